Source: an optimization exercise on an open RTL-to-GDS flow (aim: small area, a short achievable clock period and few clock cycles per item). Production flows keep margins and buffers that such runs may drop.
At most, simulation tests tie the RTL to the original design; equivalence was not proved.
Runs are listed by start time; runs that overlapped did not see each other's results, and the first one shown may already differ from the original design.
Some runs may be left out. An edit can pass the tests and still lose a function that they never use.
Function not checked in runs 2 to 8, 15, 18, 19, 22, 25, 29 and 34 to 36: the RTL went through the layout flow alone.
No activity file was given, so power comes from the tool's default toggle rates.

$ cat flow/run.sh
#!/bin/bash
# synth_recipe.tcl (not shown) runs the flow's synth.tcl, then flattens the netlist and writes it again
# the make line also repeats each setting of config.mk as NAME=value (left out here)
make -C /OpenROAD-flow-scripts/flow DESIGN_CONFIG=/design/flow/config.mk WORK_HOME=/design/flow/orfs CLKGATE_MAP_FILE= SYNTH_SCRIPT=/design/flow/synth_recipe.tcl finish
$ cat flow/design.v
module suma_fp(input clk, input rst, input start, input [31:0] A, B, output [31:0] Y, output done);
reg idle;                      
reg done_r;                    
reg [23:0] upMA, upMB;         
reg [7:0] eA, eB;              
reg shift_listo;               
reg suma_lista;                
reg [31:0] cont_shift;
reg [7:0] veces_shift;         
reg caerle_encima;             
reg comparador;
reg normalizado;               
reg signoA, signoB;
reg [24:0] comp2_A, comp2_B, posA, posB, res_mantissa;
reg [31:0] resultado_final;
always @ (posedge clk) begin
  done_r <= 1'b0;
  if (rst) begin
    idle = 1'b1;
  end else if (idle) begin
    if (start) begin
      cont_shift = 32'b0;
      upMA = {1'b1, A[22:0]};
      upMB = {1'b1, B[22:0]};
      eA = A[30:23];
      eB = B[30:23];
      signoA = A[31];
      signoB = B[31];
      shift_listo = 1'b0;
      suma_lista = 1'b0;
      caerle_encima = 1'b0;
      normalizado = 1'b0;
      if (eA > eB) begin
        veces_shift = eA-eB;
        comparador = 1'b0;
      end else if (eA < eB) begin
        veces_shift = eB-eA;
        comparador = 1'b1;
      end else begin
        veces_shift = 0;
      end
      idle = 1'b0;
    end
  end else begin
    if (cont_shift == {24'b0, veces_shift}) begin
      shift_listo = 1;
    end else begin
      if (comparador) begin
        upMA = upMA >> 1;
        eA = eA + 1;
      end else begin
        upMB = upMB >> 1;
        eB = eB + 1;
      end
      cont_shift = cont_shift + 1'b1;
    end
    if (shift_listo == 1) begin         
      if (signoA ^ signoB) begin        
        if (suma_lista == 0) begin      
          comp2_A = {1'b1, ~(upMA)+1'b1};
          comp2_B = {1'b1, ~(upMB)+1'b1};
          if (signoA) begin             
            posB = {1'b0, upMB};
            posA = comp2_A;
          end else begin
            posA = {1'b0, upMA};
            posB = comp2_B;
          end
          res_mantissa = posA + posB;
          if (res_mantissa[24]) begin    
            res_mantissa = ~(res_mantissa)+1'b1;
            caerle_encima = 1'b1;
          end
          if (res_mantissa == 25'b0) begin   
            resultado_final = 32'b0;
            idle = 1'b1;
            done_r <= 1'b1;
          end
          suma_lista = 1'b1;
        end else begin                  
          if (res_mantissa[24:23] == 2'b01) begin
            normalizado = 1'b1;
          end else if (res_mantissa[24:23] == 2'b00) begin
            res_mantissa = res_mantissa << 1;
            eA = eA - 1;
          end else begin
            res_mantissa = res_mantissa >> 1;
            eA = eA + 1;
            normalizado = 1'b1;
          end
          if (normalizado) begin
            if (caerle_encima) begin
              res_mantissa[24] = 1'b1;
            end
            resultado_final = {res_mantissa[24], eA, res_mantissa[22:0]};
            idle = 1'b1;
            done_r <= 1'b1;
          end
        end
      end else begin        
        posA = {1'b0, upMA};
        posB = {1'b0, upMB};
        res_mantissa = posA + posB;
        if (res_mantissa[23] == 0) begin
          res_mantissa = res_mantissa >> 1;
          eA = eA + 1;
        end else if (res_mantissa[24]) begin
          res_mantissa = res_mantissa >> 1;
          eA = eA + 1;
        end
        res_mantissa[24] = signoA && signoB;
        resultado_final = {res_mantissa[24], eA, res_mantissa[22:0]};
        idle = 1'b1;
        done_r <= 1'b1;
      end
    end  
  end
end
assign Y = resultado_final;
assign done = done_r;
endmodule
$ cat flow/config.mk
export PLATFORM = sky130hd
export DESIGN_NAME = suma_fp
export DESIGN_NICKNAME = suma_fp
export VERILOG_FILES = /design/flow/design.v
export SDC_FILE = /design/flow/constraint.sdc
export NUM_CORES = 4
export LEC_CHECK = 0
export CAP_MARGIN = 20
export CORE_MARGIN = 2
export CORE_UTILIZATION = 40
export PLACE_DENSITY = 0.6
export SLEW_MARGIN = 20
$ cat flow/constraint.sdc
create_clock -name core_clock -period 20.0 [get_ports {clk}]
set_input_delay 4.0000 -clock core_clock [delete_from_list [all_inputs] [get_ports {clk}]]
set_output_delay 4.0000 -clock core_clock [all_outputs]
set_load 0.01 [all_outputs]
==> results of run 1 <==
## routing by layer
metal	global-route usage	wire length, um	vias up
met5	0	0	-
met4	0.0526	657	0
li1	-	-	6503
met2	0.402	21800	384
met1	0.336	21500	6418
met3	0.0299	2250	36
## power by group
| part | switching, mW | internal, mW |
|---|---|---|
| Sequential | 0.0238 | 0.420 |
| Clock | 0.151 | 0.223 |
| Combinational | 0.453 | 0.266 |
| Total | 0.628 | 0.909 |
## worst min-delay path, delay by kind of cell, from the launching register on
kind | cells | cell delay [ns]
simple gates | 1 | 0.07
flops | 1 | 0.39
xor+xnor | 1 | 0.08
## cells in the mapped netlist (8+ instances only)
cell type    n
nand2_1    213
nor2_1     164
edfxtp_1   160
a21oi_1    132
xnor2_1     87
clkbuf_1    76
o21ai_0     71
inv_1       70
xor2_1      69
ha_1        67
a21o_1      65
mux2i_1     48
nand3_1     47
mux2_2      43
nor3_1      38
nand4_1     28
and3_1      21
a31oi_1     19
o22ai_1     18
and2_1      15
nor4_1      14
o21a_1      14
or3_1       14
nor2b_1     13
o31ai_1     13
a211oi_1    12
or2_2       12
nand2b_1    11
o211ai_1    11
and4_1      10
a311oi_1     9
a31o_2       8
o21bai_1     8
## cells by family (layout without fill, tap and decap cells)
group / after synthesis / after routing
muxes: 91 / 91
and+or+nand+nor: 632 / 632
DFF: 162 / 162
AOI/OAI and AO/OA: 462 / 462
adders and majority gates: 70 / 70
buffers and inverters: 162 / 226
xor gates and xnor gates: 157 / 157
## state kept, by name (all words and copies together) (netlist names), 8 cells and up
| name | count |
|---|---|
| eA | 8 |
| upMB | 24 |
| cont_shift | 32 |
| resultado_final | 32 |
| upMA | 24 |
| res_mantissa | 25 |
| veces_shift | 8 |
## through the flow
step                cells   util  worst slack (ns)  hold slack, ns  instance area [um^2]
floorplan            1736      -             10.90           0.554                 14900
global placement     2237  0.446             11.48           0.629                 16300
detailed placement   2237  0.446             11.50           0.632                 16300
CTS                  2268  0.463             11.47           0.654                 17000
global route         2268  0.463             10.77           0.676                 17000
finish               2268  0.463             11.44           0.657                 17000
## cell type report
class | count | area share
inverter | 72 | 0.0159
multi-input combinational | 1412 | 0.556
tap | 468 | 0.0345
timing repair buffer | 123 | 0.0690
clock inverter | 14 | 0.0134
clock buffer | 17 | 0.0251
sequential | 162 | 0.286
## worst paths after layout
check	from	end	slack, ns	depth (start not counted)
worst max-delay path	cont_shift[20]	resultado_final[12]	11.44	23
worst min-delay path	cont_shift[27]	cont_shift[27]	0.66	2
worst max register to register	cont_shift[20]	resultado_final[12]	11.44	23
worst min register to register	cont_shift[27]	cont_shift[27]	0.66	2
==> reports/metrics.yaml, run 1 <==
floorplanning:
  rows: 70
  die-area_um2: 38700
  chipHeight_um: 197
  core_area_um2: 36600
  pin_count: 100
  initial_core_util: 0.406
  die-width_um: 197
drt:
  dr.pass1.iters: 5
  vias_per_cell: 5.88
  drt-wirelength-per-cell_um: 20.4
  drc: 0
  vias: 13300
  ant_nets: 0
  wl_um: 46200
  first_iter_violations: 1134
cells_and_area:
  layout.nets: 1925
  seq_area_um2: 4850
  drive_gt1_frac: 0.0789
  fillers: 3577
  multiInputGateArea_um2: 9440
  syn2layout_area_growth_pct: 14.2
  final_common_cell: "nand2_1"
  layout_common_cells: "nand2_1 (213), nor2_1 (163), edfxtp_1 (160)"
  diodes: 0
logic_synthesis:
  syn-num-nets: 1873
  synth_mux_area_frac: 0.0649
  synth_area_leaders: "edfxtp_1 (32%), ha_1 (5.6%), nand2_1 (5.4%), xnor2_1 (5.1%), a21oi_1 (4.4%)"
  syn_avg_cell_area_um2: 8.56
  synth_top_family_by_area: "compound AO/OA/AOI/OAI gates"
  yosysWarningCount: 1
  synth.largest_area_cell: "edfxtp_1"
  yosysSeqAreaShare: 0.326
  yosys.area_share.simple: 0.203
  yosysUniqueCellTypes: 83
  syn_area_um2: 14900
  synth_xor_area_frac: 0.0930
  synthAdderAreaFrac: 0.0605
  ys_ff_latch: 162
  synthCells: 1736
  synth_top_area_frac: 0.323
  synth_edf_count: 160
  synth_compound_area_frac: 0.210
  ys.flop_type: "edfxtp_1"
  ys_async_sr_fraction: 0
worst_setup_path:
  crit_chain: "nor4_2 -> nand4_1 -> o41ai_4 -> buf_4 -> mux2i_1 -> and4_1 -> nand3_1 -> or2_2 -> o21ai_0 -> xnor2_1 -> ha_1 -> a21oi_1 -> mux2_2 -> a211o_1 -> a211o_1 -> o21ai_1 -> or4_1 -> nor4_1 -> nand4_1 -> a311oi_1 -> o2111ai_1 -> a311oi_4 -> buf_4"
  cp.arrival_ns: 8.69
  endpoint_kind: "flop"
  critPathSlowestCell: "a311oi_4"
  cpLargestDelayFamily: "compound AO/OA/AOI/OAI gates"
  setup.worst_path.class: "flop to flop"
  cp-start-kind: "flop"
  required_ns: 20.13
  cp.buffers_inverters: 2
  crit_fanout: 25
  slowest_delay_ns: 0.88
power_and_ir_drop:
  p_leak_nw: 6.62
  powerDensity_nw_per_um2: 90.6
  finalPower_mw: 1.54
  peakVddDrop_v: 0.0000734
hold_path:
  hp-class: "flop to flop"
timing:
  min_period_over_period: 0.428
  fin_skew_ns: 0.0153
  layout_min_cycle_time_ns: 8.56
  timing.setup.tns_ns: 0
  setup_violations: 0
  rsz0062_at_grt: "false"
  fmax_mhz: 117
  slew_viol_final: 0
  slew-limit-headroom: 0.332
  tightest_slew_ns: 1.00
  hold_violations: 0
clock_tree:
  clock_latency_ns: 0.45
  clock_sinks: 162
  cts.htree.levels: 4
  cts_setup_buffers: 0
  cts.repair.resized: 0
  clk_pin_slew_ns: 0.07
  cts_tree: "yes"
  postCtsHoldBufs: 0
  clock_path_buffers: 2
  cts_buffers: 17
  root_buffer: "clkbuf_16"
placed_design:
  place_congestion: 0.942
  portBuffers: 99
  dp_hpwl_um: 35800
global_route:
  overflow: 0
  grt.total_usage: 0.241
  grt_pass1_vias: 12700
  grt_max_degree: 70
  grt_pass1_wl_um: 73000
  antenna_found_initial: 0
run_status:
  status: "complete, no violations"
job:
  maxCapViolations: 0
Testbench counts, summed over its fixed seeds: cycles 34,347, items 3,200.
==> inputs of run 2 (changes only) <==
==> flow/design.v (replaced) <==
module suma_fp(input clk, input rst, input start, input [31:0] A, B, output [31:0] Y, output done);
wire        sA = A[31], sB = B[31];
wire [7:0]  eA = A[30:23], eB = B[30:23];
wire [23:0] mA = {1'b1, A[22:0]}, mB = {1'b1, B[22:0]};
wire        e_lt  = eA < eB;                  
wire        swap  = A[30:0] < B[30:0];        
wire [7:0]  d     = e_lt ? (eB - eA) : (eA - eB);
wire [23:0] Xm    = swap ? mB : mA;           
wire [23:0] Zm    = swap ? mA : mB;           
wire [7:0]  ex    = e_lt ? eB : eA;
wire        xs    = swap ? sB : sA;
wire        zs    = swap ? sA : sB;
wire        far   = d > 8'd23;
wire [23:0] Zs    = far ? 24'd0 : (Zm >> d[4:0]);
wire        sub   = sA ^ sB;
wire        q     = sub & zs & far;
wire        inv   = sub & ~q;
wire [24:0] R     = {1'b0, Xm ^ {24{q}}} + {inv, Zs ^ {24{inv}}} + {24'd0, sub};
reg [24:0] r_q;
reg [7:0]  e1_q;      
reg        neg_q;
reg        done_q;
always @(posedge clk) begin
  r_q    <= R;
  e1_q   <= ex + 8'd1;
  neg_q  <= xs | q;
  done_q <= start & ~rst;
end
reg [4:0] lz;
integer i;
always @* begin
  lz = 5'd25;
  for (i = 0; i < 25; i = i + 1)
    if (r_q[i]) lz = 5'd24 - i[4:0];
end
wire [24:0] nrm  = r_q << lz;
wire        zero = ~|r_q;
wire [7:0]  eo   = e1_q - {3'd0, lz};
assign Y    = zero ? 32'd0 : {neg_q, eo, nrm[23:1]};
assign done = done_q;
endmodule
==> run 2 against run 1 <==
  * Still clean
  * Setup slack worse by 2.9 ns
  * Routed wire length down 47%
  * Sequential cell count down 127
  * Global-route usage down 1.5 points
  * Count of clock-buffer cells in the layout down 11
  * Combinational power up 26%
  * Non-clock buffer count down 12
  * Worst hold slack better by 3.6 ns
  * Via count down 39%
  * Sequential share of layout area down 21 points
  * Largest cell class unchanged
==> reports/metrics.yaml, run 2 <==
drt:
  vias_per_cell: 5.83
  wl_um: 24500
  first_iter_violations: 523
  vias: 8165
  ant_nets: 0
  dr.pass1.iters: 6
  drt-wirelength-per-cell_um: 17.5
  drc: 0
timing:
  slew-limit-headroom: 0.380
  timing.setup.tns_ns: 0
  setup_violations: 0
  min_period_over_period: 0.574
  fmax_mhz: 87.0
  tightest_slew_ns: 0.923
  rsz0062_at_grt: "false"
  layout_min_cycle_time_ns: 11.49
  hold_violations: 0
  slew_viol_final: 0
logic_synthesis:
  ys_async_sr_fraction: 0
  syn_area_um2: 7940
  syn_avg_cell_area_um2: 7.40
  synthCells: 1074
  synth_top_area_frac: 0.108
  ys.flop_type: "dfxtp_1"
  ys_ff_latch: 35
  yosysSeqAreaShare: 0.0882
  synth.largest_area_cell: "mux2i_1"
  yosysMostFrequentCell: "a21oi_1"
  synth_edf_count: 0
  synth_area_leaders: "mux2i_1 (11%), ha_1 (11%), dfxtp_1 (8.8%), xnor2_1 (8.2%), a21oi_1 (6.9%)"
  ys_top_cells_by_count: "a21oi_1 (110), nor2_1 (93), nand2_1 (87)"
  yosysUniqueCellTypes: 76
  yosysWarningCount: 1
  syn-num-nets: 1213
clock_tree:
  clk_pin_slew_ns: 0.05
  cts_buffers: 5
  clock_path_buffers: 2
  postCtsHoldBufs: 0
  cts_tree: "yes"
  cts_setup_buffers: 0
  root_buffer: "clkbuf_16"
  clock_sinks: 35
  cts.htree.levels: 2
  cts.repair.resized: 0
cells_and_area:
  fillers: 1982
  seq_area_um2: 701
  layout.nets: 1274
  final_common_cell: "a21oi_1"
  multiInputGateArea_um2: 6740
  top_register: "r_q"
  drive_gt1_frac: 0.0660
  diodes: 0
  largest_reg_flops: 25
  layout_common_cells: "a21oi_1 (110), clkdlybuf4s50_1 (99), nor2_1 (92)"
  layout.cells.non_filler: 1401
  syn2layout_area_growth_pct: 16.3
hold_path:
  hp-class: "input port to flop"
  min_from: "rst"
  worstHoldPathCells: 2
  whs_endpoint: "done_q"
global_route:
  grt.total_usage: 0.226
  antenna_found_initial: 0
  overflow: 0
  grt_pass1_vias: 7774
  grt_max_degree: 51
  grt_pass1_wl_um: 40000
power_and_ir_drop:
  powerDensity_nw_per_um2: 122
  p_leak_nw: 3.93
  p_clk_frac: 0.063
  peakVddDrop_v: 0.0000495
  p_seq_frac: 0.130
  p_switching_mw: 0.556
  intPower_mw: 0.571
  pwr-share-comb: 0.806
  switching_share: 0.493
floorplanning:
  initial_core_util: 0.408
  chipHeight_um: 145
  core_area_um2: 19500
  pin_count: 100
  die-width_um: 145
  rows: 51
  die-area_um2: 21000
worst_setup_path:
  cp.arrival_ns: 11.62
  crit_fanout: 30
  setup.worst_path.class: "input port to flop"
  endpoint_kind: "flop"
  cp-start-kind: "input port"
  required_ns: 20.13
run_status:
  status: "complete, no violations"
placed_design:
  portBuffers: 99
  dp_hpwl_um: 19900
  place_congestion: 0.995
  dp_cells: 1393
job:
  maxCapViolations: 0
## run 2: through the flow
stage	worst slack, ns	power (mW)	cell area, um^2	hold slack [ns]	utilization
6_report	8.51	1.13	9240	4.26	0.475
4_1_cts	8.53	1.12	9240	4.26	0.475
5_1_grt	7.70	1.22	9240	4.28	0.475
2_1_floorplan	10.24	0.746	7940	4.07	-
3_3_place_gp	8.45	1.04	9100	4.53	0.467
3_5_place_dp	8.29	1.05	9100	4.55	0.467
## run 2: worst max-delay path, stage by stage
cell and delay [ns]:
clkdlybuf4s50_1 0.51, inv_1 0.08, ha_1 0.83, nand3_1 0.30, a21o_4 0.31, a21oi_1 0.50, a211o_1 0.78, mux2i_1 0.17
a21o_1 0.23, a21o_1 0.24, a221oi_1 0.43, xnor2_1 0.16, fa_1 0.42, inv_1 0.08, fa_1 0.21, nor2b_1 0.06
o21a_1 0.17, o21ai_0 0.22, a31oi_1 0.23, a211oi_1 0.34, nor3_1 0.11, a2111oi_0 0.60, o21bai_1 0.11, a21oi_1 0.23
o21ai_0 0.15, xnor2_1 0.15
## run 2: power groups by stage
stage	sequential (mW)	clock, mW	combinational [mW]
2_1_floorplan	0.127	0	0.619
3_3_place_gp	0.147	0	0.897
3_5_place_dp	0.148	0	0.899
4_1_cts	0.146	0.0735	0.904
5_1_grt	0.152	0.0759	0.992
6_report	0.147	0.0714	0.908
## run 2: logic make-up after synthesis
logic type	count (synthesis)	synth area share
compound gates	333	0.271
flops	35	0.0882
xor+xnor	82	0.0904
buf+inv	123	0.0649
mux	118	0.182
simple gates	311	0.186
fa+ha+maj	72	0.118
## run 2: area by class of cell
cell class | instances | share of cell area
Sequential cell | 35 | 0.0758
Clock buffer | 6 | 0.0140
Multi-Input combinational cell | 916 | 0.729
Timing Repair Buffer | 111 | 0.117
Tap cell | 265 | 0.0359
Inverter | 66 | 0.0268
Clock inverter | 2 | 0.00135
## run 2: metal layers
metal / GRT usage / wire, um
met2: 0.378 / 11200
met1: 0.300 / 11000
met3: 0.0173 / 1230
met4: 0.0960 / 1030
met5: 0 / 0
## run 2: worst max-delay path by stage
stage / to / cells after the start / slack [ns] / start
2_1_floorplan: r_q[24] / 29 / 10.24 / B[23]
3_3_place_gp: r_q[24] / 26 / 8.45 / A[25]
3_5_place_dp: r_q[24] / 26 / 8.29 / A[25]
4_1_cts: r_q[24] / 26 / 8.53 / A[25]
5_1_grt: r_q[24] / 26 / 7.70 / A[25]
6_report: r_q[24] / 26 / 8.51 / A[25]
==> inputs of run 3 (changes only) <==
--- a/flow/config.mk
+++ b/flow/config.mk
@@ -5,6 +5,7 @@
 export SDC_FILE = /design/flow/constraint.sdc
 export NUM_CORES = 4
 export LEC_CHECK = 0
+export ABC_CLOCK_PERIOD_IN_PS = 6000
 export CAP_MARGIN = 20
 export CORE_MARGIN = 2
 export CORE_UTILIZATION = 40
==> run 3 against run 2 <==
  * Setup slack is the same
  * Area after synthesis is the same
  * Total power is the same
  * Global-route usage is the same
  * Via count is the same
  * Core utilization is the same
  * Worst hold slack is the same
  * Die area is the same
  * Design area is the same
  * Combinational power is essentially flat
  * Non-clock buffer count is the same
  * Count of clock-buffer cells in the layout is the same
  * Critical path type unchanged
==> reports/metrics.yaml, run 3 <==
logic_synthesis:
  synth_top_area_frac: 0.108
  ys_async_sr_fraction: 0
  syn_avg_cell_area_um2: 7.40
  yosysUniqueCellTypes: 76
  ys_ff_latch: 35
  yosysWarningCount: 1
  synth_area_leaders: "mux2i_1 (11%), ha_1 (11%), dfxtp_1 (8.8%), xnor2_1 (8.2%), a21oi_1 (6.9%)"
  synthCells: 1074
  ys.flop_type: "dfxtp_1"
  synth.largest_area_cell: "mux2i_1"
  yosysMostFrequentCell: "a21oi_1"
  yosysSeqAreaShare: 0.0882
  synth_edf_count: 0
  syn_area_um2: 7940
  syn-num-nets: 1213
  ys_top_cells_by_count: "a21oi_1 (110), nor2_1 (93), nand2_1 (87)"
global_route:
  antenna_found_initial: 0
  overflow: 0
  grt.total_usage: 0.226
  grt_pass1_vias: 7774
  grt_pass1_wl_um: 40000
  grt_max_degree: 51
floorplanning:
  initial_core_util: 0.408
  chipHeight_um: 145
  die-area_um2: 21000
  pin_count: 100
  rows: 51
  die-width_um: 145
  core_area_um2: 19500
drt:
  vias: 8165
  wl_um: 24500
  drc: 0
  vias_per_cell: 5.83
  drt-wirelength-per-cell_um: 17.5
  first_iter_violations: 523
  dr.pass1.iters: 6
  ant_nets: 0
worst_setup_path:
  cp.arrival_ns: 11.62
  required_ns: 20.13
  cp-start-kind: "input port"
  critPathSlowestCell: "ha_1"
  crit_fanout: 30
  setup.worst_path.class: "input port to flop"
  endpoint_kind: "flop"
  slowest_delay_ns: 0.83
power_and_ir_drop:
  p_leak_nw: 3.93
  powerDensity_nw_per_um2: 122
  peakVddDrop_v: 0.0000495
timing:
  hold_violations: 0
  rsz0062_at_grt: "false"
  layout_min_cycle_time_ns: 11.49
  tightest_slew_ns: 0.923
  slew_viol_final: 0
  min_period_over_period: 0.574
  timing.setup.tns_ns: 0
  whs_ns: 4.26
  fmax_mhz: 87.0
  setup_violations: 0
  slew-limit-headroom: 0.380
cells_and_area:
  layout_common_cells: "a21oi_1 (110), clkdlybuf4s50_1 (99), nor2_1 (92)"
  fillers: 1982
  fin_util: 0.475
  syn2layout_area_growth_pct: 16.3
  layout.nets: 1274
  final_common_cell: "a21oi_1"
  drive_gt1_frac: 0.0660
  top_register: "r_q"
  largest_reg_flops: 25
  diodes: 0
hold_path:
  worstHoldPathCells: 2
  hp-class: "input port to flop"
clock_tree:
  root_buffer: "clkbuf_16"
  clock_path_buffers: 2
  cts_tree: "yes"
  clock_sinks: 35
  cts_setup_buffers: 0
  cts.repair.resized: 0
  cts.htree.levels: 2
  cts_buffers: 5
  postCtsHoldBufs: 0
  clk_pin_slew_ns: 0.05
placed_design:
  portBuffers: 99
  place_congestion: 0.995
  dp_hpwl_um: 19900
run_status:
  status: "complete, no violations"
job:
  maxCapViolations: 0
run 3: cells by family (layout without fill, tap and decap cells):
family / after synthesis / in the layout / share of synthesized area
XOR/XNOR: 82 / 82 / 0.0904
adder cells (fa/ha/maj): 72 / 72 / 0.118
buffers and inverters: 123 / 185 / 0.0649
AND/OR/NAND/NOR: 311 / 311 / 0.186
multiplexers: 118 / 118 / 0.182
AO/OA/AOI/OAI: 333 / 333 / 0.271
flip-flops: 35 / 35 / 0.0882
run 3: per-layer routing:
layer,vias up,track usage,share of wire
li1,4076,-,-
met4,0,0.0960,0.042
met3,56,0.0173,0.050
met1,3747,0.300,0.45
met2,286,0.378,0.46
met5,-,0,0
run 3: final timing paths:
| path | start | endpoint |
|---|---|---|
| worst max-delay path | A[25] | r_q[24] |
| worst min-delay path | rst | done_q |
run 3: report_power, final:
part	internal (mW)	total, mW	switching [mW]
sequential	0.103	0.147	0.0439
clock	0.0458	0.0714	0.0256
combinational	0.422	0.908	0.486
run 3: worst max-delay path: cells and delay by family:
kind                       cells  cell delay, ns
AOI/OAI and AO/OA             14            4.54
xor gates and xnor gates       2            0.31
adders and majority gates      3            1.46
buffers and inverters          3            0.67
muxes                          1            0.17
and+or+nand+nor                3            0.47
run 3: cell type report:
cell class                 count  area [um^2]  area share
clock buffer                   6          129      0.0140
tap                          265          332      0.0359
timing repair buffer         111         1080       0.117
sequential                    35          701      0.0758
multi-input combinational    916         6740       0.729
inverter                      66          248      0.0268
clock inverter                 2         12.5     0.00135
run 3: through the flow:
step                worst slack (ns)  power (mW)  area [um^2]  cells
floorplan                      10.24       0.746         7940   1074
global placement                8.45        1.04         9100   1393
detailed placement              8.29        1.05         9100   1393
CTS                             8.53        1.12         9240   1401
global route                    7.70        1.22         9240   1401
finish                          8.51        1.13         9240   1401
==> inputs of run 4 (changes only) <==
--- a/flow/config.mk
+++ b/flow/config.mk
@@ -5,7 +5,7 @@
 export SDC_FILE = /design/flow/constraint.sdc
 export NUM_CORES = 4
 export LEC_CHECK = 0
-export ABC_CLOCK_PERIOD_IN_PS = 6000
+export ABC_CLOCK_PERIOD_IN_PS = 3000
 export CAP_MARGIN = 20
 export CORE_MARGIN = 2
 export CORE_UTILIZATION = 40
==> run 4 against run 3 <==
  * Count of clock-buffer cells in the layout stayed put
  * Routed wire length stayed put
  * Still clean
  * Critical path depth stayed put
  * Setup slack stayed put
  * Global-route usage stayed put
  * Combinational power hardly changed
  * First-iteration DRC count stayed put
  * Final cell count stayed put
==> reports/metrics.yaml, run 4 <==
run_status:
  status: "complete, no violations"
power_and_ir_drop:
  powerDensity_nw_per_um2: 122
  intPower_mw: 0.571
  pwr-share-comb: 0.806
  p_switching_mw: 0.556
  p_seq_frac: 0.130
  finalPower_mw: 1.13
  switching_share: 0.493
  p_leak_nw: 3.93
  peakVddDrop_v: 0.0000495
  p_clk_frac: 0.063
hold_path:
  whs_endpoint: "done_q"
  min_from: "rst"
  hp-class: "input port to flop"
  worstHoldPathCells: 2
drt:
  vias_per_cell: 5.83
  wl_um: 24500
  dr.pass1.iters: 6
  drc: 0
  first_iter_violations: 523
  drt-wirelength-per-cell_um: 17.5
  vias: 8165
  ant_nets: 0
timing:
  rsz0062_at_grt: "false"
  min_period_over_period: 0.574
  timing.setup.tns_ns: 0
  layout_min_cycle_time_ns: 11.49
  hold_violations: 0
  whs_ns: 4.26
  fin_ws_ns: 8.51
  slew-limit-headroom: 0.380
  slew_viol_final: 0
  setup_violations: 0
  fmax_mhz: 87.0
  tightest_slew_ns: 0.923
cells_and_area:
  layout.cells.non_filler: 1401
  layout.nets: 1274
  fin_util: 0.475
  top_register: "r_q"
  fin_area_um2: 9240
  layout_common_cells: "a21oi_1 (110), clkdlybuf4s50_1 (99), nor2_1 (92)"
  final_common_cell: "a21oi_1"
  syn2layout_area_growth_pct: 16.3
  largest_reg_flops: 25
  diodes: 0
  drive_gt1_frac: 0.0660
  fillers: 1982
placed_design:
  dpl_cell_area_um2: 9100
  dp_hpwl_um: 19900
  portBuffers: 99
  dp_slack_ns: 8.29
  dp_cells: 1393
  place_congestion: 0.995
logic_synthesis:
  ys_ff_latch: 35
  synth_top_area_frac: 0.108
  synth_edf_count: 0
  syn_avg_cell_area_um2: 7.40
  synth.largest_area_cell: "mux2i_1"
  ys_top_cells_by_count: "a21oi_1 (110), nor2_1 (93), nand2_1 (87)"
  syn_area_um2: 7940
  ys.flop_type: "dfxtp_1"
  yosysWarningCount: 1
  yosysUniqueCellTypes: 76
  yosysMostFrequentCell: "a21oi_1"
  ys_async_sr_fraction: 0
  synthCells: 1074
  syn-num-nets: 1213
  yosysSeqAreaShare: 0.0882
  synth_area_leaders: "mux2i_1 (11%), ha_1 (11%), dfxtp_1 (8.8%), xnor2_1 (8.2%), a21oi_1 (6.9%)"
worst_setup_path:
  cp.buffers_inverters: 3
  slowest_delay_ns: 0.83
  cpLargestDelayFamily: "compound AO/OA/AOI/OAI gates"
  critical_path.startpoint: "A[25]"
  required_ns: 20.13
  crit_fanout: 30
  setup.worst_path.class: "input port to flop"
  endpoint_kind: "flop"
  critPathSlowestCell: "ha_1"
  cp-start-kind: "input port"
  path_depth: 26
  cp.arrival_ns: 11.62
floorplanning:
  core_area_um2: 19500
  initial_core_util: 0.408
  chipHeight_um: 145
  die-width_um: 145
  rows: 51
  die-area_um2: 21000
  pin_count: 100
clock_tree:
  cts.htree.levels: 2
  cts_setup_buffers: 0
  root_buffer: "clkbuf_16"
  cts_tree: "yes"
  cts.repair.resized: 0
  postCtsHoldBufs: 0
  clock_path_buffers: 2
  clock_sinks: 35
  clk_pin_slew_ns: 0.05
  cts_buffers: 5
global_route:
  grt_pass1_wl_um: 40000
  grt_pass1_vias: 7774
  grt.total_usage: 0.226
  antenna_found_initial: 0
  overflow: 0
  grt_max_degree: 51
job:
  maxCapViolations: 0
[run 4: worst max-delay path by stage]
stage / endpoint / slack [ns]
after floorplan: r_q[24] / 10.24
after global placement: r_q[24] / 8.45
after detailed placement: r_q[24] / 8.29
after CTS: r_q[24] / 8.53
after global routing: r_q[24] / 7.70
final: r_q[24] / 8.51
[run 4: layer usage]
metal	vias to the layer above	part of all wire	track usage
li1	4076	-	-
met1	3747	0.45	0.300
met2	286	0.46	0.378
met3	56	0.050	0.0173
met4	0	0.042	0.0960
met5	-	0	0
[run 4: cell families after synthesis]
logic type / after synthesis / synth area share
mux: 118 / 0.182
buf+inv: 123 / 0.0649
fa+ha+maj: 72 / 0.118
compound gates: 333 / 0.271
xor+xnor: 82 / 0.0904
flops: 35 / 0.0882
simple gates: 311 / 0.186
[run 4: power by group through the flow]
stage	registers (mW)	clock network (mW)	logic [mW]
3_5_place_dp	0.148	0	0.899
6_report	0.147	0.0714	0.908
5_1_grt	0.152	0.0759	0.992
3_3_place_gp	0.147	0	0.897
2_1_floorplan	0.127	0	0.619
4_1_cts	0.146	0.0735	0.904
[run 4: layout make-up]
cell class / instances / area, um^2 / share of cell area
multi-input cells: 916 / 6740 / 0.729
repair buffers: 111 / 1080 / 0.117
flip-flops and latches: 35 / 701 / 0.0758
well taps: 265 / 332 / 0.0359
inverters: 66 / 248 / 0.0268
clock buffers: 6 / 129 / 0.0140
clock inverters: 2 / 12.5 / 0.00135
==> inputs of run 5 (changes only) <==
--- a/flow/config.mk
+++ b/flow/config.mk
@@ -5,7 +5,7 @@
 export SDC_FILE = /design/flow/constraint.sdc
 export NUM_CORES = 4
 export LEC_CHECK = 0
-export ABC_CLOCK_PERIOD_IN_PS = 3000
+export ABC_AREA = 1
 export CAP_MARGIN = 20
 export CORE_MARGIN = 2
 export CORE_UTILIZATION = 40
==> run 5 against run 4 <==
  * Still clean
  * Via count shrank 1.7%
  * Sequential share of layout area grew 0.75 points
  * Synthesized cell count grew 17%
  * Maximum frequency grew 6.1%
  * Global-route usage grew 0.75 points
  * Total power grew 5.2%
  * Combinational power grew 5.3%
  * First-iteration DRC count grew 15%
  * Routed wire length shrank 13%
  * Critical path type unchanged
==> reports/metrics.yaml, run 5 <==
logic_synthesis:
  yosysWarningCount: 1
  ys_top_cells_by_count: "nand2_1 (371), nand3_1 (185), inv_1 (153)"
  synth.largest_area_cell: "nand2_1"
  syn_avg_cell_area_um2: 5.66
  yosysMostFrequentCell: "nand2_1"
  yosysSeqAreaShare: 0.0982
  ys.flop_type: "dfxtp_1"
  yosysUniqueCellTypes: 48
  synth_edf_count: 0
  ys_ff_latch: 35
  syn-num-nets: 1400
  syn_area_um2: 7130
  ys_async_sr_fraction: 0
  synth_area_leaders: "nand2_1 (20%), nand3_1 (13%), ha_1 (12%), dfxtp_1 (9.8%), inv_1 (8.0%)"
  synthCells: 1261
  synth_top_area_frac: 0.195
drt:
  vias: 8026
  dr.pass1.iters: 6
  drt-wirelength-per-cell_um: 13.7
  wl_um: 21300
  first_iter_violations: 600
  ant_nets: 0
  drc: 0
  vias_per_cell: 5.18
power_and_ir_drop:
  peakVddDrop_v: 0.000124
  switching_share: 0.532
  p_clk_frac: 0.074
  p_switching_mw: 0.631
  intPower_mw: 0.554
  p_leak_nw: 4.23
  powerDensity_nw_per_um2: 141
  p_seq_frac: 0.119
  pwr-share-comb: 0.807
clock_tree:
  cts_setup_buffers: 0
  clock_sinks: 35
  postCtsHoldBufs: 0
  clk_pin_slew_ns: 0.05
  clock_path_buffers: 2
  cts_buffers: 5
  cts.repair.resized: 0
  cts.htree.levels: 2
  root_buffer: "clkbuf_16"
  cts_tree: "yes"
global_route:
  grt.total_usage: 0.234
  antenna_found_initial: 0
  grt_max_degree: 94
  grt_pass1_vias: 7462
  grt_pass1_wl_um: 35500
  overflow: 0
floorplanning:
  chipHeight_um: 138
  die-area_um2: 18900
  initial_core_util: 0.411
  die-width_um: 138
  pin_count: 100
  core_area_um2: 17400
  rows: 48
worst_setup_path:
  endpoint_kind: "flop"
  path_common_cell: "o21ai_1"
  required_ns: 20.22
  cp.arrival_ns: 11.05
  cp-start-kind: "input port"
  slowest_delay_ns: 0.54
  crit_fanout: 30
  critPathSlowestCell: "or3_1"
  setup.worst_path.class: "input port to flop"
timing:
  setup_violations: 0
  hold_violations: 0
  min_period_over_period: 0.541
  slew-limit-headroom: 0.396
  layout_min_cycle_time_ns: 10.83
  slew_viol_final: 0
  tightest_slew_ns: 0.904
  rsz0062_at_grt: "false"
  timing.setup.tns_ns: 0
  fmax_mhz: 92.3
cells_and_area:
  final_common_cell: "nand2_1"
  drive_gt1_frac: 0.0272
  top_register: "r_q"
  largest_reg_flops: 25
  fillers: 1903
  diodes: 0
  fin_area_um2: 8400
  layout_common_cells: "nand2_1 (371), nand3_1 (184), inv_1 (153)"
  layout.nets: 1462
  syn2layout_area_growth_pct: 17.8
placed_design:
  place_congestion: 0.893
  dpl_cell_area_um2: 8240
  portBuffers: 99
  dp_hpwl_um: 17800
run_status:
  status: "complete, no violations"
job:
  maxCapViolations: 0
hold_path:
  hp-class: "input port to flop"
-- run 5: cell types whose count changed after synthesis, sizes merged, moves of 16 or more --
cell,previous run,this run
xor2,8,61
a211oi,20,3
xnor2,74,15
a22oi,21,0
inv,65,156
mux2i,86,1
nand3,31,185
o21ai,60,108
nand2,88,373
a21o,22,2
nor2,95,58
a21oi,113,65
mux4,19,0
nor3,30,14
-- run 5: final timing paths --
check | from | end | cells after the start
worst max-delay path | A[29] | r_q[20] | 34
worst min-delay path | rst | done_q | 2
-- run 5: cell type report --
| cell class | count | area, um^2 | share of cell area |
|---|---|---|---|
| timing repair buffer | 108 | 1060 | 0.126 |
| clock inverter | 3 | 43.8 | 0.00521 |
| sequential | 35 | 701 | 0.0834 |
| clock buffer | 5 | 125 | 0.0149 |
| tap | 225 | 282 | 0.0335 |
| multi-input combinational | 1013 | 5590 | 0.666 |
| inverter | 160 | 601 | 0.0715 |
-- run 5: power by group through the flow --
stage          Sequential (mW)  Combinational, mW  Clock (mW)
5_1_grt                  0.145               1.08      0.0934
3_3_place_gp             0.141              0.947           0
4_1_cts                  0.140              0.953      0.0909
2_1_floorplan            0.126              0.647           0
3_5_place_dp             0.141              0.949           0
6_report                 0.141              0.956      0.0882
-- run 5: critical path, delay by kind of cell --
| kind | cells | cell delay, ns |
|---|---|---|
| adder cells (fa/ha/maj) | 3 | 0.95 |
| buffers and inverters | 8 | 1.65 |
| AO/OA/AOI/OAI | 13 | 2.24 |
| XOR/XNOR | 2 | 0.29 |
| AND/OR/NAND/NOR | 8 | 1.88 |
-- run 5: kinds of logic after synthesis --
group	synth area share
DFF	0.0982
buffers and inverters	0.119
muxes	0.00140
xor gates and xnor gates	0.0944
adders and majority gates	0.132
and+or+nand+nor	0.388
AOI/OAI and AO/OA	0.167
-- run 5: per-layer routing --
metal | GRT usage | up-vias | part of all wire
met5 | 0 | - | 0
met2 | 0.410 | 209 | 0.47
met4 | 0.0830 | 0 | 0.031
met3 | 0.0235 | 37 | 0.038
li1 | - | 4253 | -
met1 | 0.296 | 3527 | 0.46
-- run 5: per-stage QoR --
step / setup slack [ns] / hold WS (ns) / instances / total power, mW / utilization
2_1_floorplan: 11.05 / 4.07 / 1261 / 0.774 / -
3_3_place_gp: 9.08 / 4.52 / 1541 / 1.09 / 0.474
3_5_place_dp: 8.87 / 4.54 / 1541 / 1.09 / 0.474
4_1_cts: 9.17 / 4.23 / 1549 / 1.18 / 0.484
5_1_grt: 8.39 / 4.26 / 1549 / 1.32 / 0.484
6_report: 9.17 / 4.24 / 1549 / 1.18 / 0.484
==> inputs of run 6 (changes only) <==
==> flow/flow/run.sh (new file) <==
#!/bin/bash
set -e
export BUFFER_PORTS_ARGS="-buffer_cell sky130_fd_sc_hd__buf_1"
bash standard.sh > standard.log 2>&1
==> flow/standard.sh (new file) <==
#!/bin/bash
# synth_recipe.tcl (not shown) runs the flow's synth.tcl, then flattens the netlist and writes it again
# the make line also repeats each setting of config.mk as NAME=value (left out here)
make -C /OpenROAD-flow-scripts/flow DESIGN_CONFIG=/design/flow/config.mk WORK_HOME=/design/flow/orfs CLKGATE_MAP_FILE= SYNTH_SCRIPT=/design/flow/synth_recipe.tcl "${@:-finish}"
--- a/flow/config.mk
+++ b/flow/config.mk
@@ -5,7 +5,6 @@
 export SDC_FILE = /design/flow/constraint.sdc
 export NUM_CORES = 4
 export LEC_CHECK = 0
-export ABC_AREA = 1
 export CAP_MARGIN = 20
 export CORE_MARGIN = 2
 export CORE_UTILIZATION = 40
removed: flow/run.sh
==> run 6 against run 5 <==
  * Via count grew 2.6%
  * Worst hold slack lost 0.36 ns
  * Die area grew 11%
  * Routed wire length grew 14%
  * Area after synthesis grew 11%
  * First-iteration DRC count shrank 6.7%
  * Sequential share of layout area shrank 0.22 points
  * Clock power shrank 12%
  * Critical path depth shrank 8
  * Global-route usage shrank 1.2 points
  * Critical path type unchanged
  * Largest power group unchanged
==> reports/metrics.yaml, run 6 <==
logic_synthesis:
  synth_area_leaders: "mux2i_1 (11%), ha_1 (11%), dfxtp_1 (8.8%), xnor2_1 (8.2%), a21oi_1 (6.9%)"
  synth_top_family_by_area: "compound AO/OA/AOI/OAI gates"
  syn_area_um2: 7940
  yosysWarningCount: 1
  ys_top_cells_by_count: "a21oi_1 (110), nor2_1 (93), nand2_1 (87)"
  synth_xor_area_frac: 0.0904
  syn-num-nets: 1213
  yosysMostFrequentCell: "a21oi_1"
  yosysSeqAreaShare: 0.0882
  synth_edf_count: 0
  ys_async_sr_fraction: 0
  yosys.area_share.simple: 0.186
  synthAdderAreaFrac: 0.118
  ys_ff_latch: 35
  synthCells: 1074
  synth_mux_area_frac: 0.182
  synth.largest_area_cell: "mux2i_1"
  synth_compound_area_frac: 0.271
  synth_top_area_frac: 0.108
  ys.flop_type: "dfxtp_1"
  syn_avg_cell_area_um2: 7.40
  yosysUniqueCellTypes: 76
timing:
  slew-limit-headroom: 0.360
  min_period_over_period: 0.561
  setup_violations: 0
  tightest_slew_ns: 0.953
  slew_viol_final: 0
  hold_violations: 0
  layout_min_cycle_time_ns: 11.23
  timing.setup.tns_ns: 0
  rsz0062_at_grt: "false"
  fmax_mhz: 89.1
run_status:
  status: "complete, no violations"
clock_tree:
  clock_path_buffers: 2
  root_buffer: "clkbuf_16"
  clock_sinks: 35
  cts_buffers: 5
  cts_setup_buffers: 0
  cts_tree: "yes"
  postCtsHoldBufs: 0
  cts.htree.levels: 2
  clk_pin_slew_ns: 0.05
  cts.repair.resized: 0
global_route:
  overflow: 0
  grt_pass1_wl_um: 39300
  antenna_found_initial: 0
  grt_max_degree: 51
  grt_pass1_vias: 7553
  grt.total_usage: 0.222
cells_and_area:
  largest_reg_flops: 25
  layout.cells.non_filler: 1401
  final_common_cell: "a21oi_1"
  top_register: "r_q"
  fin_area_um2: 8640
  layout_common_cells: "a21oi_1 (110), buf_1 (99), nor2_1 (92)"
  syn2layout_area_growth_pct: 8.73
  layout.nets: 1274
  diodes: 0
  drive_gt1_frac: 0.0669
power_and_ir_drop:
  p_switching_mw: 0.553
  pwr-share-comb: 0.783
  powerDensity_nw_per_um2: 120
  finalPower_mw: 1.03
  p_seq_frac: 0.142
  p_leak_nw: 3.67
  peakVddDrop_v: 0.0000466
  intPower_mw: 0.481
  switching_share: 0.535
  p_clk_frac: 0.075
floorplanning:
  core_area_um2: 19500
  chipHeight_um: 145
  die-area_um2: 21000
  rows: 51
  initial_core_util: 0.408
  pin_count: 100
  die-width_um: 145
hold_path:
  min_from: "rst"
  hp-class: "input port to flop"
drt:
  ant_nets: 0
  drt-wirelength-per-cell_um: 17.3
  vias: 8238
  drc: 0
  first_iter_violations: 560
  vias_per_cell: 5.88
  dr.pass1.iters: 5
  wl_um: 24200
placed_design:
  dp_hpwl_um: 19700
  portBuffers: 99
  dpl_cell_area_um2: 8480
  dp_cells: 1393
  place_congestion: 0.940
worst_setup_path:
  required_ns: 20.12
  cp-start-kind: "input port"
  cpLargestDelayFamily: "compound AO/OA/AOI/OAI gates"
  setup.worst_path.class: "input port to flop"
  critical_path.startpoint: "A[25]"
  slowest_delay_ns: 0.83
  cp.arrival_ns: 11.35
  crit_fanout: 30
  cp.buffers_inverters: 3
  critPathSlowestCell: "ha_1"
  endpoint_kind: "flop"
job:
  maxCapViolations: 0
-- run 6: cell count changes after synthesis, sizes merged, moves of 16 or more --
cell	previous run	this run
a211oi	3	20
a21o	2	22
a21oi	65	113
a22oi	0	21
inv	156	65
mux2i	1	86
mux4	0	19
nand2	373	88
nand3	185	31
nor2	58	95
nor3	14	30
o21ai	108	60
xnor2	15	74
xor2	61	8
-- run 6: metal layers --
metal / share of wire / track usage
met1: 0.46 / 0.300
met2: 0.44 / 0.359
met3: 0.053 / 0.0151
met4: 0.046 / 0.106
met5: 0 / 0
-- run 6: final timing paths --
check	to	slack (ns)	cells past startpoint
max	r_q[24]	8.77	26
min	done_q	3.88	2
-- run 6: final cells by class --
| class | instances | area, um^2 |
|---|---|---|
| fillers | 2058 | 10800 |
| multi-input cells | 916 | 6740 |
| flip-flops and latches | 35 | 701 |
| repair buffers | 111 | 462 |
| well taps | 265 | 332 |
| inverters | 66 | 248 |
| clock buffers | 7 | 153 |
| clock inverters | 1 | 7.51 |
-- run 6: cells by family (layout without fill, tap and decap cells) --
kind of cell,after synthesis,count (layout)
XOR/XNOR,82,82
multiplexers,118,118
flip-flops,35,35
AND/OR/NAND/NOR,311,311
AO/OA/AOI/OAI,333,333
adder cells (fa/ha/maj),72,72
buffers and inverters,123,185
-- run 6: per-stage QoR --
step / utilization / worst slack [ns] / hold WS [ns]
floorplan: - / 10.24 / 4.07
global placement: 0.436 / 8.88 / 4.15
detailed placement: 0.436 / 8.62 / 4.16
CTS: 0.444 / 8.92 / 3.87
global route: 0.444 / 8.25 / 3.89
finish: 0.444 / 8.77 / 3.88
-- run 6: power by group through the flow --
stage          Clock, mW  Combinational [mW]  Sequential (mW)
2_1_floorplan          0               0.619            0.127
3_3_place_gp           0               0.798            0.147
3_5_place_dp           0               0.802            0.147
4_1_cts           0.0797               0.806            0.145
5_1_grt           0.0823               0.896            0.152
6_report          0.0778               0.810            0.146
==> inputs of run 7 (changes only) <==
--- a/flow/design.v
+++ b/flow/design.v
@@ -15,7 +15,31 @@
 wire        sub   = sA ^ sB;
 wire        q     = sub & zs & far;
 wire        inv   = sub & ~q;
-wire [24:0] R     = {1'b0, Xm ^ {24{q}}} + {inv, Zs ^ {24{inv}}} + {24'd0, sub};
+wire [23:0] opa   = Xm ^ {24{q}};
+wire [23:0] opb   = Zs ^ {24{inv}};
+wire [23:0] g0 = opa & opb;
+wire [23:0] p0 = opa ^ opb;
+wire [24:0] G [0:5];
+wire [24:0] P [0:5];
+assign G[0] = {g0, sub};
+assign P[0] = {p0, 1'b0};
+genvar l, k;
+generate
+  for (l = 0; l < 5; l = l + 1) begin : lv
+    for (k = 0; k < 25; k = k + 1) begin : bt
+      if ((k >> l) & 1) begin : cmb
+        localparam integer J = ((k >> l) << l) - 1;
+        assign G[l+1][k] = G[l][k] | (P[l][k] & G[l][J]);
+        assign P[l+1][k] = P[l][k] & P[l][J];
+      end else begin : pas
+        assign G[l+1][k] = G[l][k];
+        assign P[l+1][k] = P[l][k];
+      end
+    end
+  end
+endgenerate
+wire [24:0] cy = G[5];                
+wire [24:0] R  = {cy[24] ^ inv, p0 ^ cy[23:0]};
 reg [24:0] r_q;
 reg [7:0]  e1_q;      
 reg        neg_q;
==> flow/flow/run.sh (replaced) <==
#!/bin/bash
set -e
export BUFFER_PORTS_ARGS="-buffer_cell sky130_fd_sc_hd__buf_1"
export SETUP_SLACK_MARGIN=11
bash standard.sh > standard.log 2>&1
--- a/flow/config.mk
+++ b/flow/config.mk
@@ -5,6 +5,7 @@
 export SDC_FILE = /design/flow/constraint.sdc
 export NUM_CORES = 4
 export LEC_CHECK = 0
+export ABC_AREA = 1
 export CAP_MARGIN = 20
 export CORE_MARGIN = 2
 export CORE_UTILIZATION = 40
==> run 7 against run 6 <==
  * Still clean on timing, DRC and antenna
  * Count of clock-buffer cells in the layout did not move
  * Worst hold slack got worse by 0.012 ns
  * Clock power shrank 6.9%
  * Die area decreased by 11%
  * Core utilization is 7.2 points higher
  * Largest cell class unchanged
  * Largest power group unchanged
==> reports/metrics.yaml, run 7 <==
run_status:
  status: "complete, no violations"
global_route:
  grt.total_usage: 0.215
  antenna_found_initial: 0
  grt_max_degree: 44
  grt_pass1_vias: 7103
  overflow: 0
  grt_pass1_wl_um: 33300
placed_design:
  place_congestion: 0.891
  dp_slack_ns: 9.35
  portBuffers: 99
  dp_hpwl_um: 15300
logic_synthesis:
  syn-num-nets: 1396
  ys_top_cells_by_count: "nand2_1 (399), nand3_1 (188), inv_1 (156)"
  syn_avg_cell_area_um2: 5.60
  yosysUniqueCellTypes: 46
  synth_area_leaders: "nand2_1 (21%), nand3_1 (13%), ha_1 (12%), dfxtp_1 (10%), inv_1 (8.3%)"
  synth.largest_area_cell: "nand2_1"
  ys_ff_latch: 35
  ys_async_sr_fraction: 0
  yosysWarningCount: 1
  yosysMostFrequentCell: "nand2_1"
  ys.flop_type: "dfxtp_1"
  synth_top_area_frac: 0.213
  synthCells: 1255
  yosysSeqAreaShare: 0.0996
  syn_area_um2: 7030
  synth_edf_count: 0
clock_tree:
  root_buffer: "clkbuf_16"
  cts_buffers: 5
  cts_tree: "yes"
  clk_pin_slew_ns: 0.05
  clock_path_buffers: 2
  clock_sinks: 35
  cts.htree.levels: 2
worst_setup_path:
  cp.arrival_ns: 9.03
  endpoint_kind: "flop"
  slowest_delay_ns: 0.31
  setup.worst_path.class: "input port to flop"
  critical_path.startpoint: "A[28]"
  critPathSlowestCell: "ha_4"
  crit_fanout: 9
  cp-start-kind: "input port"
  required_ns: 20.22
floorplanning:
  initial_core_util: 0.408
  die-area_um2: 18700
  pin_count: 100
  die-width_um: 137
  core_area_um2: 17200
  chipHeight_um: 137
  rows: 48
job:
  maxCapViolations: 0
cells_and_area:
  final_common_cell: "nand2_1"
  layout.nets: 1529
  largest_reg_flops: 25
  syn2layout_area_growth_pct: 26.5
  drive_gt1_frac: 0.140
  layout_common_cells: "nand2_1 (375), nand3_1 (180), inv_1 (149)"
  top_register: "r_q"
  diodes: 0
timing:
  rsz0062_at_grt: "false"
  tightest_slew_ns: 1.05
  hold_violations: 0
  min_period_over_period: 0.440
  layout_min_cycle_time_ns: 8.81
  timing.setup.tns_ns: 0
  fin_ws_ns: 11.19
  fmax_mhz: 114
  setup_violations: 0
  slew-limit-headroom: 0.297
  slew_viol_final: 0
drt:
  ant_nets: 0
  drt-wirelength-per-cell_um: 13.6
  dr.pass1.iters: 5
  vias_per_cell: 5.16
  m1WireLength_um: 9970
  vias: 8336
  dr_wl_met3_um: 817
  drc: 0
  first_iter_violations: 468
  routed.top_layer: "met4"
  wl_um: 21900
  wl_met2_um: 10500
hold_path:
  min_from: "rst"
  hp-class: "input port to flop"
power_and_ir_drop:
  powerDensity_nw_per_um2: 127
  switching_share: 0.569
  p_clk_frac: 0.064
  peakVddDrop_v: 0.0000932
  p_seq_frac: 0.119
  p_switching_mw: 0.645
  p_leak_nw: 4.50
  intPower_mw: 0.488
  pwr-share-comb: 0.818
[run 7: changes by cell type after synthesis, moves of 49 or more]
cell / delta
a21oi_1: -65
inv_1: +93
mux2i_1: -84
nand2_1: +312
nand3_1: +158
xnor2_1: -65
xor2_1: +49
[run 7: kinds of logic (layout without fill, tap and decap cells)]
group,count (synthesis),after routing,share of synthesized area
buffers and inverters,212,334,0.119
DFF,35,35,0.0996
AOI/OAI and AO/OA,173,173,0.137
and+or+nand+nor,691,702,0.415
xor gates and xnor gates,67,68,0.0861
muxes,3,3,0.00445
adders and majority gates,74,74,0.139
[run 7: layout make-up]
cell class	instances	area, um^2
Fill cell	1831	8340
Multi-Input combinational cell	1020	6170
Timing Repair Buffer	165	988
Sequential cell	35	701
Inverter	161	624
Tap cell	225	282
Clock buffer	7	133
Clock inverter	1	5.00
[run 7: stage by stage]
step | instance area [um^2] | std cells | utilization | total power, mW | hold slack, ns
finish | 8900 | 1614 | 0.516 | 1.13 | 3.87
global route | 8900 | 1614 | 0.516 | 1.27 | 3.89
CTS | 8050 | 1559 | 0.467 | 1.06 | 3.86
detailed placement | 7490 | 1532 | 0.435 | 0.953 | 4.15
global placement | 7490 | 1532 | 0.435 | 0.948 | 4.15
floorplan | 7030 | 1255 | - | 0.761 | 4.07
[run 7: final timing paths]
path / to / slack [ns] / depth (start not counted)
max: r_q[17] / 11.19 / 42
min: done_q / 3.87 / 2
[run 7: timing repair]
action / CTS / global route
endpoints found under the hold margin: 0 / 0
pin swaps: 11 / 50
hold buffers: 0 / 0
cloned: 6 / 9
setup buffers: 13 / 46
setup endpoints to repair: 18 / 18
gates resized for setup: 44 / 121
[run 7: worst max-delay path, delay by kind of cell]
family,cells,cell delay [ns]
simple gates,21,1.88
xor+xnor,1,0.15
fa+ha+maj,2,0.60
compound gates,12,1.61
buf+inv,6,0.79
[run 7: power groups by stage]
stage          combinational, mW  clock, mW  sequential (mW)
2_1_floorplan              0.635          0            0.126
3_3_place_gp               0.813          0            0.135
3_5_place_dp               0.818          0            0.135
4_1_cts                    0.852     0.0746            0.134
5_1_grt                     1.06     0.0769            0.141
6_report                   0.926     0.0724            0.134
[run 7: layer usage]
metal / GRT usage / vias to the layer above
met1: 0.300 / 3710
met3: 0.00704 / 44
li1: - / 4345
met5: 0 / -
met4: 0.0677 / 0
met2: 0.358 / 237
==> inputs of run 8 (changes only) <==
==> flow/flow/run.sh (replaced) <==
#!/bin/bash
set -e
export BUFFER_PORTS_ARGS="-buffer_cell sky130_fd_sc_hd__buf_1"
export SETUP_SLACK_MARGIN=0
bash standard.sh > standard.log 2>&1
==> run 8 against run 7 <==
  * Die area did not move
  * Critical path depth decreased by 5
  * Count of clock-buffer cells in the layout unchanged
  * Maximum frequency is 15% lower
  * Synthesized cell count unchanged
  * Worst hold slack improved by 0.0020 ns
  * Largest power group unchanged
==> reports/metrics.yaml, run 8 <==
cells_and_area:
  syn2layout_area_growth_pct: 8.59
  multiInputGateArea_um2: 5510
  fillers: 1967
  seq_area_um2: 701
  layout.nets: 1455
  final_common_cell: "nand2_1"
  drive_gt1_frac: 0.0221
  layout_common_cells: "nand2_1 (398), nand3_1 (188), inv_1 (156)"
  top_register: "r_q"
  layout.cells.non_filler: 1540
  diodes: 0
  largest_reg_flops: 25
timing:
  hold_violations: 0
  min_period_over_period: 0.516
  setup_violations: 0
  slew-limit-headroom: 0.330
  tightest_slew_ns: 1.00
  layout_min_cycle_time_ns: 10.33
  fmax_mhz: 96.8
  timing.setup.tns_ns: 0
  fin_ws_ns: 9.67
  rsz0062_at_grt: "false"
  slew_viol_final: 0
power_and_ir_drop:
  peakVddDrop_v: 0.0000937
  p_seq_frac: 0.131
  p_clk_frac: 0.070
  p_leak_nw: 3.99
  p_switching_mw: 0.595
  powerDensity_nw_per_um2: 134
  switching_share: 0.580
  pwr-share-comb: 0.799
  intPower_mw: 0.430
placed_design:
  place_congestion: 0.891
  dp_cells: 1532
  portBuffers: 99
  dp_slack_ns: 9.35
  dp_hpwl_um: 15300
logic_synthesis:
  synth_area_leaders: "nand2_1 (21%), nand3_1 (13%), ha_1 (12%), dfxtp_1 (10%), inv_1 (8.3%)"
  synthAdderAreaFrac: 0.139
  synth_edf_count: 0
  ys_async_sr_fraction: 0
  synthCells: 1255
  yosys.area_share.simple: 0.415
  syn_area_um2: 7030
  synth_top_area_frac: 0.213
  synth.largest_area_cell: "nand2_1"
  syn-num-nets: 1396
  ys_ff_latch: 35
  yosysUniqueCellTypes: 46
  synth_mux_area_frac: 0.00445
  yosysSeqAreaShare: 0.0996
  ys.flop_type: "dfxtp_1"
  yosysWarningCount: 1
  ys_top_cells_by_count: "nand2_1 (399), nand3_1 (188), inv_1 (156)"
  synth_xor_area_frac: 0.0861
  synth_compound_area_frac: 0.137
  yosysMostFrequentCell: "nand2_1"
  syn_avg_cell_area_um2: 5.60
  synth_top_family_by_area: "simple AND/OR/NAND/NOR gates"
worst_setup_path:
  cp.arrival_ns: 10.50
  crit_fanout: 29
  cp-start-kind: "input port"
  slowest_delay_ns: 0.70
  required_ns: 20.17
  critPathSlowestCell: "xor2_1"
  path_common_cell: "nand2_1"
  setup.worst_path.class: "input port to flop"
  endpoint_kind: "flop"
job:
  maxCapViolations: 0
drt:
  drc: 0
  vias: 7682
  first_iter_violations: 434
  wl_um: 18500
  drt-wirelength-per-cell_um: 12.0
  dr.pass1.iters: 5
  vias_per_cell: 4.99
  ant_nets: 0
global_route:
  grt_pass1_wl_um: 31700
  grt_pass1_vias: 6788
  grt_max_degree: 87
  grt.total_usage: 0.204
  antenna_found_initial: 0
  overflow: 0
clock_tree:
  cts_buffers: 5
  clock_sinks: 35
  cts.repair.resized: 0
  postCtsHoldBufs: 0
  cts_tree: "yes"
  cts.htree.levels: 2
  clk_pin_slew_ns: 0.05
  cts_setup_buffers: 0
  root_buffer: "clkbuf_16"
  clock_path_buffers: 2
floorplanning:
  rows: 48
  chipHeight_um: 137
  pin_count: 100
  initial_core_util: 0.408
  die-width_um: 137
  die-area_um2: 18700
  core_area_um2: 17200
run_status:
  status: "complete, no violations"
hold_path:
  hp-class: "input port to flop"
==> run 8: cell counts after synthesis <==
No cell type changed its count.
==> run 8: worst paths after layout <==
path                  start      end  cells after the start
worst max-delay path  A[27]  r_q[20]                     37
worst min-delay path    rst   done_q                      2
==> run 8: final cells by class <==
class	count	share of cell area
timing repair buffer	103	0.0526
inverter	161	0.0791
clock inverter	1	0.000655
clock buffer	7	0.0174
tap	225	0.0369
sequential	35	0.0917
multi-input combinational	1008	0.722
==> run 8: per-stage QoR <==
stage / area [um^2] / utilization / hold WS (ns) / power (mW)
floorplan: 7030 / - / 4.07 / 0.761
global placement: 7490 / 0.435 / 4.15 / 0.948
detailed placement: 7490 / 0.435 / 4.15 / 0.953
CTS: 7630 / 0.443 / 3.86 / 1.03
global route: 7640 / 0.443 / 3.89 / 1.17
finish: 7640 / 0.443 / 3.87 / 1.02
==> run 8: worst max-delay path: cells and delay by family <==
family / cells / cell delay, ns
compound gates: 9 / 1.49
buf+inv: 4 / 0.65
xor+xnor: 2 / 0.98
fa+ha+maj: 2 / 0.65
simple gates: 20 / 2.74
==> run 8: cells by family after synthesis <==
| kind of cell | Yosys count |
|---|---|
| muxes | 3 |
| xor gates and xnor gates | 67 |
| and+or+nand+nor | 691 |
| DFF | 35 |
| AOI/OAI and AO/OA | 173 |
| buffers and inverters | 212 |
| adders and majority gates | 74 |
==> run 8: per-layer routing <==
layer | global-route usage | wire length [um] | vias up | part of all wire
met3 | 0.00667 | 561 | 23 | 0.030
met4 | 0.0602 | 355 | 0 | 0.019
met5 | 0 | 0 | - | 0
met1 | 0.295 | 9320 | 3305 | 0.50
met2 | 0.329 | 8260 | 171 | 0.45
li1 | - | - | 4183 | -
==> run 8: power by group through the flow <==
stage | combinational, mW | clock [mW] | sequential [mW]
finish | 0.819 | 0.0720 | 0.134
detailed placement | 0.818 | 0 | 0.135
floorplan | 0.635 | 0 | 0.126
global placement | 0.813 | 0 | 0.135
global route | 0.951 | 0.0769 | 0.141
CTS | 0.821 | 0.0746 | 0.134
==> inputs of run 9 (changes only) <==
==> flow/design.v (replaced) <==
module suma_fp(input clk, input rst, input start, input [31:0] A, B, output [31:0] Y, output done);
wire        sA = A[31], sB = B[31];
wire [7:0]  eA = A[30:23], eB = B[30:23];
wire [23:0] mA = {1'b1, A[22:0]}, mB = {1'b1, B[22:0]};
wire        e_lt  = eA < eB;                  
wire [7:0]  d     = e_lt ? (eB - eA) : (eA - eB);
wire [23:0] Xm    = e_lt ? mB : mA;           
wire [23:0] Zm    = e_lt ? mA : mB;           
wire [7:0]  ex    = e_lt ? eB : eA;
wire        xs    = e_lt ? sB : sA;
wire        zs    = e_lt ? sA : sB;
wire        far   = d > 8'd23;
wire [23:0] Zs    = far ? 24'd0 : (Zm >> d[4:0]);
wire        sub   = sA ^ sB;
wire        q     = sub & zs & far;
wire [23:0] opa = Xm;
wire [23:0] opb = Zs ^ {24{sub}};
wire [23:0] g0  = opa & opb;
wire [23:0] p0  = opa ^ opb;
wire [23:0] G [0:5];
wire [23:0] P [0:5];
assign G[0] = g0;
assign P[0] = p0;
genvar l, k;
generate
  for (l = 0; l < 5; l = l + 1) begin : lv
    for (k = 0; k < 24; k = k + 1) begin : bt
      if ((k >> l) & 1) begin : cmb
        localparam integer J = ((k >> l) << l) - 1;
        assign G[l+1][k] = G[l][k] | (P[l][k] & G[l][J]);
        assign P[l+1][k] = P[l][k] & P[l][J];
      end else begin : pas
        assign G[l+1][k] = G[l][k];
        assign P[l+1][k] = P[l][k];
      end
    end
  end
endgenerate
wire        cout = G[5][23];
wire        eac  = sub & ~q & cout;
wire [23:0] cy   = {G[5][22:0] | (P[5][22:0] & {23{eac}}), eac};
wire [23:0] S    = p0 ^ cy;
wire        inv  = sub & (q | ~cout);
wire        neg  = sub ? (q | (cout ? xs : zs)) : sA;
reg [24:0] r_q;       
reg        inv_q;     
reg [7:0]  e1_q;      
reg        neg_q;
reg        done_q;
always @(posedge clk) begin
  r_q    <= {~sub & cout, S};
  inv_q  <= inv;
  e1_q   <= ex + 8'd1;
  neg_q  <= neg;
  done_q <= start & ~rst;
end
wire [24:0] rm = {r_q[24], r_q[23:0] ^ {24{inv_q}}};
reg [4:0] lz;
integer i;
always @* begin
  lz = 5'd25;
  for (i = 0; i < 25; i = i + 1)
    if (rm[i]) lz = 5'd24 - i[4:0];
end
wire [24:0] nrm  = rm << lz;
wire        zero = ~|rm;
wire [7:0]  eo   = e1_q - {3'd0, lz};
assign Y    = zero ? 32'd0 : {neg_q, eo, nrm[23:1]};
assign done = done_q;
endmodule
==> run 9 against run 8 <==
  * First-iteration DRC count increased by 0.46%
  * Routed wire length decreased by 3.8%
  * Sequential cell count increased by 1
  * Non-clock buffer count unchanged
  * Sequential power decreased by about 10%
  * Final cell count decreased by 5.0%
  * Clock power decreased by 2%
  * Core utilization decreased by 0.31 points
  * Highest routed layer unchanged
  * Synthesized cell count decreased by 5.2%
  * Combinational power increased by 3.2%
==> reports/metrics.yaml, run 9 <==
placed_design:
  place_congestion: 0.970
  dp_hpwl_um: 14800
  dp_cells: 1456
  portBuffers: 99
global_route:
  grt.total_usage: 0.202
  antenna_found_initial: 0
  grt_pass1_vias: 6456
  grt_pass1_wl_um: 30400
  grt_max_degree: 60
  grt_busiest_layer: "met2"
  grt.met2_usage: 0.345
  use_met3: 0.00690
  overflow: 0
  grt_use_met1: 0.280
cells_and_area:
  syn2layout_area_growth_pct: 8.64
  largest_reg_flops: 25
  layout.cells.non_filler: 1463
  layout.nets: 1357
  layout_common_cells: "nand2_1 (317), inv_1 (159), nand3_1 (155)"
  diodes: 0
  drive_gt1_frac: 0.0265
  final_common_cell: "nand2_1"
  top_register: "r_q"
  fin_util: 0.440
floorplanning:
  rows: 47
  die-area_um2: 17700
  die-width_um: 133
  core_area_um2: 16400
  initial_core_util: 0.405
  chipHeight_um: 133
  pin_count: 100
worst_setup_path:
  critPathSlowestCell: "xor2_1"
  slowest_delay_ns: 0.78
  required_ns: 20.14
  cp-start-kind: "input port"
  endpoint_kind: "flop"
  path_common_cell: "nand2_1"
  cp.arrival_ns: 11.39
  setup.worst_path.class: "input port to flop"
  crit_fanout: 59
drt:
  dr.pass1.iters: 5
  wl_um: 17800
  vias_per_cell: 4.98
  drc: 0
  ant_nets: 0
  first_iter_violations: 436
  vias: 7284
  drt-wirelength-per-cell_um: 12.2
power_and_ir_drop:
  p_leak_nw: 3.50
  powerDensity_nw_per_um2: 143
  p_seq_frac: 0.116
  intPower_mw: 0.428
  pwr-share-comb: 0.816
  peakVddDrop_v: 0.0000785
  p_switching_mw: 0.607
  switching_share: 0.586
  p_clk_frac: 0.068
timing:
  slew-limit-headroom: 0.337
  setup_violations: 0
  timing.setup.tns_ns: 0
  whs_ns: 3.87
  fmax_mhz: 89.0
  min_period_over_period: 0.562
  tightest_slew_ns: 0.991
  hold_violations: 0
  layout_min_cycle_time_ns: 11.24
  rsz0062_at_grt: "false"
  slew_viol_final: 0
logic_synthesis:
  yosysSeqAreaShare: 0.108
  synth.largest_area_cell: "nand2_1"
  yosysWarningCount: 1
  syn_avg_cell_area_um2: 5.58
  syn-num-nets: 1304
  ys.flop_type: "dfxtp_1"
  synthCells: 1190
  syn_area_um2: 6640
  ys_ff_latch: 36
  synth_top_area_frac: 0.180
  synth_area_leaders: "nand2_1 (18%), nand3_1 (12%), dfxtp_1 (11%), inv_1 (9.0%), o21ai_0 (8.4%)"
  ys_top_cells_by_count: "nand2_1 (318), inv_1 (159), nand3_1 (155)"
  ys_async_sr_fraction: 0
  yosysMostFrequentCell: "nand2_1"
  synth_edf_count: 0
  yosysUniqueCellTypes: 46
job:
  maxCapViolations: 0
clock_tree:
  cts_buffers: 5
  cts_tree: "yes"
  cts.repair.resized: 0
  clock_path_buffers: 2
  cts.htree.levels: 2
  postCtsHoldBufs: 0
  cts_setup_buffers: 0
  root_buffer: "clkbuf_16"
  clk_pin_slew_ns: 0.05
  clock_sinks: 36
run_status:
  status: "complete, no violations"
hold_path:
  worstHoldPathCells: 2
  hp-class: "input port to flop"
-- run 9: cell count changes in the layout (fill, tap and decap cells not counted), moves of 5 or more --
cell | previous run | this run
nand3_1 | 188 | 155
a31oi_1 | 2 | 8
o221ai_1 | 1 | 6
xnor2_1 | 9 | 25
nand2_1 | 398 | 317
o21ai_0 | 89 | 111
nand4_1 | 6 | 14
nor2_1 | 71 | 82
ha_1 | 67 | 44
-- run 9: logic make-up (layout without fill, tap and decap cells) --
family                     after synthesis  after routing  share of synthesized area
and+or+nand+nor                        591            591                      0.378
buffers and inverters                  221            274                      0.130
AOI/OAI and AO/OA                      214            214                      0.183
xor gates and xnor gates                80             80                      0.107
adders and majority gates               47             47                     0.0919
DFF                                     36             36                      0.108
muxes                                    1              1                    0.00151
-- run 9: power by group through the flow --
stage / logic [mW] / clock network [mW] / registers, mW
3_3_place_gp: 0.841 / 0 / 0.122
2_1_floorplan: 0.649 / 0 / 0.115
4_1_cts: 0.845 / 0.0721 / 0.121
3_5_place_dp: 0.843 / 0 / 0.122
5_1_grt: 0.967 / 0.0748 / 0.125
6_report: 0.845 / 0.0703 / 0.120
-- run 9: path summary, 6_finish.rpt --
kind	slack (ns)	from	endpoint
max	8.76	A[23]	r_q[23]
min	3.87	rst	done_q
-- run 9: critical path, delay by kind of cell --
family	cells	cell delay, ns
XOR/XNOR	2	0.95
AO/OA/AOI/OAI	6	1.45
adder cells (fa/ha/maj)	3	0.77
buffers and inverters	7	1.65
AND/OR/NAND/NOR	18	2.57
-- run 9: cell type report --
cell class	count	area, um^2
inverters	164	621
repair buffers	103	402
fillers	1844	9190
clock buffers	5	125
well taps	220	275
flip-flops and latches	36	722
clock inverters	2	12.5
multi-input cells	933	5060
-- run 9: routing by layer --
layer / vias to the layer above / wire length, um
met3: 18 / 621
met5: - / 0
met2: 172 / 8150
li1: 3964 / -
met1: 3130 / 8750
met4: 0 / 261
-- run 9: through the flow --
| step | area (um^2) | worst slack (ns) | power, mW |
|---|---|---|---|
| 5_1_grt | 7220 | 7.78 | 1.17 |
| 6_report | 7220 | 8.76 | 1.04 |
| 3_3_place_gp | 7080 | 8.66 | 0.963 |
| 3_5_place_dp | 7080 | 8.47 | 0.965 |
| 2_1_floorplan | 6640 | 10.77 | 0.764 |
| 4_1_cts | 7220 | 8.79 | 1.04 |
Testbench counts for the RTL of run 9, summed over its fixed seeds: cycles 3,200, items 3,200.
==> inputs of run 10 (changes only) <==
==> flow/flow/run.sh (replaced) <==
#!/bin/bash
set -e
export BUFFER_PORTS_ARGS="-buffer_cell sky130_fd_sc_hd__buf_1"
export SETUP_SLACK_MARGIN=10
bash standard.sh > standard.log 2>&1
==> run 10 against run 9 <==
  * Non-clock buffer count rose by 25
  * Sequential power is essentially flat
  * Routed wire length is 9.3% higher
  * Maximum frequency increased by 16%
  * Final cell count grew 2.1%
  * Sequential share of layout area decreased by 0.63 points
  * Critical path type unchanged
==> reports/metrics.yaml, run 10 <==
run_status:
  status: "complete, no violations"
logic_synthesis:
  yosysSeqAreaShare: 0.108
  synth.largest_area_cell: "nand2_1"
  synth_edf_count: 0
  syn-num-nets: 1304
  yosysWarningCount: 1
  synth_top_area_frac: 0.180
  ys_async_sr_fraction: 0
  yosysUniqueCellTypes: 46
  synth_area_leaders: "nand2_1 (18%), nand3_1 (12%), dfxtp_1 (11%), inv_1 (9.0%), o21ai_0 (8.4%)"
  yosysMostFrequentCell: "nand2_1"
  syn_area_um2: 6640
  syn_avg_cell_area_um2: 5.58
  synthCells: 1190
  ys_ff_latch: 36
  ys_top_cells_by_count: "nand2_1 (318), inv_1 (159), nand3_1 (155)"
  ys.flop_type: "dfxtp_1"
cells_and_area:
  syn2layout_area_growth_pct: 16.0
  layout.nets: 1388
  fillers: 1791
  layout_common_cells: "nand2_1 (316), inv_1 (155), nand3_1 (155)"
  diodes: 0
  drive_gt1_frac: 0.0628
  final_common_cell: "nand2_1"
  largest_reg_flops: 25
  top_register: "r_q"
global_route:
  overflow: 0
  grt.total_usage: 0.207
  antenna_found_initial: 0
  grt_pass1_wl_um: 31100
  grt_pass1_vias: 6594
  grt_max_degree: 60
floorplanning:
  core_area_um2: 16400
  die-area_um2: 17700
  die-width_um: 133
  initial_core_util: 0.405
  chipHeight_um: 133
  pin_count: 100
  rows: 47
worst_setup_path:
  cp-start-kind: "input port"
  cp.arrival_ns: 9.87
  setup.worst_path.class: "input port to flop"
  critical_path.startpoint: "A[23]"
  endpoint_kind: "flop"
  crit_fanout: 30
  path_common_cell: "inv_1"
  slowest_delay_ns: 0.39
  critPathSlowestCell: "fa_1"
  required_ns: 20.20
timing:
  tightest_slew_ns: 0.929
  setup_violations: 0
  whs_ns: 3.87
  timing.setup.tns_ns: 0
  rsz0062_at_grt: "true"
  hold_violations: 0
  slew-limit-headroom: 0.380
  fmax_mhz: 103
  layout_min_cycle_time_ns: 9.67
  slew_viol_final: 0
  fin_ws_ns: 10.33
  min_period_over_period: 0.484
drt:
  vias_per_cell: 5.06
  drt-wirelength-per-cell_um: 13.0
  wl_um: 19400
  dr.pass1.iters: 6
  first_iter_violations: 448
  vias: 7565
  ant_nets: 0
  drc: 0
clock_tree:
  postCtsHoldBufs: 0
  clock_path_buffers: 2
  clk_pin_slew_ns: 0.05
  cts.htree.levels: 2
  clock_sinks: 36
  root_buffer: "clkbuf_16"
  cts_buffers: 5
  cts_tree: "yes"
placed_design:
  dp_slack_ns: 8.47
  dp_hpwl_um: 14800
  portBuffers: 99
  place_congestion: 0.970
power_and_ir_drop:
  p_leak_nw: 3.68
  powerDensity_nw_per_um2: 140
  finalPower_mw: 1.08
  peakVddDrop_v: 0.0000786
hold_path:
  min_from: "rst"
  hp-class: "input port to flop"
  whs_endpoint: "done_q"
  worstHoldPathCells: 2
job:
  maxCapViolations: 0
## run 10: cell type report
class / count / area (um^2) / share of cell area
clock buffer: 5 / 125 / 0.0162
clock inverter: 2 / 12.5 / 0.00162
sequential: 36 / 722 / 0.0937
inverter: 164 / 666 / 0.0864
timing repair buffer: 128 / 639 / 0.0830
tap: 220 / 275 / 0.0357
multi-input combinational: 936 / 5240 / 0.680
timing repair inverter: 3 / 26.3 / 0.00341
## run 10: through the flow
step / util / instances / area (um^2)
floorplan: - / 1190 / 6640
CTS: 0.451 / 1473 / 7400
global route: 0.470 / 1494 / 7700
finish: 0.470 / 1494 / 7700
detailed placement: 0.431 / 1456 / 7080
global placement: 0.431 / 1456 / 7080
## run 10: timing repair
action / 4_1_cts / 5_1_grt
setup endpoints to repair: 27 / 27
cloned: 3 / 4
hold endpoints to repair: 0 / 0
gates resized for setup: 19 / 33
setup buffers: 7 / 17
pin swaps: 4 / 7
## run 10: power breakdown
part	switching [mW]	leakage, nW	internal (mW)	total, mW
Sequential	0.0172	0.304	0.103	0.121
Clock	0.0258	0.0657	0.0450	0.0708
Combinational	0.585	3.31	0.306	0.891
Total	0.628	3.68	0.454	1.08
## run 10: layer usage
metal / global-route usage / routed length, um / vias to the layer above
met3: 0.00651 / 774 / 23
li1: - / - / 4032
met4: 0.0532 / 303 / 0
met1: 0.282 / 9100 / 3297
met5: 0 / 0 / -
met2: 0.361 / 9260 / 213
## run 10: worst max-delay path by stage
stage                          to  slack, ns  depth (start not counted)
after floorplan           r_q[16]      10.77                         41
after global placement    r_q[23]       8.66                         36
after detailed placement  r_q[23]       8.47                         36
after CTS                 r_q[17]      10.05                         39
after global routing      r_q[12]       9.85                         41
final                      r_q[9]      10.33                         41
## run 10: worst max-delay path: cells and delay by family
kind                       cells  cell delay, ns
xor gates and xnor gates       3            0.49
adders and majority gates      3            0.89
and+or+nand+nor               17            2.39
AOI/OAI and AO/OA              6            0.69
buffers and inverters         12            1.41
## run 10: cell families after synthesis
| logic type | share of synthesized area |
|---|---|
| AO/OA/AOI/OAI | 0.183 |
| XOR/XNOR | 0.107 |
| adder cells (fa/ha/maj) | 0.0919 |
| buffers and inverters | 0.130 |
| flip-flops | 0.108 |
| multiplexers | 0.00151 |
| AND/OR/NAND/NOR | 0.378 |
==> inputs of run 11 (changes only) <==
--- a/flow/design.v
+++ b/flow/design.v
@@ -2,15 +2,17 @@
 wire        sA = A[31], sB = B[31];
 wire [7:0]  eA = A[30:23], eB = B[30:23];
 wire [23:0] mA = {1'b1, A[22:0]}, mB = {1'b1, B[22:0]};
-wire        e_lt  = eA < eB;                  
-wire [7:0]  d     = e_lt ? (eB - eA) : (eA - eB);
+wire [8:0]  de    = {1'b0, eA} - {1'b0, eB};
+wire        e_lt  = de[8];                    
+wire [7:0]  d     = de[7:0] ^ {8{e_lt}};
 wire [23:0] Xm    = e_lt ? mB : mA;           
-wire [23:0] Zm    = e_lt ? mA : mB;           
+wire [23:0] Zm    = e_lt ? {1'b0, mA[23:1]} : mB;    
 wire [7:0]  ex    = e_lt ? eB : eA;
 wire        xs    = e_lt ? sB : sA;
 wire        zs    = e_lt ? sA : sB;
-wire        far   = d > 8'd23;
-wire [23:0] Zs    = far ? 24'd0 : (Zm >> d[4:0]);
+wire        big   = |d[7:5];
+wire        far   = big | (d[4] & d[3]) | (e_lt & d[4] & d[2] & d[1] & d[0]);
+wire [23:0] Zs    = big ? 24'd0 : (Zm >> d[4:0]);
 wire        sub   = sA ^ sB;
 wire        q     = sub & zs & far;
 wire [23:0] opa = Xm;
==> flow/flow/run.sh (replaced) <==
#!/bin/bash
set -e
export BUFFER_PORTS_ARGS="-buffer_cell sky130_fd_sc_hd__buf_1"
export SETUP_SLACK_MARGIN=12
bash standard.sh > standard.log 2>&1
==> run 11 against run 10 <==
  * Maximum frequency grew 7.8%
  * Non-clock buffer count grew 89
  * Critical path type unchanged
  * Sequential cell count is the same
==> reports/metrics.yaml, run 11 <==
power_and_ir_drop:
  p_leak_nw: 4.05
  powerDensity_nw_per_um2: 156
  finalPower_mw: 1.35
  peakVddDrop_v: 0.0000734
timing:
  tightest_slew_ns: 0.665
  slew_viol_final: 0
  whs_ns: 3.87
  rsz0062_at_grt: "true"
  hold_violations: 0
  min_period_over_period: 0.449
  timing.setup.tns_ns: 0
  layout_min_cycle_time_ns: 8.97
  fmax_mhz: 111
  fin_ws_ns: 11.03
  slew-limit-headroom: 0.556
  setup_violations: 0
worst_setup_path:
  cp.buffers_inverters: 15
  setup.worst_path.class: "input port to flop"
  endpoint_kind: "flop"
  critPathSlowestCell: "ha_4"
  slowest_delay_ns: 0.43
  path_common_cell: "buf_4"
  cp.arrival_ns: 9.14
  cp-start-kind: "input port"
  required_ns: 20.17
  crit_fanout: 7
  cpLargestDelayFamily: "simple AND/OR/NAND/NOR gates"
logic_synthesis:
  yosysSeqAreaShare: 0.114
  ys_async_sr_fraction: 0
  ys_top_cells_by_count: "nand2_1 (306), nand3_1 (139), inv_1 (123)"
  yosysWarningCount: 1
  synth_top_area_frac: 0.182
  ys.flop_type: "dfxtp_1"
  synth_edf_count: 0
  syn_area_um2: 6310
  synth.largest_area_cell: "nand2_1"
  synthCells: 1103
  ys_ff_latch: 36
  yosysUniqueCellTypes: 53
  syn-num-nets: 1212
  syn_avg_cell_area_um2: 5.72
  yosysMostFrequentCell: "nand2_1"
  synth_area_leaders: "nand2_1 (18%), dfxtp_1 (11%), nand3_1 (11%), o21ai_0 (9.2%), ha_1 (7.7%)"
global_route:
  antenna_found_initial: 0
  grt.total_usage: 0.235
  grt_max_degree: 53
  grt_pass1_wl_um: 32400
  grt_pass1_vias: 6984
  overflow: 0
cells_and_area:
  drive_gt1_frac: 0.217
  layout.nets: 1394
  top_register: "r_q"
  fin_util: 0.564
  largest_reg_flops: 25
  final_common_cell: "nand2_1"
  layout_common_cells: "nand2_1 (283), nand3_1 (134), inv_1 (109)"
  syn2layout_area_growth_pct: 36.8
  diodes: 0
placed_design:
  dp_hpwl_um: 14100
  dp_slack_ns: 9.90
  portBuffers: 99
  place_congestion: 0.938
floorplanning:
  pin_count: 100
  die-width_um: 130
  initial_core_util: 0.412
  rows: 45
  chipHeight_um: 130
  die-area_um2: 16800
  core_area_um2: 15300
job:
  maxCapViolations: 0
drt:
  drt-wirelength-per-cell_um: 13.8
  dr.pass1.iters: 5
  ant_nets: 0
  first_iter_violations: 460
  wl_um: 20700
  vias_per_cell: 5.15
  vias: 7714
  drc: 0
run_status:
  status: "complete, no violations"
clock_tree:
  clock_sinks: 36
  cts.htree.levels: 2
  clock_path_buffers: 2
  clk_pin_slew_ns: 0.05
  cts_buffers: 5
  cts_tree: "yes"
  root_buffer: "clkbuf_16"
hold_path:
  hp-class: "input port to flop"
==> run 11: cell count changes in the layout (fill, tap and decap cells not counted), sizes merged, moves of 7 or more <==
cell   change
a21oi      -7
buf       +87
inv       -30
nand3     -19
nand4     -10
nor2       -7
==> run 11: worst paths after layout <==
path / slack, ns / to / depth (start not counted) / from
worst min-delay path: 3.87 / done_q / 2 / rst
worst max-delay path: 11.03 / r_q[15] / 43 / A[23]
==> run 11: layer usage <==
metal  global-route usage  vias to the layer above  share of wire
li1                     -                     3962              -
met1                0.296                     3465           0.43
met2                0.421                      239           0.50
met3               0.0120                       48          0.040
met4               0.0892                        0          0.030
met5                    0                        -              0
==> run 11: layout make-up <==
type / instances / area (um^2)
Sequential cell: 36 / 724
Timing Repair Buffer: 217 / 1420
Inverter: 131 / 541
Clock buffer: 6 / 129
Tap cell: 211 / 264
Fill cell: 1560 / 6680
Timing Repair inverter: 2 / 18.8
Clock inverter: 2 / 35.0
Multi-Input combinational cell: 892 / 5510
==> run 11: timing repair <==
item                                    in CTS  in global routing
pin swaps                                   55                 57
hold buffers                                 0                  0
gates cloned                                 8                  2
endpoints found under the setup margin      31                 45
buffers inserted                            70                 40
resized for setup                          101                 73
==> run 11: per-stage QoR <==
| stage | cells | cell area, um^2 |
|---|---|---|
| final | 1497 | 8630 |
| after floorplan | 1103 | 6450 |
| after CTS | 1455 | 8050 |
| after global routing | 1497 | 8630 |
| after detailed placement | 1369 | 6850 |
| after global placement | 1369 | 6850 |
==> run 11: cells by family (layout without fill, tap and decap cells) <==
logic type                 Yosys count  after routing  share of synthesized area
DFF                                 36             36                      0.114
adders and majority gates           42             42                     0.0868
muxes                                1              1                    0.00159
xor gates and xnor gates            83             84                      0.123
and+or+nand+nor                    557            561                      0.376
buffers and inverters              180            358                      0.114
AOI/OAI and AO/OA                  204            204                      0.184
==> run 11: report_power, final <==
group | total, mW | internal [mW] | leakage [nW] | switching (mW)
Clock | 0.0862 | 0.0585 | 0.0808 | 0.0277
Sequential | 0.121 | 0.105 | 0.304 | 0.0163
Combinational | 1.14 | 0.450 | 3.66 | 0.688
Testbench counts for the RTL of run 11, summed over its fixed seeds: cycles 3,200, items 3,200.
==> inputs of run 12 (changes only) <==
==> flow/flow/run.sh (replaced) <==
#!/bin/bash
set -e
export BUFFER_PORTS_ARGS="-buffer_cell sky130_fd_sc_hd__buf_1"
export SETUP_SLACK_MARGIN=0
bash standard.sh > standard.log 2>&1
==> run 12 against run 11 <==
  * Still clean on timing, DRC and antenna
  * Area after synthesis unchanged
  * First-iteration DRC count down 12%
  * Setup slack worse by 1.5 ns
  * Sequential power about the same
  * Routed wire length shrank 18%
  * Via count is 9.9% lower
  * Total power fell by 18%
  * Count of clock-buffer cells in the layout shrank 1
  * Clock power shrank 1%
  * Largest power group unchanged
==> reports/metrics.yaml, run 12 <==
timing:
  tightest_slew_ns: 0.800
  timing.setup.tns_ns: 0
  hold_violations: 0
  fin_ws_ns: 9.52
  rsz0062_at_grt: "false"
  setup_violations: 0
  min_period_over_period: 0.524
  fmax_mhz: 95.4
  slew-limit-headroom: 0.466
  slew_viol_final: 0
  layout_min_cycle_time_ns: 10.48
power_and_ir_drop:
  intPower_mw: 0.464
  powerDensity_nw_per_um2: 158
  p_switching_mw: 0.633
  p_leak_nw: 3.32
  p_seq_frac: 0.109
  p_clk_frac: 0.078
  switching_share: 0.577
  pwr-share-comb: 0.814
  peakVddDrop_v: 0.0000799
clock_tree:
  cts_tree: "yes"
  postCtsHoldBufs: 0
  cts.htree.levels: 2
  root_buffer: "clkbuf_16"
  cts_setup_buffers: 0
  clock_path_buffers: 2
  clk_pin_slew_ns: 0.05
  cts_buffers: 5
  cts.repair.resized: 0
  clock_sinks: 36
logic_synthesis:
  syn_area_um2: 6310
  syn-num-nets: 1212
  ys.flop_type: "dfxtp_1"
  syn_avg_cell_area_um2: 5.72
  yosysUniqueCellTypes: 53
  yosysSeqAreaShare: 0.114
  synth_edf_count: 0
  synthCells: 1103
  ys_async_sr_fraction: 0
  yosysMostFrequentCell: "nand2_1"
  synth_top_area_frac: 0.182
  synth.largest_area_cell: "nand2_1"
  ys_top_cells_by_count: "nand2_1 (306), nand3_1 (139), inv_1 (123)"
  synth_area_leaders: "nand2_1 (18%), dfxtp_1 (11%), nand3_1 (11%), o21ai_0 (9.2%), ha_1 (7.7%)"
  ys_ff_latch: 36
  yosysWarningCount: 1
floorplanning:
  rows: 45
  chipHeight_um: 130
  pin_count: 100
  core_area_um2: 15300
  die-width_um: 130
  initial_core_util: 0.412
  die-area_um2: 16800
drt:
  drc: 0
  first_iter_violations: 407
  ant_nets: 0
  dr.pass1.iters: 6
  drt-wirelength-per-cell_um: 12.3
  vias: 6954
  wl_um: 17000
  vias_per_cell: 5.05
global_route:
  grt_pass1_wl_um: 28200
  grt_pass1_vias: 6173
  grt_max_degree: 69
  grt_use_met1: 0.276
  use_met3: 0.00372
  grt.met2_usage: 0.343
  overflow: 0
  antenna_found_initial: 0
  grt_busiest_layer: "met2"
  grt.total_usage: 0.201
worst_setup_path:
  cp.buffers_inverters: 8
  cp-start-kind: "input port"
  endpoint_kind: "flop"
  cpLargestDelayFamily: "compound AO/OA/AOI/OAI gates"
  critPathSlowestCell: "ha_1"
  crit_fanout: 68
  required_ns: 20.16
  path_common_cell: "inv_1"
  cp.arrival_ns: 10.64
  slowest_delay_ns: 0.74
  setup.worst_path.class: "input port to flop"
job:
  maxCapViolations: 0
placed_design:
  portBuffers: 99
  dp_slack_ns: 9.22
  place_congestion: 0.929
  dp_hpwl_um: 14100
cells_and_area:
  layout_common_cells: "nand2_1 (306), nand3_1 (139), inv_1 (123)"
  top_register: "r_q"
  diodes: 0
  syn2layout_area_growth_pct: 9.83
  fin_util: 0.453
  drive_gt1_frac: 0.0428
  largest_reg_flops: 25
  fillers: 1757
  final_common_cell: "nand2_1"
  layout.nets: 1275
run_status:
  status: "complete, no violations"
hold_path:
  hp-class: "input port to flop"
## run 12: changes by cell type in the layout (fill, tap and decap cells not counted), moves of 16 or more
cell / delta
o21ai_2: -16
o21ai_0: +35
nand2_2: -18
nand2_1: +23
buf_4: -98
o21ai_1: -16
## run 12: layer usage
layer / routed length (um) / part of all wire
met2: 7810 / 0.46
met4: 308 / 0.018
met5: 0 / 0
met1: 8250 / 0.49
met3: 605 / 0.036
## run 12: cells by family (layout without fill, tap and decap cells)
family,after synthesis,after routing,share of synthesized area
AOI/OAI and AO/OA,204,204,0.184
buffers and inverters,180,244,0.114
DFF,36,36,0.114
adders and majority gates,42,42,0.0868
xor gates and xnor gates,83,83,0.123
and+or+nand+nor,557,557,0.376
muxes,1,1,0.00159
## run 12: per-stage QoR
stage,hold slack (ns),total power [mW],cell area [um^2],std cells
3_5_place_dp,4.16,1.01,6770,1370
2_1_floorplan,4.07,0.808,6310,1103
6_report,3.87,1.10,6930,1378
4_1_cts,3.86,1.10,6930,1378
3_3_place_gp,4.15,1.01,6770,1370
5_1_grt,3.89,1.23,6930,1378
## run 12: area by class of cell
type	count	area (um^2)	share of cell area
Timing Repair Buffer	105	417	0.0601
Sequential cell	36	721	0.104
Clock inverter	3	42.5	0.00614
Multi-Input combinational cell	887	4870	0.702
Inverter	131	494	0.0713
Tap cell	211	264	0.0381
Clock buffer	5	125	0.0180
## run 12: power by group through the flow
| stage | Sequential (mW) | Clock [mW] | Combinational, mW |
|---|---|---|---|
| 6_report | 0.119 | 0.0850 | 0.893 |
| 4_1_cts | 0.120 | 0.0871 | 0.894 |
| 3_5_place_dp | 0.122 | 0 | 0.891 |
| 3_3_place_gp | 0.121 | 0 | 0.887 |
| 2_1_floorplan | 0.117 | 0 | 0.691 |
| 5_1_grt | 0.123 | 0.0895 | 1.02 |
## run 12: worst paths after layout
path                   from  endpoint  depth (start not counted)
worst max-delay path  A[23]    r_q[9]                         37
worst min-delay path    rst    done_q                          2
==> inputs of run 13 (changes only) <==
==> flow/flow/run.sh (replaced) <==
#!/bin/bash
set -e
export BUFFER_PORTS_ARGS="-buffer_cell sky130_fd_sc_hd__buf_1"
export SETUP_SLACK_MARGIN=11
bash standard.sh > standard.log 2>&1
==> run 13 against run 12 <==
  * Core utilization is 5.2 points higher
  * Synthesized cell count did not move
  * Global-route usage is 0.85 points higher
  * Combinational power up 11%
  * Setup slack gained 1.6 ns
  * Sequential power about the same
  * Total power is 7.6% higher
  * Final cell count up 3.0%
  * First-iteration DRC count is 0.98% lower
  * Worst hold slack gained 0.0041 ns
  * Largest cell class unchanged
==> reports/metrics.yaml, run 13 <==
floorplanning:
  chipHeight_um: 130
  die-width_um: 130
  pin_count: 100
  initial_core_util: 0.412
  core_area_um2: 15300
  die-area_um2: 16800
  rows: 45
hold_path:
  hp-class: "input port to flop"
drt:
  vias: 7195
  dr.pass1.iters: 6
  wl_um: 18700
  first_iter_violations: 403
  drc: 0
  vias_per_cell: 5.07
  ant_nets: 0
  drt-wirelength-per-cell_um: 13.2
clock_tree:
  postCtsHoldBufs: 0
  cts_buffers: 5
  root_buffer: "clkbuf_16"
  cts_tree: "yes"
  cts.htree.levels: 2
  clk_pin_slew_ns: 0.05
  clock_sinks: 36
  clock_path_buffers: 2
worst_setup_path:
  endpoint_kind: "flop"
  slowest_delay_ns: 0.39
  required_ns: 20.16
  cp-start-kind: "input port"
  crit_fanout: 6
  cp.arrival_ns: 9.09
  critPathSlowestCell: "fa_2"
  setup.worst_path.class: "input port to flop"
placed_design:
  portBuffers: 99
  dp_slack_ns: 9.89
  dp_hpwl_um: 14100
  place_congestion: 0.937
logic_synthesis:
  yosysWarningCount: 1
  syn_area_um2: 6310
  synth_edf_count: 0
  syn-num-nets: 1212
  ys_ff_latch: 36
  synth.largest_area_cell: "nand2_1"
  synth_area_leaders: "nand2_1 (18%), dfxtp_1 (11%), nand3_1 (11%), o21ai_0 (9.2%), ha_1 (7.7%)"
  yosysMostFrequentCell: "nand2_1"
  synthCells: 1103
  ys.flop_type: "dfxtp_1"
  ys_async_sr_fraction: 0
  synth_top_area_frac: 0.182
  yosysUniqueCellTypes: 53
  syn_avg_cell_area_um2: 5.72
  ys_top_cells_by_count: "nand2_1 (306), nand3_1 (139), inv_1 (123)"
  yosysSeqAreaShare: 0.114
cells_and_area:
  layout_common_cells: "nand2_1 (299), nand3_1 (136), inv_1 (114)"
  drive_gt1_frac: 0.126
  top_register: "r_q"
  syn2layout_area_growth_pct: 22.5
  largest_reg_flops: 25
  final_common_cell: "nand2_1"
  layout.nets: 1318
  diodes: 0
global_route:
  grt.total_usage: 0.209
  grt_max_degree: 53
  antenna_found_initial: 0
  overflow: 0
  grt_pass1_wl_um: 29100
  grt_pass1_vias: 6302
job:
  maxCapViolations: 0
timing:
  fin_ws_ns: 11.07
  layout_min_cycle_time_ns: 8.93
  min_period_over_period: 0.446
  rsz0062_at_grt: "true"
  slew_viol_final: 0
  slew-limit-headroom: 0.554
  timing.setup.tns_ns: 0
  setup_violations: 0
  fmax_mhz: 112
  tightest_slew_ns: 0.668
  hold_violations: 0
power_and_ir_drop:
  peakVddDrop_v: 0.0000678
  powerDensity_nw_per_um2: 153
  p_leak_nw: 3.61
run_status:
  status: "complete, no violations"
[run 13: cell count changes in the layout (fill, tap and decap cells not counted), sizes merged, moves of 2 or more]
cell	before	now
buf	105	138
nand2	314	316
clkinvlp	1	3
clkbuf	5	9
[run 13: worst max-delay path, delay by kind of cell]
kind	cells	cell delay (ns)
xor+xnor	2	0.28
buf+inv	8	0.73
simple gates	11	1.03
fa+ha+maj	4	1.19
compound gates	13	1.87
[run 13: cell type report]
| cell class | count | area, um^2 |
|---|---|---|
| clock buffer | 5 | 125 |
| clock inverter | 2 | 12.5 |
| fill | 1646 | 7580 |
| inverter | 131 | 531 |
| multi-input combinational | 890 | 5250 |
| sequential | 36 | 721 |
| tap | 211 | 264 |
| timing repair buffer | 143 | 817 |
| timing repair inverter | 2 | 16.3 |
[run 13: logic make-up after synthesis]
| kind of cell | Yosys count | synth area share |
|---|---|---|
| muxes | 1 | 0.00159 |
| AOI/OAI and AO/OA | 204 | 0.184 |
| xor gates and xnor gates | 83 | 0.123 |
| and+or+nand+nor | 557 | 0.376 |
| DFF | 36 | 0.114 |
| adders and majority gates | 42 | 0.0868 |
| buffers and inverters | 180 | 0.114 |
[run 13: report_power, final]
| part | total [mW] | switching, mW | internal, mW |
|---|---|---|---|
| sequential | 0.119 | 0.0139 | 0.105 |
| combinational | 0.991 | 0.632 | 0.358 |
| clock | 0.0713 | 0.0263 | 0.0450 |
| total | 1.18 | 0.673 | 0.508 |
[run 13: path summary, 6_finish.rpt]
kind,start,to,cells after the start
hold / removal,rst,done_q,2
setup / recovery,A[23],r_q[3],38
[run 13: timing repair]
item,CTS,global route
resized for setup,21,68
pin swaps,5,51
setup buffers,7,30
endpoints found under the setup margin,27,27
endpoints found under the hold margin,0,0
gates cloned,4,3
[run 13: routing by layer]
| metal | GRT usage | wire length [um] | up-vias |
|---|---|---|---|
| li1 | - | - | 3799 |
| met1 | 0.282 | 8600 | 3160 |
| met2 | 0.363 | 8950 | 196 |
| met3 | 0.00619 | 669 | 40 |
| met4 | 0.0651 | 518 | 0 |
| met5 | 0 | 0 | - |
[run 13: metrics by stage]
stage	area (um^2)	cells	util	hold slack [ns]	total power [mW]
2_1_floorplan	6450	1103	-	4.07	0.821
3_3_place_gp	6850	1369	0.447	4.15	1.02
3_5_place_dp	6850	1369	0.447	4.16	1.02
4_1_cts	7200	1387	0.470	3.87	1.12
5_1_grt	7730	1420	0.505	3.89	1.32
6_report	7730	1420	0.505	3.87	1.18
==> inputs of run 14 (changes only) <==
==> flow/flow/run.sh (replaced) <==
#!/bin/bash
set -e
export BUFFER_PORTS_ARGS="-buffer_cell sky130_fd_sc_hd__buf_1"
export SETUP_SLACK_MARGIN=10
bash standard.sh > standard.log 2>&1
==> run 14 against run 13 <==
  * Worst hold slack lost 0.0044 ns
  * Core utilization shrank 3.9 points
  * Setup slack lost 0.48 ns
  * Critical path type unchanged
==> reports/metrics.yaml, run 14 <==
floorplanning:
  core_area_um2: 15300
  pin_count: 100
  die-width_um: 130
  chipHeight_um: 130
  initial_core_util: 0.412
  die-area_um2: 16800
  rows: 45
clock_tree:
  clock_path_buffers: 2
  cts.htree.levels: 2
  cts_buffers: 5
  clock_sinks: 36
  clk_pin_slew_ns: 0.05
  cts_tree: "yes"
  root_buffer: "clkbuf_16"
logic_synthesis:
  yosysUniqueCellTypes: 53
  synth_area_leaders: "nand2_1 (18%), dfxtp_1 (11%), nand3_1 (11%), o21ai_0 (9.2%), ha_1 (7.7%)"
  yosysWarningCount: 1
  synth.largest_area_cell: "nand2_1"
  synthAdderAreaFrac: 0.0868
  ys_async_sr_fraction: 0
  syn-num-nets: 1212
  synth_mux_area_frac: 0.00159
  synth_top_family_by_area: "simple AND/OR/NAND/NOR gates"
  synth_edf_count: 0
  synth_compound_area_frac: 0.184
  yosysMostFrequentCell: "nand2_1"
  syn_avg_cell_area_um2: 5.72
  synth_xor_area_frac: 0.123
  ys_top_cells_by_count: "nand2_1 (306), nand3_1 (139), inv_1 (123)"
  ys.flop_type: "dfxtp_1"
  ys_ff_latch: 36
  yosysSeqAreaShare: 0.114
  syn_area_um2: 6310
  synthCells: 1103
  synth_top_area_frac: 0.182
  yosys.area_share.simple: 0.376
timing:
  rsz0062_at_grt: "false"
  hold_violations: 0
  slew_viol_final: 0
  min_period_over_period: 0.471
  fmax_mhz: 106
  tightest_slew_ns: 0.665
  timing.setup.tns_ns: 0
  setup_violations: 0
  fin_ws_ns: 10.59
  whs_ns: 3.87
  slew-limit-headroom: 0.556
  layout_min_cycle_time_ns: 9.41
run_status:
  status: "complete, no violations"
drt:
  vias_per_cell: 5.07
  ant_nets: 0
  first_iter_violations: 436
  wl_um: 17400
  vias: 7071
  drc: 0
  drt-wirelength-per-cell_um: 12.5
  dr.pass1.iters: 6
global_route:
  grt_busiest_layer: "met2"
  overflow: 0
  use_met3: 0.00413
  grt_use_met1: 0.277
  antenna_found_initial: 0
  grt_pass1_vias: 6212
  grt.total_usage: 0.202
  grt_pass1_wl_um: 28400
  grt_max_degree: 69
  grt.met2_usage: 0.345
worst_setup_path:
  path_depth: 39
  endpoint_kind: "flop"
  cp.buffers_inverters: 10
  critical_path.startpoint: "A[23]"
  cp.arrival_ns: 9.58
  crit_end: "r_q[23]"
  cp-start-kind: "input port"
  cpLargestDelayFamily: "compound AO/OA/AOI/OAI gates"
  required_ns: 20.17
  crit_fanout: 34
  slowest_delay_ns: 0.40
  critPathSlowestCell: "fa_1"
  path_common_cell: "inv_1"
  setup.worst_path.class: "input port to flop"
cells_and_area:
  multiInputGateArea_um2: 4930
  diodes: 0
  fin_area_um2: 7140
  layout.cells.non_filler: 1396
  fillers: 1754
  syn2layout_area_growth_pct: 13.1
  top_register: "r_q"
  layout.nets: 1293
  seq_area_um2: 721
  layout_common_cells: "nand2_1 (305), nand3_1 (139), inv_1 (121)"
  largest_reg_flops: 25
  final_common_cell: "nand2_1"
  drive_gt1_frac: 0.0633
power_and_ir_drop:
  p_leak_nw: 3.40
  powerDensity_nw_per_um2: 157
  peakVddDrop_v: 0.0000800
job:
  maxCapViolations: 0
placed_design:
  dp_slack_ns: 9.22
  dpl_cell_area_um2: 6770
  dp_cells: 1370
  portBuffers: 99
  place_congestion: 0.929
  dp_hpwl_um: 14100
hold_path:
  hp-class: "input port to flop"
-- run 14: cell counts after synthesis --
Identical to the previous run, type by type.
-- run 14: cell type report --
type,count,area share
clock buffer,5,0.0175
clock inverter,3,0.00596
inverter,131,0.0706
multi-input combinational,888,0.690
sequential,36,0.101
tap,211,0.0370
timing repair buffer,119,0.0755
timing repair inverter,3,0.00280
-- run 14: per-layer routing --
metal	wire length, um	vias up
li1	-	3751
met1	8400	3125
met2	8110	165
met3	546	30
met4	360	0
met5	0	-
-- run 14: how the worst min path moves through the flow --
stage                     from  endpoint  slack (ns)  cells past startpoint
after floorplan            rst    done_q        4.07                      1
final                      rst    done_q        3.87                      2
after global routing       rst    done_q        3.89                      2
after detailed placement   rst    done_q        4.16                      2
after CTS                  rst    done_q        3.86                      2
after global placement     rst    done_q        4.15                      2
-- run 14: power by group --
part / internal (mW) / switching (mW) / total [mW]
sequential: 0.105 / 0.0148 / 0.119
combinational: 0.315 / 0.600 / 0.915
clock: 0.0584 / 0.0267 / 0.0851
-- run 14: repair_timing --
action | CTS | global route
resized for setup | 5 | 10
hold buffers | 0 | 0
pin swaps | 0 | 3
setup endpoints to repair | 27 | 27
gates cloned | 1 | 3
setup buffers | 0 | 14
-- run 14: kinds of logic after synthesis --
group / Yosys count
AOI/OAI and AO/OA: 204
xor gates and xnor gates: 83
adders and majority gates: 42
buffers and inverters: 180
DFF: 36
muxes: 1
and+or+nand+nor: 557
-- run 14: stage by stage --
step / util / power [mW]
detailed placement: 0.442 / 1.01
finish: 0.466 / 1.12
floorplan: - / 0.808
CTS: 0.455 / 1.10
global placement: 0.442 / 1.01
global route: 0.466 / 1.25
==> inputs of run 15 (changes only) <==
==> flow/design.v (replaced) <==
module suma_fp(input clk, input rst, input start, input [31:0] A, B, output [31:0] Y, output done);
wire        sA = A[31], sB = B[31];
wire [7:0]  eA = A[30:23], eB = B[30:23];
wire [23:0] mA = {1'b1, A[22:0]}, mB = {1'b1, B[22:0]};
wire [8:0]  de    = {1'b0, eA} - {1'b0, eB};
wire        e_lt  = de[8];                    
wire [7:0]  d     = de[7:0] ^ {8{e_lt}};
wire [23:0] Xm    = e_lt ? mB : mA;           
wire [23:0] Zm    = e_lt ? {1'b0, mA[23:1]} : mB;    
wire [7:0]  ex    = e_lt ? eB : eA;
wire        xs    = e_lt ? sB : sA;
wire        zs    = e_lt ? sA : sB;
wire        big   = |d[7:5];
wire        far   = big | (d[4] & d[3]) | (e_lt & d[4] & d[2] & d[1] & d[0]);
wire [23:0] Zs    = big ? 24'd0 : (Zm >> d[4:0]);
wire        sub   = sA ^ sB;
wire        q     = sub & zs & far;
wire [23:0] opb = Zs ^ {24{sub}};
wire [23:0] p0  = Xm ^ opb;
wire [23:0] G [0:5];
wire [23:0] P [0:5];
assign G[0] = Xm & opb;
assign P[0] = p0;
genvar l, m;
generate
  for (l = 0; l < 5; l = l + 1) begin : lv
    for (m = 0; m < 24; m = m + 1) begin : bt
      if ((m >> l) & 1) begin : cmb
        localparam integer J = ((m >> l) << l) - 1;
        assign G[l+1][m] = G[l][m] | (P[l][m] & G[l][J]);
        assign P[l+1][m] = P[l][m] & P[l][J];
      end else begin : pas
        assign G[l+1][m] = G[l][m];
        assign P[l+1][m] = P[l][m];
      end
    end
  end
endgenerate
wire [24:0] S    = {G[5][23], p0 ^ {G[5][22:0], 1'b0}};
wire        cout = S[24];
wire        inc  = sub & ~q & cout;
wire        inv  = sub & (q | ~cout);
wire        neg  = sub ? (q | (cout ? xs : zs)) : sA;
reg [24:0] r_q;       
reg        inc_q;     
reg        inv_q;     
reg [7:0]  e1_q;      
reg        neg_q;
reg        done_q;
always @(posedge clk) begin
  r_q    <= {~sub & cout, S[23:0]};
  inc_q  <= inc;
  inv_q  <= inv;
  e1_q   <= ex + 8'd1;
  neg_q  <= neg;
  done_q <= start & ~rst;
end
reg  [23:0] all1;     
integer j;
always @* begin
  all1[0] = 1'b1;
  for (j = 1; j < 24; j = j + 1) all1[j] = all1[j-1] & r_q[j-1];
end
wire [24:0] rm = {r_q[24], (r_q[23:0] ^ {24{inv_q}}) ^ (all1 & {24{inc_q}})};
wire [31:0] lzin = {rm, 7'b1111111};
wire [15:0] v1;  wire [15:0] z1;
wire [7:0]  v2;  wire [15:0] z2;
wire [3:0]  v3;  wire [11:0] z3;
wire [1:0]  v4;  wire [7:0]  z4;
genvar k;
generate
  for (k = 0; k < 16; k = k + 1) begin : l1
    assign v1[k] = lzin[2*k+1] | lzin[2*k];
    assign z1[k] = ~lzin[2*k+1];
  end
  for (k = 0; k < 8; k = k + 1) begin : l2
    assign v2[k] = v1[2*k+1] | v1[2*k];
    assign z2[2*k+1:2*k] = v1[2*k+1] ? {1'b0, z1[2*k+1]} : {1'b1, z1[2*k]};
  end
  for (k = 0; k < 4; k = k + 1) begin : l3
    assign v3[k] = v2[2*k+1] | v2[2*k];
    assign z3[3*k+2:3*k] = v2[2*k+1] ? {1'b0, z2[4*k+3:4*k+2]} : {1'b1, z2[4*k+1:4*k]};
  end
  for (k = 0; k < 2; k = k + 1) begin : l4
    assign v4[k] = v3[2*k+1] | v3[2*k];
    assign z4[4*k+3:4*k] = v3[2*k+1] ? {1'b0, z3[6*k+5:6*k+3]} : {1'b1, z3[6*k+2:6*k]};
  end
endgenerate
wire [4:0]  lz   = v4[1] ? {1'b0, z4[7:4]} : {1'b1, z4[3:0]};
wire        zero = ~|rm;
wire [24:0] n4 = lz[4] ? {rm[8:0], 16'd0} : rm;
wire [24:0] n3 = lz[3] ? {n4[16:0], 8'd0} : n4;
wire [24:0] n2 = lz[2] ? {n3[20:0], 4'd0} : n3;
wire [24:0] n1 = lz[1] ? {n2[22:0], 2'd0} : n2;
wire [24:0] n0 = lz[0] ? {n1[23:0], 1'd0} : n1;
wire [7:0]  eo = e1_q - {3'd0, lz};
assign Y    = {neg_q & ~zero, eo & {8{~zero}}, n0[23:1]};
assign done = done_q;
endmodule
==> run 15 against run 14 <==
  * Core utilization fell by 0.41 points
  * Critical path depth fell by 3
  * Via count fell by 0.41%
  * Routed wire length rose by 5.8%
  * Sequential cell count rose by 1
  * Sequential share of layout area barely moved
  * Non-clock buffer count fell by 4
  * Clock power rose by 5.2%
  * Global-route usage barely moved
  * First-iteration DRC count rose by 18%
  * Critical path type unchanged
  * Critical endpoint is now r_q[15]
  * Largest power group unchanged
==> reports/metrics.yaml, run 15 <==
placed_design:
  dpl_cell_area_um2: 7020
  portBuffers: 99
  dp_hpwl_um: 14900
  place_congestion: 0.895
job:
  maxCapViolations: 0
logic_synthesis:
  synthAdderAreaFrac: 0.0939
  ys.flop_type: "dfxtp_1"
  yosysWarningCount: 1
  ys_async_sr_fraction: 0
  synthCells: 1096
  yosys.area_share.simple: 0.360
  ys_top_cells_by_count: "nand2_1 (297), inv_1 (131), o21ai_0 (129)"
  syn_area_um2: 6560
  syn_avg_cell_area_um2: 5.98
  synth_edf_count: 0
  syn-num-nets: 1208
  synth.largest_area_cell: "nand2_1"
  synth_area_leaders: "nand2_1 (17%), dfxtp_1 (11%), o21ai_0 (9.8%), xor2_1 (9.0%), nand3_1 (7.9%)"
  yosysUniqueCellTypes: 49
  ys_ff_latch: 37
  yosysSeqAreaShare: 0.113
  yosysMostFrequentCell: "nand2_1"
  synth_xor_area_frac: 0.136
  synth_compound_area_frac: 0.177
  synth_top_family_by_area: "simple AND/OR/NAND/NOR gates"
  synth_mux_area_frac: 0.00458
  synth_top_area_frac: 0.170
global_route:
  grt.total_usage: 0.202
  grt_pass1_vias: 6280
  grt_pass1_wl_um: 29900
  overflow: 0
  antenna_found_initial: 0
  grt_max_degree: 64
power_and_ir_drop:
  p_leak_nw: 3.47
  powerDensity_nw_per_um2: 152
  peakVddDrop_v: 0.0000741
clock_tree:
  cts_tree: "yes"
  cts.htree.levels: 2
  clock_sinks: 37
  clk_pin_slew_ns: 0.05
  clock_path_buffers: 2
  cts_buffers: 5
  root_buffer: "clkbuf_16"
  postCtsHoldBufs: 0
worst_setup_path:
  setup.worst_path.class: "input port to flop"
  crit_fanout: 32
  required_ns: 20.20
  cp-start-kind: "input port"
  slowest_delay_ns: 0.39
  endpoint_kind: "flop"
  path_common_cell: "a21oi_1"
  critPathSlowestCell: "fa_1"
  cp.arrival_ns: 9.72
drt:
  vias: 7042
  vias_per_cell: 5.06
  drc: 0
  dr.pass1.iters: 5
  drt-wirelength-per-cell_um: 13.2
  first_iter_violations: 516
  wl_um: 18400
  ant_nets: 0
floorplanning:
  chipHeight_um: 132
  die-area_um2: 17400
  initial_core_util: 0.411
  die-width_um: 132
  pin_count: 100
  rows: 46
  core_area_um2: 15900
timing:
  rsz0062_at_grt: "true"
  layout_min_cycle_time_ns: 9.51
  tightest_slew_ns: 0.856
  timing.setup.tns_ns: 0
  hold_violations: 0
  slew-limit-headroom: 0.429
  slew_viol_final: 0
  min_period_over_period: 0.476
  setup_violations: 0
  fmax_mhz: 105
cells_and_area:
  top_register: "r_q"
  layout.nets: 1287
  final_common_cell: "nand2_1"
  layout_common_cells: "nand2_1 (296), inv_1 (129), o21ai_0 (118)"
  fin_area_um2: 7370
  drive_gt1_frac: 0.0638
  largest_reg_flops: 25
  diodes: 0
  fillers: 1770
  syn2layout_area_growth_pct: 12.4
hold_path:
  hp-class: "input port to flop"
run_status:
  status: "complete, no violations"
==> run 15: cell count changes after synthesis, moves of 7 or more <==
cell	previous run	this run
nand4_1	4	13
inv_1	123	131
nor2_4	0	7
xnor2_1	23	33
xor2_1	55	67
o21ai_0	116	129
nor2_1	74	60
nand2_1	306	297
nand3_1	139	103
==> run 15: final timing paths <==
check	cells after the start	to	slack, ns	start
max	36	r_q[15]	10.49	A[23]
min	2	done_q	3.87	rst
==> run 15: power breakdown <==
group	switching, mW	internal, mW
sequential	0.0346	0.106
clock	0.0275	0.0621
combinational	0.587	0.301
==> run 15: repair_timing <==
item / CTS / global route
hold endpoints to repair: 0 / 0
endpoints found under the setup margin: 12 / 14
resized for setup: 6 / 26
pin swaps: 0 / 2
cloned: 1 / 4
buffers inserted: 0 / 7
==> run 15: through the flow <==
step	utilization	hold WS [ns]	worst slack, ns	power (mW)	cells
after floorplan	-	4.07	10.06	0.807	1096
after global placement	0.440	4.15	9.18	1.01	1372
after detailed placement	0.440	4.16	9.13	1.01	1372
after CTS	0.453	3.86	10.09	1.10	1381
after global routing	0.462	3.88	10.00	1.25	1392
final	0.462	3.87	10.49	1.12	1392
==> run 15: critical path: cells and delay by family <==
kind            cells  cell delay, ns
compound gates     14            2.55
buf+inv             8            0.99
fa+ha+maj           3            0.83
simple gates        8            0.77
xor+xnor            3            0.58
==> run 15: kinds of logic after synthesis <==
group / Yosys count
AND/OR/NAND/NOR: 516
AO/OA/AOI/OAI: 208
buffers and inverters: 186
XOR/XNOR: 101
adder cells (fa/ha/maj): 45
flip-flops: 37
multiplexers: 3
==> run 15: area by class of cell <==
type	instances	area, um^2	area share
Multi-Input combinational cell	874	5090	0.691
Timing Repair inverter	3	20.0	0.00272
Timing Repair Buffer	115	529	0.0718
Sequential cell	37	741	0.101
Clock inverter	2	37.5	0.00509
Tap cell	216	270	0.0367
Inverter	139	539	0.0732
Clock buffer	6	139	0.0188
==> run 15: metal layers <==
layer | vias up | routed length [um] | global-route usage
li1 | 3745 | - | -
met1 | 3113 | 8770 | 0.279
met2 | 166 | 8770 | 0.348
met3 | 18 | 659 | 0.00846
met4 | 0 | 227 | 0.0471
met5 | - | 0 | 0
==> inputs of run 16 (changes only) <==
==> flow/design.v (replaced) <==
module suma_fp(input clk, input rst, input start, input [31:0] A, B, output [31:0] Y, output done);
wire        sA = A[31], sB = B[31];
wire [7:0]  eA = A[30:23], eB = B[30:23];
wire [23:0] mA = {1'b1, A[22:0]}, mB = {1'b1, B[22:0]};
wire [8:0]  de    = {1'b0, eA} - {1'b0, eB};
wire        e_lt  = de[8];                    
wire [7:0]  d     = de[7:0] ^ {8{e_lt}};
wire [23:0] Xm    = e_lt ? mB : mA;           
wire [23:0] Zm    = e_lt ? {1'b0, mA[23:1]} : mB;    
wire [7:0]  ex    = e_lt ? eB : eA;
wire        xs    = e_lt ? sB : sA;
wire        zs    = e_lt ? sA : sB;
wire        big   = |d[7:5];
wire        far   = big | (d[4] & d[3]) | (e_lt & d[4] & d[2] & d[1] & d[0]);
wire [23:0] Zs    = big ? 24'd0 : (Zm >> d[4:0]);
wire        sub   = sA ^ sB;
wire        q     = sub & zs & far;
wire [23:0] opa = Xm;
wire [23:0] opb = Zs ^ {24{sub}};
wire [23:0] g0  = opa & opb;
wire [23:0] p0  = opa ^ opb;
wire [23:0] G [0:5];
wire [23:0] P [0:5];
assign G[0] = g0;
assign P[0] = p0;
genvar l, k;
generate
  for (l = 0; l < 5; l = l + 1) begin : lv
    for (k = 0; k < 24; k = k + 1) begin : bt
      if ((k >> l) & 1) begin : cmb
        localparam integer J = ((k >> l) << l) - 1;
        assign G[l+1][k] = G[l][k] | (P[l][k] & G[l][J]);
        assign P[l+1][k] = P[l][k] & P[l][J];
      end else begin : pas
        assign G[l+1][k] = G[l][k];
        assign P[l+1][k] = P[l][k];
      end
    end
  end
endgenerate
wire        cout = G[5][23];
wire        eac  = sub & ~q & cout;
wire [23:0] cy   = {G[5][22:0] | (P[5][22:0] & {23{eac}}), eac};
wire [23:0] S    = p0 ^ cy;
wire        inv  = sub & (q | ~cout);
wire        neg  = sub ? (q | (cout ? xs : zs)) : sA;
reg [24:0] r_q;       
reg        inv_q;     
reg [7:0]  e1_q;      
reg        neg_q;
reg        done_q;
always @(posedge clk) begin
  r_q    <= {~sub & cout, S};
  inv_q  <= inv;
  e1_q   <= ex + 8'd1;
  neg_q  <= neg;
  done_q <= start & ~rst;
end
wire [24:0] rm = {r_q[24], r_q[23:0] ^ {24{inv_q}}};
reg [4:0] lz;
integer i;
always @* begin
  lz = 5'd25;
  for (i = 0; i < 25; i = i + 1)
    if (rm[i]) lz = 5'd24 - i[4:0];
end
wire [24:0] nrm  = rm << lz;
wire        zero = ~|rm;
wire [7:0]  eo   = e1_q - {3'd0, lz};
assign Y    = {neg_q & ~zero, eo & {8{~zero}}, nrm[23:1]};
assign done = done_q;
endmodule
==> run 16 against run 15 <==
  * Via count shrank 2.4%
  * Core utilization fell by 0.39 points
  * Count of clock-buffer cells in the layout unchanged
  * Critical path depth grew 3
  * Design area is 5.1% lower
  * Critical path type unchanged
  * Largest power group unchanged
  * Highest routed layer unchanged
==> reports/metrics.yaml, run 16 <==
clock_tree:
  clk_pin_slew_ns: 0.05
  root_buffer: "clkbuf_16"
  clock_sinks: 36
  cts.htree.levels: 2
  cts_tree: "yes"
  cts_buffers: 5
  clock_path_buffers: 2
cells_and_area:
  largest_reg_flops: 25
  syn2layout_area_growth_pct: 11.5
  layout.nets: 1266
  final_common_cell: "nand2_1"
  layout_common_cells: "nand2_1 (272), nand3_1 (138), inv_1 (121)"
  drive_gt1_frac: 0.0648
  top_register: "r_q"
  diodes: 0
  fin_util: 0.458
global_route:
  grt.total_usage: 0.202
  grt_pass1_wl_um: 28100
  grt_pass1_vias: 6158
  antenna_found_initial: 0
  overflow: 0
  grt_max_degree: 69
power_and_ir_drop:
  p_leak_nw: 3.33
  p_switching_mw: 0.593
  switching_share: 0.578
  peakVddDrop_v: 0.0000576
  powerDensity_nw_per_um2: 147
  p_clk_frac: 0.072
  finalPower_mw: 1.03
  p_seq_frac: 0.113
  intPower_mw: 0.434
  pwr-share-comb: 0.815
logic_synthesis:
  synth_edf_count: 0
  ys_ff_latch: 36
  syn_avg_cell_area_um2: 5.79
  synth.largest_area_cell: "nand2_1"
  yosysSeqAreaShare: 0.115
  synth_area_leaders: "nand2_1 (16%), dfxtp_1 (11%), nand3_1 (11%), o21ai_0 (8.9%), xor2_1 (8.1%)"
  ys_top_cells_by_count: "nand2_1 (273), nand3_1 (138), inv_1 (121)"
  ys_async_sr_fraction: 0
  synth_top_area_frac: 0.163
  syn-num-nets: 1194
  synthCells: 1084
  yosysMostFrequentCell: "nand2_1"
  ys.flop_type: "dfxtp_1"
  yosysWarningCount: 1
  syn_area_um2: 6270
  yosysUniqueCellTypes: 47
drt:
  vias_per_cell: 5.03
  routed.top_layer: "met4"
  vias: 6875
  ant_nets: 0
  drc: 0
  dr_wl_met3_um: 702
  dr.pass1.iters: 5
  wl_um: 17400
  drt-wirelength-per-cell_um: 12.8
  first_iter_violations: 411
  wl_met2_um: 8130
  m1WireLength_um: 8200
timing:
  rsz0062_at_grt: "false"
  fmax_mhz: 105
  layout_min_cycle_time_ns: 9.49
  setup_violations: 0
  hold_violations: 0
  slew-limit-headroom: 0.489
  min_period_over_period: 0.474
  slew_viol_final: 0
  timing.setup.tns_ns: 0
  tightest_slew_ns: 0.764
worst_setup_path:
  cp-start-kind: "input port"
  path_depth: 39
  crit_end: "r_q[10]"
  cpLargestDelayFamily: "compound AO/OA/AOI/OAI gates"
  setup.worst_path.class: "input port to flop"
  endpoint_kind: "flop"
  required_ns: 20.15
  critical_path.startpoint: "A[23]"
  critPathSlowestCell: "fa_1"
  cp.buffers_inverters: 7
  cp.arrival_ns: 9.64
  crit_fanout: 18
  slowest_delay_ns: 0.39
placed_design:
  portBuffers: 99
  place_congestion: 0.961
  dp_hpwl_um: 14000
run_status:
  status: "complete, no violations"
job:
  maxCapViolations: 0
floorplanning:
  initial_core_util: 0.411
  pin_count: 100
  chipHeight_um: 129
  die-width_um: 129
  die-area_um2: 16700
  rows: 45
  core_area_um2: 15300
hold_path:
  hp-class: "input port to flop"
-- run 16: changes by cell type after synthesis, sizes merged, moves of 9 or more --
cell   before  now
nand3     107  138
nand2     302  283
nand4      19    3
nor2       69   81
o21ai     135  145
xnor2      33   24
-- run 16: cells by family after synthesis --
kind of cell / synth area share
buf+inv: 0.118
flops: 0.115
xor+xnor: 0.125
simple gates: 0.359
compound gates: 0.193
fa+ha+maj: 0.0894
-- run 16: what timing repair did --
item | in CTS | in global routing
endpoints found under the setup margin | 27 | 27
resized for setup | 5 | 10
hold buffers | 0 | 0
gates cloned | 0 | 3
buffers inserted | 0 | 4
endpoints found under the hold margin | 0 | 0
pin swaps | 0 | 3
-- run 16: worst min-delay path by stage --
| stage | from | end | slack (ns) | cells after the start |
|---|---|---|---|---|
| 2_1_floorplan | rst | done_q | 4.07 | 1 |
| 3_3_place_gp | rst | done_q | 4.15 | 2 |
| 3_5_place_dp | rst | done_q | 4.18 | 2 |
| 4_1_cts | rst | done_q | 3.88 | 2 |
| 5_1_grt | rst | done_q | 3.90 | 2 |
| 6_report | rst | done_q | 3.88 | 2 |
-- run 16: power by group through the flow --
stage          Sequential (mW)  Combinational (mW)  Clock, mW
2_1_floorplan            0.116               0.634          0
3_3_place_gp             0.118               0.819          0
3_5_place_dp             0.118               0.821          0
4_1_cts                  0.116               0.825     0.0762
5_1_grt                  0.119               0.950     0.0793
6_report                 0.116               0.837     0.0740
-- run 16: layer usage --
metal,up-vias,global-route usage
met2,184,0.343
met1,2992,0.274
met4,0,0.0748
li1,3671,-
met5,-,0
met3,28,0.00619
-- run 16: final cells by class --
cell class | instances | area (um^2)
fillers | 1717 | 8260
multi-input cells | 867 | 4890
flip-flops and latches | 36 | 721
inverters | 137 | 527
repair buffers | 109 | 447
well taps | 211 | 264
clock buffers | 6 | 139
clock inverters | 2 | 10.0
-- run 16: metrics by stage --
stage | instance area (um^2) | setup slack, ns | cells | hold WS [ns]
2_1_floorplan | 6270 | 10.06 | 1084 | 4.07
3_3_place_gp | 6730 | 8.93 | 1353 | 4.15
3_5_place_dp | 6730 | 8.82 | 1353 | 4.18
4_1_cts | 6900 | 10.05 | 1361 | 3.88
5_1_grt | 6990 | 9.99 | 1368 | 3.90
6_report | 6990 | 10.51 | 1368 | 3.88
Testbench counts for the RTL of run 16, summed over its fixed seeds: cycles 3,200, items 3,200.
==> inputs of run 17 (changes only) <==
--- a/flow/config.mk
+++ b/flow/config.mk
@@ -8,6 +8,7 @@
 export ABC_AREA = 1
 export CAP_MARGIN = 20
 export CORE_MARGIN = 2
-export CORE_UTILIZATION = 40
-export PLACE_DENSITY = 0.6
+export CORE_UTILIZATION = 65
+export CTS_BUF_LIST = sky130_fd_sc_hd__clkbuf_4
+export PLACE_DENSITY = 0.8
 export SLEW_MARGIN = 20
==> run 17 against run 16 <==
  * Still clean on timing, DRC and antenna
  * Core utilization is 27 points higher
  * Sequential power hardly changed
  * Total power is 4.4% lower
  * Routed wire length is 3.8% lower
  * Design area is 3.3% lower
  * Maximum frequency is 0.40% higher
  * Via count is 3.1% higher
  * Synthesized cell count stayed put
  * First-iteration DRC count is 2.7% lower
  * Sequential share of layout area is 0.35 points higher
  * Sequential cell count stayed put
  * Highest routed layer unchanged
==> reports/metrics.yaml, run 17 <==
run_status:
  status: "complete, no violations"
logic_synthesis:
  ys_async_sr_fraction: 0
  yosysMostFrequentCell: "nand2_1"
  ys_ff_latch: 36
  synth_top_area_frac: 0.163
  synthCells: 1084
  syn_avg_cell_area_um2: 5.79
  syn-num-nets: 1194
  ys.flop_type: "dfxtp_1"
  ys_top_cells_by_count: "nand2_1 (273), nand3_1 (138), inv_1 (121)"
  syn_area_um2: 6270
  yosysWarningCount: 1
  yosysUniqueCellTypes: 47
  synth_area_leaders: "nand2_1 (16%), dfxtp_1 (11%), nand3_1 (11%), o21ai_0 (8.9%), xor2_1 (8.1%)"
  yosysSeqAreaShare: 0.115
  synth.largest_area_cell: "nand2_1"
  synth_edf_count: 0
floorplanning:
  core_area_um2: 9280
  die-area_um2: 10500
  die-width_um: 102
  pin_count: 100
  initial_core_util: 0.676
  chipHeight_um: 102
  rows: 35
timing:
  timing.setup.tns_ns: 0
  min_period_over_period: 0.472
  rsz0062_at_grt: "false"
  tightest_slew_ns: 0.749
  whs_ns: 3.81
  slew_viol_final: 0
  hold_violations: 0
  layout_min_cycle_time_ns: 9.45
  fmax_mhz: 106
  slew-limit-headroom: 0.500
  setup_violations: 0
power_and_ir_drop:
  switching_share: 0.598
  p_leak_nw: 3.26
  powerDensity_nw_per_um2: 145
  p_seq_frac: 0.119
  peakVddDrop_v: 0.0000972
  pwr-share-comb: 0.847
  p_clk_frac: 0.033
  intPower_mw: 0.395
  p_switching_mw: 0.587
global_route:
  overflow: 0
  grt_pass1_vias: 6058
  grt_max_degree: 69
  antenna_found_initial: 0
  grt.total_usage: 0.313
  grt_pass1_wl_um: 26900
drt:
  drc: 0
  dr.pass1.iters: 5
  first_iter_violations: 400
  drt-wirelength-per-cell_um: 13.1
  wl_um: 16800
  vias_per_cell: 5.53
  vias: 7091
  ant_nets: 0
cells_and_area:
  largest_reg_flops: 25
  top_register: "r_q"
  layout.nets: 1263
  diodes: 0
  drive_gt1_frac: 0.0598
  layout_common_cells: "nand2_1 (272), nand3_1 (138), inv_1 (121)"
  fillers: 890
  final_common_cell: "nand2_1"
  syn2layout_area_growth_pct: 7.82
placed_design:
  portBuffers: 99
  place_congestion: 1.00
  dp_hpwl_um: 13500
worst_setup_path:
  slowest_delay_ns: 0.40
  cp.arrival_ns: 9.66
  cp-start-kind: "input port"
  crit_fanout: 18
  required_ns: 20.21
  setup.worst_path.class: "input port to flop"
  path_common_cell: "inv_1"
  endpoint_kind: "flop"
  critPathSlowestCell: "fa_1"
clock_tree:
  root_buffer: "clkbuf_4"
  cts.htree.levels: 2
  postCtsHoldBufs: 0
  cts_tree: "yes"
  clk_pin_slew_ns: 0.10
  clock_sinks: 36
  cts_buffers: 5
  clock_path_buffers: 2
job:
  maxCapViolations: 0
hold_path:
  hp-class: "input port to flop"
==> run 17: final cells by class <==
type	instances	area (um^2)	area share
clock buffers	5	37.5	0.00555
well taps	129	161	0.0239
multi-input cells	867	4890	0.723
repair buffers	106	424	0.0627
flip-flops and latches	36	721	0.107
clock inverters	2	7.51	0.00111
inverters	137	524	0.0775
==> run 17: worst max-delay path: cells and delay by family <==
kind                       cells  cell delay, ns
and+or+nand+nor               10            1.08
AOI/OAI and AO/OA             14            2.26
xor gates and xnor gates       2            0.37
buffers and inverters         10            0.88
adders and majority gates      4            1.07
==> run 17: cells by family after synthesis <==
logic type      synth area share
fa+ha+maj                 0.0894
xor+xnor                   0.125
simple gates               0.359
buf+inv                    0.118
flops                      0.115
compound gates             0.193
==> run 17: stage by stage <==
| stage | power [mW] | cells | cell area, um^2 | setup slack, ns | utilization |
|---|---|---|---|---|---|
| CTS | 0.964 | 1278 | 6690 | 10.08 | 0.721 |
| detailed placement | 0.928 | 1271 | 6630 | 8.96 | 0.714 |
| floorplan | 0.750 | 1084 | 6270 | 10.06 | - |
| global placement | 0.916 | 1271 | 6630 | 9.19 | 0.714 |
| finish | 0.981 | 1282 | 6760 | 10.55 | 0.728 |
| global route | 1.10 | 1282 | 6760 | 10.10 | 0.728 |
==> run 17: path summary, 6_finish.rpt <==
kind,start,endpoint,depth (start not counted)
worst max-delay path,A[23],r_q[10],40
worst min-delay path,rst,done_q,2
==> run 17: metal layers <==
layer | track usage | routed length [um]
met1 | 0.401 | 7250
met2 | 0.538 | 7990
met3 | 0.0246 | 926
met4 | 0.141 | 610
met5 | 0 | 0
==> run 17: what timing repair did <==
item                                   in CTS  in global routing
resized for setup                           4                  9
endpoints found under the hold margin       0                  0
pin swaps                                   0                  3
cloned                                      0                  3
setup endpoints to repair                  27                 27
setup buffers                               0                  1
==> run 17: power groups by stage <==
stage	Combinational (mW)	Sequential [mW]	Clock [mW]
detailed placement	0.809	0.119	0
floorplan	0.634	0.116	0
finish	0.832	0.117	0.0328
global placement	0.798	0.118	0
CTS	0.813	0.117	0.0338
global route	0.943	0.120	0.0362
==> inputs of run 18 (changes only) <==
--- a/flow/design.v
+++ b/flow/design.v
@@ -2,9 +2,17 @@
 wire        sA = A[31], sB = B[31];
 wire [7:0]  eA = A[30:23], eB = B[30:23];
 wire [23:0] mA = {1'b1, A[22:0]}, mB = {1'b1, B[22:0]};
-wire [8:0]  de    = {1'b0, eA} - {1'b0, eB};
-wire        e_lt  = de[8];                    
-wire [7:0]  d     = de[7:0] ^ {8{e_lt}};
+wire        sub = sA ^ sB;
+wire [7:0]  lt0 = ~eA & eB;
+wire [7:0]  eq0 = ~(eA ^ eB);
+wire [3:0]  lt1 = {lt0[7] | (eq0[7] & lt0[6]), lt0[5] | (eq0[5] & lt0[4]),
+                                      lt0[3] | (eq0[3] & lt0[2]), lt0[1] | (eq0[1] & lt0[0])};
+wire [3:0]  eq1 = {eq0[7] & eq0[6], eq0[5] & eq0[4], eq0[3] & eq0[2], eq0[1] & eq0[0]};
+wire [1:0]  lt2 = {lt1[3] | (eq1[3] & lt1[2]), lt1[1] | (eq1[1] & lt1[0])};
+wire        eq2 = eq1[3] & eq1[2];
+wire        e_lt = lt2[1] | (eq2 & lt2[0]);   
+wire [7:0]  de    = eA - eB;
+wire [7:0]  d     = de ^ {8{e_lt}};
 wire [23:0] Xm    = e_lt ? mB : mA;           
 wire [23:0] Zm    = e_lt ? {1'b0, mA[23:1]} : mB;    
 wire [7:0]  ex    = e_lt ? eB : eA;
@@ -13,15 +21,12 @@
 wire        big   = |d[7:5];
 wire        far   = big | (d[4] & d[3]) | (e_lt & d[4] & d[2] & d[1] & d[0]);
 wire [23:0] Zs    = big ? 24'd0 : (Zm >> d[4:0]);
-wire        sub   = sA ^ sB;
 wire        q     = sub & zs & far;
-wire [23:0] opa = Xm;
-wire [23:0] opb = Zs ^ {24{sub}};
-wire [23:0] g0  = opa & opb;
-wire [23:0] p0  = opa ^ opb;
+wire [23:0] opa = Xm ^ {24{sub}};
+wire [23:0] p0  = opa ^ Zs;
 wire [23:0] G [0:5];
 wire [23:0] P [0:5];
-assign G[0] = g0;
+assign G[0] = opa & Zs;
 assign P[0] = p0;
 genvar l, k;
 generate
@@ -39,11 +44,11 @@
   end
 endgenerate
 wire        cout = G[5][23];
-wire        eac  = sub & ~q & cout;
+wire        eac  = sub & (q | cout);
 wire [23:0] cy   = {G[5][22:0] | (P[5][22:0] & {23{eac}}), eac};
 wire [23:0] S    = p0 ^ cy;
-wire        inv  = sub & (q | ~cout);
-wire        neg  = sub ? (q | (cout ? xs : zs)) : sA;
+wire        inv  = sub & ~q & ~cout;
+wire        neg  = sub ? (q | (cout ? zs : xs)) : sA;
 reg [24:0] r_q;       
 reg        inv_q;     
 reg [7:0]  e1_q;      
==> run 18 against run 17 <==
  * Still clean
  * Worst hold slack worse by 0.012 ns
  * Sequential cell count unchanged
  * Area after synthesis up 3.3%
  * Sequential share of layout area down 0.44 points
  * Critical path depth is 6 lower
  * First-iteration DRC count rose by 42%
  * Design area up 4.3%
  * Global-route usage fell by 2.6 points
  * Die area increased by 3.2%
  * Setup slack worse by 0.13 ns
  * Largest power group unchanged
==> reports/metrics.yaml, run 18 <==
logic_synthesis:
  yosysMostFrequentCell: "nand2_1"
  synth.largest_area_cell: "nand2_1"
  yosysSeqAreaShare: 0.111
  syn-num-nets: 1242
  syn_area_um2: 6480
  ys_async_sr_fraction: 0
  yosysWarningCount: 1
  synthCells: 1125
  syn_avg_cell_area_um2: 5.76
  yosysUniqueCellTypes: 48
  ys.flop_type: "dfxtp_1"
  synth_area_leaders: "nand2_1 (16%), dfxtp_1 (11%), nand3_1 (10%), ha_1 (9.1%), o21ai_0 (9.0%)"
  ys_top_cells_by_count: "nand2_1 (273), inv_1 (142), nand3_1 (133)"
  synth_top_area_frac: 0.158
  synth_edf_count: 0
  ys_ff_latch: 36
worst_setup_path:
  slowest_delay_ns: 0.39
  endpoint_kind: "flop"
  cp.arrival_ns: 9.84
  required_ns: 20.26
  cpLargestDelayFamily: "compound AO/OA/AOI/OAI gates"
  cp-start-kind: "input port"
  setup.worst_path.class: "input port to flop"
  path_depth: 34
  cp.buffers_inverters: 9
  critPathSlowestCell: "ha_1"
  path_common_cell: "o21ai_0"
  crit_fanout: 52
global_route:
  grt_pass1_wl_um: 26700
  antenna_found_initial: 0
  grt.total_usage: 0.288
  grt_max_degree: 53
  grt_pass1_vias: 6113
  overflow: 0
clock_tree:
  root_buffer: "clkbuf_4"
  clock_sinks: 36
  cts_buffers: 5
  cts_tree: "yes"
  clk_pin_slew_ns: 0.10
  cts.htree.levels: 2
  postCtsHoldBufs: 0
  clock_path_buffers: 2
drt:
  vias_per_cell: 5.37
  drt-wirelength-per-cell_um: 12.2
  wl_um: 16200
  first_iter_violations: 568
  dr.pass1.iters: 6
  vias: 7152
  drc: 0
  ant_nets: 0
timing:
  fmax_mhz: 104
  layout_min_cycle_time_ns: 9.58
  hold_violations: 0
  fin_ws_ns: 10.42
  setup_violations: 0
  min_period_over_period: 0.479
  slew-limit-headroom: 0.451
  rsz0062_at_grt: "false"
  slew_viol_final: 0
  timing.setup.tns_ns: 0
  tightest_slew_ns: 0.822
hold_path:
  hp-class: "input port to flop"
  worstHoldPathCells: 2
cells_and_area:
  diodes: 0
  drive_gt1_frac: 0.0526
  syn2layout_area_growth_pct: 8.82
  fillers: 943
  layout_common_cells: "nand2_1 (272), inv_1 (141), nand3_1 (133)"
  final_common_cell: "nand2_1"
  top_register: "r_q"
  largest_reg_flops: 25
  fin_area_um2: 7050
  layout.nets: 1314
floorplanning:
  chipHeight_um: 104
  initial_core_util: 0.666
  pin_count: 100
  rows: 36
  die-width_um: 104
  die-area_um2: 10800
  core_area_um2: 9730
placed_design:
  dpl_cell_area_um2: 6810
  dp_hpwl_um: 12700
  place_congestion: 0.976
  dp_slack_ns: 8.59
  portBuffers: 99
job:
  maxCapViolations: 0
power_and_ir_drop:
  peakVddDrop_v: 0.0000710
  powerDensity_nw_per_um2: 121
  p_leak_nw: 3.55
run_status:
  status: "complete, no violations"
==> run 18: cell types whose count changed in the layout (fill, tap and decap cells not counted), moves of 8 or more <==
cell / before / now
inv_1: 121 / 141
inv_2: 13 / 4
nor2_1: 79 / 88
nand4_1: 3 / 11
o21ai_1: 25 / 15
ha_1: 38 / 46
==> run 18: area by class of cell <==
class	instances	area [um^2]	share of cell area
clock buffer	5	37.5	0.00532
timing repair inverter	2	12.5	0.00177
sequential	36	721	0.102
tap	133	166	0.0236
multi-input combinational	892	5060	0.718
inverter	147	557	0.0790
timing repair buffer	113	480	0.0681
clock inverter	3	13.8	0.00195
==> run 18: worst paths after layout <==
check | end | from
max | r_q[12] | A[26]
min | done_q | rst
==> run 18: logic make-up (layout without fill, tap and decap cells) <==
group,Yosys count,count (layout),share of synthesized area
flops,36,36,0.111
fa+ha+maj,50,50,0.100
buf+inv,200,270,0.126
simple gates,541,543,0.360
mux,1,1,0.00154
compound gates,212,212,0.183
xor+xnor,85,86,0.118
==> run 18: through the flow <==
stage / instances / hold slack, ns / util / power, mW
floorplan: 1125 / 4.07 / - / 0.662
global placement: 1310 / 4.15 / 0.700 / 0.796
detailed placement: 1310 / 4.15 / 0.700 / 0.803
CTS: 1321 / 3.78 / 0.713 / 0.843
global route: 1331 / 3.81 / 0.725 / 0.959
finish: 1331 / 3.80 / 0.725 / 0.856
==> run 18: where the power goes <==
group          internal [mW]  leakage (nW)  switching, mW
clock                 0.0129        0.0324         0.0215
combinational          0.243          3.22          0.470
sequential            0.0977         0.303         0.0117
==> run 18: per-layer routing <==
metal,part of all wire,global-route usage,vias to the layer above
li1,-,-,3816
met1,0.45,0.381,3057
met2,0.46,0.495,232
met3,0.048,0.0113,47
met4,0.039,0.109,0
met5,0,0,-
==> run 18: timing repair <==
item                       CTS  global route
setup buffers                1             7
setup endpoints to repair   27            27
resized for setup            8             8
cloned                       2             3
pin swaps                    2             7
==> inputs of run 19 (changes only) <==
--- a/flow/design.v
+++ b/flow/design.v
@@ -3,16 +3,9 @@
 wire [7:0]  eA = A[30:23], eB = B[30:23];
 wire [23:0] mA = {1'b1, A[22:0]}, mB = {1'b1, B[22:0]};
 wire        sub = sA ^ sB;
-wire [7:0]  lt0 = ~eA & eB;
-wire [7:0]  eq0 = ~(eA ^ eB);
-wire [3:0]  lt1 = {lt0[7] | (eq0[7] & lt0[6]), lt0[5] | (eq0[5] & lt0[4]),
-                                      lt0[3] | (eq0[3] & lt0[2]), lt0[1] | (eq0[1] & lt0[0])};
-wire [3:0]  eq1 = {eq0[7] & eq0[6], eq0[5] & eq0[4], eq0[3] & eq0[2], eq0[1] & eq0[0]};
-wire [1:0]  lt2 = {lt1[3] | (eq1[3] & lt1[2]), lt1[1] | (eq1[1] & lt1[0])};
-wire        eq2 = eq1[3] & eq1[2];
-wire        e_lt = lt2[1] | (eq2 & lt2[0]);   
-wire [7:0]  de    = eA - eB;
-wire [7:0]  d     = de ^ {8{e_lt}};
+wire [8:0]  de    = {1'b0, eA} - {1'b0, eB};
+wire        e_lt  = de[8];                    
+wire [7:0]  d     = de[7:0] ^ {8{e_lt}};
 wire [23:0] Xm    = e_lt ? mB : mA;           
 wire [23:0] Zm    = e_lt ? {1'b0, mA[23:1]} : mB;    
 wire [7:0]  ex    = e_lt ? eB : eA;
==> run 19 against run 18 <==
  * Still clean
  * Count of clock-buffer cells in the layout unchanged
  * Final cell count fell by 2.0%
  * First-iteration DRC count decreased by 35%
  * Routed wire length increased by 4.2%
  * Area after synthesis fell by 2.4%
  * Combinational power fell by 3.8%
  * Sequential power hardly changed
  * Sequential cell count unchanged
  * Die area down 2.3%
  * Design area fell by 2.1%
  * Maximum frequency up 0.54%
  * Largest cell class unchanged
==> reports/metrics.yaml, run 19 <==
hold_path:
  hp-class: "input port to flop"
placed_design:
  dp_hpwl_um: 13300
  portBuffers: 99
  dpl_cell_area_um2: 6710
  dp_cells: 1289
  place_congestion: 0.998
  dp_slack_ns: 9.55
logic_synthesis:
  ys.flop_type: "dfxtp_1"
  syn_avg_cell_area_um2: 5.77
  yosysMostFrequentCell: "nand2_1"
  synth_top_area_frac: 0.159
  synth_area_leaders: "nand2_1 (16%), dfxtp_1 (11%), nand3_1 (10%), o21ai_0 (9.7%), inv_1 (8.4%)"
  ys_async_sr_fraction: 0
  yosysWarningCount: 1
  yosysSeqAreaShare: 0.114
  synth.largest_area_cell: "nand2_1"
  syn-num-nets: 1208
  yosysUniqueCellTypes: 48
  ys_top_cells_by_count: "nand2_1 (268), inv_1 (142), nand3_1 (128)"
  synth_edf_count: 0
  ys_ff_latch: 36
  syn_area_um2: 6330
  synthCells: 1097
drt:
  vias: 7172
  first_iter_violations: 368
  wl_um: 16900
  vias_per_cell: 5.50
  drc: 0
  dr.pass1.iters: 5
  drt-wirelength-per-cell_um: 13.0
  ant_nets: 0
cells_and_area:
  final_common_cell: "nand2_1"
  diodes: 0
  layout.cells.non_filler: 1305
  largest_reg_flops: 25
  top_register: "r_q"
  syn2layout_area_growth_pct: 9.16
  seq_area_um2: 721
  multiInputGateArea_um2: 4890
  drive_gt1_frac: 0.0546
  layout_common_cells: "nand2_1 (267), inv_1 (140), nand3_1 (128)"
  layout.nets: 1283
  fin_area_um2: 6910
  fillers: 913
clock_tree:
  clk_pin_slew_ns: 0.10
  cts_buffers: 5
  postCtsHoldBufs: 0
  clock_path_buffers: 2
  root_buffer: "clkbuf_4"
  cts_tree: "yes"
  clock_sinks: 36
  cts.htree.levels: 2
global_route:
  grt.total_usage: 0.309
  grt_pass1_vias: 6010
  antenna_found_initial: 0
  grt_pass1_wl_um: 26800
  overflow: 0
  grt_max_degree: 60
timing:
  min_period_over_period: 0.476
  rsz0062_at_grt: "false"
  slew-limit-headroom: 0.364
  slew_viol_final: 0
  fmax_mhz: 105
  whs_ns: 3.81
  fin_ws_ns: 10.48
  timing.setup.tns_ns: 0
  layout_min_cycle_time_ns: 9.52
  setup_violations: 0
  hold_violations: 0
  tightest_slew_ns: 0.952
floorplanning:
  chipHeight_um: 103
  initial_core_util: 0.659
  core_area_um2: 9590
  rows: 36
  die-area_um2: 10500
  die-width_um: 103
  pin_count: 100
worst_setup_path:
  endpoint_kind: "flop"
  crit_fanout: 57
  cp-start-kind: "input port"
  slowest_delay_ns: 0.39
  cp.arrival_ns: 9.74
  setup.worst_path.class: "input port to flop"
  required_ns: 20.21
  critPathSlowestCell: "fa_1"
  path_common_cell: "o21ai_0"
power_and_ir_drop:
  powerDensity_nw_per_um2: 120
  p_leak_nw: 3.48
  peakVddDrop_v: 0.0000608
job:
  maxCapViolations: 0
run_status:
  status: "complete, no violations"
-- run 19: cell types whose count changed in the layout (fill, tap and decap cells not counted), sizes merged, moves of 2 or more --
cell    delta
a21oi     -12
and2       -3
ha         -6
mux2i      +2
nand2      -4
nand3b     -2
nand4      -3
nor2       +5
nor3b      -2
o211ai     -2
o21ai      +7
o311ai     -2
o31ai      -2
-- run 19: layout make-up --
cell class              instances  area share
multi-input cells             867       0.707
flip-flops and latches         36       0.104
inverters                     147      0.0810
repair buffers                113      0.0745
well taps                     133      0.0241
clock buffers                   5     0.00543
repair inverters                2     0.00217
clock inverters                 2     0.00109
-- run 19: worst paths after layout --
path / start / end / slack (ns) / cells after the start
hold / removal: rst / done_q / 3.81 / 2
setup / recovery: A[23] / r_q[3] / 10.48 / 36
-- run 19: stage by stage --
stage | power [mW] | utilization
3_3_place_gp | 0.763 | 0.699
6_report | 0.830 | 0.720
5_1_grt | 0.933 | 0.720
3_5_place_dp | 0.771 | 0.699
2_1_floorplan | 0.627 | -
4_1_cts | 0.807 | 0.705
-- run 19: critical path: cells and delay by family --
family / cells / cell delay, ns
adders and majority gates: 3 / 0.83
and+or+nand+nor: 12 / 1.38
xor gates and xnor gates: 1 / 0.15
buffers and inverters: 6 / 0.77
AOI/OAI and AO/OA: 14 / 2.53
-- run 19: per-layer routing --
metal  up-vias  GRT usage  part of all wire
met5         -          0                 0
met4         0      0.115             0.038
met3        51     0.0231             0.049
met2       256      0.542              0.48
met1      3158      0.396              0.44
li1       3707          -                 -
-- run 19: what timing repair did --
action | CTS | global route
resized for setup | 2 | 15
setup buffers | 0 | 5
gates cloned | 0 | 4
setup endpoints to repair | 16 | 25
pin swaps | 0 | 2
-- run 19: kinds of logic (layout without fill, tap and decap cells) --
family | Yosys count | count (layout) | share of synthesized area
AO/OA/AOI/OAI | 203 | 203 | 0.179
XOR/XNOR | 84 | 85 | 0.122
adder cells (fa/ha/maj) | 44 | 44 | 0.0906
buffers and inverters | 195 | 269 | 0.124
flip-flops | 36 | 36 | 0.114
multiplexers | 3 | 3 | 0.00475
AND/OR/NAND/NOR | 532 | 532 | 0.365
-- run 19: power by group --
group / internal (mW) / leakage (nW) / switching, mW
sequential: 0.0971 / 0.303 / 0.0124
clock: 0.0123 / 0.0261 / 0.0214
combinational: 0.231 / 3.15 / 0.455
==> inputs of run 20 (changes only) <==
--- a/flow/design.v
+++ b/flow/design.v
@@ -2,7 +2,6 @@
 wire        sA = A[31], sB = B[31];
 wire [7:0]  eA = A[30:23], eB = B[30:23];
 wire [23:0] mA = {1'b1, A[22:0]}, mB = {1'b1, B[22:0]};
-wire        sub = sA ^ sB;
 wire [8:0]  de    = {1'b0, eA} - {1'b0, eB};
 wire        e_lt  = de[8];                    
 wire [7:0]  d     = de[7:0] ^ {8{e_lt}};
@@ -14,12 +13,15 @@
 wire        big   = |d[7:5];
 wire        far   = big | (d[4] & d[3]) | (e_lt & d[4] & d[2] & d[1] & d[0]);
 wire [23:0] Zs    = big ? 24'd0 : (Zm >> d[4:0]);
+wire        sub   = sA ^ sB;
 wire        q     = sub & zs & far;
-wire [23:0] opa = Xm ^ {24{sub}};
-wire [23:0] p0  = opa ^ Zs;
+wire [23:0] opa = Xm;
+wire [23:0] opb = Zs ^ {24{sub}};
+wire [23:0] g0  = opa & opb;
+wire [23:0] p0  = opa ^ opb;
 wire [23:0] G [0:5];
 wire [23:0] P [0:5];
-assign G[0] = opa & Zs;
+assign G[0] = g0;
 assign P[0] = p0;
 genvar l, k;
 generate
@@ -37,11 +39,11 @@
   end
 endgenerate
 wire        cout = G[5][23];
-wire        eac  = sub & (q | cout);
+wire        eac  = sub & ~q & cout;
 wire [23:0] cy   = {G[5][22:0] | (P[5][22:0] & {23{eac}}), eac};
 wire [23:0] S    = p0 ^ cy;
-wire        inv  = sub & ~q & ~cout;
-wire        neg  = sub ? (q | (cout ? zs : xs)) : sA;
+wire        inv  = sub & (q | ~cout);
+wire        neg  = sub ? (q | (cout ? xs : zs)) : sA;
 reg [24:0] r_q;       
 reg        inv_q;     
 reg [7:0]  e1_q;      
--- a/flow/config.mk
+++ b/flow/config.mk
@@ -5,7 +5,7 @@
 export SDC_FILE = /design/flow/constraint.sdc
 export NUM_CORES = 4
 export LEC_CHECK = 0
-export ABC_AREA = 1
+export ABC_AREA = 0
 export CAP_MARGIN = 20
 export CORE_MARGIN = 2
 export CORE_UTILIZATION = 65
==> run 20 against run 19 <==
  * Still clean on timing, DRC and antenna
  * Critical path depth shrank 9
  * Setup slack lost 0.28 ns
  * Via count grew 3.9%
  * Global-route usage grew 2.4 points
  * Maximum frequency shrank 2.8%
  * Combinational power grew 32%
  * Sequential power grew 45%
  * Largest power group unchanged
==> reports/metrics.yaml, run 20 <==
clock_tree:
  root_buffer: "clkbuf_4"
  clock_path_buffers: 2
  postCtsHoldBufs: 0
  clock_sinks: 36
  cts.htree.levels: 2
  cts_tree: "yes"
  clk_pin_slew_ns: 0.11
  cts_buffers: 5
placed_design:
  portBuffers: 99
  place_congestion: 0.980
  dp_hpwl_um: 15300
global_route:
  grt_pass1_vias: 6544
  grt_pass1_wl_um: 31300
  antenna_found_initial: 0
  overflow: 0
  grt_max_degree: 64
  grt.total_usage: 0.332
cells_and_area:
  multiInputGateArea_um2: 5970
  seq_area_um2: 721
  final_common_cell: "nand2_1"
  syn2layout_area_growth_pct: 13.4
  top_register: "r_q"
  drive_gt1_frac: 0.101
  fillers: 850
  fin_util: 0.754
  largest_reg_flops: 25
  layout_common_cells: "nand2_1 (133), buf_1 (99), nor2_1 (80), mux2i_1 (80), xnor2_1 (69)"
  diodes: 0
  layout.nets: 1141
hold_path:
  worstHoldPathCells: 2
  hp-class: "input port to flop"
  whs_endpoint: "done_q"
  min_from: "rst"
floorplanning:
  die-area_um2: 11400
  die-width_um: 107
  initial_core_util: 0.665
  core_area_um2: 10300
  rows: 37
  chipHeight_um: 107
  pin_count: 100
worst_setup_path:
  slowest_delay_ns: 0.42
  endpoint_kind: "flop"
  cp.buffers_inverters: 5
  cp.arrival_ns: 10.04
  required_ns: 20.23
  setup.worst_path.class: "input port to flop"
  crit_fanout: 32
  cp-start-kind: "input port"
  cpLargestDelayFamily: "compound AO/OA/AOI/OAI gates"
  critPathSlowestCell: "fa_2"
timing:
  rsz0062_at_grt: "false"
  setup_violations: 0
  min_period_over_period: 0.490
  slew-limit-headroom: 0.340
  timing.setup.tns_ns: 0
  hold_violations: 0
  tightest_slew_ns: 0.982
  layout_min_cycle_time_ns: 9.80
  slew_viol_final: 0
  fmax_mhz: 102
logic_synthesis:
  synth_area_leaders: "mux2i_1 (12%), dfxtp_1 (11%), xnor2_1 (9.5%), ha_1 (7.3%), nand2_1 (7.3%)"
  yosysSeqAreaShare: 0.105
  syn-num-nets: 1063
  synthCells: 953
  syn_area_um2: 6840
  ys_top_cells_by_count: "nand2_1 (133), mux2i_1 (85), nor2_1 (82)"
  ys_async_sr_fraction: 0
  ys.flop_type: "dfxtp_1"
  yosysWarningCount: 1
  synth.largest_area_cell: "mux2i_1"
  yosysMostFrequentCell: "nand2_1"
  synth_edf_count: 0
  synth_top_area_frac: 0.124
  yosysUniqueCellTypes: 77
  ys_ff_latch: 36
  syn_avg_cell_area_um2: 7.18
drt:
  first_iter_violations: 690
  dr.pass1.iters: 5
  ant_nets: 0
  drt-wirelength-per-cell_um: 17.0
  vias_per_cell: 6.38
  vias: 7452
  drc: 0
  wl_um: 19800
power_and_ir_drop:
  switching_share: 0.544
  powerDensity_nw_per_um2: 144
  p_switching_mw: 0.607
  p_clk_frac: 0.045
  p_seq_frac: 0.143
  intPower_mw: 0.508
  p_leak_nw: 3.14
  pwr-share-comb: 0.812
  peakVddDrop_v: 0.000101
run_status:
  status: "complete, no violations"
job:
  maxCapViolations: 0
run 20: final cells by class:
cell class                 instances  share of cell area
clock buffer                       5             0.00484
clock inverter                     3             0.00549
inverter                          37              0.0195
multi-input combinational        824               0.770
sequential                        36              0.0929
tap                              136              0.0219
timing repair buffer             127              0.0852
run 20: worst max path at each step:
stage / from / endpoint / depth (start not counted)
4_1_cts: A[23] / r_q[22] / 26
2_1_floorplan: A[23] / r_q[12] / 33
6_report: A[23] / r_q[22] / 27
3_5_place_dp: A[23] / r_q[12] / 28
3_3_place_gp: A[23] / r_q[22] / 26
5_1_grt: A[23] / r_q[22] / 29
run 20: what timing repair did:
action	in CTS	in global routing
pin swaps	1	8
setup endpoints to repair	24	25
buffers inserted	2	16
gates resized for setup	5	25
gates cloned	0	1
run 20: metrics by stage:
stage / cells / hold WS (ns) / worst slack, ns / instance area (um^2) / power [mW]
floorplan: 953 / 4.07 / 9.88 / 7040 / 0.816
global placement: 1141 / 4.15 / 9.40 / 7330 / 1.00
global route: 1168 / 3.79 / 9.96 / 7750 / 1.20
finish: 1168 / 3.79 / 10.20 / 7750 / 1.11
detailed placement: 1141 / 4.17 / 9.24 / 7330 / 1.01
CTS: 1151 / 3.79 / 10.01 / 7460 / 1.07
run 20: power groups by stage:
stage / clock, mW / combinational (mW) / sequential (mW)
2_1_floorplan: 0 / 0.689 / 0.127
3_3_place_gp: 0 / 0.845 / 0.157
3_5_place_dp: 0 / 0.850 / 0.158
4_1_cts: 0.0511 / 0.859 / 0.156
5_1_grt: 0.0544 / 0.981 / 0.164
6_report: 0.0503 / 0.905 / 0.159
run 20: cells by family (layout without fill, tap and decap cells):
kind of cell	Yosys count	after routing	share of synthesized area
AO/OA/AOI/OAI	240	240	0.241
XOR/XNOR	88	88	0.113
adder cells (fa/ha/maj)	43	43	0.0820
buffers and inverters	93	172	0.0547
flip-flops	36	36	0.105
multiplexers	102	102	0.169
AND/OR/NAND/NOR	351	351	0.235
run 20: metal layers:
| layer | up-vias | global-route usage | wire length (um) |
|---|---|---|---|
| met2 | 386 | 0.556 | 9500 |
| met4 | 0 | 0.108 | 482 |
| met3 | 41 | 0.0359 | 1380 |
| li1 | 3626 | - | - |
| met5 | - | 0 | 0 |
| met1 | 3399 | 0.449 | 8460 |
Testbench counts for the RTL of run 20, summed over its fixed seeds: cycles 3,200, items 3,200.
==> inputs of run 21 (changes only) <==
==> flow/flow/run.sh (replaced) <==
#!/bin/bash
set -e
export BUFFER_PORTS_ARGS="-buffer_cell sky130_fd_sc_hd__buf_1"
export SETUP_SLACK_MARGIN=10.5
bash standard.sh > standard.log 2>&1
--- a/flow/config.mk
+++ b/flow/config.mk
@@ -5,7 +5,7 @@
 export SDC_FILE = /design/flow/constraint.sdc
 export NUM_CORES = 4
 export LEC_CHECK = 0
-export ABC_AREA = 0
+export ABC_AREA = 1
 export CAP_MARGIN = 20
 export CORE_MARGIN = 2
 export CORE_UTILIZATION = 65
==> run 21 against run 20 <==
  * Worst hold slack improved by 0.022 ns
  * Still clean
  * Routed wire length decreased by 18%
  * Synthesized cell count increased by 14%
  * Design area decreased by 11%
  * Count of clock-buffer cells in the layout unchanged
==> reports/metrics.yaml, run 21 <==
run_status:
  status: "complete, no violations"
worst_setup_path:
  setup.worst_path.class: "input port to flop"
  slowest_delay_ns: 0.36
  cp.arrival_ns: 9.47
  crit_fanout: 28
  required_ns: 20.23
  endpoint_kind: "flop"
  cp-start-kind: "input port"
  critPathSlowestCell: "fa_2"
timing:
  tightest_slew_ns: 0.730
  rsz0062_at_grt: "false"
  fmax_mhz: 108
  slew-limit-headroom: 0.512
  timing.setup.tns_ns: 0
  slew_viol_final: 0
  hold_violations: 0
  layout_min_cycle_time_ns: 9.25
  min_period_over_period: 0.462
  setup_violations: 0
logic_synthesis:
  yosysMostFrequentCell: "nand2_1"
  ys.flop_type: "dfxtp_1"
  synth_top_area_frac: 0.163
  syn_area_um2: 6270
  ys_async_sr_fraction: 0
  synth_area_leaders: "nand2_1 (16%), dfxtp_1 (11%), nand3_1 (11%), o21ai_0 (8.9%), xor2_1 (8.1%)"
  yosysSeqAreaShare: 0.115
  synth.largest_area_cell: "nand2_1"
  ys_ff_latch: 36
  synth_edf_count: 0
  syn_avg_cell_area_um2: 5.79
  yosysWarningCount: 1
  ys_top_cells_by_count: "nand2_1 (273), nand3_1 (138), inv_1 (121)"
  synthCells: 1084
  syn-num-nets: 1194
  yosysUniqueCellTypes: 47
cells_and_area:
  fin_util: 0.739
  drive_gt1_frac: 0.0725
  largest_reg_flops: 25
  layout_common_cells: "nand2_1 (272), nand3_1 (138), inv_1 (121)"
  top_register: "r_q"
  layout.nets: 1267
  final_common_cell: "nand2_1"
  diodes: 0
  syn2layout_area_growth_pct: 9.42
global_route:
  grt.met2_usage: 0.532
  grt.total_usage: 0.304
  use_met3: 0.0198
  overflow: 0
  grt_use_met1: 0.387
  grt_max_degree: 70
  antenna_found_initial: 0
  grt_pass1_wl_um: 26100
  grt_busiest_layer: "met2"
  grt_pass1_vias: 5955
drt:
  first_iter_violations: 452
  wl_um: 16300
  drt-wirelength-per-cell_um: 12.6
  ant_nets: 0
  drc: 0
  dr.pass1.iters: 9
  vias_per_cell: 5.46
  vias: 7033
power_and_ir_drop:
  peakVddDrop_v: 0.0000762
  powerDensity_nw_per_um2: 146
  p_leak_nw: 3.31
floorplanning:
  core_area_um2: 9280
  die-width_um: 102
  chipHeight_um: 102
  die-area_um2: 10500
  rows: 35
  initial_core_util: 0.676
  pin_count: 100
clock_tree:
  clk_pin_slew_ns: 0.11
  cts.htree.levels: 2
  postCtsHoldBufs: 0
  clock_path_buffers: 2
  cts_tree: "yes"
  root_buffer: "clkbuf_4"
  cts_buffers: 5
  clock_sinks: 36
placed_design:
  dp_hpwl_um: 12800
  portBuffers: 99
  place_congestion: 0.983
hold_path:
  hp-class: "input port to flop"
job:
  maxCapViolations: 0
[run 21: report_power, final]
group | internal, mW | switching (mW) | leakage, nW
Clock | 0.0260 | 0.0234 | 0.0412
Combinational | 0.284 | 0.550 | 2.96
Sequential | 0.103 | 0.0137 | 0.304
Total | 0.413 | 0.587 | 3.31
[run 21: cell type report]
cell class,instances,area [um^2]
inverter,137,524
tap,129,161
fill,895,2420
sequential,36,721
multi-input combinational,867,4920
clock buffer,5,37.5
clock inverter,3,42.5
timing repair buffer,110,454
[run 21: metal layers]
metal	vias to the layer above	part of all wire	wire [um]
met3	46	0.057	926
li1	3684	-	-
met2	251	0.48	7790
met1	3052	0.43	6990
met4	0	0.034	561
met5	-	0	0
[run 21: final timing paths]
kind / startpoint / endpoint / slack [ns] / cells past startpoint
hold / removal: rst / done_q / 3.81 / 2
setup / recovery: A[23] / r_q[14] / 10.75 / 38
[run 21: per-stage QoR]
stage          area [um^2]  setup WS [ns]  cells  hold slack [ns]  power, mW
2_1_floorplan         6330          10.51   1084             4.07      0.756
3_3_place_gp          6660           9.94   1271             4.15      0.917
3_5_place_dp          6660           9.83   1271             4.17      0.929
4_1_cts               6780          10.55   1282             3.80      0.984
5_1_grt               6860          10.47   1287             3.80       1.11
6_report              6860          10.75   1287             3.81       1.00
[run 21: kinds of logic after synthesis]
logic type	count (synthesis)	share of synthesized area
AND/OR/NAND/NOR	524	0.359
AO/OA/AOI/OAI	213	0.193
adder cells (fa/ha/maj)	43	0.0894
flip-flops	36	0.115
buffers and inverters	184	0.118
XOR/XNOR	84	0.125
[run 21: what timing repair did]
action,CTS,global route
pin swaps,3,3
cloned,1,2
resized for setup,2,17
setup endpoints to repair,24,26
setup buffers,2,3
[run 21: critical path, delay by kind of cell]
family / cells / cell delay [ns]
buffers and inverters: 6 / 0.51
AND/OR/NAND/NOR: 12 / 1.23
XOR/XNOR: 2 / 0.28
adder cells (fa/ha/maj): 4 / 1.18
AO/OA/AOI/OAI: 14 / 2.24
==> inputs of run 22 (changes only) <==
--- a/flow/design.v
+++ b/flow/design.v
@@ -15,18 +15,21 @@
 wire [23:0] Zs    = big ? 24'd0 : (Zm >> d[4:0]);
 wire        sub   = sA ^ sB;
 wire        q     = sub & zs & far;
-wire [23:0] opa = Xm;
+wire        e_eq = ~|de;
+wire        m_gt = A[22:0] > B[22:0];
+wire        xgt  = ~e_eq | m_gt;              
+wire        eac  = sub & ~q & xgt;
+wire        inv  = sub & (q | ~xgt);
 wire [23:0] opb = Zs ^ {24{sub}};
-wire [23:0] g0  = opa & opb;
-wire [23:0] p0  = opa ^ opb;
-wire [23:0] G [0:5];
-wire [23:0] P [0:5];
-assign G[0] = g0;
-assign P[0] = p0;
+wire [24:0] G [0:5];
+wire [24:0] P [0:5];
+wire [23:0] p0 = Xm ^ opb;
+assign G[0] = {Xm & opb, eac};
+assign P[0] = {p0, 1'b0};
 genvar l, k;
 generate
   for (l = 0; l < 5; l = l + 1) begin : lv
-    for (k = 0; k < 24; k = k + 1) begin : bt
+    for (k = 0; k < 25; k = k + 1) begin : bt
       if ((k >> l) & 1) begin : cmb
         localparam integer J = ((k >> l) << l) - 1;
         assign G[l+1][k] = G[l][k] | (P[l][k] & G[l][J]);
@@ -38,12 +41,9 @@
     end
   end
 endgenerate
-wire        cout = G[5][23];
-wire        eac  = sub & ~q & cout;
-wire [23:0] cy   = {G[5][22:0] | (P[5][22:0] & {23{eac}}), eac};
-wire [23:0] S    = p0 ^ cy;
-wire        inv  = sub & (q | ~cout);
-wire        neg  = sub ? (q | (cout ? xs : zs)) : sA;
+wire        cout = G[5][24];
+wire [23:0] S    = p0 ^ G[5][23:0];
+wire        neg  = sub ? (q | (xgt ? xs : zs)) : sA;
 reg [24:0] r_q;       
 reg        inv_q;     
 reg [7:0]  e1_q;      
==> run 22 against run 21 <==
  * Routed wire length grew 14%
  * Critical path depth shrank 1
  * Combinational power grew 5.6%
  * Total power grew 3.3%
  * Final cell count grew 6.3%
==> reports/metrics.yaml, run 22 <==
clock_tree:
  root_buffer: "clkbuf_4"
  clock_path_buffers: 2
  cts.htree.levels: 2
  cts_buffers: 5
  postCtsHoldBufs: 0
  cts_tree: "yes"
  clock_sinks: 36
  clk_pin_slew_ns: 0.10
drt:
  vias: 7621
  vias_per_cell: 5.57
  dr.pass1.iters: 7
  ant_nets: 0
  drt-wirelength-per-cell_um: 13.6
  first_iter_violations: 608
  drc: 0
  wl_um: 18600
logic_synthesis:
  synth_edf_count: 0
  synthCells: 1151
  ys_top_cells_by_count: "nand2_1 (309), inv_1 (145), o21ai_0 (126)"
  yosysUniqueCellTypes: 51
  ys_ff_latch: 36
  syn_avg_cell_area_um2: 5.84
  synth.largest_area_cell: "nand2_1"
  syn_area_um2: 6720
  ys.flop_type: "dfxtp_1"
  synth_area_leaders: "nand2_1 (17%), ha_1 (12%), dfxtp_1 (11%), o21ai_0 (9.4%), nand3_1 (9.1%)"
  synth_top_area_frac: 0.173
  yosysWarningCount: 1
  ys_async_sr_fraction: 0
  syn-num-nets: 1287
  yosysMostFrequentCell: "nand2_1"
  yosysSeqAreaShare: 0.107
worst_setup_path:
  cp-start-kind: "input port"
  cpLargestDelayFamily: "compound AO/OA/AOI/OAI gates"
  critPathSlowestCell: "fa_2"
  endpoint_kind: "flop"
  setup.worst_path.class: "input port to flop"
  required_ns: 20.23
  cp.arrival_ns: 9.44
  slowest_delay_ns: 0.40
  cp.buffers_inverters: 5
  critical_path.startpoint: "A[23]"
  path_common_cell: "a21oi_2"
  crit_fanout: 17
placed_design:
  dpl_cell_area_um2: 7200
  dp_slack_ns: 9.03
  place_congestion: 0.967
  dp_hpwl_um: 14500
  portBuffers: 99
timing:
  fin_ws_ns: 10.80
  hold_violations: 0
  slew-limit-headroom: 0.528
  layout_min_cycle_time_ns: 9.20
  timing.setup.tns_ns: 0
  tightest_slew_ns: 0.707
  slew_viol_final: 0
  min_period_over_period: 0.460
  setup_violations: 0
  fmax_mhz: 109
  rsz0062_at_grt: "false"
cells_and_area:
  fin_area_um2: 7480
  top_register: "r_q"
  largest_reg_flops: 25
  syn2layout_area_growth_pct: 11.3
  layout.nets: 1367
  final_common_cell: "nand2_1"
  drive_gt1_frac: 0.0771
  layout_common_cells: "nand2_1 (303), inv_1 (141), nand3_1 (119)"
  diodes: 0
hold_path:
  min_from: "rst"
  hp-class: "input port to flop"
global_route:
  grt.total_usage: 0.328
  grt_pass1_vias: 6779
  antenna_found_initial: 0
  grt_max_degree: 51
  grt_pass1_wl_um: 30700
  overflow: 0
floorplanning:
  pin_count: 100
  die-area_um2: 11200
  die-width_um: 106
  rows: 37
  chipHeight_um: 106
  core_area_um2: 10200
  initial_core_util: 0.660
job:
  maxCapViolations: 0
run_status:
  status: "complete, no violations"
power_and_ir_drop:
  powerDensity_nw_per_um2: 138
  peakVddDrop_v: 0.0000937
  p_leak_nw: 3.69
==> run 22: cells by family after synthesis <==
group | synth area share
and+or+nand+nor | 0.349
xor gates and xnor gates | 0.106
muxes | 0.00298
adders and majority gates | 0.136
buffers and inverters | 0.120
AOI/OAI and AO/OA | 0.178
DFF | 0.107
==> run 22: final timing paths <==
kind                   to  depth (start not counted)
setup / recovery  r_q[16]                         37
hold / removal     done_q                          2
==> run 22: stage by stage <==
stage	total power, mW	std cells	hold WS, ns	util
3_5_place_dp	0.961	1345	4.16	0.707
6_report	1.03	1368	3.80	0.735
3_3_place_gp	0.949	1345	4.15	0.707
2_1_floorplan	0.781	1151	4.07	-
4_1_cts	1.00	1358	3.79	0.721
5_1_grt	1.15	1368	3.82	0.735
==> run 22: timing repair <==
action	4_1_cts	5_1_grt
setup endpoints to repair	14	11
pin swaps	4	12
gates resized for setup	11	37
buffers inserted	2	8
cloned	3	2
==> run 22: power breakdown <==
part           switching, mW  internal, mW  total, mW  leakage, nW
sequential            0.0147         0.102      0.117        0.303
clock                 0.0216        0.0129     0.0345       0.0324
combinational          0.578         0.303      0.881         3.36
total                  0.614         0.418       1.03         3.69
==> run 22: layer usage <==
metal | share of wire | global-route usage | routed length (um) | up-vias
met5 | 0 | 0 | 0 | -
met4 | 0.033 | 0.123 | 616 | 0
met3 | 0.051 | 0.0148 | 951 | 34
met2 | 0.48 | 0.579 | 8920 | 255
met1 | 0.44 | 0.421 | 8130 | 3395
li1 | - | - | - | 3937
==> run 22: layout make-up <==
cell class,count,area [um^2]
clock buffer,5,37.5
multi-input combinational,918,5420
tap,136,170
sequential,36,721
timing repair inverter,1,8.76
clock inverter,3,13.8
timing repair buffer,117,513
inverter,152,601
fill,976,2700
==> inputs of run 23 (changes only) <==
--- a/flow/design.v
+++ b/flow/design.v
@@ -15,21 +15,18 @@
 wire [23:0] Zs    = big ? 24'd0 : (Zm >> d[4:0]);
 wire        sub   = sA ^ sB;
 wire        q     = sub & zs & far;
-wire        e_eq = ~|de;
-wire        m_gt = A[22:0] > B[22:0];
-wire        xgt  = ~e_eq | m_gt;              
-wire        eac  = sub & ~q & xgt;
-wire        inv  = sub & (q | ~xgt);
+wire [23:0] opa = Xm;
 wire [23:0] opb = Zs ^ {24{sub}};
-wire [24:0] G [0:5];
-wire [24:0] P [0:5];
-wire [23:0] p0 = Xm ^ opb;
-assign G[0] = {Xm & opb, eac};
-assign P[0] = {p0, 1'b0};
+wire [23:0] g0  = opa & opb;
+wire [23:0] p0  = opa ^ opb;
+wire [23:0] G [0:5];
+wire [23:0] P [0:5];
+assign G[0] = g0;
+assign P[0] = p0;
 genvar l, k;
 generate
   for (l = 0; l < 5; l = l + 1) begin : lv
-    for (k = 0; k < 25; k = k + 1) begin : bt
+    for (k = 0; k < 24; k = k + 1) begin : bt
       if ((k >> l) & 1) begin : cmb
         localparam integer J = ((k >> l) << l) - 1;
         assign G[l+1][k] = G[l][k] | (P[l][k] & G[l][J]);
@@ -41,9 +38,12 @@
     end
   end
 endgenerate
-wire        cout = G[5][24];
-wire [23:0] S    = p0 ^ G[5][23:0];
-wire        neg  = sub ? (q | (xgt ? xs : zs)) : sA;
+wire        cout = G[5][23];
+wire        eac  = sub & ~q & cout;
+wire [23:0] cy   = {G[5][22:0] | (P[5][22:0] & {23{eac}}), eac};
+wire [23:0] S    = p0 ^ cy;
+wire        inv  = sub & (q | ~cout);
+wire        neg  = sub ? (q | (cout ? xs : zs)) : sA;
 reg [24:0] r_q;       
 reg        inv_q;     
 reg [7:0]  e1_q;      
--- a/flow/config.mk
+++ b/flow/config.mk
@@ -10,5 +10,6 @@
 export CORE_MARGIN = 2
 export CORE_UTILIZATION = 65
 export CTS_BUF_LIST = sky130_fd_sc_hd__clkbuf_4
+export GPL_TIMING_DRIVEN = 1
 export PLACE_DENSITY = 0.8
 export SLEW_MARGIN = 20
==> run 23 against run 22 <==
  * Clock power is 43% higher
  * Worst hold slack better by 0.012 ns
  * Synthesized cell count is 5.8% lower
  * Still clean
  * Sequential share of layout area grew 0.87 points
  * Area after synthesis fell by 6.7%
  * Critical path depth up 1
  * Final cell count down 5.9%
  * Global-route usage down 2.4 points
  * Critical path type unchanged
==> reports/metrics.yaml, run 23 <==
floorplanning:
  pin_count: 100
  chipHeight_um: 102
  core_area_um2: 9280
  die-width_um: 102
  rows: 35
  initial_core_util: 0.676
  die-area_um2: 10500
timing:
  timing.setup.tns_ns: 0
  rsz0062_at_grt: "false"
  layout_min_cycle_time_ns: 9.25
  tightest_slew_ns: 0.730
  hold_violations: 0
  slew-limit-headroom: 0.512
  fmax_mhz: 108
  min_period_over_period: 0.462
  slew_viol_final: 0
  whs_ns: 3.81
  setup_violations: 0
clock_tree:
  clk_pin_slew_ns: 0.11
  root_buffer: "clkbuf_4"
  cts_tree: "yes"
  clock_sinks: 36
  cts_buffers: 5
  clock_path_buffers: 2
  cts.htree.levels: 2
drt:
  vias: 7033
  drt-wirelength-per-cell_um: 12.6
  drc: 0
  vias_per_cell: 5.46
  ant_nets: 0
  wl_um: 16300
  first_iter_violations: 452
  dr.pass1.iters: 9
global_route:
  grt.total_usage: 0.304
  grt_pass1_wl_um: 26100
  grt_pass1_vias: 5955
  antenna_found_initial: 0
  overflow: 0
  grt_max_degree: 70
cells_and_area:
  top_register: "r_q"
  final_common_cell: "nand2_1"
  multiInputGateArea_um2: 4920
  layout_common_cells: "nand2_1 (272), nand3_1 (138), inv_1 (121)"
  diodes: 0
  syn2layout_area_growth_pct: 9.42
  fillers: 895
  largest_reg_flops: 25
  layout.nets: 1267
  seq_area_um2: 721
  drive_gt1_frac: 0.0725
  layout.cells.non_filler: 1287
worst_setup_path:
  cp.buffers_inverters: 6
  endpoint_kind: "flop"
  critPathSlowestCell: "fa_2"
  path_depth: 38
  crit_fanout: 28
  required_ns: 20.23
  cp-start-kind: "input port"
  critical_path.startpoint: "A[23]"
  setup.worst_path.class: "input port to flop"
  cpLargestDelayFamily: "compound AO/OA/AOI/OAI gates"
  crit_end: "r_q[14]"
  cp.arrival_ns: 9.47
  slowest_delay_ns: 0.36
power_and_ir_drop:
  switching_share: 0.587
  p_switching_mw: 0.587
  intPower_mw: 0.413
  peakVddDrop_v: 0.0000762
  powerDensity_nw_per_um2: 146
  p_clk_frac: 0.050
  p_seq_frac: 0.116
  finalPower_mw: 1.00
  p_leak_nw: 3.31
  pwr-share-comb: 0.834
placed_design:
  dp_hpwl_um: 12800
  dp_cells: 1271
  portBuffers: 99
  place_congestion: 0.983
logic_synthesis:
  ys.flop_type: "dfxtp_1"
  ys_top_cells_by_count: "nand2_1 (273), nand3_1 (138), inv_1 (121)"
  yosysUniqueCellTypes: 47
  synth_edf_count: 0
  synthCells: 1084
  synth.largest_area_cell: "nand2_1"
  syn_avg_cell_area_um2: 5.79
  syn_area_um2: 6270
  synth_top_area_frac: 0.163
  syn-num-nets: 1194
  yosysSeqAreaShare: 0.115
  synth_area_leaders: "nand2_1 (16%), dfxtp_1 (11%), nand3_1 (11%), o21ai_0 (8.9%), xor2_1 (8.1%)"
  yosysWarningCount: 1
  ys_async_sr_fraction: 0
  ys_ff_latch: 36
  yosysMostFrequentCell: "nand2_1"
job:
  maxCapViolations: 0
hold_path:
  hp-class: "input port to flop"
run_status:
  status: "complete, no violations"
==> run 23: changes by cell type after synthesis, moves of 5 or more <==
cell,delta
inv_1,-24
inv_2,+10
o21ai_1,+21
a21oi_1,-14
nand4_1,-10
o211ai_1,+7
ha_1,-22
nand3_1,+16
nor2_1,+5
o21ai_0,-14
xor2_1,+6
nand2_1,-36
==> run 23: repair_timing <==
action                     in CTS  in global routing
pin swaps                       3                  3
cloned                          1                  2
setup buffers                   2                  3
setup endpoints to repair      24                 26
hold buffers                    0                  0
resized for setup               2                 17
==> run 23: layer usage <==
metal | wire, um | global-route usage | vias to the layer above
met3 | 926 | 0.0198 | 46
met4 | 561 | 0.129 | 0
li1 | - | - | 3684
met1 | 6990 | 0.387 | 3052
met5 | 0 | 0 | -
met2 | 7790 | 0.532 | 251
==> run 23: worst min path at each step <==
stage / from / to / slack, ns / depth (start not counted)
finish: rst / done_q / 3.81 / 2
global route: rst / done_q / 3.80 / 2
CTS: rst / done_q / 3.80 / 2
detailed placement: rst / done_q / 4.17 / 2
global placement: rst / done_q / 4.15 / 2
floorplan: rst / done_q / 4.07 / 1
==> run 23: layout make-up <==
| class | count | area share |
|---|---|---|
| multi-input cells | 867 | 0.717 |
| clock inverters | 3 | 0.00620 |
| repair buffers | 110 | 0.0662 |
| inverters | 137 | 0.0764 |
| clock buffers | 5 | 0.00547 |
| well taps | 129 | 0.0235 |
| flip-flops and latches | 36 | 0.105 |
==> run 23: cell families (layout without fill, tap and decap cells) <==
group / count (synthesis) / after routing / share of synthesized area
AOI/OAI and AO/OA: 213 / 213 / 0.193
xor gates and xnor gates: 84 / 85 / 0.125
adders and majority gates: 43 / 43 / 0.0894
buffers and inverters: 184 / 255 / 0.118
DFF: 36 / 36 / 0.115
and+or+nand+nor: 524 / 526 / 0.359
==> run 23: power groups by stage <==
stage                     sequential [mW]  combinational [mW]  clock, mW
after detailed placement            0.119               0.810          0
after floorplan                     0.116               0.640          0
after global routing                0.119               0.942     0.0528
after CTS                           0.117               0.816     0.0506
final                               0.116               0.834     0.0495
after global placement              0.118               0.799          0
==> run 23: metrics by stage <==
stage           util  setup slack (ns)  cell area (um^2)
3_5_place_dp   0.718              9.83              6660
3_3_place_gp   0.718              9.94              6660
2_1_floorplan      -             10.51              6330
4_1_cts        0.731             10.55              6780
6_report       0.739             10.75              6860
5_1_grt        0.739             10.47              6860
Testbench counts for the RTL of run 23, summed over its fixed seeds: cycles 3,200, items 3,200.
==> inputs of run 24 (changes only) <==
==> flow/config.mk (replaced) <==
export PLATFORM = sky130hd
export DESIGN_NAME = suma_fp
export DESIGN_NICKNAME = suma_fp
export VERILOG_FILES = /design/flow/design.v
export SDC_FILE = /design/flow/constraint.sdc
export NUM_CORES = 4
export LEC_CHECK = 0
export ABC_AREA = 1
export CAP_MARGIN = 0
export CORE_MARGIN = 2
export CORE_UTILIZATION = 75
export CTS_BUF_LIST = sky130_fd_sc_hd__clkbuf_4
export PLACE_DENSITY = 0.9
export SLEW_MARGIN = 0
==> run 24 against run 23 <==
  * Still clean
  * Non-clock buffer count decreased by 2
  * Critical path depth decreased by 1
  * Sequential cell count unchanged
  * Worst hold slack got worse by 0.0049 ns
  * Final cell count decreased by 2.1%
  * Global-route usage grew 7.3 points
  * Total power is 0.32% higher
  * Sequential power hardly changed
  * Critical path type unchanged
  * Sequential share of layout area grew 0.058 points
  * Die area is 13% lower
  * Via count is 4.9% higher
==> reports/metrics.yaml, run 24 <==
run_status:
  status: "complete, no violations"
floorplanning:
  initial_core_util: 0.767
  pin_count: 100
  chipHeight_um: 95.5
  core_area_um2: 8180
  rows: 33
  die-area_um2: 9110
  die-width_um: 95.5
logic_synthesis:
  ys_top_cells_by_count: "nand2_1 (273), nand3_1 (138), inv_1 (121)"
  synth_top_area_frac: 0.163
  synth_area_leaders: "nand2_1 (16%), dfxtp_1 (11%), nand3_1 (11%), o21ai_0 (8.9%), xor2_1 (8.1%)"
  synth_xor_area_frac: 0.125
  yosysSeqAreaShare: 0.115
  syn-num-nets: 1194
  ys.flop_type: "dfxtp_1"
  ys_async_sr_fraction: 0
  synth.largest_area_cell: "nand2_1"
  synth_edf_count: 0
  yosysWarningCount: 1
  synth_compound_area_frac: 0.193
  synth_top_family_by_area: "simple AND/OR/NAND/NOR gates"
  synthAdderAreaFrac: 0.0894
  yosysMostFrequentCell: "nand2_1"
  yosysUniqueCellTypes: 47
  ys_ff_latch: 36
  syn_area_um2: 6270
  synthCells: 1084
  syn_avg_cell_area_um2: 5.79
  yosys.area_share.simple: 0.359
  synth_mux_area_frac: 0
worst_setup_path:
  endpoint_kind: "flop"
  cp.arrival_ns: 9.48
  cp-start-kind: "input port"
  crit_fanout: 18
  path_common_cell: "nand2_4"
  required_ns: 20.23
  critPathSlowestCell: "ha_4"
  setup.worst_path.class: "input port to flop"
  slowest_delay_ns: 0.38
cells_and_area:
  fin_util: 0.835
  fillers: 614
  layout.nets: 1265
  layout_common_cells: "nand2_1 (272), nand3_1 (138), inv_1 (121)"
  final_common_cell: "nand2_1"
  diodes: 0
  drive_gt1_frac: 0.0753
  top_register: "r_q"
  syn2layout_area_growth_pct: 8.82
  layout.cells.non_filler: 1260
  largest_reg_flops: 25
job:
  maxCapViolations: 0
drt:
  vias_per_cell: 5.86
  drc: 0
  dr.pass1.iters: 8
  wl_um: 17500
  drt-wirelength-per-cell_um: 13.9
  vias: 7379
  first_iter_violations: 601
  ant_nets: 0
power_and_ir_drop:
  peakVddDrop_v: 0.0000727
  switching_share: 0.600
  intPower_mw: 0.401
  p_seq_frac: 0.117
  finalPower_mw: 1.00
  p_clk_frac: 0.034
  p_leak_nw: 3.29
  pwr-share-comb: 0.849
  powerDensity_nw_per_um2: 147
  p_switching_mw: 0.602
hold_path:
  worstHoldPathCells: 2
  hp-class: "input port to flop"
clock_tree:
  clock_sinks: 36
  root_buffer: "clkbuf_4"
  cts_buffers: 5
  cts_tree: "yes"
  clk_pin_slew_ns: 0.10
  clock_path_buffers: 2
  cts.htree.levels: 2
  postCtsHoldBufs: 0
global_route:
  grt.total_usage: 0.377
  grt_pass1_wl_um: 27900
  grt_max_degree: 53
  antenna_found_initial: 0
  grt_pass1_vias: 6344
  overflow: 0
timing:
  hold_violations: 0
  rsz0062_at_grt: "true"
  fmax_mhz: 108
  timing.setup.tns_ns: 0
  tightest_slew_ns: 0.752
  slew_viol_final: 0
  setup_violations: 0
  whs_ns: 3.81
  min_period_over_period: 0.463
  layout_min_cycle_time_ns: 9.25
  slew-limit-headroom: 0.497
placed_design:
  portBuffers: 99
  dp_cells: 1247
  place_congestion: 0.966
  dp_hpwl_um: 13400
-- run 24: cell types whose count changed in the layout (fill, tap and decap cells not counted), moves of 2 or more --
cell,delta
nor2_2,+3
clkinv_1,+2
a21oi_1,-2
nor2_1,-3
buf_4,-3
a21oi_2,+2
-- run 24: final timing paths --
path / end / start / slack [ns]
setup / recovery: r_q[15] / A[23] / 10.75
hold / removal: done_q / rst / 3.81
-- run 24: final cells by class --
cell class | instances | area, um^2 | area share
Multi-Input combinational cell | 867 | 4960 | 0.727
Sequential cell | 36 | 721 | 0.106
Inverter | 137 | 527 | 0.0772
Timing Repair Buffer | 108 | 439 | 0.0643
Tap cell | 105 | 131 | 0.0192
Clock buffer | 5 | 37.5 | 0.00550
Clock inverter | 2 | 7.51 | 0.00110
-- run 24: metal layers --
layer	global-route usage	routed length, um	up-vias	part of all wire
met5	0	0	-	0
met4	0.193	784	0	0.045
met3	0.0443	1220	70	0.069
met2	0.677	8630	391	0.49
met1	0.438	6870	3232	0.39
li1	-	-	3686	-
-- run 24: per-stage QoR --
step | worst slack, ns | area [um^2]
3_3_place_gp | 9.96 | 6630
3_5_place_dp | 9.68 | 6630
2_1_floorplan | 10.51 | 6330
6_report | 10.75 | 6830
4_1_cts | 10.52 | 6730
5_1_grt | 10.45 | 6830
-- run 24: timing repair --
item	CTS	global route
gates cloned	2	1
buffers inserted	2	1
resized for setup	3	29
endpoints found under the setup margin	24	28
pin swaps	3	4
-- run 24: worst max-delay path: cells and delay by family --
kind / cells / cell delay [ns]
buffers and inverters: 7 / 0.68
and+or+nand+nor: 10 / 1.17
AOI/OAI and AO/OA: 14 / 2.10
adders and majority gates: 4 / 1.20
xor gates and xnor gates: 2 / 0.34
-- run 24: kinds of logic (layout without fill, tap and decap cells) --
kind of cell               after synthesis  count (layout)
adders and majority gates               43              43
and+or+nand+nor                        524             526
DFF                                     36              36
buffers and inverters                  184             252
AOI/OAI and AO/OA                      213             213
xor gates and xnor gates                84              85
-- run 24: power by group through the flow --
| stage | logic [mW] | registers (mW) | clock network, mW |
|---|---|---|---|
| after floorplan | 0.640 | 0.116 | 0 |
| after global placement | 0.791 | 0.117 | 0 |
| after detailed placement | 0.811 | 0.119 | 0 |
| after CTS | 0.820 | 0.117 | 0.0340 |
| after global routing | 0.966 | 0.120 | 0.0362 |
| final | 0.852 | 0.117 | 0.0339 |
==> inputs of run 25 (changes only) <==
--- a/flow/design.v
+++ b/flow/design.v
@@ -41,22 +41,20 @@
 wire        cout = G[5][23];
 wire        eac  = sub & ~q & cout;
 wire [23:0] cy   = {G[5][22:0] | (P[5][22:0] & {23{eac}}), eac};
-wire [23:0] S    = p0 ^ cy;
+wire [23:0] S    = p0 ^ cy ^ {24{inv}};      
 wire        inv  = sub & (q | ~cout);
 wire        neg  = sub ? (q | (cout ? xs : zs)) : sA;
 reg [24:0] r_q;       
-reg        inv_q;     
 reg [7:0]  e1_q;      
 reg        neg_q;
 reg        done_q;
 always @(posedge clk) begin
   r_q    <= {~sub & cout, S};
-  inv_q  <= inv;
   e1_q   <= ex + 8'd1;
   neg_q  <= neg;
   done_q <= start & ~rst;
 end
-wire [24:0] rm = {r_q[24], r_q[23:0] ^ {24{inv_q}}};
+wire [24:0] rm = r_q;
 reg [4:0] lz;
 integer i;
 always @* begin
==> run 25 against run 24 <==
  * Critical endpoint is now r_q[3]
  * First-iteration DRC count is 110% higher
  * Synthesized cell count increased by 7.3%
  * Non-clock buffer count up 16
  * Total power shrank 3.5%
  * Routed wire length rose by 23%
  * Maximum frequency shrank 2.2%
  * Design area grew 6.6%
  * Highest routed layer unchanged
  * Critical path depth shrank 2
  * Sequential power grew 6%
  * Clock power is 57% higher
  * Sequential share of layout area is 0.93 points lower
==> reports/metrics.yaml, run 25 <==
logic_synthesis:
  yosysMostFrequentCell: "nand2_1"
  ys_ff_latch: 35
  synthAdderAreaFrac: 0.0831
  ys_top_cells_by_count: "nand2_1 (339), nand3_1 (151), inv_1 (138)"
  synth_area_leaders: "nand2_1 (20%), nand3_1 (12%), dfxtp_1 (11%), o21ai_0 (9.2%), inv_1 (8.0%)"
  yosysWarningCount: 1
  yosys.area_share.simple: 0.409
  ys.flop_type: "dfxtp_1"
  yosysSeqAreaShare: 0.108
  synth_top_family_by_area: "simple AND/OR/NAND/NOR gates"
  yosysUniqueCellTypes: 48
  syn_area_um2: 6510
  ys_async_sr_fraction: 0
  synth_xor_area_frac: 0.105
  synth_compound_area_frac: 0.170
  synthCells: 1163
  synth.largest_area_cell: "nand2_1"
  syn_avg_cell_area_um2: 5.60
  synth_mux_area_frac: 0.00308
  synth_edf_count: 0
  syn-num-nets: 1272
  synth_top_area_frac: 0.196
placed_design:
  dp_hpwl_um: 14500
  portBuffers: 99
  dpl_cell_area_um2: 6860
  place_congestion: 0.978
cells_and_area:
  final_common_cell: "nand2_1"
  fillers: 501
  layout_common_cells: "nand2_1 (336), nand3_1 (151), inv_1 (137)"
  multiInputGateArea_um2: 5200
  diodes: 0
  seq_area_um2: 701
  drive_gt1_frac: 0.0698
  largest_reg_flops: 25
  layout.nets: 1355
  syn2layout_area_growth_pct: 11.8
  fin_area_um2: 7270
  top_register: "r_q"
clock_tree:
  clk_pin_slew_ns: 0.12
  cts_buffers: 5
  root_buffer: "clkbuf_4"
  clock_sinks: 35
  clock_path_buffers: 2
  cts_tree: "yes"
  cts.htree.levels: 2
power_and_ir_drop:
  finalPower_mw: 0.968
  p_leak_nw: 3.62
  powerDensity_nw_per_um2: 133
  peakVddDrop_v: 0.000114
timing:
  rsz0062_at_grt: "false"
  slew-limit-headroom: 0.425
  fmax_mhz: 106
  min_period_over_period: 0.473
  hold_violations: 0
  timing.setup.tns_ns: 0
  layout_min_cycle_time_ns: 9.47
  slew_viol_final: 0
  tightest_slew_ns: 0.856
  setup_violations: 0
hold_path:
  worstHoldPathCells: 2
  hp-class: "input port to flop"
  min_from: "rst"
floorplanning:
  pin_count: 100
  core_area_um2: 8300
  initial_core_util: 0.784
  chipHeight_um: 97.2
  die-area_um2: 9440
  rows: 33
  die-width_um: 97.2
drt:
  first_iter_violations: 1261
  dr.pass1.iters: 8
  vias: 8467
  drt-wirelength-per-cell_um: 15.9
  vias_per_cell: 6.26
  ant_nets: 0
  drc: 0
  wl_um: 21500
global_route:
  use_met3: 0.0878
  overflow: 0
  grt_pass1_wl_um: 31700
  grt.total_usage: 0.396
  grt_max_degree: 51
  antenna_found_initial: 0
  grt_use_met1: 0.496
  grt_pass1_vias: 7124
  grt.met2_usage: 0.681
  grt_busiest_layer: "met2"
worst_setup_path:
  cp-start-kind: "input port"
  cp.arrival_ns: 9.73
  critical_path.startpoint: "A[30]"
  crit_fanout: 27
  endpoint_kind: "flop"
  required_ns: 20.26
  slowest_delay_ns: 0.38
  critPathSlowestCell: "ha_4"
  setup.worst_path.class: "input port to flop"
run_status:
  status: "complete, no violations"
job:
  maxCapViolations: 0
## run 25: cell types whose count changed after synthesis, sizes merged, moves of 5 or more
cell    before  now
nand2      283  344
a31oi        1    7
nand3b       2    8
nor4         2    7
inv        135  145
a21oi       32   37
nand4        3   11
or2          3    9
o21ai      145  128
nand3      138  152
nor2        81   63
xnor2       24    8
## run 25: path summary, 6_finish.rpt
check                     to
worst max-delay path  r_q[3]
worst min-delay path  done_q
## run 25: logic make-up after synthesis
family | after synthesis
and+or+nand+nor | 610
AOI/OAI and AO/OA | 201
buffers and inverters | 201
xor gates and xnor gates | 72
adders and majority gates | 42
DFF | 35
muxes | 2
## run 25: power breakdown
part / total [mW] / leakage [nW] / switching (mW) / internal (mW)
clock network: 0.0532 / 0.0452 / 0.0269 / 0.0263
logic: 0.791 / 3.28 / 0.527 / 0.264
registers: 0.124 / 0.295 / 0.0228 / 0.101
total: 0.968 / 3.62 / 0.577 / 0.391
## run 25: metal layers
metal	share of wire	vias to the layer above
li1	-	3967
met1	0.38	3696
met2	0.45	677
met3	0.12	127
met4	0.050	0
met5	0	-
## run 25: metrics by stage
| stage | instances | hold WS (ns) | utilization | setup slack, ns |
|---|---|---|---|---|
| after floorplan | 1163 | 4.07 | - | 10.51 |
| after global placement | 1324 | 4.15 | 0.826 | 9.43 |
| after detailed placement | 1324 | 4.18 | 0.826 | 9.17 |
| after CTS | 1336 | 3.81 | 0.846 | 10.51 |
| after global routing | 1352 | 3.76 | 0.876 | 10.28 |
| final | 1352 | 3.79 | 0.876 | 10.53 |
## run 25: cell type report
type	count	area share
clock buffers	5	0.00516
well taps	105	0.0181
inverters	149	0.0791
repair buffers	124	0.0796
clock inverters	3	0.00602
flip-flops and latches	35	0.0963
multi-input cells	931	0.716
## run 25: timing repair
| action | in CTS | in global routing |
|---|---|---|
| hold buffers | 0 | 0 |
| gates resized for setup | 9 | 38 |
| setup buffers | 2 | 14 |
| gates cloned | 2 | 2 |
| setup endpoints to repair | 25 | 25 |
| pin swaps | 2 | 8 |
## run 25: critical path: cells and delay by family
kind	cells	cell delay (ns)
AOI/OAI and AO/OA	10	2.03
xor gates and xnor gates	2	0.33
adders and majority gates	3	1.08
buffers and inverters	7	0.69
and+or+nand+nor	13	1.54
==> inputs of run 26 (changes only) <==
--- a/flow/design.v
+++ b/flow/design.v
@@ -41,20 +41,22 @@
 wire        cout = G[5][23];
 wire        eac  = sub & ~q & cout;
 wire [23:0] cy   = {G[5][22:0] | (P[5][22:0] & {23{eac}}), eac};
-wire [23:0] S    = p0 ^ cy ^ {24{inv}};      
+wire [23:0] S    = p0 ^ cy;
 wire        inv  = sub & (q | ~cout);
 wire        neg  = sub ? (q | (cout ? xs : zs)) : sA;
 reg [24:0] r_q;       
+reg        inv_q;     
 reg [7:0]  e1_q;      
 reg        neg_q;
 reg        done_q;
 always @(posedge clk) begin
   r_q    <= {~sub & cout, S};
+  inv_q  <= inv;
   e1_q   <= ex + 8'd1;
   neg_q  <= neg;
   done_q <= start & ~rst;
 end
-wire [24:0] rm = r_q;
+wire [24:0] rm = {r_q[24], r_q[23:0] ^ {24{inv_q}}};
 reg [4:0] lz;
 integer i;
 always @* begin
==> flow/flow/run.sh (replaced) <==
#!/bin/bash
set -e
export BUFFER_PORTS_ARGS="-buffer_cell sky130_fd_sc_hd__buf_1"
export SETUP_SLACK_MARGIN=11
bash standard.sh > standard.log 2>&1
--- a/flow/config.mk
+++ b/flow/config.mk
@@ -9,6 +9,6 @@
 export CAP_MARGIN = 0
 export CORE_MARGIN = 2
 export CORE_UTILIZATION = 75
-export CTS_BUF_LIST = sky130_fd_sc_hd__clkbuf_4
+export CTS_BUF_LIST = sky130_fd_sc_hd__clkbuf_8
 export PLACE_DENSITY = 0.9
 export SLEW_MARGIN = 0
==> run 26 against run 25 <==
  * Area after synthesis decreased by 3.6%
  * The flow now stops in global routing (5_1_grt)
  * Synthesized cell count decreased by 6.8%
==> reports/metrics.yaml, run 26 <==
run_status:
  status: "aborted with a tool error"
  haltStage: "global routing (5_1_grt)"
  first-error: "[ERROR GRT-0232] Routing congestion too high. Check the congestion heatmap in the GUI."
logic_synthesis:
  yosysMostFrequentCell: "nand2_1"
  ys.flop_type: "dfxtp_1"
  syn-num-nets: 1194
  synth_mux_area_frac: 0
  synthAdderAreaFrac: 0.0894
  synth_top_area_frac: 0.163
  synth.largest_area_cell: "nand2_1"
  synth_edf_count: 0
  ys_async_sr_fraction: 0
  yosysUniqueCellTypes: 47
  yosysWarningCount: 1
  syn_avg_cell_area_um2: 5.79
  synth_compound_area_frac: 0.193
  yosys.area_share.simple: 0.359
  synthCells: 1084
  ys_ff_latch: 36
  synth_area_leaders: "nand2_1 (16%), dfxtp_1 (11%), nand3_1 (11%), o21ai_0 (8.9%), xor2_1 (8.1%)"
  synth_top_family_by_area: "simple AND/OR/NAND/NOR gates"
  ys_top_cells_by_count: "nand2_1 (273), nand3_1 (138), inv_1 (121)"
  yosysSeqAreaShare: 0.115
  synth_xor_area_frac: 0.125
  syn_area_um2: 6270
floorplanning:
  pin_count: 100
  chipHeight_um: 95.5
  rows: 33
  initial_core_util: 0.767
  die-width_um: 95.5
placed_design:
  dp_cells: 1247
  portBuffers: 99
  place_congestion: 1.02
  dp_hpwl_um: 13100
clock_tree:
  root_buffer: "clkbuf_8"
  postCtsHoldBufs: 0
  clock_path_buffers: 2
  cts_buffers: 5
  cts.htree.levels: 2
  clock_sinks: 36
global_route:
  grt.total_usage: 0.775
  grt_max_degree: 53
  overflow: 68
timing:
  worstEpCategory: "sequential cell input"
  grt_repair_worst_endpoint: "r_q[20]$_DFF_P_/D"
run 26: cell count changes after synthesis, moves of 8 or more:
cell,before,now
nand4_1,11,3
o21ai_0,120,112
nand2_1,339,273
xnor2_1,8,21
inv_1,138,121
o21ai_1,6,24
nand3_1,151,138
nor2_1,61,80
run 26: through the flow:
step,area [um^2],setup WS (ns),power (mW)
2_1_floorplan,6420,10.66,0.762
3_3_place_gp,6670,9.82,0.912
3_5_place_dp,6670,9.60,0.931
4_1_cts,7090,11.04,1.04
run 26: timing repair:
item,CTS
endpoints found under the hold margin,0
resized for setup,40
pin swaps,25
setup endpoints to repair,28
cloned,3
buffers inserted,21
run 26: worst min-delay path by stage:
| stage | from | end | slack [ns] |
|---|---|---|---|
| floorplan | rst | done_q | 4.07 |
| global placement | rst | done_q | 4.15 |
| detailed placement | rst | done_q | 4.16 |
| CTS | rst | done_q | 3.88 |
run 26: cell families after synthesis:
logic type | count (synthesis)
adder cells (fa/ha/maj) | 43
XOR/XNOR | 84
buffers and inverters | 184
AND/OR/NAND/NOR | 524
flip-flops | 36
AO/OA/AOI/OAI | 213
run 26: power by group through the flow:
stage	combinational, mW	sequential (mW)	clock, mW
floorplan	0.647	0.116	0
global placement	0.794	0.118	0
detailed placement	0.812	0.119	0
CTS	0.860	0.119	0.0639
run 26: per-layer routing:
layer / global-route usage / overflow
met1: 0.781 / 2
met2: 0.957 / 30
met3: 0.586 / 5
met4: 0.821 / 31
met5: 0.0655 / 0
Testbench counts for the RTL of run 26, summed over its fixed seeds: cycles 3,200, items 3,200.
==> inputs of run 27 (changes only) <==
==> flow/flow/run.sh (replaced) <==
#!/bin/bash
set -e
export BUFFER_PORTS_ARGS="-buffer_cell sky130_fd_sc_hd__buf_1"
export SETUP_SLACK_MARGIN=10.5
bash standard.sh > standard.log 2>&1
==> run 27 against run 26 <==
  * The run now finishes clean
  * Area after synthesis is the same
  * Synthesized cell count did not move
==> reports/metrics.yaml, run 27 <==
run_status:
  status: "complete, no violations"
global_route:
  grt.total_usage: 0.376
  grt_pass1_wl_um: 27800
  overflow: 0
  grt_max_degree: 53
  grt_pass1_vias: 6298
  antenna_found_initial: 0
clock_tree:
  clk_pin_slew_ns: 0.07
  clock_sinks: 36
  clock_path_buffers: 2
  cts_tree: "yes"
  cts.htree.levels: 2
  cts_buffers: 5
  root_buffer: "clkbuf_8"
cells_and_area:
  layout_common_cells: "nand2_1 (272), nand3_1 (138), inv_1 (121)"
  diodes: 0
  final_common_cell: "nand2_1"
  drive_gt1_frac: 0.0827
  top_register: "r_q"
  syn2layout_area_growth_pct: 10.5
  fillers: 591
  largest_reg_flops: 25
  layout.nets: 1271
drt:
  m1WireLength_um: 6920
  routed.top_layer: "met4"
  dr_wl_met3_um: 1560
  first_iter_violations: 623
  dr.pass1.iters: 6
  drt-wirelength-per-cell_um: 14.3
  vias_per_cell: 5.94
  wl_um: 18000
  ant_nets: 0
  vias: 7517
  drc: 0
  wl_met2_um: 8570
floorplanning:
  die-width_um: 95.5
  core_area_um2: 8180
  chipHeight_um: 95.5
  die-area_um2: 9110
  pin_count: 100
  rows: 33
  initial_core_util: 0.767
worst_setup_path:
  slowest_delay_ns: 0.36
  setup.worst_path.class: "input port to flop"
  required_ns: 20.17
  cp.arrival_ns: 9.43
  cp-start-kind: "input port"
  endpoint_kind: "flop"
  crit_fanout: 10
  critPathSlowestCell: "fa_2"
logic_synthesis:
  yosysSeqAreaShare: 0.115
  synth_area_leaders: "nand2_1 (16%), dfxtp_1 (11%), nand3_1 (11%), o21ai_0 (8.9%), xor2_1 (8.1%)"
  synth.largest_area_cell: "nand2_1"
  yosysUniqueCellTypes: 47
  syn_avg_cell_area_um2: 5.79
  synth_edf_count: 0
  yosysMostFrequentCell: "nand2_1"
  ys_top_cells_by_count: "nand2_1 (273), nand3_1 (138), inv_1 (121)"
  synthCells: 1084
  ys.flop_type: "dfxtp_1"
  yosysWarningCount: 1
  syn-num-nets: 1194
  syn_area_um2: 6270
  ys_ff_latch: 36
  ys_async_sr_fraction: 0
  synth_top_area_frac: 0.163
timing:
  layout_min_cycle_time_ns: 9.26
  rsz0062_at_grt: "false"
  setup_violations: 0
  slew_viol_final: 0
  hold_violations: 0
  min_period_over_period: 0.463
  tightest_slew_ns: 0.724
  timing.setup.tns_ns: 0
  slew-limit-headroom: 0.516
  fmax_mhz: 108
hold_path:
  worstHoldPathCells: 2
  hp-class: "input port to flop"
placed_design:
  portBuffers: 99
  place_congestion: 0.966
  dp_hpwl_um: 13400
power_and_ir_drop:
  p_leak_nw: 3.35
  peakVddDrop_v: 0.0000636
  powerDensity_nw_per_um2: 149
  finalPower_mw: 1.04
job:
  maxCapViolations: 0
[run 27: cell counts after synthesis]
Identical to the previous run, type by type.
[run 27: final cells by class]
type,instances,area [um^2],share of cell area
Timing Repair Buffer,114,484,0.0698
Tap cell,105,131,0.0189
Inverter,137,529,0.0763
Multi-Input combinational cell,867,4970,0.717
Clock buffer,7,96.3,0.0139
Sequential cell,36,721,0.104
[run 27: what timing repair did]
action | CTS | global route
cloned | 2 | 1
setup endpoints to repair | 25 | 26
pin swaps | 3 | 7
setup buffers | 2 | 7
gates resized for setup | 4 | 32
hold buffers | 0 | 0
[run 27: power by group]
part	leakage, nW	internal, mW	switching (mW)
combinational	3.00	0.289	0.574
clock	0.0503	0.0306	0.0240
sequential	0.304	0.103	0.0150
total	3.35	0.422	0.613
[run 27: cell families (layout without fill, tap and decap cells)]
logic type / after synthesis / count (layout) / share of synthesized area
compound gates: 213 / 213 / 0.193
xor+xnor: 84 / 85 / 0.125
fa+ha+maj: 43 / 43 / 0.0894
buf+inv: 184 / 258 / 0.118
flops: 36 / 36 / 0.115
simple gates: 524 / 526 / 0.359
[run 27: final timing paths]
check	startpoint	to	slack, ns
min	rst	done_q	3.86
max	A[23]	r_q[15]	10.74
[run 27: stage by stage]
stage	setup slack, ns	hold slack, ns	utilization	cells	area, um^2
6_report	10.74	3.86	0.848	1266	6930
3_3_place_gp	9.96	4.15	0.811	1247	6630
4_1_cts	10.53	3.86	0.830	1258	6780
3_5_place_dp	9.68	4.16	0.811	1247	6630
2_1_floorplan	10.51	4.07	-	1084	6330
5_1_grt	10.44	3.86	0.848	1266	6930
[run 27: metal layers]
metal,up-vias,GRT usage
li1,3691,-
met1,3269,0.434
met2,463,0.680
met3,94,0.0490
met4,0,0.185
met5,-,0
[run 27: critical path: cells and delay by family]
kind                     cells  cell delay (ns)
AO/OA/AOI/OAI               13             1.91
buffers and inverters        7             0.70
XOR/XNOR                     2             0.41
AND/OR/NAND/NOR             12             1.22
adder cells (fa/ha/maj)      4             1.18
==> inputs of run 28 (changes only) <==
--- a/flow/design.v
+++ b/flow/design.v
@@ -67,6 +67,6 @@
 wire [24:0] nrm  = rm << lz;
 wire        zero = ~|rm;
 wire [7:0]  eo   = e1_q - {3'd0, lz};
-assign Y    = {neg_q & ~zero, eo & {8{~zero}}, nrm[23:1]};
+assign Y    = zero ? 32'd0 : {neg_q, eo, nrm[23:1]};
 assign done = done_q;
 endmodule
--- a/flow/config.mk
+++ b/flow/config.mk
@@ -9,6 +9,6 @@
 export CAP_MARGIN = 0
 export CORE_MARGIN = 2
 export CORE_UTILIZATION = 75
-export CTS_BUF_LIST = sky130_fd_sc_hd__clkbuf_8
+export CTS_BUF_LIST = sky130_fd_sc_hd__clkbuf_4
 export PLACE_DENSITY = 0.9
 export SLEW_MARGIN = 0
==> run 28 against run 27 <==
  * Still clean on timing, DRC and antenna
  * Sequential cell count unchanged
  * Count of clock-buffer cells in the layout decreased by 2
  * Non-clock buffer count increased by 2
  * First-iteration DRC count increased by 32%
  * Clock power decreased by 35%
  * Via count increased by 1.5%
  * Combinational power increased by 8.7%
  * Area after synthesis increased by 0.64%
  * Maximum frequency decreased by 1.1%
  * Critical endpoint is now r_q[23]
  * Largest power group unchanged
==> reports/metrics.yaml, run 28 <==
clock_tree:
  clock_sinks: 36
  cts_tree: "yes"
  cts_buffers: 5
  clk_pin_slew_ns: 0.11
  root_buffer: "clkbuf_4"
  clock_path_buffers: 2
  cts.htree.levels: 2
worst_setup_path:
  slowest_delay_ns: 0.40
  path_common_cell: "nor2_1"
  cp.arrival_ns: 9.60
  critPathSlowestCell: "fa_1"
  crit_fanout: 8
  endpoint_kind: "flop"
  cp.buffers_inverters: 8
  setup.worst_path.class: "input port to flop"
  required_ns: 20.24
  cp-start-kind: "input port"
  cpLargestDelayFamily: "simple AND/OR/NAND/NOR gates"
timing:
  min_period_over_period: 0.468
  fmax_mhz: 107
  setup_violations: 0
  tightest_slew_ns: 0.704
  rsz0062_at_grt: "false"
  fin_ws_ns: 10.64
  timing.setup.tns_ns: 0
  slew_viol_final: 0
  hold_violations: 0
  layout_min_cycle_time_ns: 9.36
  slew-limit-headroom: 0.530
placed_design:
  portBuffers: 99
  place_congestion: 1.05
  dp_hpwl_um: 13800
  dpl_cell_area_um2: 6650
  dp_slack_ns: 9.59
logic_synthesis:
  yosysSeqAreaShare: 0.114
  yosysUniqueCellTypes: 53
  yosysMostFrequentCell: "nand2_1"
  ys_top_cells_by_count: "nand2_1 (306), nand3_1 (139), inv_1 (123)"
  yosysWarningCount: 1
  ys_async_sr_fraction: 0
  ys_ff_latch: 36
  synthCells: 1103
  syn-num-nets: 1212
  ys.flop_type: "dfxtp_1"
  synth_top_area_frac: 0.182
  synth_area_leaders: "nand2_1 (18%), dfxtp_1 (11%), nand3_1 (11%), o21ai_0 (9.2%), ha_1 (7.7%)"
  synth_edf_count: 0
  syn_avg_cell_area_um2: 5.72
  syn_area_um2: 6310
  synth.largest_area_cell: "nand2_1"
global_route:
  grt_max_degree: 53
  grt_pass1_wl_um: 28400
  overflow: 0
  grt_pass1_vias: 6586
  antenna_found_initial: 0
  grt.total_usage: 0.381
power_and_ir_drop:
  peakVddDrop_v: 0.0000699
  p_leak_nw: 3.35
  powerDensity_nw_per_um2: 158
drt:
  wl_um: 18100
  first_iter_violations: 820
  drt-wirelength-per-cell_um: 14.0
  vias_per_cell: 5.93
  dr.pass1.iters: 9
  vias: 7632
  drc: 0
  ant_nets: 0
floorplanning:
  die-area_um2: 9170
  die-width_um: 95.7
  rows: 33
  core_area_um2: 8180
  chipHeight_um: 95.7
  initial_core_util: 0.772
  pin_count: 100
hold_path:
  hp-class: "input port to flop"
cells_and_area:
  layout_common_cells: "nand2_1 (304), nand3_1 (139), inv_1 (121)"
  multiInputGateArea_um2: 4990
  diodes: 0
  layout.nets: 1290
  seq_area_um2: 721
  syn2layout_area_growth_pct: 9.81
  fillers: 582
  drive_gt1_frac: 0.0694
  fin_area_um2: 6930
  largest_reg_flops: 25
  top_register: "r_q"
  final_common_cell: "nand2_1"
job:
  maxCapViolations: 0
run_status:
  status: "complete, no violations"
## run 28: cell types whose count changed in the layout (fill, tap and decap cells not counted), moves of 3 or more
cell	change
nand2_1	+32
clkbuf_4	+4
clkbuf_8	-7
nor2_1	-3
o21ai_0	+7
o21bai_2	-4
inv_2	-8
o21ai_2	-8
o21ai_1	-18
clkinvlp_4	+5
nor3b_1	-3
a21oi_1	+11
xor2_1	-5
## run 28: metal layers
layer  vias to the layer above  track usage  routed length [um]
met5                         -            0                   0
met1                      3333        0.455                6990
li1                       3744            -                   -
met2                       465        0.692                8840
met4                         0        0.148                 736
met3                        90       0.0478                1490
## run 28: worst paths after layout
kind,start,end,depth (start not counted)
worst max-delay path,A[23],r_q[23],40
worst min-delay path,rst,done_q,2
## run 28: logic make-up after synthesis
family | after synthesis | share of synthesized area
fa+ha+maj | 42 | 0.0868
xor+xnor | 83 | 0.123
buf+inv | 180 | 0.114
flops | 36 | 0.114
simple gates | 557 | 0.376
compound gates | 204 | 0.184
mux | 1 | 0.00159
## run 28: power by group
group	switching, mW	internal [mW]	leakage, nW	total, mW
registers	0.0155	0.104	0.303	0.120
clock network	0.0227	0.0128	0.0271	0.0355
logic	0.621	0.317	3.02	0.938
## run 28: through the flow
step                power [mW]  cells  utilization  hold WS [ns]
finish                    1.09   1286        0.848          3.83
global route              1.22   1286        0.848          3.83
CTS                       1.05   1275        0.828          3.84
detailed placement        1.01   1263        0.813          4.19
global placement         0.976   1263        0.813          4.15
floorplan                0.811   1103            -          4.07
## run 28: timing repair
action,in CTS,in global routing
gates resized for setup,5,31
setup endpoints to repair,27,27
pin swaps,2,8
setup buffers,3,9
cloned,2,2
hold buffers,0,0
## run 28: cell type report
class,count,share of cell area
well taps,105,0.0190
clock buffers,5,0.00542
clock inverters,2,0.00181
repair buffers,116,0.0749
flip-flops and latches,36,0.104
repair inverters,2,0.00217
inverters,131,0.0727
multi-input cells,889,0.720
Testbench counts for the RTL of run 28, summed over its fixed seeds: cycles 3,200, items 3,200.
==> inputs of run 29 (changes only) <==
--- a/flow/design.v
+++ b/flow/design.v
@@ -2,6 +2,7 @@
 wire        sA = A[31], sB = B[31];
 wire [7:0]  eA = A[30:23], eB = B[30:23];
 wire [23:0] mA = {1'b1, A[22:0]}, mB = {1'b1, B[22:0]};
+wire        sub = sA ^ sB;
 wire [8:0]  de    = {1'b0, eA} - {1'b0, eB};
 wire        e_lt  = de[8];                    
 wire [7:0]  d     = de[7:0] ^ {8{e_lt}};
@@ -13,15 +14,12 @@
 wire        big   = |d[7:5];
 wire        far   = big | (d[4] & d[3]) | (e_lt & d[4] & d[2] & d[1] & d[0]);
 wire [23:0] Zs    = big ? 24'd0 : (Zm >> d[4:0]);
-wire        sub   = sA ^ sB;
 wire        q     = sub & zs & far;
-wire [23:0] opa = Xm;
-wire [23:0] opb = Zs ^ {24{sub}};
-wire [23:0] g0  = opa & opb;
-wire [23:0] p0  = opa ^ opb;
+wire [23:0] opa = Xm ^ {24{sub}};
+wire [23:0] p0  = opa ^ Zs;
 wire [23:0] G [0:5];
 wire [23:0] P [0:5];
-assign G[0] = g0;
+assign G[0] = opa & Zs;
 assign P[0] = p0;
 genvar l, k;
 generate
@@ -39,11 +37,11 @@
   end
 endgenerate
 wire        cout = G[5][23];
-wire        eac  = sub & ~q & cout;
+wire        eac  = sub & (q | cout);
 wire [23:0] cy   = {G[5][22:0] | (P[5][22:0] & {23{eac}}), eac};
 wire [23:0] S    = p0 ^ cy;
-wire        inv  = sub & (q | ~cout);
-wire        neg  = sub ? (q | (cout ? xs : zs)) : sA;
+wire        inv  = sub & ~q & ~cout;
+wire        neg  = sub ? (q | (cout ? zs : xs)) : sA;
 reg [24:0] r_q;       
 reg        inv_q;     
 reg [7:0]  e1_q;      
@@ -67,6 +65,6 @@
 wire [24:0] nrm  = rm << lz;
 wire        zero = ~|rm;
 wire [7:0]  eo   = e1_q - {3'd0, lz};
-assign Y    = zero ? 32'd0 : {neg_q, eo, nrm[23:1]};
+assign Y    = {neg_q & ~zero, eo & {8{~zero}}, nrm[23:1]};
 assign done = done_q;
 endmodule
==> run 29 against run 28 <==
  * Sequential cell count unchanged
  * Area after synthesis grew 0.24%
  * First-iteration DRC count shrank 25%
  * Final cell count decreased by 0.70%
  * Largest cell class unchanged
  * Largest power group unchanged
  * Highest routed layer unchanged
==> reports/metrics.yaml, run 29 <==
worst_setup_path:
  critPathSlowestCell: "fa_1"
  slowest_delay_ns: 0.42
  required_ns: 20.26
  setup.worst_path.class: "input port to flop"
  cp-start-kind: "input port"
  crit_fanout: 15
  endpoint_kind: "flop"
  critical_path.startpoint: "A[23]"
  cp.arrival_ns: 9.79
floorplanning:
  chipHeight_um: 95.9
  rows: 33
  initial_core_util: 0.770
  pin_count: 100
  die-width_um: 95.9
  core_area_um2: 8220
  die-area_um2: 9190
timing:
  layout_min_cycle_time_ns: 9.54
  whs_ns: 3.81
  timing.setup.tns_ns: 0
  min_period_over_period: 0.477
  rsz0062_at_grt: "false"
  setup_violations: 0
  tightest_slew_ns: 0.933
  slew-limit-headroom: 0.377
  slew_viol_final: 0
  hold_violations: 0
  fmax_mhz: 105
drt:
  dr.pass1.iters: 8
  wl_um: 17900
  drt-wirelength-per-cell_um: 14.1
  ant_nets: 0
  vias: 7450
  first_iter_violations: 616
  vias_per_cell: 5.83
  drc: 0
cells_and_area:
  largest_reg_flops: 25
  top_register: "r_q"
  layout_common_cells: "nand2_1 (266), inv_1 (139), nand3_1 (128)"
  drive_gt1_frac: 0.0666
  layout.nets: 1282
  syn2layout_area_growth_pct: 9.95
  final_common_cell: "nand2_1"
  diodes: 0
logic_synthesis:
  ys_ff_latch: 36
  ys_top_cells_by_count: "nand2_1 (268), inv_1 (142), nand3_1 (128)"
  yosysMostFrequentCell: "nand2_1"
  ys.flop_type: "dfxtp_1"
  synth_area_leaders: "nand2_1 (16%), dfxtp_1 (11%), nand3_1 (10%), o21ai_0 (9.7%), inv_1 (8.4%)"
  synth_top_area_frac: 0.159
  synth.largest_area_cell: "nand2_1"
  yosysWarningCount: 1
  ys_async_sr_fraction: 0
  synth_edf_count: 0
  syn_area_um2: 6330
  yosysSeqAreaShare: 0.114
  synthCells: 1097
  syn-num-nets: 1208
  syn_avg_cell_area_um2: 5.77
  yosysUniqueCellTypes: 48
power_and_ir_drop:
  switching_share: 0.583
  powerDensity_nw_per_um2: 123
  p_clk_frac: 0.060
  p_switching_mw: 0.499
  p_seq_frac: 0.129
  peakVddDrop_v: 0.0000485
  p_leak_nw: 3.54
  intPower_mw: 0.357
  pwr-share-comb: 0.811
clock_tree:
  cts_buffers: 5
  postCtsHoldBufs: 0
  clk_pin_slew_ns: 0.11
  cts.htree.levels: 2
  clock_sinks: 36
  root_buffer: "clkbuf_4"
  cts_tree: "yes"
  clock_path_buffers: 2
global_route:
  grt_pass1_vias: 6255
  grt_pass1_wl_um: 27400
  antenna_found_initial: 0
  grt_max_degree: 59
  grt.total_usage: 0.365
  overflow: 0
run_status:
  status: "complete, no violations"
placed_design:
  dp_hpwl_um: 13100
  place_congestion: 1.02
  portBuffers: 99
hold_path:
  hp-class: "input port to flop"
  min_from: "rst"
job:
  maxCapViolations: 0
run 29: cell count changes in the layout (fill, tap and decap cells not counted), sizes merged, moves of 7 or more:
cell    previous run  this run
nand3            139       132
nand2            316       281
o211ai            17         7
nor2              77        95
inv              127       145
a21oi             41        27
o21ai            127       141
run 29: timing repair:
action                     CTS  global route
gates cloned                 1             2
gates resized for setup     10            29
setup buffers                1             4
pin swaps                    3             5
setup endpoints to repair   27            25
run 29: path summary, 6_finish.rpt:
kind	to	cells after the start	slack (ns)
max	r_q[18]	36	10.46
min	done_q	2	3.81
run 29: logic make-up after synthesis:
| kind of cell | count (synthesis) | share of synthesized area |
|---|---|---|
| xor gates and xnor gates | 84 | 0.122 |
| and+or+nand+nor | 532 | 0.365 |
| buffers and inverters | 195 | 0.124 |
| adders and majority gates | 44 | 0.0906 |
| AOI/OAI and AO/OA | 203 | 0.179 |
| muxes | 3 | 0.00475 |
| DFF | 36 | 0.114 |
run 29: layer usage:
metal | vias up | track usage | share of wire
li1 | 3712 | - | -
met1 | 3221 | 0.431 | 0.39
met2 | 417 | 0.645 | 0.47
met3 | 100 | 0.0423 | 0.078
met4 | 0 | 0.193 | 0.053
met5 | - | 0 | 0
run 29: worst max-delay path, delay by kind of cell:
family	cells	cell delay (ns)
compound gates	11	2.03
xor+xnor	1	0.27
fa+ha+maj	4	1.26
buf+inv	7	0.68
simple gates	13	1.55
run 29: stage by stage:
step | setup WS [ns] | power (mW) | util | std cells | area (um^2)
4_1_cts | 10.55 | 0.825 | 0.829 | 1271 | 6810
6_report | 10.46 | 0.857 | 0.847 | 1277 | 6960
3_5_place_dp | 9.54 | 0.767 | 0.813 | 1261 | 6680
2_1_floorplan | 10.54 | 0.629 | - | 1097 | 6350
5_1_grt | 10.24 | 0.955 | 0.847 | 1277 | 6960
3_3_place_gp | 9.83 | 0.753 | 0.813 | 1261 | 6680
run 29: layout make-up:
type                       count  area [um^2]
sequential                    36          721
timing repair buffer         113          507
multi-input combinational    868         4960
fill                         601         1260
tap                          105          131
clock inverter                 2         35.0
inverter                     147          558
clock buffer                   6         45.0
run 29: power groups by stage:
stage,registers [mW],clock network (mW),logic [mW]
final,0.110,0.0517,0.695
after floorplan,0.109,0,0.520
after global routing,0.112,0.0552,0.787
after CTS,0.110,0.0515,0.663
after global placement,0.111,0,0.642
after detailed placement,0.112,0,0.655
==> inputs of run 30 (changes only) <==
--- a/flow/design.v
+++ b/flow/design.v
@@ -2,7 +2,6 @@
 wire        sA = A[31], sB = B[31];
 wire [7:0]  eA = A[30:23], eB = B[30:23];
 wire [23:0] mA = {1'b1, A[22:0]}, mB = {1'b1, B[22:0]};
-wire        sub = sA ^ sB;
 wire [8:0]  de    = {1'b0, eA} - {1'b0, eB};
 wire        e_lt  = de[8];                    
 wire [7:0]  d     = de[7:0] ^ {8{e_lt}};
@@ -14,12 +13,15 @@
 wire        big   = |d[7:5];
 wire        far   = big | (d[4] & d[3]) | (e_lt & d[4] & d[2] & d[1] & d[0]);
 wire [23:0] Zs    = big ? 24'd0 : (Zm >> d[4:0]);
+wire        sub   = sA ^ sB;
 wire        q     = sub & zs & far;
-wire [23:0] opa = Xm ^ {24{sub}};
-wire [23:0] p0  = opa ^ Zs;
+wire [23:0] opa = Xm;
+wire [23:0] opb = Zs ^ {24{sub}};
+wire [23:0] g0  = opa & opb;
+wire [23:0] p0  = opa ^ opb;
 wire [23:0] G [0:5];
 wire [23:0] P [0:5];
-assign G[0] = opa & Zs;
+assign G[0] = g0;
 assign P[0] = p0;
 genvar l, k;
 generate
@@ -37,11 +39,11 @@
   end
 endgenerate
 wire        cout = G[5][23];
-wire        eac  = sub & (q | cout);
+wire        eac  = sub & ~q & cout;
 wire [23:0] cy   = {G[5][22:0] | (P[5][22:0] & {23{eac}}), eac};
 wire [23:0] S    = p0 ^ cy;
-wire        inv  = sub & ~q & ~cout;
-wire        neg  = sub ? (q | (cout ? zs : xs)) : sA;
+wire        inv  = sub & (q | ~cout);
+wire        neg  = sub ? (q | (cout ? xs : zs)) : sA;
 reg [24:0] r_q;       
 reg        inv_q;     
 reg [7:0]  e1_q;      
==> flow/flow/run.sh (replaced) <==
#!/bin/bash
set -e
export BUFFER_PORTS_ARGS="-buffer_cell sky130_fd_sc_hd__buf_1"
export SETUP_SLACK_MARGIN=10.25
bash standard.sh > standard.log 2>&1
--- a/flow/config.mk
+++ b/flow/config.mk
@@ -6,9 +6,9 @@
 export NUM_CORES = 4
 export LEC_CHECK = 0
 export ABC_AREA = 1
-export CAP_MARGIN = 0
+export CAP_MARGIN = 20
 export CORE_MARGIN = 2
-export CORE_UTILIZATION = 75
+export CORE_UTILIZATION = 65
 export CTS_BUF_LIST = sky130_fd_sc_hd__clkbuf_4
-export PLACE_DENSITY = 0.9
-export SLEW_MARGIN = 0
+export PLACE_DENSITY = 0.8
+export SLEW_MARGIN = 20
==> run 30 against run 29 <==
  * Still clean
  * Design area decreased by 2.2%
  * Critical path type unchanged
  * Combinational power up 19%
  * Largest cell class unchanged
  * Clock power shrank 31%
  * Die area up 14%
  * Synthesized cell count decreased by 1.2%
  * Area after synthesis fell by 0.87%
  * Setup slack improved by 0.17 ns
  * Non-clock buffer count decreased by 6
  * Sequential share of layout area increased by 0.23 points
==> reports/metrics.yaml, run 30 <==
logic_synthesis:
  yosysSeqAreaShare: 0.115
  syn-num-nets: 1194
  syn_area_um2: 6270
  synth.largest_area_cell: "nand2_1"
  yosysMostFrequentCell: "nand2_1"
  yosysUniqueCellTypes: 47
  synth_top_area_frac: 0.163
  synthCells: 1084
  ys_async_sr_fraction: 0
  synth_area_leaders: "nand2_1 (16%), dfxtp_1 (11%), nand3_1 (11%), o21ai_0 (8.9%), xor2_1 (8.1%)"
  ys_top_cells_by_count: "nand2_1 (273), nand3_1 (138), inv_1 (121)"
  yosysWarningCount: 1
  syn_avg_cell_area_um2: 5.79
  synth_edf_count: 0
  ys.flop_type: "dfxtp_1"
  ys_ff_latch: 36
floorplanning:
  pin_count: 100
  rows: 35
  chipHeight_um: 102
  core_area_um2: 9280
  die-area_um2: 10500
  die-width_um: 102
  initial_core_util: 0.676
job:
  maxCapViolations: 0
clock_tree:
  clock_path_buffers: 2
  root_buffer: "clkbuf_4"
  clk_pin_slew_ns: 0.11
  cts_buffers: 5
  cts_tree: "yes"
  clock_sinks: 36
  cts.htree.levels: 2
  postCtsHoldBufs: 0
power_and_ir_drop:
  finalPower_mw: 0.985
  peakVddDrop_v: 0.0000904
  powerDensity_nw_per_um2: 145
  p_leak_nw: 3.28
worst_setup_path:
  path_common_cell: "o21ai_0"
  required_ns: 20.22
  cp-start-kind: "input port"
  critPathSlowestCell: "xor2_4"
  cp.arrival_ns: 9.58
  setup.worst_path.class: "input port to flop"
  endpoint_kind: "flop"
  slowest_delay_ns: 0.47
  crit_fanout: 19
timing:
  setup_violations: 0
  slew_viol_final: 0
  min_period_over_period: 0.468
  tightest_slew_ns: 0.762
  fmax_mhz: 107
  timing.setup.tns_ns: 0
  hold_violations: 0
  slew-limit-headroom: 0.492
  layout_min_cycle_time_ns: 9.37
  rsz0062_at_grt: "false"
global_route:
  grt_max_degree: 69
  grt_pass1_wl_um: 26200
  grt.total_usage: 0.307
  antenna_found_initial: 1
  overflow: 0
  grt_pass1_vias: 5916
placed_design:
  portBuffers: 99
  dp_hpwl_um: 13000
  place_congestion: 0.991
run_status:
  status: "complete, no violations"
cells_and_area:
  largest_reg_flops: 25
  final_common_cell: "nand2_1"
  layout.nets: 1264
  syn2layout_area_growth_pct: 8.48
  top_register: "r_q"
  layout_common_cells: "nand2_1 (272), nand3_1 (138), inv_1 (121)"
  drive_gt1_frac: 0.0658
hold_path:
  hp-class: "input port to flop"
drt:
  wl_um: 16600
  dr.pass1.iters: 5
  drc: 0
  vias_per_cell: 5.47
  drt-wirelength-per-cell_um: 13.0
  vias: 7033
  first_iter_violations: 320
  ant_nets: 0
[run 30: changes by cell type after synthesis, sizes merged, moves of 3 or more]
cell / change
nand2: +4
inv: -11
o211ai: +9
a31oi: -5
nand4: -5
nand3: +6
a211oi: -5
o21ai: +4
nor2: -14
a21oi: +5
mux2i: -3
[run 30: logic make-up after synthesis]
logic type	Yosys count	synth area share
buffers and inverters	184	0.118
adders and majority gates	43	0.0894
AOI/OAI and AO/OA	213	0.193
xor gates and xnor gates	84	0.125
DFF	36	0.115
and+or+nand+nor	524	0.359
[run 30: metrics by stage]
step / instance area (um^2) / hold WS, ns / worst slack [ns] / util / instances
after global routing: 6800 / 3.81 / 10.15 / 0.733 / 1285
after detailed placement: 6630 / 4.18 / 9.38 / 0.714 / 1271
after floorplan: 6280 / 4.07 / 10.25 / - / 1084
after CTS: 6720 / 3.81 / 10.33 / 0.723 / 1279
after global placement: 6630 / 4.15 / 9.44 / 0.714 / 1271
final: 6800 / 3.82 / 10.63 / 0.733 / 1285
[run 30: layout make-up]
cell class              instances  area, um^2
diodes                          1        2.50
flip-flops and latches         36         721
clock inverters                 3        13.8
clock buffers                   5        37.5
inverters                     137         527
well taps                     129         161
multi-input cells             867        4910
repair buffers                107         432
fillers                       919        2480
[run 30: worst paths after layout]
check | startpoint | to | slack (ns) | cells past startpoint
max | A[23] | r_q[11] | 10.63 | 37
min | rst | done_q | 3.82 | 2
[run 30: timing repair]
action / 4_1_cts / 5_1_grt
resized for setup: 7 / 13
pin swaps: 0 / 3
setup buffers: 0 / 2
setup endpoints to repair: 26 / 27
gates cloned: 0 / 3
[run 30: worst max-delay path: cells and delay by family]
family | cells | cell delay [ns]
AO/OA/AOI/OAI | 13 | 2.10
adder cells (fa/ha/maj) | 3 | 0.89
AND/OR/NAND/NOR | 11 | 1.15
buffers and inverters | 7 | 0.66
XOR/XNOR | 3 | 0.77
[run 30: layer usage]
metal  track usage  vias to the layer above  routed length, um
li1              -                     3680                  -
met2         0.534                      241               8030
met3        0.0171                       45                808
met5             0                        -                  0
met1         0.402                     3067               7280
met4         0.112                        0                526
[run 30: power breakdown]
part | leakage [nW] | switching, mW | internal (mW)
registers | 0.304 | 0.0164 | 0.103
logic | 2.95 | 0.550 | 0.281
clock network | 0.0324 | 0.0230 | 0.0129
Testbench counts for the RTL of run 30, summed over its fixed seeds: cycles 3,200, items 3,200.
==> inputs of run 31 (changes only) <==
==> flow/flow/run.sh (replaced) <==
#!/bin/bash
set -e
export BUFFER_PORTS_ARGS="-buffer_cell sky130_fd_sc_hd__buf_1"
export SETUP_SLACK_MARGIN=10.75
bash standard.sh > standard.log 2>&1
==> run 31 against run 30 <==
  * Highest routed layer unchanged
  * Routed wire length rose by 3.4%
  * Worst hold slack got worse by 0.019 ns
  * Maximum frequency up 3.7%
  * Sequential cell count did not move
  * Synthesized cell count unchanged
  * Count of clock-buffer cells in the layout did not move
  * Global-route usage increased by 1.1 points
==> reports/metrics.yaml, run 31 <==
run_status:
  status: "complete, no violations"
cells_and_area:
  fillers: 819
  drive_gt1_frac: 0.0992
  top_register: "r_q"
  seq_area_um2: 721
  syn2layout_area_growth_pct: 12.6
  fin_area_um2: 7060
  diodes: 0
  layout_common_cells: "nand2_1 (271), nand3_1 (136), inv_1 (119)"
  multiInputGateArea_um2: 5030
  layout.cells.non_filler: 1298
  final_common_cell: "nand2_1"
  layout.nets: 1279
  largest_reg_flops: 25
  fin_util: 0.761
drt:
  wl_um: 17200
  drt-wirelength-per-cell_um: 13.3
  first_iter_violations: 395
  drc: 0
  vias_per_cell: 5.53
  vias: 7183
  ant_nets: 0
  dr.pass1.iters: 5
power_and_ir_drop:
  p_switching_mw: 0.604
  peakVddDrop_v: 0.0000802
  p_seq_frac: 0.115
  pwr-share-comb: 0.851
  powerDensity_nw_per_um2: 144
  intPower_mw: 0.416
  p_clk_frac: 0.034
  p_leak_nw: 3.38
  finalPower_mw: 1.02
  switching_share: 0.593
global_route:
  antenna_found_initial: 0
  grt.total_usage: 0.317
  grt_max_degree: 53
  grt_pass1_vias: 6073
  overflow: 0
  grt_pass1_wl_um: 27000
timing:
  whs_ns: 3.80
  min_period_over_period: 0.452
  fmax_mhz: 111
  tightest_slew_ns: 0.779
  slew_viol_final: 0
  hold_violations: 0
  setup_violations: 0
  slew-limit-headroom: 0.480
  layout_min_cycle_time_ns: 9.03
  rsz0062_at_grt: "true"
  fin_ws_ns: 10.97
  timing.setup.tns_ns: 0
placed_design:
  dp_cells: 1271
  dp_hpwl_um: 13200
  place_congestion: 0.951
  dpl_cell_area_um2: 6700
  dp_slack_ns: 9.69
  portBuffers: 99
logic_synthesis:
  synth_top_area_frac: 0.163
  ys_top_cells_by_count: "nand2_1 (273), nand3_1 (138), inv_1 (121)"
  ys_async_sr_fraction: 0
  ys_ff_latch: 36
  yosysWarningCount: 1
  syn_avg_cell_area_um2: 5.79
  synth.largest_area_cell: "nand2_1"
  yosysSeqAreaShare: 0.115
  synth_area_leaders: "nand2_1 (16%), dfxtp_1 (11%), nand3_1 (11%), o21ai_0 (8.9%), xor2_1 (8.1%)"
  yosysMostFrequentCell: "nand2_1"
  syn-num-nets: 1194
  synthCells: 1084
  syn_area_um2: 6270
  ys.flop_type: "dfxtp_1"
  yosysUniqueCellTypes: 47
  synth_edf_count: 0
worst_setup_path:
  critical_path.startpoint: "A[23]"
  path_common_cell: "nor2_1"
  cp.buffers_inverters: 8
  setup.worst_path.class: "input port to flop"
  slowest_delay_ns: 0.40
  cpLargestDelayFamily: "simple AND/OR/NAND/NOR gates"
  required_ns: 20.24
  endpoint_kind: "flop"
  critPathSlowestCell: "fa_2"
  cp-start-kind: "input port"
  crit_fanout: 18
  cp.arrival_ns: 9.27
clock_tree:
  cts_buffers: 5
  postCtsHoldBufs: 0
  cts_tree: "yes"
  clock_sinks: 36
  root_buffer: "clkbuf_4"
  clk_pin_slew_ns: 0.10
  clock_path_buffers: 2
  cts.htree.levels: 2
floorplanning:
  rows: 35
  die-area_um2: 10500
  core_area_um2: 9280
  initial_core_util: 0.676
  pin_count: 100
  die-width_um: 102
  chipHeight_um: 102
hold_path:
  min_from: "rst"
  hp-class: "input port to flop"
job:
  maxCapViolations: 0
## run 31: cell counts after synthesis
No cell type changed its count.
## run 31: final timing paths
path                  to  cells past startpoint
hold / removal    done_q                      2
setup / recovery  r_q[5]                     41
## run 31: routing by layer
layer,vias to the layer above,global-route usage,share of wire
li1,3712,-,-
met1,3184,0.396,0.43
met2,254,0.587,0.50
met3,33,0.0130,0.052
met4,0,0.102,0.022
met5,-,0,0
## run 31: logic make-up (layout without fill, tap and decap cells)
group,count (synthesis),in the layout,synth area share
and+or+nand+nor,524,526,0.359
buffers and inverters,184,266,0.118
xor gates and xnor gates,84,85,0.125
adders and majority gates,43,43,0.0894
DFF,36,36,0.115
AOI/OAI and AO/OA,213,213,0.193
## run 31: power by group through the flow
stage | registers (mW) | clock network (mW) | logic (mW)
4_1_cts | 0.117 | 0.0355 | 0.827
6_report | 0.117 | 0.0349 | 0.868
3_5_place_dp | 0.119 | 0 | 0.815
3_3_place_gp | 0.118 | 0 | 0.803
5_1_grt | 0.119 | 0.0381 | 0.977
2_1_floorplan | 0.116 | 0 | 0.646
## run 31: final cells by class
type | instances | share of cell area
tap | 129 | 0.0229
timing repair buffer | 122 | 0.0789
sequential | 36 | 0.102
clock buffer | 5 | 0.00532
multi-input combinational | 867 | 0.713
inverter | 137 | 0.0767
clock inverter | 2 | 0.00106
## run 31: repair_timing
| item | in CTS | in global routing |
|---|---|---|
| cloned | 3 | 0 |
| gates resized for setup | 7 | 45 |
| setup endpoints to repair | 27 | 29 |
| pin swaps | 6 | 16 |
| buffers inserted | 6 | 11 |
==> inputs of run 32 (changes only) <==
==> flow/flow/run.sh (replaced) <==
#!/bin/bash
set -e
export BUFFER_PORTS_ARGS="-buffer_cell sky130_fd_sc_hd__buf_1"
export SETUP_SLACK_MARGIN=11.5
bash standard.sh > standard.log 2>&1
--- a/flow/config.mk
+++ b/flow/config.mk
@@ -12,3 +12,4 @@
 export CTS_BUF_LIST = sky130_fd_sc_hd__clkbuf_4
 export PLACE_DENSITY = 0.8
 export SLEW_MARGIN = 20
+export TNS_END_PERCENT = 5
==> run 32 against run 31 <==
  * Design area rose by 12%
  * Synthesized cell count did not move
  * Largest cell class unchanged
  * Combinational power rose by 18%
  * Still clean
==> reports/metrics.yaml, run 32 <==
run_status:
  status: "complete, no violations"
logic_synthesis:
  synth_top_family_by_area: "simple AND/OR/NAND/NOR gates"
  synth_area_leaders: "nand2_1 (16%), dfxtp_1 (11%), nand3_1 (11%), o21ai_0 (8.9%), xor2_1 (8.1%)"
  synth_mux_area_frac: 0
  synth.largest_area_cell: "nand2_1"
  syn_area_um2: 6270
  ys_top_cells_by_count: "nand2_1 (273), nand3_1 (138), inv_1 (121)"
  yosysSeqAreaShare: 0.115
  syn-num-nets: 1194
  synthAdderAreaFrac: 0.0894
  syn_avg_cell_area_um2: 5.79
  synth_compound_area_frac: 0.193
  synth_edf_count: 0
  synth_xor_area_frac: 0.125
  ys_async_sr_fraction: 0
  ys_ff_latch: 36
  synthCells: 1084
  yosys.area_share.simple: 0.359
  yosysMostFrequentCell: "nand2_1"
  yosysWarningCount: 1
  synth_top_area_frac: 0.163
  yosysUniqueCellTypes: 47
  ys.flop_type: "dfxtp_1"
floorplanning:
  chipHeight_um: 102
  rows: 35
  die-area_um2: 10500
  initial_core_util: 0.676
  core_area_um2: 9280
  die-width_um: 102
  pin_count: 100
power_and_ir_drop:
  powerDensity_nw_per_um2: 152
  peakVddDrop_v: 0.0000755
  p_leak_nw: 3.77
drt:
  ant_nets: 0
  vias: 8646
  drt-wirelength-per-cell_um: 18.3
  vias_per_cell: 6.36
  wl_um: 24900
  dr.pass1.iters: 14
  drc: 0
  first_iter_violations: 1150
worst_setup_path:
  cp-start-kind: "input port"
  required_ns: 20.25
  cp.arrival_ns: 9.87
  slowest_delay_ns: 0.67
  critPathSlowestCell: "o21ai_0"
  crit_fanout: 16
  endpoint_kind: "flop"
  setup.worst_path.class: "input port to flop"
clock_tree:
  root_buffer: "clkbuf_4"
  clock_path_buffers: 2
  cts_buffers: 5
  cts_tree: "yes"
  clock_sinks: 36
  cts.htree.levels: 2
  clk_pin_slew_ns: 0.12
global_route:
  overflow: 0
  antenna_found_initial: 0
  grt_max_degree: 53
  grt.total_usage: 0.408
  grt_pass1_wl_um: 34100
  grt_pass1_vias: 7314
cells_and_area:
  top_register: "r_q"
  fillers: 554
  fin_util: 0.849
  layout_common_cells: "nand2_1 (264), nand3_1 (137), inv_1 (115)"
  final_common_cell: "nand2_1"
  diodes: 0
  layout.nets: 1340
  drive_gt1_frac: 0.179
  syn2layout_area_growth_pct: 25.7
  largest_reg_flops: 25
hold_path:
  hp-class: "input port to flop"
placed_design:
  portBuffers: 99
  place_congestion: 0.961
  dp_hpwl_um: 13400
timing:
  layout_min_cycle_time_ns: 9.63
  slew_viol_final: 0
  rsz0062_at_grt: "true"
  tightest_slew_ns: 0.896
  slew-limit-headroom: 0.401
  setup_violations: 0
  min_period_over_period: 0.481
  timing.setup.tns_ns: 0
  whs_ns: 3.78
  fmax_mhz: 104
  hold_violations: 0
job:
  maxCapViolations: 0
==> run 32: cell types whose count changed in the layout (fill, tap and decap cells not counted), moves of 4 or more <==
cell,previous run,this run
o21ai_2,13,26
buf_12,0,5
nand2_2,5,12
buf_4,20,71
o21ai_0,91,69
inv_1,119,115
nand2_1,271,264
o21ai_4,1,7
==> run 32: cell families after synthesis <==
logic type / Yosys count
adder cells (fa/ha/maj): 43
AND/OR/NAND/NOR: 524
flip-flops: 36
XOR/XNOR: 84
AO/OA/AOI/OAI: 213
buffers and inverters: 184
==> run 32: metal layers <==
metal / track usage / part of all wire
met1: 0.464 / 0.34
met2: 0.714 / 0.44
met3: 0.0527 / 0.11
met4: 0.270 / 0.11
met5: 0 / 0
==> run 32: final timing paths <==
kind	startpoint	endpoint	slack (ns)	depth (start not counted)
setup / recovery	A[23]	r_q[18]	10.37	32
hold / removal	rst	done_q	3.78	2
==> run 32: metrics by stage <==
stage,total power [mW],cells,setup WS (ns),area [um^2]
6_report,1.20,1360,10.37,7890
5_1_grt,1.30,1360,10.18,7890
3_5_place_dp,0.934,1269,9.62,6680
3_3_place_gp,0.925,1269,9.72,6680
2_1_floorplan,0.761,1084,10.65,6410
4_1_cts,1.07,1344,11.34,7580
==> run 32: worst max-delay path: cells and delay by family <==
family,cells,cell delay (ns)
AO/OA/AOI/OAI,8,1.91
XOR/XNOR,3,0.91
adder cells (fa/ha/maj),3,0.92
buffers and inverters,9,1.08
AND/OR/NAND/NOR,9,1.02
==> run 32: final cells by class <==
type | instances | area (um^2) | share of cell area
timing repair buffer | 180 | 1090 | 0.138
multi-input combinational | 868 | 5260 | 0.667
tap | 129 | 161 | 0.0205
inverter | 137 | 553 | 0.0701
clock inverter | 2 | 35.0 | 0.00444
timing repair inverter | 2 | 21.3 | 0.00270
sequential | 36 | 721 | 0.0914
clock buffer | 6 | 45.0 | 0.00571
==> run 32: timing repair <==
item,4_1_cts,5_1_grt
gates resized for setup,77,58
setup buffers,61,15
pin swaps,47,37
hold buffers,0,0
endpoints found under the setup margin,31,32
gates cloned,6,1
hold endpoints to repair,0,0
==> run 32: power by group <==
| part | switching [mW] | internal (mW) | total, mW |
|---|---|---|---|
| logic | 0.664 | 0.358 | 1.02 |
| clock network | 0.0259 | 0.0276 | 0.0534 |
| registers | 0.0171 | 0.103 | 0.120 |
==> inputs of run 33 (changes only) <==
==> flow/flow/run.sh (replaced) <==
#!/bin/bash
set -e
export BUFFER_PORTS_ARGS="-buffer_cell sky130_fd_sc_hd__buf_1"
export SETUP_SLACK_MARGIN=11
bash standard.sh > standard.log 2>&1
==> run 33 against run 32 <==
  * Still clean
  * Worst hold slack gained 0.012 ns
  * Total power down 7.6%
  * Design area down 5.1%
  * Non-clock buffer count is 38 lower
  * Combinational power fell by 9%
  * Maximum frequency increased by 5.0%
  * Count of clock-buffer cells in the layout stayed put
  * Routed wire length down 19%
  * Setup slack improved by 0.46 ns
  * Largest cell class unchanged
==> reports/metrics.yaml, run 33 <==
placed_design:
  portBuffers: 99
  dp_hpwl_um: 13400
  place_congestion: 0.961
  dp_slack_ns: 9.62
  dp_cells: 1269
  dpl_cell_area_um2: 6680
clock_tree:
  root_buffer: "clkbuf_4"
  cts_buffers: 5
  cts_tree: "yes"
  cts.htree.levels: 2
  clk_pin_slew_ns: 0.11
  clock_sinks: 36
  clock_path_buffers: 2
worst_setup_path:
  cp.arrival_ns: 9.40
  crit_fanout: 7
  crit_end: "r_q[5]"
  cp-start-kind: "input port"
  slowest_delay_ns: 0.43
  required_ns: 20.23
  endpoint_kind: "flop"
  critPathSlowestCell: "ha_4"
  setup.worst_path.class: "input port to flop"
  critical_path.startpoint: "A[23]"
power_and_ir_drop:
  powerDensity_nw_per_um2: 148
  peakVddDrop_v: 0.0000748
  p_leak_nw: 3.57
logic_synthesis:
  yosysMostFrequentCell: "nand2_1"
  ys_async_sr_fraction: 0
  yosysWarningCount: 1
  synthCells: 1084
  syn_avg_cell_area_um2: 5.79
  ys.flop_type: "dfxtp_1"
  ys_top_cells_by_count: "nand2_1 (273), nand3_1 (138), inv_1 (121)"
  yosysSeqAreaShare: 0.115
  syn-num-nets: 1194
  synth_edf_count: 0
  syn_area_um2: 6270
  synth.largest_area_cell: "nand2_1"
  yosysUniqueCellTypes: 47
  synth_top_area_frac: 0.163
  ys_ff_latch: 36
  synth_area_leaders: "nand2_1 (16%), dfxtp_1 (11%), nand3_1 (11%), o21ai_0 (8.9%), xor2_1 (8.1%)"
drt:
  ant_nets: 0
  vias_per_cell: 5.88
  first_iter_violations: 644
  drt-wirelength-per-cell_um: 15.3
  dr.pass1.iters: 7
  drc: 0
  vias: 7761
  wl_um: 20200
timing:
  hold_violations: 0
  slew-limit-headroom: 0.419
  setup_violations: 0
  timing.setup.tns_ns: 0
  min_period_over_period: 0.459
  tightest_slew_ns: 0.869
  slew_viol_final: 0
  layout_min_cycle_time_ns: 9.17
  fmax_mhz: 109
  fin_ws_ns: 10.83
  rsz0062_at_grt: "true"
global_route:
  grt_pass1_vias: 6424
  antenna_found_initial: 0
  grt.total_usage: 0.339
  grt_max_degree: 53
  overflow: 0
  grt_pass1_wl_um: 28900
cells_and_area:
  diodes: 0
  syn2layout_area_growth_pct: 19.3
  layout_common_cells: "nand2_1 (266), nand3_1 (137), inv_1 (119)"
  drive_gt1_frac: 0.132
  top_register: "r_q"
  largest_reg_flops: 25
  fin_area_um2: 7480
  final_common_cell: "nand2_1"
  layout.cells.non_filler: 1321
  layout.nets: 1301
  fillers: 695
hold_path:
  worstHoldPathCells: 2
  hp-class: "input port to flop"
  min_from: "rst"
floorplanning:
  pin_count: 100
  core_area_um2: 9280
  die-area_um2: 10500
  initial_core_util: 0.676
  die-width_um: 102
  rows: 35
  chipHeight_um: 102
run_status:
  status: "complete, no violations"
job:
  maxCapViolations: 0
-- run 33: final cells by class --
cell class / count / area [um^2] / area share
multi-input combinational: 868 / 5190 / 0.694
timing repair buffer: 142 / 762 / 0.102
sequential: 36 / 721 / 0.0963
inverter: 137 / 559 / 0.0747
tap: 129 / 161 / 0.0216
clock buffer: 6 / 45.0 / 0.00602
clock inverter: 2 / 35.0 / 0.00468
timing repair inverter: 1 / 8.76 / 0.00117
-- run 33: repair_timing --
item                       in CTS  in global routing
buffers inserted               12                 26
setup endpoints to repair      27                 31
pin swaps                      11                 37
hold buffers                    0                  0
cloned                          3                  3
resized for setup              27                 69
-- run 33: critical path, delay by kind of cell --
kind                       cells  cell delay, ns
and+or+nand+nor               20            2.13
adders and majority gates      4            1.23
AOI/OAI and AO/OA              8            1.12
buffers and inverters          7            0.56
xor gates and xnor gates       2            0.32
-- run 33: cell families (layout without fill, tap and decap cells) --
group                      count (synthesis)  after routing  synth area share
xor gates and xnor gates                  84             86             0.125
and+or+nand+nor                          524            526             0.359
adders and majority gates                 43             43            0.0894
DFF                                       36             36             0.115
buffers and inverters                    184            288             0.118
AOI/OAI and AO/OA                        213            213             0.193
-- run 33: worst min path at each step --
stage,slack [ns],endpoint
final,3.79,done_q
after global routing,3.80,done_q
after CTS,3.79,done_q
after detailed placement,4.16,done_q
after global placement,4.15,done_q
after floorplan,4.07,done_q
-- run 33: through the flow --
| step | hold WS (ns) | total power [mW] | utilization |
|---|---|---|---|
| floorplan | 4.07 | 0.761 | - |
| global placement | 4.15 | 0.925 | 0.719 |
| detailed placement | 4.16 | 0.934 | 0.719 |
| CTS | 3.79 | 1.01 | 0.753 |
| global route | 3.80 | 1.21 | 0.806 |
| finish | 3.79 | 1.10 | 0.806 |
-- run 33: where the power goes --
| group | internal [mW] | switching [mW] |
|---|---|---|
| Sequential | 0.103 | 0.0163 |
| Clock | 0.0276 | 0.0255 |
| Combinational | 0.322 | 0.610 |
-- run 33: metal layers --
metal	GRT usage	wire length [um]	vias up
met5	0	0	-
met4	0.137	1350	0
met3	0.0205	1440	145
met2	0.617	9620	496
met1	0.414	7750	3365
li1	-	-	3755
==> inputs of run 34 (changes only) <==
--- a/flow/design.v
+++ b/flow/design.v
@@ -15,35 +15,9 @@
 wire [23:0] Zs    = big ? 24'd0 : (Zm >> d[4:0]);
 wire        sub   = sA ^ sB;
 wire        q     = sub & zs & far;
-wire [23:0] opa = Xm;
-wire [23:0] opb = Zs ^ {24{sub}};
-wire [23:0] g0  = opa & opb;
-wire [23:0] p0  = opa ^ opb;
-wire [23:0] G [0:5];
-wire [23:0] P [0:5];
-assign G[0] = g0;
-assign P[0] = p0;
-genvar l, k;
-generate
-  for (l = 0; l < 5; l = l + 1) begin : lv
-    for (k = 0; k < 24; k = k + 1) begin : bt
-      if ((k >> l) & 1) begin : cmb
-        localparam integer J = ((k >> l) << l) - 1;
-        assign G[l+1][k] = G[l][k] | (P[l][k] & G[l][J]);
-        assign P[l+1][k] = P[l][k] & P[l][J];
-      end else begin : pas
-        assign G[l+1][k] = G[l][k];
-        assign P[l+1][k] = P[l][k];
-      end
-    end
-  end
-endgenerate
-wire        cout = G[5][23];
-wire        eac  = sub & ~q & cout;
-wire [23:0] cy   = {G[5][22:0] | (P[5][22:0] & {23{eac}}), eac};
-wire [23:0] S    = p0 ^ cy;
-wire        inv  = sub & (q | ~cout);
-wire        neg  = sub ? (q | (cout ? xs : zs)) : sA;
+wire [23:0] S;
+wire        cout, inv, neg;
+fpa_add u_add(.xf(Xm[22:0]), .zs(Zs), .sub(sub), .q(q), .xsg(xs), .zsg(zs), .S(S), .cout(cout), .inv(inv), .neg(neg));
 reg [24:0] r_q;       
 reg        inv_q;     
 reg [7:0]  e1_q;      
@@ -70,3 +44,34 @@
 assign Y    = {neg_q & ~zero, eo & {8{~zero}}, nrm[23:1]};
 assign done = done_q;
 endmodule
+module fpa_add(input [22:0] xf, input [23:0] zs, input sub, q, xsg, zsg,
+               output [23:0] S, output cout, inv, neg);
+wire [23:0] opa = {1'b1, xf};
+wire [23:0] opb = zs ^ {24{sub}};
+wire [23:0] p0  = opa ^ opb;
+wire [23:0] G [0:5];
+wire [23:0] P [0:5];
+assign G[0] = opa & opb;
+assign P[0] = p0;
+genvar l, k;
+generate
+  for (l = 0; l < 5; l = l + 1) begin : lv
+    for (k = 0; k < 24; k = k + 1) begin : bt
+      if ((k >> l) & 1) begin : cmb
+        localparam integer J = ((k >> l) << l) - 1;
+        assign G[l+1][k] = G[l][k] | (P[l][k] & G[l][J]);
+        assign P[l+1][k] = P[l][k] & P[l][J];
+      end else begin : pas
+        assign G[l+1][k] = G[l][k];
+        assign P[l+1][k] = P[l][k];
+      end
+    end
+  end
+endgenerate
+assign      cout = G[5][23];
+wire        eac  = sub & ~q & cout;
+wire [23:0] cy   = {G[5][22:0] | (P[5][22:0] & {23{eac}}), eac};
+assign      S    = p0 ^ cy;
+assign      inv  = sub & (q | ~cout);
+assign      neg  = sub ? (q | (cout ? xsg : zsg)) : xsg;
+endmodule
==> flow/flow/run.sh (replaced) <==
#!/bin/bash
set -e
export BUFFER_PORTS_ARGS="-buffer_cell sky130_fd_sc_hd__buf_1"
export SETUP_SLACK_MARGIN=11.5
bash standard.sh > standard.log 2>&1
--- a/flow/config.mk
+++ b/flow/config.mk
@@ -12,4 +12,4 @@
 export CTS_BUF_LIST = sky130_fd_sc_hd__clkbuf_4
 export PLACE_DENSITY = 0.8
 export SLEW_MARGIN = 20
-export TNS_END_PERCENT = 5
+export SYNTH_HIERARCHICAL = 1
==> run 34 against run 33 <==
  * Still clean on timing, DRC and antenna
  * Final cell count rose by 11%
  * Worst hold slack got worse by 0.013 ns
  * Core utilization fell by 3.7 points
  * Maximum frequency is 10% higher
  * Design area rose by 7.0%
  * Combinational power is 18% higher
  * Area after synthesis rose by 12%
  * Sequential power is essentially flat
  * Via count up 9.2%
  * Critical endpoint is now r_q[19]
  * Highest routed layer unchanged
==> reports/metrics.yaml, run 34 <==
global_route:
  antenna_found_initial: 0
  grt_pass1_vias: 7034
  grt_pass1_wl_um: 32400
  grt.total_usage: 0.340
  grt_max_degree: 49
  overflow: 0
floorplanning:
  chipHeight_um: 108
  rows: 37
  die-width_um: 108
  pin_count: 100
  core_area_um2: 10400
  die-area_um2: 11600
  initial_core_util: 0.674
power_and_ir_drop:
  p_switching_mw: 0.767
  intPower_mw: 0.491
  p_seq_frac: 0.096
  finalPower_mw: 1.26
  p_clk_frac: 0.031
  peakVddDrop_v: 0.000163
  switching_share: 0.610
  powerDensity_nw_per_um2: 157
  p_leak_nw: 3.96
  pwr-share-comb: 0.873
timing:
  timing.setup.tns_ns: 0
  layout_min_cycle_time_ns: 8.31
  slew_viol_final: 0
  tightest_slew_ns: 1.07
  rsz0062_at_grt: "false"
  fmax_mhz: 120
  min_period_over_period: 0.415
  slew-limit-headroom: 0.289
  hold_violations: 0
  setup_violations: 0
clock_tree:
  postCtsHoldBufs: 0
  cts.htree.levels: 2
  cts_tree: "yes"
  clock_sinks: 36
  clock_path_buffers: 2
  clk_pin_slew_ns: 0.11
  root_buffer: "clkbuf_4"
  cts_buffers: 5
hold_path:
  worstHoldPathCells: 2
  hp-class: "input port to flop"
  whs_endpoint: "done_q"
  min_from: "rst"
logic_synthesis:
  synth.largest_area_cell: "nand2_1"
  syn_area_um2: 7020
  synth_mux_area_frac: 0.00143
  synth_edf_count: 0
  ys_ff_latch: 36
  yosysSeqAreaShare: 0.103
  synthCells: 1243
  synth_top_family_by_area: "simple AND/OR/NAND/NOR gates"
  syn-num-nets: 1352
  synth_top_area_frac: 0.186
  ys_async_sr_fraction: 0
  ys_top_cells_by_count: "nand2_1 (348), nand3_1 (153), inv_1 (150)"
  synth_xor_area_frac: 0.0883
  ys.flop_type: "dfxtp_1"
  yosysWarningCount: 8
  yosysMostFrequentCell: "nand2_1"
  synth_compound_area_frac: 0.163
  yosysUniqueCellTypes: 52
  yosys.area_share.simple: 0.436
  syn_avg_cell_area_um2: 5.65
  synth_area_leaders: "nand2_1 (19%), nand3_1 (11%), dfxtp_1 (10%), o21ai_0 (8.5%), inv_1 (8.0%)"
  synthAdderAreaFrac: 0.0770
placed_design:
  dp_hpwl_um: 14900
  portBuffers: 99
  place_congestion: 1.01
worst_setup_path:
  crit_fanout: 14
  required_ns: 20.26
  cp.arrival_ns: 8.56
  cp-start-kind: "input port"
  setup.worst_path.class: "input port to flop"
  endpoint_kind: "flop"
cells_and_area:
  drive_gt1_frac: 0.124
  largest_reg_flops: 25
  layout.nets: 1442
  top_register: "r_q"
  multiInputGateArea_um2: 5750
  syn2layout_area_growth_pct: 14.1
  fillers: 891
  diodes: 0
  seq_area_um2: 724
  layout_common_cells: "nand2_1 (343), nand3_1 (151), inv_1 (146)"
  final_common_cell: "nand2_1"
drt:
  drt-wirelength-per-cell_um: 14.6
  vias_per_cell: 5.76
  vias: 8474
  wl_um: 21400
  drc: 0
  ant_nets: 0
  first_iter_violations: 974
  dr.pass1.iters: 7
job:
  maxCapViolations: 0
run_status:
  status: "complete, no violations"
run 34: cell count changes in the layout (fill, tap and decap cells not counted), moves of 7 or more:
cell,previous run,this run
o21ai_0,81,91
a21oi_1,21,38
buf_4,38,17
nand2_2,9,18
nand3_1,137,151
o21ai_1,44,36
nand2_1,266,343
inv_1,119,146
nor2_1,71,94
o211ai_1,16,9
xor2_1,57,35
nand3_2,1,18
o21ai_2,19,3
run 34: power groups by stage:
stage	Clock (mW)	Sequential, mW	Combinational, mW
2_1_floorplan	0	0.118	0.781
3_3_place_gp	0	0.121	0.965
3_5_place_dp	0	0.122	0.976
4_1_cts	0.0398	0.120	0.995
5_1_grt	0.0429	0.124	1.22
6_report	0.0387	0.121	1.10
run 34: cell families (layout without fill, tap and decap cells):
logic type | Yosys count | in the layout
fa+ha+maj | 42 | 42
simple gates | 677 | 684
compound gates | 208 | 209
mux | 1 | 1
xor+xnor | 63 | 64
flops | 36 | 36
buf+inv | 216 | 298
run 34: modules after synthesis (local to each module, per instance):
module / flops+latches / cell area, um^2 / cells inside / copies in the design
suma_fp: 36 / 5020 / 896 / 1
fpa_add: 0 / 2000 / 347 / 1
run 34: cell type report:
| class | count | area share |
|---|---|---|
| multi-input combinational | 1000 | 0.718 |
| sequential | 36 | 0.0905 |
| timing repair buffer | 126 | 0.0830 |
| inverter | 163 | 0.0794 |
| tap | 136 | 0.0212 |
| clock buffer | 5 | 0.00469 |
| clock inverter | 3 | 0.00234 |
| timing repair inverter | 1 | 0.000625 |
run 34: worst max path at each step:
stage / cells after the start / slack (ns) / end / startpoint
after floorplan: 40 / 11.51 / r_q[6] / A[23]
after global placement: 33 / 10.19 / r_q[3] / A[23]
after detailed placement: 31 / 10.03 / r_q[22] / A[23]
after CTS: 24 / 11.55 / Y[30] / inv_q
after global routing: 36 / 11.42 / Y[29] / inv_q
final: 28 / 11.69 / r_q[19] / A[23]
run 34: through the flow:
| stage | setup slack [ns] | hold WS, ns | util | area [um^2] | cells |
|---|---|---|---|---|---|
| floorplan | 11.51 | 4.07 | - | 7050 | 1243 |
| global placement | 10.19 | 4.15 | 0.705 | 7350 | 1432 |
| detailed placement | 10.03 | 4.16 | 0.705 | 7350 | 1432 |
| CTS | 11.55 | 3.77 | 0.724 | 7540 | 1447 |
| global route | 11.42 | 3.78 | 0.769 | 8010 | 1470 |
| finish | 11.69 | 3.78 | 0.769 | 8010 | 1470 |
run 34: what timing repair did:
| action | CTS | global route |
|---|---|---|
| setup buffers | 3 | 16 |
| gates cloned | 4 | 7 |
| pin swaps | 5 | 21 |
| endpoints found under the setup margin | 29 | 31 |
| resized for setup | 16 | 72 |
| endpoints found under the hold margin | 0 | 0 |
run 34: metal layers:
layer  global-route usage  vias to the layer above  part of all wire
met2                0.580                      448              0.46
met3               0.0521                       42             0.098
li1                     -                     4215                 -
met5                    0                        -                 0
met1                0.457                     3769              0.42
met4               0.0641                        0             0.018
run 34: worst max-delay path, stage by stage:
cell and delay [ns]:
buf_1 0.08, inv_1 0.05, ha_1 0.15, inv_1 0.07, fa_2 0.36, a21oi_2 0.14, o21bai_2 0.09, a21oi_1 0.15
nor2_1 0.07, nor2_1 0.17, xor2_1 0.29, nor3b_1 0.09, or2_2 0.30, nand2_1 0.39, nor2_2 0.13, inv_1 0.20
nor2_1 0.08, xor2_1 0.15, ha_1 0.42, nand2_1 0.13, nor2_1 0.18, inv_1 0.15, nor2_4 0.19, nand2_8 0.12
nand2_8 0.15, nand3_2 0.09, nand3_1 0.10, nand2_1 0.07
==> inputs of run 35 (changes only) <==
==> flow/flow/run.sh (replaced) <==
#!/bin/bash
set -e
export BUFFER_PORTS_ARGS="-buffer_cell sky130_fd_sc_hd__buf_1"
export SETUP_SLACK_MARGIN=10.5
bash standard.sh > standard.log 2>&1
==> run 35 against run 34 <==
  * Design area decreased by 7.2%
  * Sequential share of layout area up 0.65 points
  * Global-route usage is 1.8 points lower
  * Count of clock-buffer cells in the layout stayed put
  * Core utilization decreased by 5.5 points
  * Sequential cell count stayed put
  * First-iteration DRC count shrank 29%
  * Clock power is essentially flat
  * Setup slack worse by 0.60 ns
  * Still clean on timing, DRC and antenna
  * Die area did not move
  * Largest power group unchanged
==> reports/metrics.yaml, run 35 <==
power_and_ir_drop:
  p_leak_nw: 3.78
  peakVddDrop_v: 0.000147
  powerDensity_nw_per_um2: 155
logic_synthesis:
  ys_ff_latch: 36
  synth.largest_area_cell: "nand2_1"
  yosysSeqAreaShare: 0.103
  synth_edf_count: 0
  ys.flop_type: "dfxtp_1"
  synthCells: 1243
  yosysUniqueCellTypes: 52
  syn_avg_cell_area_um2: 5.65
  syn-num-nets: 1352
  yosysWarningCount: 8
  ys_top_cells_by_count: "nand2_1 (348), nand3_1 (153), inv_1 (150)"
  ys_async_sr_fraction: 0
  yosysMostFrequentCell: "nand2_1"
  syn_area_um2: 7020
  synth_top_area_frac: 0.186
  synth_area_leaders: "nand2_1 (19%), nand3_1 (11%), dfxtp_1 (10%), o21ai_0 (8.5%), inv_1 (8.0%)"
worst_setup_path:
  required_ns: 20.26
  cp-start-kind: "input port"
  setup.worst_path.class: "input port to flop"
  path_common_cell: "nand2_1"
  slowest_delay_ns: 0.45
  cp.arrival_ns: 9.17
  endpoint_kind: "flop"
  crit_fanout: 63
  critPathSlowestCell: "a211oi_1"
clock_tree:
  cts_buffers: 5
  clock_path_buffers: 2
  cts.htree.levels: 2
  clk_pin_slew_ns: 0.11
  root_buffer: "clkbuf_4"
  cts_tree: "yes"
  clock_sinks: 36
drt:
  drt-wirelength-per-cell_um: 12.6
  drc: 0
  vias_per_cell: 5.52
  ant_nets: 0
  dr.pass1.iters: 8
  wl_um: 18200
  vias: 7961
  first_iter_violations: 692
cells_and_area:
  fin_area_um2: 7430
  layout.nets: 1415
  layout_common_cells: "nand2_1 (347), nand3_1 (153), inv_1 (149)"
  top_register: "r_q"
  drive_gt1_frac: 0.0796
  diodes: 0
  final_common_cell: "nand2_1"
  syn2layout_area_growth_pct: 5.94
  largest_reg_flops: 25
  fillers: 1039
global_route:
  antenna_found_initial: 0
  grt_pass1_vias: 6978
  overflow: 0
  grt_pass1_wl_um: 30900
  grt.total_usage: 0.321
  grt_max_degree: 64
floorplanning:
  initial_core_util: 0.674
  die-area_um2: 11600
  die-width_um: 108
  pin_count: 100
  chipHeight_um: 108
  rows: 37
  core_area_um2: 10400
job:
  maxCapViolations: 0
timing:
  slew-limit-headroom: 0.289
  slew_viol_final: 0
  hold_violations: 0
  tightest_slew_ns: 1.07
  setup_violations: 0
  layout_min_cycle_time_ns: 8.91
  min_period_over_period: 0.446
  rsz0062_at_grt: "false"
  timing.setup.tns_ns: 0
  fmax_mhz: 112
placed_design:
  place_congestion: 1.01
  portBuffers: 99
  dpl_cell_area_um2: 7350
  dp_hpwl_um: 14700
run_status:
  status: "complete, no violations"
hold_path:
  hp-class: "input port to flop"
  worstHoldPathCells: 2
==> run 35: critical path, delay by kind of cell <==
family / cells / cell delay [ns]
simple gates: 13 / 1.63
compound gates: 6 / 1.49
fa+ha+maj: 3 / 0.94
buf+inv: 6 / 0.93
xor+xnor: 1 / 0.12
==> run 35: path summary, 6_finish.rpt <==
kind | startpoint | end
min | rst | done_q
max | A[23] | r_q[20]
==> run 35: cell families after synthesis <==
family                   count (synthesis)  synth area share
AND/OR/NAND/NOR                        677             0.436
buffers and inverters                  216             0.132
AO/OA/AOI/OAI                          208             0.163
XOR/XNOR                                63            0.0883
adder cells (fa/ha/maj)                 42            0.0770
flip-flops                              36             0.103
multiplexers                             1           0.00143
==> run 35: per-stage QoR <==
step / hold WS [ns] / util / power [mW] / cells / setup slack [ns]
after floorplan: 4.07 / - / 0.897 / 1243 / 11.12
after global placement: 4.15 / 0.705 / 1.08 / 1434 / 10.46
after detailed placement: 4.15 / 0.705 / 1.09 / 1434 / 10.38
after CTS: 3.76 / 0.711 / 1.14 / 1442 / 10.79
after global routing: 3.76 / 0.714 / 1.29 / 1443 / 10.51
final: 3.78 / 0.714 / 1.15 / 1443 / 11.09
==> run 35: what timing repair did <==
item,4_1_cts,5_1_grt
setup buffers,0,0
hold buffers,0,0
endpoints found under the setup margin,0,27
gates resized for setup,0,6
==> run 35: modules after synthesis (local to each module, per instance) <==
module / flip-flops and latches / times used / area, um^2
fpa_add: 0 / 1 / 2000
suma_fp: 36 / 1 / 5020
==> run 35: final cells by class <==
type / count / area, um^2 / area share
Timing Repair inverter: 1 / 5.00 / 0.000673
Inverter: 163 / 617 / 0.0830
Sequential cell: 36 / 721 / 0.0969
Multi-Input combinational cell: 991 / 5420 / 0.729
Tap cell: 136 / 170 / 0.0229
Clock buffer: 5 / 37.5 / 0.00505
Timing Repair Buffer: 108 / 449 / 0.0604
Clock inverter: 3 / 18.8 / 0.00252
==> run 35: metal layers <==
metal	share of wire	vias up	global-route usage
met5	0	-	0
met3	0.072	29	0.0393
met2	0.46	303	0.556
li1	-	4131	-
met1	0.45	3498	0.432
met4	0.013	0	0.0595
==> run 35: power by group <==
group / switching, mW / internal (mW)
Combinational: 0.660 / 0.334
Clock: 0.0256 / 0.0132
Sequential: 0.0167 / 0.103
Total: 0.702 / 0.450
==> inputs of run 36 (changes only) <==
==> flow/design.v (replaced) <==
module suma_fp(input clk, input rst, input start, input [31:0] A, B, output [31:0] Y, output done);
wire        sA = A[31], sB = B[31];
wire [7:0]  eA = A[30:23], eB = B[30:23];
wire [23:0] mA = {1'b1, A[22:0]}, mB = {1'b1, B[22:0]};
wire [7:0]  de    = eA - eB;
wire [7:0]  lt0 = ~eA & eB;
wire [7:0]  eq0 = ~(eA ^ eB);
wire [3:0]  lt1 = {lt0[7] | (eq0[7] & lt0[6]), lt0[5] | (eq0[5] & lt0[4]),
                   lt0[3] | (eq0[3] & lt0[2]), lt0[1] | (eq0[1] & lt0[0])};
wire [3:0]  eq1 = {eq0[7] & eq0[6], eq0[5] & eq0[4], eq0[3] & eq0[2], eq0[1] & eq0[0]};
wire [1:0]  lt2 = {lt1[3] | (eq1[3] & lt1[2]), lt1[1] | (eq1[1] & lt1[0])};
wire        e_lt = lt2[1] | (eq1[3] & eq1[2] & lt2[0]);    
wire [7:0]  d     = de[7:0] ^ {8{e_lt}};
wire [23:0] Xm    = e_lt ? mB : mA;           
wire [23:0] Zm    = e_lt ? {1'b0, mA[23:1]} : mB;    
wire [7:0]  ex    = e_lt ? eB : eA;
wire        xs    = e_lt ? sB : sA;
wire        zs    = e_lt ? sA : sB;
wire        big   = |d[7:5];
wire        far   = big | (d[4] & d[3]) | (e_lt & d[4] & d[2] & d[1] & d[0]);
wire [23:0] Zs    = big ? 24'd0 : (Zm >> d[4:0]);
wire        sub   = sA ^ sB;
wire        q     = sub & zs & far;
wire [23:0] opa = Xm;
wire [23:0] opb = Zs ^ {24{sub}};
wire [23:0] g0  = opa & opb;
wire [23:0] p0  = opa ^ opb;
wire [23:0] G [0:5];
wire [23:0] P [0:5];
assign G[0] = g0;
assign P[0] = p0;
genvar l, k;
generate
  for (l = 0; l < 5; l = l + 1) begin : lv
    for (k = 0; k < 24; k = k + 1) begin : bt
      if ((k >> l) & 1) begin : cmb
        localparam integer J = ((k >> l) << l) - 1;
        assign G[l+1][k] = G[l][k] | (P[l][k] & G[l][J]);
        assign P[l+1][k] = P[l][k] & P[l][J];
      end else begin : pas
        assign G[l+1][k] = G[l][k];
        assign P[l+1][k] = P[l][k];
      end
    end
  end
endgenerate
wire        cout = G[5][23];
wire        eac  = sub & ~q & cout;
wire [23:0] cy   = {G[5][22:0] | (P[5][22:0] & {23{eac}}), eac};
wire [23:0] S    = p0 ^ cy;
wire        inv  = sub & (q | ~cout);
wire        neg  = sub ? (q | (cout ? xs : zs)) : sA;
reg [24:0] r_q;       
reg        inv_q;     
reg [7:0]  e1_q;      
reg        neg_q;
reg        done_q;
always @(posedge clk) begin
  r_q    <= {~sub & cout, S};
  inv_q  <= inv;
  e1_q   <= ex + 8'd1;
  neg_q  <= neg;
  done_q <= start & ~rst;
end
wire [24:0] rm = {r_q[24], r_q[23:0] ^ {24{inv_q}}};
reg [4:0] lz;
integer i;
always @* begin
  lz = 5'd25;
  for (i = 0; i < 25; i = i + 1)
    if (rm[i]) lz = 5'd24 - i[4:0];
end
wire [24:0] nrm  = rm << lz;
wire        zero = ~|rm;
wire [7:0]  eo   = e1_q - {3'd0, lz};
assign Y    = {neg_q & ~zero, eo & {8{~zero}}, nrm[23:1]};
assign done = done_q;
endmodule
--- a/flow/config.mk
+++ b/flow/config.mk
@@ -12,4 +12,3 @@
 export CTS_BUF_LIST = sky130_fd_sc_hd__clkbuf_4
 export PLACE_DENSITY = 0.8
 export SLEW_MARGIN = 20
-export SYNTH_HIERARCHICAL = 1
==> run 36 against run 35 <==
  * Synthesized cell count decreased by 9.9%
  * Clock power decreased by 6.9%
  * Non-clock buffer count increased by 18
  * Global-route usage decreased by 2.7 points
  * Maximum frequency decreased by 2.9%
  * Design area decreased by 3.5%
  * Sequential cell count unchanged
  * Area after synthesis decreased by 7.9%
  * Total power decreased by 9.0%
  * First-iteration DRC count decreased by 30%
  * Combinational power decreased by about 10%
==> reports/metrics.yaml, run 36 <==
global_route:
  grt.total_usage: 0.295
  grt_pass1_vias: 5978
  overflow: 0
  grt_max_degree: 74
  antenna_found_initial: 1
  grt_pass1_wl_um: 27000
timing:
  tightest_slew_ns: 0.881
  min_period_over_period: 0.459
  slew_viol_final: 0
  setup_violations: 0
  layout_min_cycle_time_ns: 9.18
  hold_violations: 0
  timing.setup.tns_ns: 0
  slew-limit-headroom: 0.411
  rsz0062_at_grt: "true"
  fmax_mhz: 109
clock_tree:
  clock_path_buffers: 2
  cts_tree: "yes"
  root_buffer: "clkbuf_4"
  clock_sinks: 36
  cts.htree.levels: 2
  clk_pin_slew_ns: 0.10
  cts_buffers: 5
worst_setup_path:
  cp.arrival_ns: 9.41
  slowest_delay_ns: 0.36
  cpLargestDelayFamily: "simple AND/OR/NAND/NOR gates"
  critPathSlowestCell: "ha_2"
  cp-start-kind: "input port"
  cp.buffers_inverters: 8
  endpoint_kind: "flop"
  setup.worst_path.class: "input port to flop"
  required_ns: 20.23
  crit_fanout: 23
floorplanning:
  chipHeight_um: 104
  initial_core_util: 0.664
  core_area_um2: 9730
  rows: 36
  pin_count: 100
  die-area_um2: 10800
  die-width_um: 104
logic_synthesis:
  ys_ff_latch: 36
  yosysUniqueCellTypes: 50
  synthCells: 1120
  yosysMostFrequentCell: "nand2_1"
  ys.flop_type: "dfxtp_1"
  yosysWarningCount: 1
  ys_top_cells_by_count: "nand2_1 (311), nand3_1 (133), inv_1 (130)"
  ys_async_sr_fraction: 0
  yosysSeqAreaShare: 0.112
  synth_edf_count: 0
  synth_area_leaders: "nand2_1 (18%), dfxtp_1 (11%), nand3_1 (10%), o21ai_0 (9.1%), ha_1 (9.1%)"
  synth_top_area_frac: 0.181
  syn-num-nets: 1237
  syn_area_um2: 6460
  synth.largest_area_cell: "nand2_1"
  syn_avg_cell_area_um2: 5.77
drt:
  vias: 7233
  ant_nets: 0
  drt-wirelength-per-cell_um: 12.7
  dr.pass1.iters: 7
  drc: 0
  first_iter_violations: 485
  vias_per_cell: 5.40
  wl_um: 17000
cells_and_area:
  final_common_cell: "nand2_1"
  top_register: "r_q"
  layout_common_cells: "nand2_1 (309), nand3_1 (132), inv_1 (128)"
  syn2layout_area_growth_pct: 11.1
  largest_reg_flops: 25
  fin_util: 0.738
  drive_gt1_frac: 0.0739
  layout.nets: 1322
  fillers: 920
power_and_ir_drop:
  p_leak_nw: 3.51
  powerDensity_nw_per_um2: 146
  peakVddDrop_v: 0.0000820
hold_path:
  worstHoldPathCells: 2
  hp-class: "input port to flop"
  whs_endpoint: "done_q"
  min_from: "rst"
run_status:
  status: "complete, no violations"
placed_design:
  place_congestion: 0.990
  portBuffers: 99
  dp_hpwl_um: 13100
job:
  maxCapViolations: 0
-- run 36: cell count changes after synthesis, sizes merged, moves of 7 or more --
| cell | before | now |
|---|---|---|
| nand3 | 169 | 133 |
| inv | 158 | 137 |
| xor2 | 38 | 57 |
| nor2 | 111 | 73 |
| ha | 40 | 47 |
| o211ai | 9 | 16 |
| nand2 | 371 | 316 |
| a21oi | 45 | 32 |
-- run 36: layout make-up --
| class | count | area [um^2] | area share |
|---|---|---|---|
| timing repair buffer | 126 | 586 | 0.0816 |
| timing repair inverter | 5 | 31.3 | 0.00436 |
| clock inverter | 1 | 5.00 | 0.000697 |
| multi-input combinational | 894 | 5080 | 0.708 |
| sequential | 36 | 721 | 0.100 |
| tap | 133 | 166 | 0.0232 |
| clock buffer | 6 | 45.0 | 0.00628 |
| antenna | 1 | 2.50 | 0.000349 |
| inverter | 137 | 537 | 0.0748 |
-- run 36: timing repair --
item,in CTS,in global routing
gates resized for setup,7,36
hold buffers,0,0
setup endpoints to repair,27,28
cloned,1,5
pin swaps,1,9
buffers inserted,0,20
-- run 36: kinds of logic (layout without fill, tap and decap cells) --
kind of cell	after synthesis	count (layout)	share of synthesized area
compound gates	201	202	0.175
xor+xnor	83	83	0.121
fa+ha+maj	50	50	0.100
buf+inv	191	275	0.119
flops	36	36	0.112
mux	1	1	0.00155
other cells	0	1	0
simple gates	558	558	0.370
-- run 36: per-layer routing --
layer	GRT usage	wire length (um)	up-vias
met5	0	0	-
met3	0.0151	848	23
met2	0.529	8330	245
met1	0.388	7500	3149
li1	-	-	3816
met4	0.0734	335	0
-- run 36: per-stage QoR --
stage / instance area [um^2] / cells / total power [mW] / hold slack [ns] / setup slack [ns]
floorplan: 6470 / 1120 / 0.788 / 4.07 / 10.53
global placement: 6810 / 1305 / 0.956 / 4.15 / 9.67
detailed placement: 6810 / 1305 / 0.965 / 4.15 / 9.58
CTS: 6900 / 1313 / 1.01 / 3.77 / 10.51
global route: 7180 / 1339 / 1.17 / 3.79 / 10.47
finish: 7180 / 1339 / 1.05 / 3.79 / 10.82
-- run 36: power breakdown --
part	internal, mW	total, mW	switching, mW
Combinational	0.315	0.894	0.579
Clock	0.0143	0.0362	0.0220
Sequential	0.103	0.118	0.0150
Total	0.432	1.05	0.616
-- run 36: worst max path at each step --
stage          cells after the start  endpoint  slack [ns]   from
5_1_grt                           37   r_q[11]       10.47  A[26]
3_3_place_gp                      33    r_q[9]        9.67  A[26]
2_1_floorplan                     40   r_q[11]       10.53  A[26]
4_1_cts                           31   r_q[11]       10.51  A[26]
6_report                          37   r_q[11]       10.82  A[25]
3_5_place_dp                      33    r_q[9]        9.58  A[26]
==> inputs of run 37 (changes only) <==
--- a/flow/design.v
+++ b/flow/design.v
@@ -2,14 +2,8 @@
 wire        sA = A[31], sB = B[31];
 wire [7:0]  eA = A[30:23], eB = B[30:23];
 wire [23:0] mA = {1'b1, A[22:0]}, mB = {1'b1, B[22:0]};
-wire [7:0]  de    = eA - eB;
-wire [7:0]  lt0 = ~eA & eB;
-wire [7:0]  eq0 = ~(eA ^ eB);
-wire [3:0]  lt1 = {lt0[7] | (eq0[7] & lt0[6]), lt0[5] | (eq0[5] & lt0[4]),
-                   lt0[3] | (eq0[3] & lt0[2]), lt0[1] | (eq0[1] & lt0[0])};
-wire [3:0]  eq1 = {eq0[7] & eq0[6], eq0[5] & eq0[4], eq0[3] & eq0[2], eq0[1] & eq0[0]};
-wire [1:0]  lt2 = {lt1[3] | (eq1[3] & lt1[2]), lt1[1] | (eq1[1] & lt1[0])};
-wire        e_lt = lt2[1] | (eq1[3] & eq1[2] & lt2[0]);    
+wire [8:0]  de    = {1'b0, eA} - {1'b0, eB};
+wire        e_lt  = de[8];                    
 wire [7:0]  d     = de[7:0] ^ {8{e_lt}};
 wire [23:0] Xm    = e_lt ? mB : mA;           
 wire [23:0] Zm    = e_lt ? {1'b0, mA[23:1]} : mB;    
==> flow/run.sh (new file) <==
#!/bin/bash
# synth_recipe.tcl (not shown) runs the flow's synth.tcl, then flattens the netlist and writes it again
# the make line also repeats each setting of config.mk as NAME=value (left out here)
make -C /OpenROAD-flow-scripts/flow DESIGN_CONFIG=/design/flow/config.mk WORK_HOME=/design/flow/orfs CLKGATE_MAP_FILE= SYNTH_SCRIPT=/design/flow/synth_recipe.tcl finish
--- a/flow/config.mk
+++ b/flow/config.mk
@@ -11,4 +11,5 @@
 export CORE_UTILIZATION = 65
 export CTS_BUF_LIST = sky130_fd_sc_hd__clkbuf_4
 export PLACE_DENSITY = 0.8
+export SETUP_SLACK_MARGIN = 5
 export SLEW_MARGIN = 20
removed: flow/flow/run.sh
removed: flow/standard.sh
==> run 37 against run 36 <==
  * Still clean on timing, DRC and antenna
  * Critical path depth is 3 higher
  * Area after synthesis decreased by 2.9%
  * Worst hold slack better by 0.40 ns
  * First-iteration DRC count fell by 13%
  * Non-clock buffer count decreased by 21
  * Design area rose by 1.6%
  * Critical endpoint is now r_q[15]
  * Largest cell class unchanged
  * Largest power group unchanged
==> reports/metrics.yaml, run 37 <==
floorplanning:
  pin_count: 100
  rows: 35
  chipHeight_um: 102
  die-area_um2: 10500
  initial_core_util: 0.676
  die-width_um: 102
  core_area_um2: 9280
clock_tree:
  cts_tree: "yes"
  clk_pin_slew_ns: 0.11
  postCtsHoldBufs: 0
  cts.htree.levels: 2
  root_buffer: "clkbuf_4"
  clock_path_buffers: 2
  clock_sinks: 36
  cts.repair.resized: 0
  cts_buffers: 5
  cts_setup_buffers: 0
drt:
  drc: 0
  wl_um: 16700
  vias: 7087
  first_iter_violations: 422
  vias_per_cell: 5.55
  drt-wirelength-per-cell_um: 13.1
  dr.pass1.iters: 5
  ant_nets: 0
global_route:
  antenna_found_initial: 0
  overflow: 0
  grt.total_usage: 0.325
  grt_max_degree: 69
  grt_pass1_wl_um: 27900
  grt_pass1_vias: 6256
cells_and_area:
  drive_gt1_frac: 0.0513
  syn2layout_area_growth_pct: 16.2
  layout.nets: 1259
  final_common_cell: "nand2_1"
  largest_reg_flops: 25
  diodes: 0
  layout_common_cells: "nand2_1 (273), nand3_1 (138), inv_1 (121)"
  seq_area_um2: 721
  top_register: "r_q"
  multiInputGateArea_um2: 4810
  fillers: 756
worst_setup_path:
  crit_fanout: 68
  slowest_delay_ns: 0.79
  cp-start-kind: "input port"
  path_common_cell: "nor2_1"
  required_ns: 20.22
  setup.worst_path.class: "input port to flop"
  endpoint_kind: "flop"
  cp.arrival_ns: 11.28
  critPathSlowestCell: "ha_1"
timing:
  slew_viol_final: 0
  timing.setup.tns_ns: 0
  tightest_slew_ns: 0.767
  setup_violations: 0
  fin_ws_ns: 8.94
  fmax_mhz: 90.4
  hold_violations: 0
  rsz0062_at_grt: "false"
  slew-limit-headroom: 0.488
  layout_min_cycle_time_ns: 11.06
  min_period_over_period: 0.553
logic_synthesis:
  ys_async_sr_fraction: 0
  yosysUniqueCellTypes: 47
  ys_top_cells_by_count: "nand2_1 (273), nand3_1 (138), inv_1 (121)"
  yosysSeqAreaShare: 0.115
  synth.largest_area_cell: "nand2_1"
  yosysWarningCount: 1
  synth_top_area_frac: 0.163
  yosysMostFrequentCell: "nand2_1"
  ys.flop_type: "dfxtp_1"
  syn_avg_cell_area_um2: 5.79
  ys_ff_latch: 36
  syn_area_um2: 6270
  synth_area_leaders: "nand2_1 (16%), dfxtp_1 (11%), nand3_1 (11%), o21ai_0 (8.9%), xor2_1 (8.1%)"
  synth_edf_count: 0
  synthCells: 1084
  syn-num-nets: 1194
placed_design:
  dp_hpwl_um: 13900
  dp_slack_ns: 8.76
  portBuffers: 99
  place_congestion: 0.995
power_and_ir_drop:
  powerDensity_nw_per_um2: 149
  peakVddDrop_v: 0.0000905
  p_leak_nw: 3.51
hold_path:
  hp-class: "input port to flop"
job:
  maxCapViolations: 0
run_status:
  status: "complete, no violations"
## run 37: cell types whose count changed in the layout (fill, tap and decap cells not counted), moves of 10 or more
cell,delta
buf_1,-98
nor2_1,+10
nand2_1,-36
clkdlybuf4s50_1,+99
buf_4,-19
## run 37: cell families (layout without fill, tap and decap cells)
kind of cell / Yosys count / in the layout / synth area share
and+or+nand+nor: 524 / 524 / 0.359
adders and majority gates: 43 / 43 / 0.0894
AOI/OAI and AO/OA: 213 / 213 / 0.193
DFF: 36 / 36 / 0.115
buffers and inverters: 184 / 249 / 0.118
xor gates and xnor gates: 84 / 84 / 0.125
## run 37: per-layer routing
metal | share of wire | vias up | global-route usage
met3 | 0.056 | 43 | 0.0130
met5 | 0 | - | 0
met4 | 0.030 | 0 | 0.115
met2 | 0.49 | 294 | 0.592
li1 | - | 3673 | -
met1 | 0.43 | 3077 | 0.409
## run 37: final cells by class
cell class                      instances  area share
Sequential cell                        36      0.0989
Clock inverter                          2     0.00103
Timing Repair Buffer                  105       0.142
Inverter                              137      0.0709
Clock buffer                            5     0.00515
Tap cell                              129      0.0221
Multi-Input combinational cell        864       0.660
## run 37: stage by stage
| step | hold WS [ns] | area, um^2 | power [mW] | instances | util |
|---|---|---|---|---|---|
| final | 4.19 | 7290 | 1.09 | 1278 | 0.785 |
| after global placement | 4.52 | 7250 | 1.02 | 1271 | 0.780 |
| after floorplan | 4.07 | 6270 | 0.750 | 1084 | - |
| after global routing | 4.21 | 7290 | 1.20 | 1278 | 0.785 |
| after CTS | 4.19 | 7290 | 1.08 | 1278 | 0.785 |
| after detailed placement | 4.54 | 7250 | 1.04 | 1271 | 0.780 |
## run 37: worst max-delay path: cells and delay by family
kind	cells	cell delay, ns
compound gates	9	1.43
xor+xnor	2	0.36
fa+ha+maj	4	1.62
buf+inv	7	1.52
simple gates	18	2.30
## run 37: power breakdown
| part | internal [mW] | switching (mW) |
|---|---|---|
| sequential | 0.103 | 0.0147 |
| combinational | 0.381 | 0.555 |
| clock | 0.0123 | 0.0231 |
| total | 0.496 | 0.592 |
## run 37: final timing paths
check | from | end | slack [ns] | depth (start not counted)
worst max-delay path | B[23] | r_q[15] | 8.94 | 40
worst min-delay path | start | done_q | 4.19 | 3
Testbench counts for the RTL of run 37, summed over its fixed seeds: cycles 3,200, items 3,200.

what the ideal ports hide:
No port has a modelled driver above. Below, the same layouts with a new extraction and two added sets of constraints.
Step 1 sets driving cells, clkbuf_16 on the clock port and buf_2 on the other inputs (assumed; they add their load-dependent delay and slew).
Step 2 times the ports against the registers' clock, not the clock port: input delays grow and output delays shrink by t, the midpoint of the rising clock arrivals with the driver on.
Three values: ideal ports, drivers, drivers and shift; two values: the first two.
run	t, ns	setup WS [ns]	worst slew at a driven data input, ns
run 1	0.499	11.441 / 11.441 / 11.441	0.06
run 2	0.305	8.511 / 8.521 / 8.215	0.04
run 3	0.305	8.511 / 8.521 / 8.215	0.04
run 4	0.305	8.511 / 8.521 / 8.215	0.04
run 5	0.325	9.170 / 9.182 / 8.858	0.05
run 6	0.303	8.774 / 8.787 / 8.484	0.06
run 7	0.309	11.192 / 11.203 / 10.894	0.05
run 8	0.306	9.672 / 9.675 / 9.369	0.04
run 9	0.304	8.758 / 8.770 / 8.466	0.04
run 10	0.306	10.327 / 10.341 / 10.035	0.04
run 11	0.310	11.026 / 11.013 / 10.703	0.06
run 12	0.302	9.521 / 9.533 / 9.231	0.04
run 13	0.304	11.073 / 11.057 / 10.753	0.06
run 14	0.303	10.588 / 10.600 / 10.297	0.04
run 15	0.306	10.487 / 10.502 / 10.195	0.03
run 16	0.305	10.514 / 10.529 / 10.224	0.04
run 17	0.349	10.551 / 10.557 / 10.208	0.04
run 18	0.349	10.424 / 10.425 / 10.076	0.03
run 19	0.349	10.475 / 10.480 / 10.132	0.04
run 20	0.369	10.200 / 10.209 / 9.840	0.04
run 21	0.358	10.752 / 10.757 / 10.399	0.04
run 22	0.361	10.798 / 10.806 / 10.445	0.04
run 23	0.358	10.752 / 10.757 / 10.399	0.04
run 24	0.360	10.745 / 10.748 / 10.388	0.04
run 25	0.380	10.534 / 10.544 / 10.164	0.05
run 27	0.307	10.736 / 10.737 / 10.430	0.04
run 28	0.354	10.635 / 10.642 / 10.287	0.06
run 29	0.368	10.462 / 10.468 / 10.100	0.04
run 30	0.356	10.632 / 10.639 / 10.283	0.04
run 31	0.362	10.966 / 10.970 / 10.608	0.04
run 32	0.371	10.373 / 10.368 / 9.997	0.04
run 33	0.359	10.829 / 10.820 / 10.461	0.04
run 34	0.379	11.690 / 11.702 / 11.323	0.04
run 35	0.386	11.089 / 11.096 / 10.711	0.04
run 36	0.367	10.820 / 10.827 / 10.459	0.03
run 37	0.352	8.939 / 8.943 / 8.590	0.04
After both steps every run listed still meets setup and hold. The setup slack of run 35, which loses most, moves by +0.007 ns with the drivers and by -0.378 ns with both steps.
